What follows belongs to an exercise in optimizing a design on an open flow for small area, a short achievable clock period and few clock cycles; a production flow would make more cautious choices.
At most, simulation tests tie the RTL to the original design; equivalence was not proved.
Runs are listed by start time; runs that overlapped did not see each other's results, and the first one shown may already differ from the original design.
Not every run is shown, and edits may drop behaviour that the tests do not exercise.
The RTL of run 2 was laid out without a check of its function.
Power figures rest on the tool's default switching activity, not on a simulated workload.

## flow/config.mk

```make
export PLATFORM = sky130hd
export DESIGN_NAME = MIPS
export DESIGN_NICKNAME = MIPS
export VERILOG_FILES = /design/flow/design.v
export SDC_FILE = /design/flow/constraint.sdc
export NUM_CORES = 4
export LEC_CHECK = 0
export CAP_MARGIN = 20
export CORE_MARGIN = 2
export CORE_UTILIZATION = 30
export PLACE_DENSITY = 0.45
export SLEW_MARGIN = 20
```

## flow/constraint.sdc

```tcl
create_clock -name core_clock -period 32.0 [get_ports {clk}]
set_input_delay 6.4000 -clock core_clock [delete_from_list [all_inputs] [get_ports {clk}]]
set_output_delay 6.4000 -clock core_clock [all_outputs]
set_load 0.01 [all_outputs]
```

## flow/design.v

```verilog
module MIPS(
    clk,
    rst_n,
    in_valid,
    instruction,
	output_reg,
    out_valid,
    out_1,
	out_2,
	out_3,
	out_4,
	instruction_fail
);
input clk;
input rst_n;
input in_valid;
input [31:0] instruction;
input [19:0] output_reg;
output logic out_valid, instruction_fail;
output logic [15:0] out_1, out_2, out_3, out_4;
logic in_valid_reg;
logic fail_opcode, fail_rs, fail_rt, fail_rd, fail_func, op_0,fail_gcd;
logic instruction_fail_nxt,instruction_fail_delay;
logic op_0_delay;
logic [2:0] rs_address,rs_address_nxt,rt_address,rt_address_nxt,rd_address,rd_address_nxt,func,func_nxt,write_address,write_address_nxt;
logic [15:0] rs_reg,rt_reg,ans_reg,rs_nxt,rt_nxt,ans_nxt;
logic [15:0] imm,imm_nxt;
logic [3:0] shamt,shamt_nxt;
logic [19:0] output_address_reg,output_address_nxt;
logic [15:0]out_1_nxt,out_2_nxt,out_3_nxt,out_4_nxt,out_valid_nxt;
logic [15:0] Mem[0:5],Mem_nxt[0:5];
logic [15:0] GCD_A,GCD_B,GCD_A_nxt,GCD_B_nxt;
logic [2:0] GCD_ans_address,GCD_ans_address_nxt;
logic GCD_done;
logic [1:0] state,state_nxt;
parameter INPUT = 0;
parameter CALCULATE = 1;
parameter GCD = 2;
parameter OUTPUT = 3;
assign op_0 = (in_valid && instruction[31:26] == 6'b000000) ? 1 : 0;
assign fail_opcode = in_valid && !op_0 && instruction[31:26] != 6'b001000;
assign fail_rs = in_valid &&
                 instruction[25:21] != 5'b10001 &&
                 instruction[25:21] != 5'b10010 &&
                 instruction[25:21] != 5'b01000 &&
                 instruction[25:21] != 5'b10111 &&
                 instruction[25:21] != 5'b11111 &&
                 instruction[25:21] != 5'b10000;
assign fail_rt = in_valid &&
                 instruction[20:16] != 5'b10001 && 
                 instruction[20:16] != 5'b10010 &&
                 instruction[20:16] != 5'b01000 &&
                 instruction[20:16] != 5'b10111 &&
                 instruction[20:16] != 5'b11111 &&
                 instruction[20:16] != 5'b10000;
assign fail_rd = in_valid && op_0 && (instruction[15:11] != 5'b10001 &&
                                                        instruction[15:11] != 5'b10010 &&
                                                        instruction[15:11] != 5'b01000 &&
                                                        instruction[15:11] != 5'b10111 &&
                                                        instruction[15:11] != 5'b11111 &&
                                                        instruction[15:11] != 5'b10000);
assign fail_func = in_valid && op_0 && (instruction[6:0] != 7'b0100000 &&
                                                           instruction[6:0] != 7'b0100100 &&
                                                           instruction[6:0] != 7'b0100101 &&
                                                           instruction[6:0] != 7'b0100111 &&
                                                           instruction[6:0] != 7'b0000000 &&
                                                           instruction[6:0] != 7'b0000010 &&
                                                           instruction[6:0] != 7'b1111000);
assign fail_gcd = in_valid && op_0 && instruction[6:0] == 7'b1111000 && (!rs_nxt || !rt_nxt);
assign instruction_fail_nxt = fail_opcode || fail_rs || fail_rt || fail_rd || fail_func || fail_gcd;
always_ff @(posedge clk or negedge rst_n) begin
    if(!rst_n) state <= INPUT;
    else state <= state_nxt;
end
always_comb begin
    case(state)
        INPUT: begin
            if(func_nxt == 7 && in_valid && !instruction_fail_nxt && op_0 ) state_nxt = GCD;
            else if(in_valid) state_nxt = CALCULATE;
            else state_nxt = INPUT;
        end
        CALCULATE: state_nxt = OUTPUT;
        GCD: begin
            if(GCD_done) state_nxt = OUTPUT;
            else state_nxt = GCD;
        end
        OUTPUT: state_nxt = INPUT;
        default: state_nxt = INPUT;
    endcase
end
always_ff @(posedge clk or negedge rst_n) begin
    if(!rst_n) begin
        for(int i = 0;i < 6;i++) begin
            Mem[i] <= 0;
        end
    end
    else begin
        for(int i = 0;i < 6;i++) begin
            Mem[i] <= Mem_nxt[i];
        end
    end
end
always_ff @(posedge clk or negedge rst_n) begin
    if(!rst_n) begin
        in_valid_reg <= 0;
        imm <= 0;
        shamt <= 0;
        output_address_reg <= 0;
        rs_reg <= 0;
        rt_reg <= 0;
        ans_reg <= 0;
        rs_address <= 6;
        rt_address <= 6;
        rd_address <= 6;
        write_address <= 6;
        op_0_delay <= 0;
        func <= 0;
    end
    else begin
        in_valid_reg <= in_valid;
        imm <= imm_nxt;
        shamt <= shamt_nxt;
        output_address_reg <= output_address_nxt;
        rs_reg <= rs_nxt;
        rt_reg <= rt_nxt;
        ans_reg <= ans_nxt;
        rs_address <= rs_address_nxt;
        rt_address <= rt_address_nxt;
        rd_address <= rd_address_nxt;
        write_address <= write_address_nxt;
        op_0_delay <= op_0;
        func <= func_nxt;
    end
end
always_comb begin
    if(in_valid) begin
        imm_nxt = instruction[15:0];
        shamt_nxt = instruction[11:7];
        output_address_nxt = output_reg;
    end
    else  begin
        imm_nxt = imm;
        shamt_nxt = shamt;
        output_address_nxt = output_address_reg;
    end
end
always_comb begin
    if(in_valid) begin
        case(instruction[25:21])
        5'b10001: begin rs_address_nxt = 0;rs_nxt = Mem[0]; end
        5'b10010: begin rs_address_nxt = 1;rs_nxt = Mem[1]; end
        5'b01000: begin rs_address_nxt = 2;rs_nxt = Mem[2]; end
        5'b10111: begin rs_address_nxt = 3;rs_nxt = Mem[3]; end
        5'b11111: begin rs_address_nxt = 4;rs_nxt = Mem[4]; end
        5'b10000: begin rs_address_nxt = 5;rs_nxt = Mem[5]; end
        default:  begin rs_address_nxt = 6;rs_nxt = 0; end
        endcase
        case(instruction[20:16])
        5'b10001: begin rt_address_nxt = 0; rt_nxt = Mem[0];end
        5'b10010: begin rt_address_nxt = 1; rt_nxt = Mem[1];end
        5'b01000: begin rt_address_nxt = 2; rt_nxt = Mem[2];end
        5'b10111: begin rt_address_nxt = 3; rt_nxt = Mem[3];end
        5'b11111: begin rt_address_nxt = 4; rt_nxt = Mem[4];end
        5'b10000: begin rt_address_nxt = 5; rt_nxt = Mem[5];end
        default:  begin rt_address_nxt = 6; rt_nxt = 0;end
        endcase
        case(instruction[15:11])
        5'b10001: begin rd_address_nxt = 0;end
        5'b10010: begin rd_address_nxt = 1;end
        5'b01000: begin rd_address_nxt = 2;end
        5'b10111: begin rd_address_nxt = 3;end
        5'b11111: begin rd_address_nxt = 4;end
        5'b10000: begin rd_address_nxt = 5;end
        default:  begin rd_address_nxt = 6;end
        endcase
        case(instruction[6:0])
        7'b0100000:begin func_nxt = 1;end
        7'b0100100:begin func_nxt = 2;end
        7'b0100101:begin func_nxt = 3;end
        7'b0100111:begin func_nxt = 4;end
        7'b0000000:begin func_nxt = 5;end
        7'b0000010:begin func_nxt = 6;end
        7'b1111000:begin func_nxt = 7;end
        default:   begin func_nxt = 0;end
        endcase
    end
    else begin
        rs_nxt = 0;rt_nxt = 0;
        rs_address_nxt = 6;rt_address_nxt = 6;rd_address_nxt = 6;func_nxt = 0;
    end
end
always_comb begin
    if(op_0) write_address_nxt = rd_address_nxt;
    else write_address_nxt = rt_address_nxt;
end
always_comb begin
    if(state == CALCULATE && op_0_delay && !instruction_fail_delay) begin
        case(func)
            1: ans_nxt = rs_reg + rt_reg;
            2: ans_nxt = rs_reg & rt_reg; 
            3: ans_nxt = rs_reg | rt_reg; 
            4: ans_nxt = ~(rs_reg | rt_reg); 
            5: ans_nxt = rt_reg << shamt;
            default: ans_nxt = rt_reg >> shamt;
        endcase
    end
    else if(state == CALCULATE && !instruction_fail_delay) begin
        ans_nxt = rs_reg + imm_nxt;
    end
    else begin
        ans_nxt = 0;
    end
end
always_ff @(posedge clk or negedge rst_n) begin
    if(!rst_n) begin
        GCD_A <= 0;
        GCD_B <= 0;
        GCD_ans_address <= 0;
    end
    else begin
        GCD_A <= GCD_A_nxt;
        GCD_B <= GCD_B_nxt;
        GCD_ans_address <= GCD_ans_address_nxt;
    end
end
always_comb begin
    if(state == GCD && !instruction_fail_delay && in_valid_reg) begin
        GCD_done = 0;
        if(rs_reg >= rt_reg) begin GCD_A_nxt = rs_reg; GCD_B_nxt = rt_reg; end
        else begin GCD_A_nxt = rt_reg; GCD_B_nxt = rs_reg; end
        GCD_ans_address_nxt = rd_address;
    end        
    else if(!GCD_B) begin  
        GCD_done = 0;
        GCD_A_nxt = 0;
        GCD_B_nxt = 0;
        GCD_ans_address_nxt = 0;
    end
    else begin
        GCD_A_nxt = GCD_B;
        GCD_B_nxt = GCD_A % GCD_B;
        GCD_ans_address_nxt = GCD_ans_address;
        if(!GCD_B_nxt) GCD_done = 1;
        else GCD_done = 0;
    end
end
always_comb begin
    if(state == CALCULATE && !instruction_fail_delay && write_address == 0) Mem_nxt[0] = ans_nxt;
    else if(GCD_done && state == GCD && GCD_ans_address == 0) Mem_nxt[0] = GCD_B;
    else Mem_nxt[0] = Mem[0];
    if(state == CALCULATE && !instruction_fail_delay && write_address == 1) Mem_nxt[1] = ans_nxt;
    else if(GCD_done && state == GCD && GCD_ans_address == 1) Mem_nxt[1] = GCD_B;
    else Mem_nxt[1] = Mem[1];
    if(state == CALCULATE && !instruction_fail_delay && write_address == 2) Mem_nxt[2] = ans_nxt;
    else if(GCD_done && state == GCD && GCD_ans_address == 2) Mem_nxt[2] = GCD_B;
    else Mem_nxt[2] = Mem[2];
    if(state == CALCULATE && !instruction_fail_delay && write_address == 3) Mem_nxt[3] = ans_nxt;
    else if(GCD_done && state == GCD && GCD_ans_address == 3) Mem_nxt[3] = GCD_B;
    else Mem_nxt[3] = Mem[3];
    if(state == CALCULATE && !instruction_fail_delay && write_address == 4) Mem_nxt[4] = ans_nxt;
    else if(GCD_done && state == GCD && GCD_ans_address == 4) Mem_nxt[4] = GCD_B;
    else Mem_nxt[4] = Mem[4];
    if(state == CALCULATE && !instruction_fail_delay && write_address == 5) Mem_nxt[5] = ans_nxt;
    else if(GCD_done && state == GCD && GCD_ans_address == 5) Mem_nxt[5] = GCD_B;
    else Mem_nxt[5] = Mem[5];
end
always_ff @(posedge clk or negedge rst_n) begin
    if(!rst_n) begin
        out_valid <= 0;
        out_1 <= 0;
        out_2 <= 0;
        out_3 <= 0;
        out_4 <= 0;
        instruction_fail <= 0;
        instruction_fail_delay <= 0;
    end
    else begin
        out_valid <= out_valid_nxt;
        out_1 <= out_1_nxt;
        out_2 <= out_2_nxt;
        out_3 <= out_3_nxt;
        out_4 <= out_4_nxt;
        instruction_fail <= instruction_fail_delay;
        instruction_fail_delay <= instruction_fail_nxt;
    end
end
always_comb begin
    if(state_nxt == OUTPUT && !instruction_fail_delay) begin
        case(output_address_reg[4:0])
        5'b10001: out_1_nxt = Mem_nxt[0];
        5'b10010: out_1_nxt = Mem_nxt[1];
        5'b01000: out_1_nxt = Mem_nxt[2];
        5'b10111: out_1_nxt = Mem_nxt[3];
        5'b11111: out_1_nxt = Mem_nxt[4];
        5'b10000: out_1_nxt = Mem_nxt[5];
        default:  out_1_nxt = 0;
        endcase
        case(output_address_reg[9:5])
        5'b10001: out_2_nxt = Mem_nxt[0];
        5'b10010: out_2_nxt = Mem_nxt[1];
        5'b01000: out_2_nxt = Mem_nxt[2];
        5'b10111: out_2_nxt = Mem_nxt[3];
        5'b11111: out_2_nxt = Mem_nxt[4];
        5'b10000: out_2_nxt = Mem_nxt[5];
        default:  out_2_nxt = 0;
        endcase
        case(output_address_reg[14:10])
        5'b10001: out_3_nxt = Mem_nxt[0];
        5'b10010: out_3_nxt = Mem_nxt[1];
        5'b01000: out_3_nxt = Mem_nxt[2];
        5'b10111: out_3_nxt = Mem_nxt[3];
        5'b11111: out_3_nxt = Mem_nxt[4];
        5'b10000: out_3_nxt = Mem_nxt[5];
        default:  out_3_nxt = 0;
        endcase
        case(output_address_reg[19:15])
        5'b10001: out_4_nxt = Mem_nxt[0];
        5'b10010: out_4_nxt = Mem_nxt[1];
        5'b01000: out_4_nxt = Mem_nxt[2];
        5'b10111: out_4_nxt = Mem_nxt[3];
        5'b11111: out_4_nxt = Mem_nxt[4];
        5'b10000: out_4_nxt = Mem_nxt[5];
        default:  out_4_nxt = 0;
        endcase
    end
    else begin
        out_1_nxt = 0;
        out_2_nxt = 0;
        out_3_nxt = 0;
        out_4_nxt = 0;
    end
    if(state_nxt == OUTPUT) out_valid_nxt = 1;
    else out_valid_nxt = 0;
end
endmodule
```

## flow/run.sh

```bash
#!/bin/bash
# synth_recipe.tcl (not shown) runs the flow's synth.tcl, then flattens the netlist and writes it again
# the make line also repeats each setting of config.mk as NAME=value (left out here)
make -C /OpenROAD-flow-scripts/flow DESIGN_CONFIG=/design/flow/config.mk WORK_HOME=/design/flow/orfs CLKGATE_MAP_FILE= SYNTH_SCRIPT=/design/flow/synth_recipe.tcl finish
```

==> metrics.yaml, run 1 <==
finish:
  utilization_pct: 35.5
  drive_gt1_share_pct: 12.6
  syn2layout_area_growth_pct: 17.0
  largest_reg_flops: 96
  layout_common_cells: "nor2_1, nand2_1, dfrtp_1"
  nFillCells: 10000
  final_common_cell: "nor2_1"
  final_nets: 4019
die:
  start_util_pct: 30.4
  die_w_um: 314
  fp.dieH_um: 314
  rows: 113
  core-area_sq_um: 95200
  dieArea_sq_um: 98800
  pin_count: 121
clock_tree:
  path_clk_slew_ps: 70
  clockBufferDepth: 3
  clkSinkCount: 283
  cts_tree: "done"
  root_buffer: "clkbuf_16"
  cts_buffers: 34
  insertion_delay_ps: 600
  cts_max_level: 2
logic_synthesis:
  yosysSeqAreaShare_pct: 24.5
  synth_edf_count: 0
  synth_seq_cells: 283
  syn_nets: 3888
  yosys_warnings: 3
  async_flop_share_pct: 100
  syn_inst: 3627
  synthFlopType: "dfrtp_1"
  ys_types: 105
  synth_area_sq_um: 28900
  synth.avg_cell_area_sq_um: 7.96
setup_path:
  required_ps: 32440
  cp_max_fo: 23
  cpPeakStageDelay_ps: 610
  cp.arrival_ps: 30840
  cp_slowest_cell: "or4_4"
  critPathCaptureType: "flop"
  path_class: "flop to flop"
  cp_common_cell: "ha_1"
  critPathLaunchType: "flop"
drt:
  viasPerCell: 6.13
  num_vias: 31000
  ant_nets: 0
  wl_per_cell_um: 28.5
  remaining_drc_errors: 0
  drt_wl_total_um: 144000
  drtIter0Drc: 3313
  dr.pass1.iters: 8
timing:
  fin_worst_hold_slack_ps: 504
  slew_violations: 0
  slew_headroom_pct: 20.9
  worst_slew_pin_slew_ps: 1190
  fmax_ghz: 0.0329
  setup_viol: 0
  hold_viol: 0
  post-route-min-period_ps: 30410
  fin_skew_ps: 48.1
  period_share_pct: 95.0
global_route:
  grt_pass1_vias: 29600
  grt_pass1_wl_um: 206000
  grtUsageTotal_pct: 28.1
  grt_max_degree: 92
  gr-total-overflow: 0
  antenna_found_initial: 3
placement:
  gp_congestion: 0.984
  port_buffers: 120
  post-dp-hpwl_um: 107000
job:
  drv_cap: 0
hold_path:
  hp-class: "flop to flop"
outcome:
  status: "finished clean"
==> path summary, 6_finish.rpt <==
| path | slack, ps | cells after the start | startpoint | to |
|---|---|---|---|---|
| worst max-delay path | 1590 | 124 | GCD_B[12] | out_4[9] |
| worst min-delay path | 500 | 1 | imm[3] | imm[3] |
| min in group asynchronous | 5790 | 1 | rst_n | instruction_fail |
| worst max register to register | 1590 | 124 | GCD_B[12] | out_4[9] |
| max in group asynchronous | 23800 | 3 | rst_n | GCD_B[12] |
| worst min register to register | 500 | 1 | imm[3] | imm[3] |
==> area by class of cell <==
class / instances / area [sq um] / area share (%)
Clock inverter: 13 / 171 / 0.507
Sequential cell: 283 / 7090 / 21.0
Timing Repair Buffer: 300 / 2570 / 7.61
Multi-Input combinational cell: 2979 / 20800 / 61.6
Clock buffer: 48 / 975 / 2.88
Inverter: 160 / 601 / 1.78
Antenna cell: 1 / 2.50 / 0.00740
Tap cell: 1265 / 1580 / 4.68
==> worst max-delay path: cells and delay by family (launching register included) <==
family | cells | cell delay [ps]
compound gates | 60 | 12990
simple gates | 26 | 7340
fa+ha+maj | 15 | 4630
buf+inv | 17 | 2810
mux | 6 | 1920
flops | 1 | 490
==> what timing repair did <==
item,4_1_cts,5_1_grt
setup buffers,0,8
endpoints found under the setup margin,78,178
hold buffers,0,0
pin swaps,0,8
resized for setup,7,83
==> per-stage QoR <==
step           setup slack, ps  setup TNS, ps  std cells  area, sq um
3_5_place_dp              -505         -14310       4979        32200
4_1_cts                   27.8              0       5040        33400
2_1_floorplan             2180              0       3627        28900
5_1_grt                  -35.2          -51.2       5048        33800
3_3_place_gp              -455          -8060       4978        32200
6_report                  1590              0       5049        33800
==> cell families after synthesis <==
kind of cell / share of synthesized area, %
DFF: 24.5
and+or+nand+nor: 19.1
xor gates and xnor gates: 2.91
AOI/OAI and AO/OA: 30.8
buffers and inverters: 4.98
muxes: 8.72
adders and majority gates: 9.00
==> synth_stat cells (all sizes together) (11+ instances only) <==
cell type | number | share of area, %
a41oi | 12 | 0.36
o22a | 26 | 0.79
clkbuf | 166 | 2.2
nor4 | 36 | 1.1
mux2i | 157 | 5.5
mux2 | 65 | 2.5
a211o | 13 | 0.39
o31ai | 33 | 0.86
xor2 | 34 | 1.0
nor2b | 25 | 0.54
xnor2 | 62 | 1.9
a21o | 63 | 1.6
a31oi | 96 | 2.2
nand2b | 26 | 0.56
nand4 | 29 | 0.63
a222oi | 14 | 0.49
inv | 160 | 2.1
a2111oi | 16 | 0.55
nand3 | 97 | 1.7
nor2 | 381 | 5.0
and2 | 33 | 0.72
o211ai | 41 | 1.1
or2 | 16 | 0.35
o21a | 45 | 1.2
nor3 | 85 | 1.7
o221ai | 25 | 0.76
dfrtp | 279 | 24
a21bo | 20 | 0.69
a2bb2oi | 13 | 0.39
o21bai | 16 | 0.42
or4 | 12 | 0.32
buf | 39 | 0.74
o22ai | 75 | 1.6
a211oi | 54 | 1.5
ha | 203 | 8.8
a221oi | 37 | 1.1
nand2 | 305 | 4.0
a22oi | 100 | 2.6
a21oi | 296 | 5.2
and3 | 34 | 0.74
nor3b | 11 | 0.29
a21boi | 14 | 0.36
o21ai | 188 | 3.3
or3 | 32 | 0.69
==> metal layers <==
metal	up-vias	routed length (um)	GRT usage, %
met4	2	8600	14.8
met3	392	9930	3.30
met1	15000	60500	37.5
met5	-	11	0
li1	14000	-	-
met2	1575	64600	44.5
Testbench counts, summed over its fixed seeds: cycles 10,087.
Power of run 1 is not shown: the default activity estimate is doubtful for this run.
==> inputs of run 2 (changes only) <==
==> flow/design.v (replaced) <==
module MIPS(
    clk,
    rst_n,
    in_valid,
    instruction,
    output_reg,
    out_valid,
    out_1,
    out_2,
    out_3,
    out_4,
    instruction_fail
);
input clk;
input rst_n;
input in_valid;
input [31:0] instruction;
input [19:0] output_reg;
output logic out_valid, instruction_fail;
output logic [15:0] out_1, out_2, out_3, out_4;
function automatic [5:0] dec(input [4:0] c);
    dec[0] = (c == 5'b10001);
    dec[1] = (c == 5'b10010);
    dec[2] = (c == 5'b01000);
    dec[3] = (c == 5'b10111);
    dec[4] = (c == 5'b11111);
    dec[5] = (c == 5'b10000);
endfunction
function automatic [15:0] strip(input [15:0] x);
    logic [15:0] y;
    y = x;
    if (y[7:0] == 8'd0) y = y >> 8;
    if (y[3:0] == 4'd0) y = y >> 4;
    if (y[1:0] == 2'd0) y = y >> 2;
    if (y[0] == 1'b0)   y = y >> 1;
    strip = y;
endfunction
function automatic [3:0] ctz(input [15:0] x);
    logic [15:0] y;
    y = x;
    ctz[3] = (y[7:0] == 8'd0); if (ctz[3]) y = y >> 8;
    ctz[2] = (y[3:0] == 4'd0); if (ctz[2]) y = y >> 4;
    ctz[1] = (y[1:0] == 2'd0); if (ctz[1]) y = y >> 2;
    ctz[0] = (y[0] == 1'b0);
endfunction
function automatic pow2(input [15:0] x);
    pow2 = (x != 16'd0) && ((x & (x - 16'd1)) == 16'd0);
endfunction
logic [15:0] R [0:5];
logic [15:0] A, B;
logic [3:0]  sh;
logic op_add, op_and, op_or, op_nor, op_shl, op_shr;
logic busy;
logic [5:0] dest;
logic [3:0] hit;
logic [5:0] osel [0:3];
logic [5:0]  rs1h, rt1h, rd1h, wdest;
logic        rtype, addi, f_add, f_and, f_or, f_nor, f_shl, f_shr, f_gcd, is_gcd;
logic        fail, za, zb;
logic [15:0] ra, rb;
logic [5:0]  zf;
assign rs1h  = dec(instruction[25:21]);
assign rt1h  = dec(instruction[20:16]);
assign rd1h  = dec(instruction[15:11]);
assign rtype = (instruction[31:26] == 6'b000000);
assign addi  = (instruction[31:26] == 6'b001000);
assign f_add = (instruction[6:0] == 7'b0100000);
assign f_and = (instruction[6:0] == 7'b0100100);
assign f_or  = (instruction[6:0] == 7'b0100101);
assign f_nor = (instruction[6:0] == 7'b0100111);
assign f_shl = (instruction[6:0] == 7'b0000000);
assign f_shr = (instruction[6:0] == 7'b0000010);
assign f_gcd = (instruction[6:0] == 7'b1111000);
assign is_gcd = rtype && f_gcd;
assign wdest = rtype ? rd1h : rt1h;
always_comb begin
    ra = 16'd0;
    rb = 16'd0;
    for (int j = 0; j < 6; j++) begin
        zf[j] = (R[j] == 16'd0);
        ra = ra | ({16{rs1h[j]}} & R[j]);
        rb = rb | ({16{rt1h[j]}} & R[j]);
    end
end
assign za = |(rs1h & zf);
assign zb = |(rt1h & zf);
assign fail = !(rtype || addi) || !(|rs1h) || !(|rt1h) ||
              (rtype && (!(|rd1h) ||
                         !(f_add || f_and || f_or || f_nor || f_shl || f_shr || f_gcd))) ||
              (is_gcd && (za || zb));
logic [15:0] sa, sb;
logic        pa, pb, gterm;
assign sa = strip(ra);
assign sb = strip(rb);
assign pa = pow2(ra);
assign pb = pow2(rb);
assign gterm = (sa == sb) || pa || pb;
logic [16:0] d0a, d1a;
logic [15:0] d0b, d1b, d0, d1;
logic [15:0] u1, v1, u2, v2;
logic        t1, t2;
assign d0a = {1'b0, A} - {1'b0, B};
assign d0b = B - A;
assign d0  = d0a[16] ? d0b : d0a[15:0];
assign u1  = d0a[16] ? A : B;
assign v1  = strip({1'b0, d0[15:1]});
assign t1  = (v1 == 16'd1) || (v1 == u1);
assign d1a = {1'b0, u1} - {1'b0, v1};
assign d1b = v1 - u1;
assign d1  = d1a[16] ? d1b : d1a[15:0];
assign u2  = d1a[16] ? u1 : v1;
assign v2  = strip({1'b0, d1[15:1]});
assign t2  = (v2 == 16'd1) || (v2 == u2);
logic [15:0] res;
always_comb begin
    res = ({16{op_add}} & (A + B))
        | ({16{op_and}} & (A & B))
        | ({16{op_or}}  & (A | B))
        | ({16{op_nor}} & ~(A | B))
        | ({16{op_shl}} & (B << sh))
        | ({16{op_shr}} & (B >> sh));
end
always_ff @(posedge clk or negedge rst_n) begin
    if (!rst_n) begin
        out_valid <= 1'b0;
        busy <= 1'b0;
    end else if (in_valid) begin
        out_valid <= !(is_gcd && !fail && !gterm);
        busy <= is_gcd && !fail && !gterm;
    end else if (busy) begin
        out_valid <= t1 || t2;
        busy <= !(t1 || t2);
    end else begin
        out_valid <= 1'b0;
    end
end
always_ff @(posedge clk) begin
    if (in_valid) begin
        A <= is_gcd ? sa : ra;
        if (is_gcd) B <= {sb[15:1] & {15{!pa}}, sb[0]};
        else if (addi) B <= instruction[15:0];
        else B <= rb;
        sh <= is_gcd ? ctz(ra | rb) : instruction[10:7];
        op_add <= addi || f_add;
        op_and <= !addi && f_and;
        op_or  <= !addi && f_or;
        op_nor <= !addi && f_nor;
        op_shl <= !addi && (f_shl || f_gcd);
        op_shr <= !addi && f_shr;
        instruction_fail <= fail;
        dest <= fail ? 6'd0 : wdest;
        hit[0] <= !fail && |(dec(output_reg[4:0])   & wdest);
        hit[1] <= !fail && |(dec(output_reg[9:5])   & wdest);
        hit[2] <= !fail && |(dec(output_reg[14:10]) & wdest);
        hit[3] <= !fail && |(dec(output_reg[19:15]) & wdest);
        osel[0] <= fail ? 6'd0 : dec(output_reg[4:0])   & ~wdest;
        osel[1] <= fail ? 6'd0 : dec(output_reg[9:5])   & ~wdest;
        osel[2] <= fail ? 6'd0 : dec(output_reg[14:10]) & ~wdest;
        osel[3] <= fail ? 6'd0 : dec(output_reg[19:15]) & ~wdest;
    end else if (busy) begin
        A <= u2;
        B <= t1 ? v1 : v2;
    end
end
always_ff @(posedge clk or negedge rst_n) begin
    if (!rst_n) begin
        for (int j = 0; j < 6; j++) R[j] <= 16'd0;
    end else begin
        for (int j = 0; j < 6; j++)
            if (out_valid && dest[j]) R[j] <= res;
    end
end
logic [15:0] o [0:3];
always_comb begin
    for (int k = 0; k < 4; k++) begin
        o[k] = {16{hit[k]}} & res;
        for (int j = 0; j < 6; j++)
            o[k] = o[k] | ({16{osel[k][j]}} & R[j]);
    end
end
assign out_1 = o[0];
assign out_2 = o[1];
assign out_3 = o[2];
assign out_4 = o[3];
endmodule
==> run 2 against run 1 <==
  * Still clean on timing, DRC and antenna
  * Register-to-register slack better by 18000 ps
  * Final cell count is 21% lower
  * First-iteration DRC count is 24% higher
  * Fmax is 140% higher
  * Critical path depth is 108 lower
  * Largest cell class unchanged
==> metrics.yaml, run 2 <==
outcome:
  status: "finished clean"  # unchanged
global_route:
  grt_max_degree: 62  # was 92
  antenna_found_initial: 8  # was 3
  gr-total-overflow: 0  # unchanged
  grtUsageTotal_pct: 29.4  # was 28.1%
  grt_pass1_wl_um: 174000  # was 206000 um
  grt_pass1_vias: 24600  # was 29600
die:
  start_util_pct: 30.3  # was 30.4%
  pin_count: 121  # unchanged
  die_w_um: 281  # was 314 um
  dieArea_sq_um: 78800  # was 98800 sq um
  fp.dieH_um: 281  # was 314 um
  core-area_sq_um: 75800  # was 95200 sq um
  rows: 101  # was 113
setup_path:
  r2r-end: "busy"  # was out_4[9]
  required_ps: 32400  # was 32440 ps
  cp_common_cell: "nand4_1"  # was ha_1
  cp.arrival_ps: 12820  # was 30840 ps
  critPathCaptureType: "flop"  # unchanged
  cpPeakStageDelay_ps: 960  # was 610 ps
  r2r_start: "B[2]"  # was GCD_B[12]
  path_cells: "clkdlybuf4s50_1 > and4_1 > and2_1 > a22oi_1 > and3_1 > nand4_1 > nor2_1 > a21oi_1 > o21a_1 > inv_1 > mux2i_1 > xor2_1 > nand4_1 > nor3_1 > a31oi_1 > a31o_1"
  critPathLaunchType: "primary input"  # was flop
  path_class: "primary input to flop"  # was flop to flop
  cp_slowest_cell: "nor2_1"  # was or4_4
  cp_max_fo: 17  # was 23
  rrSetupSlack_ps: 19820  # was 1590 ps
  r2r_cells: 32  # was 124
timing:
  worst_slew_pin_slew_ps: 1210  # was 1190 ps
  tns_ps: 0  # unchanged
  period_share_pct: 38.8  # was 95.0%
  slew_headroom_pct: 18.2  # was 20.9%
  setup_viol: 0  # unchanged
  fin_skew_ps: 23.7  # was 48.1 ps
  rsz0062_at_grt: "false"
  slew_violations: 0  # unchanged
  fmax_ghz: 0.0805  # was 0.0329 GHz
  hold_viol: 0  # unchanged
  post-route-min-period_ps: 12420  # was 30410 ps
logic_synthesis:
  yosys_warnings: 4  # was 3
  ys_types: 117  # was 105
  synth_area_leaders: "dfrtp_1, edfxtp_1, a21oi_1"  # was dfrtp_1, ha_1, mux2i_1
  synth_most_common_cell: "nor2_1"  # unchanged
  synth_area_sq_um: 23000  # was 28900 sq um
  synth_seq_cells: 175  # was 283
  synth_fa_ha_area_share_pct: 5.68  # was 9.00%
  yosysSeqAreaShare_pct: 20.7  # was 24.5%
  syn_inst: 3152  # was 3627
  synth_top_area_share_pct: 10.7  # was 24.2%
  synth_top_family_by_area: "compound AO/OA/AOI/OAI gates"  # unchanged
  synth_common_cells: "nor2_1, a21oi_1, nand2_1, clkbuf_1, o21ai_0"  # was nor2_1, nand2_1, a21oi_1, dfrtp_1, ha_1
  synth_top_area_cell: "dfrtp_1"  # unchanged
  synthSimpleGateAreaFrac_pct: 22.7  # was 19.1%
  synth_compound_area_share_pct: 35.5  # was 30.8%
  synth.avg_cell_area_sq_um: 7.29  # was 7.96 sq um
  async_flop_share_pct: 56.0  # was 100%
  synth_xor_xnor_area_share_pct: 2.29  # was 2.91%
  syn_nets: 3305  # was 3888
  synth_edf_count: 77  # was 0
  synthFlopType: "dfrtp_1"  # unchanged
  synth_mux_area_share_pct: 5.30  # was 8.72%
clock_tree:
  cts_buffers: 17  # was 34
  path_clk_slew_ps: 80  # was 70 ps
  cts_setup_buffers: 0  # unchanged
  clockBufferDepth: 2  # was 3
  clkSinkCount: 175  # was 283
  insertion_delay_ps: 510  # was 600 ps
  post_cts_resized: 0  # was 7
  cts_max_level: 4  # was 2
  root_buffer: "clkbuf_16"  # unchanged
  hold_buffers: 0  # unchanged
  cts_tree: "done"  # unchanged
job:
  drv_cap: 0  # unchanged
placement:
  gp_congestion: 1.02  # was 0.984
  port_buffers: 120  # unchanged
  post-dp-hpwl_um: 92700  # was 107000 um
  dp_cells: 3976  # was 4979
finish:
  largest_reg_flops: 96  # unchanged
  fin_cells: 4010  # was 5049
  final_nets: 3170  # was 4019
  nFillCells: 8176  # was 10000
  final_common_cell: "nor2_1"  # unchanged
  largest-register: "R"
  drive_gt1_share_pct: 6.73  # was 12.6%
  utilization_pct: 33.2  # was 35.5%
  layout_common_cells: "nor2_1, a21oi_1, nand2_1"  # was nor2_1, nand2_1, dfrtp_1
  syn2layout_area_growth_pct: 9.65  # was 17.0%
drt:
  remaining_drc_errors: 0  # unchanged
  dr.pass1.iters: 7  # was 8
  drt_wl_total_um: 119000  # was 144000 um
  ant_nets: 0  # unchanged
  viasPerCell: 6.63  # was 6.13
  drtIter0Drc: 4093  # was 3313
  wl_per_cell_um: 29.6  # was 28.5 um
  num_vias: 26600  # was 31000
hold_path:
  worstHoldPathCells: 1  # unchanged
  worstHoldEndpoint: "busy"  # was imm[3]
  hp-class: "flop to flop"  # unchanged
  hp-start: "busy"  # was imm[3]
run 2: cell types whose count changed after synthesis, sizes merged, moves of 51 or more:
| cell | delta |
|---|---|
| clkbuf | +98 |
| a31oi | -72 |
| edfxtp | +77 |
| mux2i | -80 |
| a221oi | +51 |
| ha | -110 |
| dfrtp | -181 |
| a22oi | +61 |
run 2: critical path, delay by kind of cell:
kind / cells / cell delay [ps]
compound gates: 5 / 1400
xor+xnor: 1 / 190
buf+inv: 2 / 1010
mux: 1 / 450
simple gates: 7 / 3320
run 2: kinds of logic (layout without fill, tap and decap cells):
logic type               Yosys count  count (layout)
AO/OA/AOI/OAI                   1179            1179
XOR/XNOR                          60              60
adder cells (fa/ha/maj)          102             102
buffers and inverters            452             330
flip-flops                       175             175
multiplexers                     111             111
other                              0               2
AND/OR/NAND/NOR                 1073            1073
run 2: how the worst max path moves through the flow:
stage	start	to	slack, ps
after floorplan	instruction[24]	busy	21280
after global placement	instruction[17]	busy	19090
after detailed placement	instruction[17]	busy	19130
after CTS	instruction[17]	busy	19650
after global routing	instruction[17]	busy	19130
final	instruction[17]	busy	19580
run 2: cell type report:
| cell class | instances | area (sq um) | share of cell area [%] |
|---|---|---|---|
| antenna | 2 | 5.00 | 0.0199 |
| multi-input combinational | 2525 | 16500 | 65.4 |
| inverter | 118 | 448 | 1.78 |
| sequential | 175 | 4760 | 18.9 |
| clock inverter | 14 | 175 | 0.696 |
| timing repair buffer | 180 | 1650 | 6.54 |
| clock buffer | 18 | 450 | 1.79 |
| tap | 978 | 1220 | 4.86 |
run 2: stage by stage:
step | hold slack (ps) | area (sq um) | setup slack (ps)
global placement | 491 | 24500 | 19090
floorplan | 474 | 23000 | 21280
finish | 529 | 25200 | 19580
global route | 557 | 25200 | 19130
CTS | 528 | 25200 | 19650
detailed placement | 509 | 24500 | 19130
run 2: routing by layer:
layer	global-route usage, %	wire, um	part of all wire [%]	vias up
met2	44.9	52200	44	1593
met5	0	13	0.011	-
li1	-	-	-	11600
met1	42.0	52800	44	13200
met3	5.64	10700	9.0	217
met4	8.17	3100	2.6	2
Power of run 2 is not shown: default switching activity piles up to over one toggle a cycle in this logic, so the estimate is an artifact.
==> inputs of run 3 (changes only) <==
--- a/flow/design.v
+++ b/flow/design.v
@@ -43,13 +43,33 @@
     ctz[1] = (y[1:0] == 2'd0); if (ctz[1]) y = y >> 2;
     ctz[0] = (y[0] == 1'b0);
 endfunction
-function automatic pow2(input [15:0] x);
-    pow2 = (x != 16'd0) && ((x & (x - 16'd1)) == 16'd0);
+function automatic onehot16(input [15:0] x);
+    logic any, multi;
+    any = 1'b0;
+    multi = 1'b0;
+    for (int i = 0; i < 16; i++) begin
+        multi = multi | (any & x[i]);
+        any = any | x[i];
+    end
+    onehot16 = any && !multi;
+endfunction
+function automatic [15:0] sstrip(input [15:0] x, input neg);
+    logic [16:0] y;
+    y = {neg, x};
+    if (y[7:0] == 8'd0) y = {{8{neg}}, y[16:8]};
+    if (y[3:0] == 4'd0) y = {{4{neg}}, y[16:4]};
+    if (y[1:0] == 2'd0) y = {{2{neg}}, y[16:2]};
+    if (y[0] == 1'b0)   y = {neg, y[16:1]};
+    sstrip = {y[15:1] ^ {15{neg}}, y[0]};
+endfunction
+function automatic [15:0] rev(input [15:0] x);
+    for (int i = 0; i < 16; i++) rev[i] = x[15 - i];
 endfunction
 logic [15:0] R [0:5];
 logic [15:0] A, B;
+logic        Bneg;
 logic [3:0]  sh;
-logic op_add, op_and, op_or, op_nor, op_shl, op_shr;
+logic op_add, op_and, op_or, op_nor, op_shl, op_shr, op_one;
 logic busy;
 logic [5:0] dest;
 logic [3:0] hit;
@@ -88,37 +108,34 @@
               (rtype && (!(|rd1h) ||
                          !(f_add || f_and || f_or || f_nor || f_shl || f_shr || f_gcd))) ||
               (is_gcd && (za || zb));
-logic [15:0] sa, sb;
-logic        pa, pb, gterm;
-assign sa = strip(ra);
-assign sb = strip(rb);
-assign pa = pow2(ra);
-assign pb = pow2(rb);
-assign gterm = (sa == sb) || pa || pb;
-logic [16:0] d0a, d1a;
-logic [15:0] d0b, d1b, d0, d1;
-logic [15:0] u1, v1, u2, v2;
+logic        pa, pb, eqab, p2, gterm;
+assign pa = onehot16(ra);
+assign pb = onehot16(rb);
+assign p2 = pa || pb;
+assign eqab = (ra == rb);
+assign gterm = eqab || p2;
+logic [15:0] us1, vs1, vs2, u1, u2;
+logic [16:0] d1, d2;
 logic        t1, t2;
-assign d0a = {1'b0, A} - {1'b0, B};
-assign d0b = B - A;
-assign d0  = d0a[16] ? d0b : d0a[15:0];
-assign u1  = d0a[16] ? A : B;
-assign v1  = strip({1'b0, d0[15:1]});
-assign t1  = (v1 == 16'd1) || (v1 == u1);
-assign d1a = {1'b0, u1} - {1'b0, v1};
-assign d1b = v1 - u1;
-assign d1  = d1a[16] ? d1b : d1a[15:0];
-assign u2  = d1a[16] ? u1 : v1;
-assign v2  = strip({1'b0, d1[15:1]});
-assign t2  = (v2 == 16'd1) || (v2 == u2);
-logic [15:0] res;
+assign us1 = strip(A);
+assign vs1 = sstrip(B, Bneg);
+assign d1  = {1'b0, us1} - {1'b0, vs1};
+assign u1  = d1[16] ? us1 : vs1;
+assign t1  = (d1 == 17'd0) || (vs1 == 16'd1);
+assign vs2 = sstrip(d1[15:0], d1[16]);
+assign d2  = {1'b0, u1} - {1'b0, vs2};
+assign u2  = d2[16] ? u1 : vs2;
+assign t2  = (d2 == 17'd0) || (vs2 == 16'd1);
+logic [15:0] res, shl;
+assign shl = B << sh;
 always_comb begin
     res = ({16{op_add}} & (A + B))
         | ({16{op_and}} & (A & B))
         | ({16{op_or}}  & (A | B))
         | ({16{op_nor}} & ~(A | B))
-        | ({16{op_shl}} & (B << sh))
-        | ({16{op_shr}} & (B >> sh));
+        | ({16{op_shl}} & shl)
+        | ({16{op_shr}} & rev(shl))
+        | ({16{op_one}} & (16'd1 << sh));
 end
 always_ff @(posedge clk or negedge rst_n) begin
     if (!rst_n) begin
@@ -136,16 +153,20 @@
 end
 always_ff @(posedge clk) begin
     if (in_valid) begin
-        A <= is_gcd ? sa : ra;
-        if (is_gcd) B <= {sb[15:1] & {15{!pa}}, sb[0]};
-        else if (addi) B <= instruction[15:0];
+        A <= ra;
+        if (addi) B <= instruction[15:0];
+        else if (rtype && f_shr) B <= rev(rb);
         else B <= rb;
-        sh <= is_gcd ? ctz(ra | rb) : instruction[10:7];
+        Bneg <= 1'b0;
+        if (!is_gcd) sh <= instruction[10:7];
+        else if (eqab && !p2) sh <= 4'd0;
+        else sh <= ctz(ra | rb);
         op_add <= addi || f_add;
         op_and <= !addi && f_and;
         op_or  <= !addi && f_or;
         op_nor <= !addi && f_nor;
-        op_shl <= !addi && (f_shl || f_gcd);
+        op_shl <= !addi && (f_shl || (f_gcd && !p2));
+        op_one <= !addi && f_gcd && p2;
         op_shr <= !addi && f_shr;
         instruction_fail <= fail;
         dest <= fail ? 6'd0 : wdest;
@@ -159,7 +180,10 @@
         osel[3] <= fail ? 6'd0 : dec(output_reg[19:15]) & ~wdest;
     end else if (busy) begin
         A <= u2;
-        B <= t1 ? v1 : v2;
+        if (t1) B <= u1;
+        else if (t2) B <= u2;
+        else B <= d2[15:0];
+        Bneg <= d2[16];
     end
 end
 always_ff @(posedge clk or negedge rst_n) begin
--- a/flow/config.mk
+++ b/flow/config.mk
@@ -5,6 +5,7 @@
 export SDC_FILE = /design/flow/constraint.sdc
 export NUM_CORES = 4
 export LEC_CHECK = 0
+export ABC_AREA = 1
 export CAP_MARGIN = 20
 export CORE_MARGIN = 2
 export CORE_UTILIZATION = 30
==> run 3 against run 2 <==
  * Critical path type is now flop to output pin
  * Count of clock-buffer cells in the layout down 1
  * Register-to-register slack improved by 2500 ps
  * Synthesized area shrank 9.4%
  * Critical path depth is 19 higher
  * Hold slack improved by 22 ps
==> metrics.yaml, run 3 <==
outcome:
  status: "finished clean"  # unchanged
die:
  core-area_sq_um: 68600  # was 75800 sq um
  start_util_pct: 30.3  # about the same
  dieArea_sq_um: 71500  # was 78800 sq um
  rows: 96  # was 101
  fp.dieH_um: 267  # was 281 um
  die_w_um: 267  # was 281 um
  pin_count: 121  # unchanged
logic_synthesis:
  synthFlopType: "dfrtp_1"  # unchanged
  synth_top_area_cell: "nand2_1"  # was dfrtp_1
  synth_top_area_share_pct: 17.0  # was 10.7%
  synth_area_sq_um: 20800  # was 23000 sq um
  syn_inst: 3314  # was 3152
  syn_nets: 3441  # was 3305
  synth_seq_cells: 177  # was 175
  synth.avg_cell_area_sq_um: 6.28  # was 7.29 sq um
  yosysSeqAreaShare_pct: 23.1  # was 20.7%
  synth_area_leaders: "nand2_1, dfrtp_1, edfxtp_1"  # was dfrtp_1, edfxtp_1, a21oi_1
  synth_edf_count: 78  # was 77
  synth_most_common_cell: "nand2_1"  # was nor2_1
  synth_common_cells: "nand2_1, inv_1, o21ai_0, nor2_1, nand3_1"  # was nor2_1, a21oi_1, nand2_1, clkbuf_1, o21ai_0
  yosys_warnings: 4  # unchanged
  ys_types: 63  # was 117
  async_flop_share_pct: 55.4  # was 56.0%
timing:
  fin_skew_ps: 21.6  # was 23.7 ps
  slew_headroom_pct: 21.7  # was 18.2%
  worst_slew_pin_slew_ps: 1170  # was 1210 ps
  fmax_ghz: 0.0834  # was 0.0805 GHz
  rsz0062_at_grt: "false"  # unchanged
  slew_violations: 0  # unchanged
  tns_ps: 0  # unchanged
  period_share_pct: 37.5  # was 38.8%
  hold_viol: 0  # unchanged
  post-route-min-period_ps: 11990  # was 12420 ps
  setup_viol: 0  # unchanged
setup_path:
  critPathLaunchType: "flop"  # was primary input
  critPathCaptureType: "output pin"  # was flop
  cpPeakStageDelay_ps: 530  # was 960 ps
  cp_slowest_cell: "clkdlybuf4s50_1"  # was nor2_1
  cp.arrival_ps: 5590  # was 12820 ps
  required_ps: 25600  # was 32400 ps
  cp_common_cell: "nor2_1"  # was nand4_1
  rrSetupSlack_ps: 22330  # was 19820 ps
  cp_max_fo: 10  # was 17
  path_class: "flop to output pin"  # was primary input to flop
drt:
  wl_per_cell_um: 24.4  # was 29.6 um
  remaining_drc_errors: 0  # unchanged
  num_vias: 24500  # was 26600
  dr.pass1.iters: 6  # was 7
  drtIter0Drc: 2469  # was 4093
  drt_wl_total_um: 105000  # was 119000 um
  ant_nets: 0  # unchanged
  viasPerCell: 5.68  # was 6.63
finish:
  drive_gt1_share_pct: 7.68  # was 6.73%
  ff_latch_area_sq_um: 4810  # was 4760 sq um
  final_common_cell: "nand2_1"  # was nor2_1
  syn2layout_area_growth_pct: 13.1  # was 9.65%
  largest-register: "R"  # unchanged
  layout_common_cells: "nand2_1, inv_1, o21ai_0"  # was nor2_1, a21oi_1, nand2_1
  final_nets: 3488  # was 3170
  utilization_pct: 34.3  # was 33.2%
  largest_reg_flops: 96  # unchanged
  nFillCells: 7491  # was 8176
  multiInputGateArea_sq_um: 13800  # was 16500 sq um
  antenna_cells: 0  # was 2
job:
  drv_cap: 0  # unchanged
clock_tree:
  cts_buffers: 17  # unchanged
  hold_buffers: 0  # unchanged
  clockBufferDepth: 2  # unchanged
  cts_tree: "done"  # unchanged
  cts_setup_buffers: 0  # unchanged
  insertion_delay_ps: 510  # about the same
  cts_max_level: 4  # unchanged
  root_buffer: "clkbuf_16"  # unchanged
  clkSinkCount: 177  # was 175
  post_cts_resized: 0  # unchanged
  path_clk_slew_ps: 80  # about the same
global_route:
  antenna_found_initial: 0  # was 8
  grt_max_degree: 58  # was 62
  grt_pass1_wl_um: 154000  # was 174000 um
  grtUsageTotal_pct: 28.9  # was 29.4%
  grt_pass1_vias: 23300  # was 24600
  gr-total-overflow: 0  # unchanged
placement:
  gp_congestion: 0.977  # was 1.02
  port_buffers: 120  # unchanged
  post-dp-hpwl_um: 80500  # was 92700 um
hold_path:
  hp-class: "flop to flop"  # unchanged
[run 3: metal layers]
metal / wire [um] / vias up / share of wire (%) / GRT usage (%)
met4: 3260 / 0 / 3.1 / 9.17
met3: 7790 / 203 / 7.4 / 5.34
met5: 0 / - / 0 / 0.347
met1: 45700 / 11700 / 43 / 38.3
met2: 48400 / 1157 / 46 / 47.5
li1: - / 11400 / - / -
[run 3: cell type report]
| class | count | share of cell area [%] |
|---|---|---|
| Multi-Input combinational cell | 2570 | 58.4 |
| Timing Repair Buffer | 174 | 6.80 |
| Tap cell | 931 | 4.95 |
| Clock inverter | 15 | 0.861 |
| Clock buffer | 17 | 1.81 |
| Inverter | 421 | 6.71 |
| Sequential cell | 177 | 20.4 |
[run 3: path summary, 6_finish.rpt]
check	endpoint	depth (start not counted)	from
worst max-delay path	out_3[15]	35	B[1]
max in group asynchronous	R[2][0]	2	rst_n
worst min-delay path	Bneg	1	busy
min in group asynchronous	R[3][13]	1	rst_n
worst min register to register	Bneg	1	busy
worst max register to register	B[3]	44	A[7]
[run 3: worst max-delay path: cells and delay by family, from the launching register on]
| family | cells | cell delay, ps |
|---|---|---|
| AOI/OAI and AO/OA | 11 | 1750 |
| and+or+nand+nor | 19 | 1640 |
| buffers and inverters | 4 | 980 |
| DFF | 1 | 480 |
| adders and majority gates | 1 | 240 |
[run 3: cell families after synthesis]
family	count (synthesis)	share of synthesized area [%]
flip-flops	177	23.1
multiplexers	10	0.481
adder cells (fa/ha/maj)	73	4.45
XOR/XNOR	25	1.14
AND/OR/NAND/NOR	1726	37.7
AO/OA/AOI/OAI	736	22.1
buffers and inverters	567	11.0
[run 3: through the flow]
step | hold slack, ps | cell area [sq um] | cells | worst slack, ps
finish | 550 | 23500 | 4305 | 20010
detailed placement | 523 | 22900 | 4273 | 20540
floorplan | 458 | 20800 | 3314 | 21670
CTS | 541 | 23500 | 4305 | 19970
global placement | 530 | 22900 | 4273 | 20480
global route | 572 | 23500 | 4305 | 19400
Testbench counts for the RTL of run 3, summed over its fixed seeds: cycles 6,181.
Power of run 3 is left out for the same reason.
==> inputs of run 4 (changes only) <==
==> flow/flow/run.sh (new file) <==
#!/bin/bash
# Standard layout (standard.sh, unchanged synthesis and steps), with
# timing repair asked to over-fix setup by a margin, so that the achieved
# period improves although the 32 ns target is met without repair.
set -euo pipefail
export SETUP_SLACK_MARGIN=22
bash standard.sh > standard.log 2>&1
==> flow/standard.sh (new file) <==
#!/bin/bash
# synth_recipe.tcl (not shown) runs the flow's synth.tcl, then flattens the netlist and writes it again
# the make line also repeats each setting of config.mk as NAME=value (left out here)
make -C /OpenROAD-flow-scripts/flow DESIGN_CONFIG=/design/flow/config.mk WORK_HOME=/design/flow/orfs CLKGATE_MAP_FILE= SYNTH_SCRIPT=/design/flow/synth_recipe.tcl "${@:-finish}"
removed: flow/run.sh
==> run 4 against run 3 <==
  * Wire length increased by 3.2%
  * Final area increased by 7.3%
  * Synthesized area unchanged
  * Count of clock-buffer cells in the layout unchanged
  * Non-clock buffer count increased by 124
  * Fmax increased by 4.7%
  * Largest cell class unchanged
  * Still clean
==> metrics.yaml, run 4 <==
timing:
  setup_viol: 0  # unchanged
  period_share_pct: 35.8  # was 37.5%
  worst_slew_pin_slew_ps: 1240  # was 1170 ps
  slew_headroom_pct: 17.3  # was 21.7%
  hold_viol: 0  # unchanged
  post-route-min-period_ps: 11450  # was 11990 ps
  rsz0062_at_grt: "true"  # was false
  setup_slack_ps: 20550  # was 20010 ps
  fmax_ghz: 0.0874  # was 0.0834 GHz
  tns_ps: 0  # unchanged
  slew_violations: 0  # unchanged
  fin_skew_ps: 19.9  # was 21.6 ps
clock_tree:
  cts_max_level: 4  # unchanged
  root_buffer: "clkbuf_16"  # unchanged
  cts_buffers: 17  # unchanged
  hold_buffers: 0  # unchanged
  path_clk_slew_ps: 80  # about the same
  cts_tree: "done"  # unchanged
  clkSinkCount: 177  # unchanged
  clockBufferDepth: 2  # unchanged
  insertion_delay_ps: 510  # about the same
placement:
  post_dp_cell_area_sq_um: 22900  # about the same
  gp_congestion: 0.981  # was 0.977
  post-dp-hpwl_um: 80900  # was 80500 um
  port_buffers: 120  # unchanged
  dp_slack_ps: 20710  # was 20540 ps
logic_synthesis:
  syn_nets: 3441  # unchanged
  synth.avg_cell_area_sq_um: 6.28  # unchanged
  synth_seq_cells: 177  # unchanged
  async_flop_share_pct: 55.4  # unchanged
  yosysSeqAreaShare_pct: 23.1  # unchanged
  yosys_warnings: 4  # unchanged
  synth_edf_count: 78  # unchanged
  synthFlopType: "dfrtp_1"  # unchanged
  synth_top_area_share_pct: 17.0  # unchanged
  synth_area_leaders: "nand2_1, dfrtp_1, edfxtp_1"  # unchanged
  synth_most_common_cell: "nand2_1"  # unchanged
  synth_top_area_cell: "nand2_1"  # unchanged
  synth_common_cells: "nand2_1, inv_1, o21ai_0, nor2_1, nand3_1"  # unchanged
  syn_inst: 3314  # unchanged
  ys_types: 63  # unchanged
  synth_area_sq_um: 20800  # unchanged
outcome:
  status: "finished clean"  # unchanged
setup_path:
  r2r_start: "B[1]"  # was A[7]
  cp_max_fo: 5  # was 10
  critPathCaptureType: "output pin"  # unchanged
  rrSetupSlack_ps: 22780  # was 22330 ps
  r2r-end: "B[2]"  # was B[3]
  critPathLaunchType: "flop"  # unchanged
  cp_common_cell: "nor2_1"  # unchanged
  cp.arrival_ps: 5050  # was 5590 ps
  r2r_cells: 59  # was 44
  cpPeakStageDelay_ps: 470  # was 530 ps
  cp_slowest_cell: "edfxtp_1"  # was clkdlybuf4s50_1
  path_class: "flop to output pin"  # unchanged
  required_ps: 25600  # about the same
finish:
  largest_reg_flops: 96  # unchanged
  largest-register: "R"  # unchanged
  nFillCells: 7465  # was 7491
  syn2layout_area_growth_pct: 21.4  # was 13.1%
  final_common_cell: "nand2_1"  # unchanged
  layout_common_cells: "nand2_1, inv_1, o21ai_0"  # unchanged
  drive_gt1_share_pct: 16.4  # was 7.68%
  final_nets: 3612  # was 3488
  postLayoutCellArea_sq_um: 25300  # was 23500 sq um
global_route:
  grt_max_degree: 67  # was 58
  grt_pass1_wl_um: 158000  # was 154000 um
  gr-total-overflow: 0  # unchanged
  antenna_found_initial: 6  # was 0
  grt_pass1_vias: 24000  # was 23300
  grtUsageTotal_pct: 29.6  # was 28.9%
hold_path:
  worstHoldEndpoint: "Bneg"  # unchanged
  worstHoldPathCells: 1  # unchanged
  hp-start: "busy"  # unchanged
  hp-class: "flop to flop"  # unchanged
die:
  fp.dieH_um: 267  # unchanged
  pin_count: 121  # unchanged
  core-area_sq_um: 68600  # unchanged
  start_util_pct: 30.3  # unchanged
  die_w_um: 267  # unchanged
  dieArea_sq_um: 71500  # unchanged
  rows: 96  # unchanged
drt:
  drt_wl_total_um: 108000  # was 105000 um
  remaining_drc_errors: 0  # unchanged
  viasPerCell: 5.72  # was 5.68
  wl_per_cell_um: 24.5  # was 24.4 um
  drtIter0Drc: 2481  # was 2469
  dr.pass1.iters: 6  # unchanged
  num_vias: 25400  # was 24500
  ant_nets: 0  # unchanged
job:
  drv_cap: 0  # unchanged
## run 4: cell count changes in the layout (fill, tap and decap cells not counted), sizes merged
cell and change:
buf +168, bufinv +3, clkbuf +4, clkdlybuf4s15 +7
clkdlybuf4s50 -71, clkinv -4, clkinvlp +2, diode +3
dlygate4sd2 +9, dlymetal6s2s +7, inv -1
## run 4: area by class of cell
type	count	area, sq um	area share [%]
well taps	931	1160	4.61
clock buffers	17	425	1.68
flip-flops and latches	177	4810	19.1
inverters	421	1640	6.48
repair buffers	298	2440	9.66
multi-input cells	2570	14600	57.7
diodes	3	7.51	0.0297
clock inverters	15	196	0.777
## run 4: logic make-up (layout without fill, tap and decap cells)
| kind of cell | after synthesis | count (layout) | synth area share [%] |
|---|---|---|---|
| flip-flops | 177 | 177 | 23.1 |
| other | 0 | 3 | 0 |
| buffers and inverters | 567 | 751 | 11.0 |
| AO/OA/AOI/OAI | 736 | 736 | 22.1 |
| multiplexers | 10 | 10 | 0.481 |
| XOR/XNOR | 25 | 25 | 1.14 |
| AND/OR/NAND/NOR | 1726 | 1726 | 37.7 |
| adder cells (fa/ha/maj) | 73 | 73 | 4.45 |
## run 4: how the worst max path moves through the flow
stage,startpoint,to,slack (ps)
4_1_cts,B[1],out_2[15],20620
6_report,B[1],out_2[15],20550
3_5_place_dp,A[1],out_2[15],20710
2_1_floorplan,A[1],out_3[15],21850
3_3_place_gp,A[1],out_2[15],20800
5_1_grt,B[1],out_2[15],20290
## run 4: repair_timing
item | in CTS | in global routing
endpoints found under the hold margin | 0 | 0
setup buffers | 89 | 46
gates resized for setup | 324 | 120
endpoints found under the setup margin | 72 | 106
pin swaps | 24 | 28
## run 4: worst max-delay path: cells and delay by family, from the launching register on
family | cells | cell delay (ps)
simple gates | 19 | 1630
flops | 1 | 470
compound gates | 11 | 1630
fa+ha+maj | 1 | 200
buf+inv | 4 | 600
## run 4: through the flow
stage | cells | hold WS (ps) | utilization, %
after floorplan | 3314 | 458 | -
after CTS | 4383 | 543 | 35.6
after detailed placement | 4262 | 541 | 33.3
after global routing | 4431 | 585 | 36.8
after global placement | 4262 | 542 | 33.3
final | 4432 | 548 | 36.8
## run 4: per-layer routing
| layer | GRT usage [%] | share of wire [%] |
|---|---|---|
| met1 | 38.9 | 42 |
| met2 | 48.5 | 45 |
| met3 | 5.39 | 8.5 |
| met4 | 10.3 | 3.9 |
| met5 | 0 | 0.021 |
Power of run 4 is left out for the same reason.
==> inputs of run 5 (changes only) <==
==> flow/run.sh (new file) <==
#!/bin/bash
# synth_recipe.tcl (not shown) runs the flow's synth.tcl, then flattens the netlist and writes it again
# the make line also repeats each setting of config.mk as NAME=value (left out here)
make -C /OpenROAD-flow-scripts/flow DESIGN_CONFIG=/design/flow/config.mk WORK_HOME=/design/flow/orfs CLKGATE_MAP_FILE= SYNTH_SCRIPT=/design/flow/synth_recipe.tcl finish
--- a/flow/config.mk
+++ b/flow/config.mk
@@ -5,7 +5,6 @@
 export SDC_FILE = /design/flow/constraint.sdc
 export NUM_CORES = 4
 export LEC_CHECK = 0
-export ABC_AREA = 1
 export CAP_MARGIN = 20
 export CORE_MARGIN = 2
 export CORE_UTILIZATION = 30
removed: flow/flow/run.sh
removed: flow/standard.sh
==> run 5 against run 4 <==
  * Die area grew 1.4%
  * Sequential share of layout area grew 1.6 points
  * Critical path depth fell by 16
  * Count of clock-buffer cells in the layout unchanged
  * Synthesized area increased by 1.4%
  * Highest routed layer unchanged
  * Still clean on timing, DRC and antenna
  * Global-route usage decreased by 2.4 points
  * Register-to-register slack worse by 2400 ps
  * Final area down 7.9%
  * Setup slack got worse by 630 ps
  * Final cell count decreased by 17%
==> metrics.yaml, run 5 <==
outcome:
  status: "finished clean"  # unchanged
timing:
  setup_viol: 0  # unchanged
  slew_violations: 0  # unchanged
  period_share_pct: 37.7  # was 35.8%
  worst_slew_pin_slew_ps: 1160  # was 1240 ps
  fin_skew_ps: 14.1  # was 19.9 ps
  hold_viol: 0  # unchanged
  fmax_ghz: 0.0828  # was 0.0874 GHz
  post-route-min-period_ps: 12070  # was 11450 ps
  tns_ps: 0  # unchanged
  rsz0062_at_grt: "false"  # was true
  slew_headroom_pct: 22.4  # was 17.3%
drt:
  ant_nets: 0  # unchanged
  dr.pass1.iters: 8  # was 6
  drtIter0Drc: 3243  # was 2481
  drt_wl_total_um: 103000  # was 108000 um
  remaining_drc_errors: 0  # unchanged
  wl_per_cell_um: 28.2  # was 24.5 um
  num_vias: 23400  # was 25400
  viasPerCell: 6.39  # was 5.72
die:
  pin_count: 121  # unchanged
  rows: 97  # was 96
  core-area_sq_um: 69800  # was 68600 sq um
  fp.dieH_um: 269  # was 267 um
  die_w_um: 269  # was 267 um
  dieArea_sq_um: 72500  # was 71500 sq um
  start_util_pct: 30.2  # was 30.3%
setup_path:
  required_ps: 25600  # about the same
  rrSetupSlack_ps: 20350  # was 22780 ps
  r2r-end: "B[0]"  # was B[2]
  r2r_start: "B[0]"  # was B[1]
  crit_path_end: "out_3[12]"  # was out_2[15]
  r2r_cells: 28  # was 59
  cp_common_cell: "a21oi_1"  # was nor2_1
  critPathLaunchType: "flop"  # unchanged
  cp_max_fo: 15  # was 5
  path_class: "flop to output pin"  # unchanged
  startpoint: "B[0]"  # was B[1]
  path_cells: "ha_1 > fa_1 > a21o_1 > a21o_1 > a21oi_1 > nor2_1 > nor2_1 > o21bai_1 > a21oi_1 > o21bai_1 > a21oi_1 > o21bai_1 > a21oi_1 > xnor2_1 > a221oi_1 > buf_4 > nand2b_1 > nand4_1 > clkdlybuf4s50_1"
  cpPeakStageDelay_ps: 700  # was 470 ps
  cp_slowest_cell: "edfxtp_1"  # unchanged
  critPathCaptureType: "output pin"  # unchanged
  cp.arrival_ps: 5670  # was 5050 ps
logic_synthesis:
  synth_common_cells: "nor2_1, a21oi_1, a22oi_1, clkbuf_1, nand2_1"  # was nand2_1, inv_1, o21ai_0, nor2_1, nand3_1
  synth_top_area_cell: "dfrtp_1"  # was nand2_1
  synth_area_leaders: "dfrtp_1, edfxtp_1, a22oi_1"  # was nand2_1, dfrtp_1, edfxtp_1
  synth_edf_count: 78  # unchanged
  syn_nets: 2946  # was 3441
  synth_fa_ha_area_share_pct: 4.49  # was 4.45%
  synth_mux_area_share_pct: 6.28  # was 0.481%
  synth_top_area_share_pct: 11.6  # was 17.0%
  synth_compound_area_share_pct: 32.3  # was 22.1%
  synth_area_sq_um: 21100  # was 20800 sq um
  synthFlopType: "dfrtp_1"  # unchanged
  synthSimpleGateAreaFrac_pct: 23.1  # was 37.7%
  syn_inst: 2819  # was 3314
  synth_top_family_by_area: "compound AO/OA/AOI/OAI gates"  # was simple AND/OR/NAND/NOR gates
  synth.avg_cell_area_sq_um: 7.49  # was 6.28 sq um
  yosysSeqAreaShare_pct: 22.8  # was 23.1%
  synth_seq_cells: 177  # unchanged
  synth_xor_xnor_area_share_pct: 3.39  # was 1.14%
  ys_types: 117  # was 63
  async_flop_share_pct: 55.4  # unchanged
  yosys_warnings: 4  # unchanged
  synth_most_common_cell: "nor2_1"  # was nand2_1
global_route:
  grtUsageTotal_pct: 27.2  # was 29.6%
  gr-total-overflow: 0  # unchanged
  grt_pass1_vias: 22200  # was 24000
  antenna_found_initial: 2  # was 6
  grt_max_degree: 63  # was 67
  grt_pass1_wl_um: 151000  # was 158000 um
finish:
  final_nets: 2831  # was 3612
  utilization_pct: 33.4  # was 36.8%
  layout_common_cells: "nor2_1, a21oi_1, a22oi_1"  # was nand2_1, inv_1, o21ai_0
  largest_reg_flops: 96  # unchanged
  largest-register: "R"  # unchanged
  final_common_cell: "nor2_1"  # was nand2_1
  antenna_cells: 0  # was 3
  drive_gt1_share_pct: 6.00  # was 16.4%
  syn2layout_area_growth_pct: 10.3  # was 21.4%
clock_tree:
  post_cts_resized: 0  # was 324
  cts_tree: "done"  # unchanged
  cts_max_level: 4  # unchanged
  cts_buffers: 17  # unchanged
  path_clk_slew_ps: 80  # about the same
  insertion_delay_ps: 480  # was 510 ps
  cts_setup_buffers: 0  # was 89
  hold_buffers: 0  # unchanged
  root_buffer: "clkbuf_16"  # unchanged
  clkSinkCount: 177  # unchanged
  clockBufferDepth: 2  # unchanged
placement:
  port_buffers: 120  # unchanged
  post-dp-hpwl_um: 77600  # was 80900 um
  gp_congestion: 0.950  # was 0.981
hold_path:
  hp-class: "flop to flop"  # unchanged
job:
  drv_cap: 0  # unchanged
[run 5: cell types whose count changed in the layout (fill, tap and decap cells not counted), sizes merged, moves of 71 or more]
cell / previous run / this run
o21ai: 313 / 138
clkdlybuf4s50: 47 / 118
nand2b: 0 / 81
nand2: 1008 / 199
a22oi: 3 / 225
buf: 224 / 41
a21oi: 144 / 264
mux2i: 10 / 105
nand3: 247 / 54
inv: 422 / 121
[run 5: final cells by class]
| cell class | instances | area, sq um |
|---|---|---|
| multi-input combinational | 2234 | 14800 |
| fill | 7460 | 46500 |
| tap | 940 | 1180 |
| clock buffer | 17 | 425 |
| inverter | 114 | 428 |
| sequential | 177 | 4810 |
| clock inverter | 15 | 169 |
| timing repair buffer | 160 | 1490 |
[run 5: per-stage QoR]
stage	instance area [sq um]	hold slack, ps	setup slack [ps]	std cells
floorplan	21100	468	21700	2819
global placement	22700	575	19790	3624
detailed placement	22700	581	19900	3624
CTS	23300	602	19720	3656
global route	23300	624	19590	3657
finish	23300	608	19930	3657
[run 5: critical path: cells and delay by family (launching register included)]
kind            cells  cell delay [ps]
simple gates        4              500
flops               1              700
fa+ha+maj           2              830
xor+xnor            1              130
compound gates     10             2200
buf+inv             2              830
[run 5: worst min path at each step]
stage	start	end	slack [ps]	depth (start not counted)
CTS	busy	Bneg	600	1
global placement	busy	Bneg	570	1
detailed placement	busy	Bneg	580	1
global route	busy	Bneg	620	1
floorplan	busy	Bneg	470	1
finish	busy	Bneg	610	1
[run 5: per-layer routing]
layer  global-route usage [%]  wire length (um)  up-vias
met2                     46.1             49200     1304
li1                         -                 -    10400
met3                     3.58              7060      288
met1                     34.2             41600    11400
met5                        0                14        -
met4                     12.6              5140        4
[run 5: kinds of logic (layout without fill, tap and decap cells)]
group           count (synthesis)  after routing
flops                         177            177
buf+inv                       408            306
simple gates                  979            979
fa+ha+maj                      75             75
xor+xnor                       77             77
compound gates                981            981
mux                           122            122
Power of run 5 is left out for the same reason.
==> inputs of run 6 (changes only) <==
==> flow/design.v (replaced) <==
module MIPS(
    clk,
    rst_n,
    in_valid,
    instruction,
    output_reg,
    out_valid,
    out_1,
    out_2,
    out_3,
    out_4,
    instruction_fail
);
input clk;
input rst_n;
input in_valid;
input [31:0] instruction;
input [19:0] output_reg;
output logic out_valid, instruction_fail;
output logic [15:0] out_1, out_2, out_3, out_4;
function automatic [5:0] dec(input [4:0] c);
    dec[0] = (c == 5'b10001);
    dec[1] = (c == 5'b10010);
    dec[2] = (c == 5'b01000);
    dec[3] = (c == 5'b10111);
    dec[4] = (c == 5'b11111);
    dec[5] = (c == 5'b10000);
endfunction
function automatic [15:0] strip(input [15:0] x);
    logic [15:0] y;
    y = x;
    if (y[7:0] == 8'd0) y = y >> 8;
    if (y[3:0] == 4'd0) y = y >> 4;
    if (y[1:0] == 2'd0) y = y >> 2;
    if (y[0] == 1'b0)   y = y >> 1;
    strip = y;
endfunction
function automatic [15:0] sstrip(input [15:0] x, input neg);
    logic [16:0] y;
    y = {neg, x};
    if (y[7:0] == 8'd0) y = {{8{neg}}, y[16:8]};
    if (y[3:0] == 4'd0) y = {{4{neg}}, y[16:4]};
    if (y[1:0] == 2'd0) y = {{2{neg}}, y[16:2]};
    if (y[0] == 1'b0)   y = {neg, y[16:1]};
    sstrip = {y[15:1] ^ {15{neg}}, y[0]};
endfunction
function automatic [3:0] ctz(input [15:0] x);
    logic [15:0] y;
    y = x;
    ctz[3] = (y[7:0] == 8'd0); if (ctz[3]) y = y >> 8;
    ctz[2] = (y[3:0] == 4'd0); if (ctz[2]) y = y >> 4;
    ctz[1] = (y[1:0] == 2'd0); if (ctz[1]) y = y >> 2;
    ctz[0] = (y[0] == 1'b0);
endfunction
function automatic [15:0] lowbit(input [15:0] x);
    logic seen;
    seen = 1'b0;
    for (int i = 0; i < 16; i++) begin
        lowbit[i] = x[i] && !seen;
        seen = seen || x[i];
    end
endfunction
function automatic onehot16(input [15:0] x);
    logic any, multi;
    any = 1'b0;
    multi = 1'b0;
    for (int i = 0; i < 16; i++) begin
        multi = multi | (any & x[i]);
        any = any | x[i];
    end
    onehot16 = any && !multi;
endfunction
function automatic [15:0] rev(input [15:0] x);
    for (int i = 0; i < 16; i++) rev[i] = x[15 - i];
endfunction
logic [15:0] R [0:5];
logic [15:0] A, B;
logic        Bneg;
logic [3:0]  sh;
logic op_add, op_and, op_or, op_nor, op_shl, op_shr, op_one;
logic busy, first;
logic [5:0] dest;
logic [3:0] hit;
logic [5:0] osel [0:3];
logic [5:0]  rs1h, rt1h, rd1h, wdest;
logic        rtype, addi, f_add, f_and, f_or, f_nor, f_shl, f_shr, f_gcd, is_gcd;
logic        fail, za, zb, pa, pb, same, gdone;
logic [15:0] ra, rb;
logic [5:0]  zf, pf;
assign rs1h  = dec(instruction[25:21]);
assign rt1h  = dec(instruction[20:16]);
assign rd1h  = dec(instruction[15:11]);
assign rtype = (instruction[31:26] == 6'b000000);
assign addi  = (instruction[31:26] == 6'b001000);
assign f_add = (instruction[6:0] == 7'b0100000);
assign f_and = (instruction[6:0] == 7'b0100100);
assign f_or  = (instruction[6:0] == 7'b0100101);
assign f_nor = (instruction[6:0] == 7'b0100111);
assign f_shl = (instruction[6:0] == 7'b0000000);
assign f_shr = (instruction[6:0] == 7'b0000010);
assign f_gcd = (instruction[6:0] == 7'b1111000);
assign is_gcd = rtype && f_gcd;
assign wdest = rtype ? rd1h : rt1h;
always_comb begin
    ra = 16'd0;
    rb = 16'd0;
    for (int j = 0; j < 6; j++) begin
        zf[j] = (R[j] == 16'd0);
        pf[j] = onehot16(R[j]);
        ra = ra | ({16{rs1h[j]}} & R[j]);
        rb = rb | ({16{rt1h[j]}} & R[j]);
    end
end
assign za = |(rs1h & zf);
assign zb = |(rt1h & zf);
assign pa = |(rs1h & pf);
assign pb = |(rt1h & pf);
assign same = (instruction[25:21] == instruction[20:16]);
assign fail = !(rtype || addi) || !(|rs1h) || !(|rt1h) ||
              (rtype && (!(|rd1h) ||
                         !(f_add || f_and || f_or || f_nor || f_shl || f_shr || f_gcd))) ||
              (is_gcd && (za || zb));
assign gdone = same || pa || pb;
logic [15:0] u1, u2;
logic [16:0] d2;
logic        t1, t2;
MIPS_gcd_step gcd_step (.A(A), .B(B), .Bneg(Bneg), .u1(u1), .u2(u2), .d2(d2), .t1(t1), .t2(t2));
logic [15:0] res;
MIPS_alu_out alu_out (
    .A(A), .B(B), .sh(sh),
    .op_add(op_add), .op_and(op_and), .op_or(op_or), .op_nor(op_nor),
    .op_shl(op_shl), .op_shr(op_shr), .op_one(op_one),
    .hit(hit), .osel0(osel[0]), .osel1(osel[1]), .osel2(osel[2]), .osel3(osel[3]),
    .R0(R[0]), .R1(R[1]), .R2(R[2]), .R3(R[3]), .R4(R[4]), .R5(R[5]),
    .res(res), .out_1(out_1), .out_2(out_2), .out_3(out_3), .out_4(out_4));
always_ff @(posedge clk or negedge rst_n) begin
    if (!rst_n) begin
        out_valid <= 1'b0;
        busy <= 1'b0;
    end else if (in_valid) begin
        out_valid <= !(is_gcd && !fail && !gdone);
        busy <= is_gcd && !fail && !gdone;
    end else if (busy) begin
        out_valid <= t1 || t2;
        busy <= !(t1 || t2);
    end else begin
        out_valid <= 1'b0;
    end
end
always_ff @(posedge clk) begin
    if (busy) begin
        A <= t1 ? u1 : u2;
        B <= d2[15:0];
        Bneg <= d2[16];
    end else begin
        if (rtype && f_shl) A <= rb;
        else if (rtype && f_shr) A <= rev(rb);
        else A <= ra;
        B <= addi ? instruction[15:0] : rb;
        Bneg <= 1'b0;
    end
end
always_ff @(posedge clk) begin
    first <= in_valid;
    if (busy) begin
        if (first) sh <= ctz(A | B);
    end else begin
        sh <= instruction[10:7];
    end
end
always_ff @(posedge clk) begin
    if (!busy) begin
        op_add <= addi || f_add;
        op_and <= !addi && f_and;
        op_or  <= !addi && (f_or || (f_gcd && same));
        op_nor <= !addi && f_nor;
        op_shl <= !addi && (f_shl || (f_gcd && !gdone));
        op_shr <= !addi && f_shr;
        op_one <= !addi && f_gcd && !same && (pa || pb);
        instruction_fail <= fail;
        dest <= fail ? 6'd0 : wdest;
        hit[0] <= !fail && |(dec(output_reg[4:0])   & wdest);
        hit[1] <= !fail && |(dec(output_reg[9:5])   & wdest);
        hit[2] <= !fail && |(dec(output_reg[14:10]) & wdest);
        hit[3] <= !fail && |(dec(output_reg[19:15]) & wdest);
        osel[0] <= fail ? 6'd0 : dec(output_reg[4:0])   & ~wdest;
        osel[1] <= fail ? 6'd0 : dec(output_reg[9:5])   & ~wdest;
        osel[2] <= fail ? 6'd0 : dec(output_reg[14:10]) & ~wdest;
        osel[3] <= fail ? 6'd0 : dec(output_reg[19:15]) & ~wdest;
    end
end
always_ff @(posedge clk or negedge rst_n) begin
    if (!rst_n) begin
        for (int j = 0; j < 6; j++) R[j] <= 16'd0;
    end else begin
        for (int j = 0; j < 6; j++)
            if (out_valid && dest[j]) R[j] <= res;
    end
end
endmodule
module MIPS_gcd_step (
    input  logic [15:0] A,
    input  logic [15:0] B,
    input  logic        Bneg,
    output logic [15:0] u1,
    output logic [15:0] u2,
    output logic [16:0] d2,
    output logic        t1,
    output logic        t2
);
function automatic [5:0] dec(input [4:0] c);
    dec[0] = (c == 5'b10001);
    dec[1] = (c == 5'b10010);
    dec[2] = (c == 5'b01000);
    dec[3] = (c == 5'b10111);
    dec[4] = (c == 5'b11111);
    dec[5] = (c == 5'b10000);
endfunction
function automatic [15:0] strip(input [15:0] x);
    logic [15:0] y;
    y = x;
    if (y[7:0] == 8'd0) y = y >> 8;
    if (y[3:0] == 4'd0) y = y >> 4;
    if (y[1:0] == 2'd0) y = y >> 2;
    if (y[0] == 1'b0)   y = y >> 1;
    strip = y;
endfunction
function automatic [15:0] sstrip(input [15:0] x, input neg);
    logic [16:0] y;
    y = {neg, x};
    if (y[7:0] == 8'd0) y = {{8{neg}}, y[16:8]};
    if (y[3:0] == 4'd0) y = {{4{neg}}, y[16:4]};
    if (y[1:0] == 2'd0) y = {{2{neg}}, y[16:2]};
    if (y[0] == 1'b0)   y = {neg, y[16:1]};
    sstrip = {y[15:1] ^ {15{neg}}, y[0]};
endfunction
function automatic [3:0] ctz(input [15:0] x);
    logic [15:0] y;
    y = x;
    ctz[3] = (y[7:0] == 8'd0); if (ctz[3]) y = y >> 8;
    ctz[2] = (y[3:0] == 4'd0); if (ctz[2]) y = y >> 4;
    ctz[1] = (y[1:0] == 2'd0); if (ctz[1]) y = y >> 2;
    ctz[0] = (y[0] == 1'b0);
endfunction
function automatic [15:0] lowbit(input [15:0] x);
    logic seen;
    seen = 1'b0;
    for (int i = 0; i < 16; i++) begin
        lowbit[i] = x[i] && !seen;
        seen = seen || x[i];
    end
endfunction
function automatic onehot16(input [15:0] x);
    logic any, multi;
    any = 1'b0;
    multi = 1'b0;
    for (int i = 0; i < 16; i++) begin
        multi = multi | (any & x[i]);
        any = any | x[i];
    end
    onehot16 = any && !multi;
endfunction
function automatic [15:0] rev(input [15:0] x);
    for (int i = 0; i < 16; i++) rev[i] = x[15 - i];
endfunction
logic [15:0] us1, vs1, vs2;
logic [16:0] d1;
assign us1 = strip(A);
assign vs1 = sstrip(B, Bneg);
assign d1  = {1'b0, us1} - {1'b0, vs1};
assign u1  = d1[16] ? us1 : vs1;
assign t1  = (d1 == 17'd0) || (vs1 == 16'd1);
assign vs2 = sstrip(d1[15:0], d1[16]);
assign d2  = {1'b0, u1} - {1'b0, vs2};
assign u2  = d2[16] ? u1 : vs2;
assign t2  = (d2 == 17'd0) || (vs2 == 16'd1);
endmodule
module MIPS_alu_out (
    input  logic [15:0] A,
    input  logic [15:0] B,
    input  logic [3:0]  sh,
    input  logic        op_add, op_and, op_or, op_nor, op_shl, op_shr, op_one,
    input  logic [3:0]  hit,
    input  logic [5:0]  osel0, osel1, osel2, osel3,
    input  logic [15:0] R0, R1, R2, R3, R4, R5,
    output logic [15:0] res,
    output logic [15:0] out_1, out_2, out_3, out_4
);
function automatic [5:0] dec(input [4:0] c);
    dec[0] = (c == 5'b10001);
    dec[1] = (c == 5'b10010);
    dec[2] = (c == 5'b01000);
    dec[3] = (c == 5'b10111);
    dec[4] = (c == 5'b11111);
    dec[5] = (c == 5'b10000);
endfunction
function automatic [15:0] strip(input [15:0] x);
    logic [15:0] y;
    y = x;
    if (y[7:0] == 8'd0) y = y >> 8;
    if (y[3:0] == 4'd0) y = y >> 4;
    if (y[1:0] == 2'd0) y = y >> 2;
    if (y[0] == 1'b0)   y = y >> 1;
    strip = y;
endfunction
function automatic [15:0] sstrip(input [15:0] x, input neg);
    logic [16:0] y;
    y = {neg, x};
    if (y[7:0] == 8'd0) y = {{8{neg}}, y[16:8]};
    if (y[3:0] == 4'd0) y = {{4{neg}}, y[16:4]};
    if (y[1:0] == 2'd0) y = {{2{neg}}, y[16:2]};
    if (y[0] == 1'b0)   y = {neg, y[16:1]};
    sstrip = {y[15:1] ^ {15{neg}}, y[0]};
endfunction
function automatic [3:0] ctz(input [15:0] x);
    logic [15:0] y;
    y = x;
    ctz[3] = (y[7:0] == 8'd0); if (ctz[3]) y = y >> 8;
    ctz[2] = (y[3:0] == 4'd0); if (ctz[2]) y = y >> 4;
    ctz[1] = (y[1:0] == 2'd0); if (ctz[1]) y = y >> 2;
    ctz[0] = (y[0] == 1'b0);
endfunction
function automatic [15:0] lowbit(input [15:0] x);
    logic seen;
    seen = 1'b0;
    for (int i = 0; i < 16; i++) begin
        lowbit[i] = x[i] && !seen;
        seen = seen || x[i];
    end
endfunction
function automatic onehot16(input [15:0] x);
    logic any, multi;
    any = 1'b0;
    multi = 1'b0;
    for (int i = 0; i < 16; i++) begin
        multi = multi | (any & x[i]);
        any = any | x[i];
    end
    onehot16 = any && !multi;
endfunction
function automatic [15:0] rev(input [15:0] x);
    for (int i = 0; i < 16; i++) rev[i] = x[15 - i];
endfunction
logic [15:0] shl;
assign shl = A << sh;
always_comb begin
    res = ({16{op_add}} & (A + B))
        | ({16{op_and}} & (A & B))
        | ({16{op_or}}  & (A | B))
        | ({16{op_nor}} & ~(A | B))
        | ({16{op_shl}} & shl)
        | ({16{op_shr}} & rev(shl))
        | ({16{op_one}} & lowbit(A | B));
end
logic [15:0] R [0:5];
logic [5:0]  osel [0:3];
assign R[0] = R0; assign R[1] = R1; assign R[2] = R2;
assign R[3] = R3; assign R[4] = R4; assign R[5] = R5;
assign osel[0] = osel0; assign osel[1] = osel1; assign osel[2] = osel2; assign osel[3] = osel3;
logic [15:0] o [0:3];
always_comb begin
    for (int k = 0; k < 4; k++) begin
        o[k] = {16{hit[k]}} & res;
        for (int j = 0; j < 6; j++)
            o[k] = o[k] | ({16{osel[k][j]}} & R[j]);
    end
end
assign out_1 = o[0];
assign out_2 = o[1];
assign out_3 = o[2];
assign out_4 = o[3];
endmodule
--- a/flow/config.mk
+++ b/flow/config.mk
@@ -10,3 +10,4 @@
 export CORE_UTILIZATION = 30
 export PLACE_DENSITY = 0.45
 export SLEW_MARGIN = 20
+export SYNTH_HIERARCHICAL = 1
==> run 6 against run 5 <==
  * Die area is 0.22% higher
  * Register-to-register slack improved by 1300 ps
  * Utilization increased by 0.63 points
  * Largest cell class unchanged
==> metrics.yaml, run 6 <==
outcome:
  status: "finished clean"  # unchanged
die:
  start_util_pct: 30.3  # was 30.2%
  dieArea_sq_um: 72600  # was 72500 sq um
  fp.dieH_um: 270  # was 269 um
  rows: 97  # unchanged
  pin_count: 121  # unchanged
  core-area_sq_um: 69900  # was 69800 sq um
  die_w_um: 270  # was 269 um
logic_synthesis:
  synth_common_cells: "a22oi_1, nand2_1, nor2_1, o21ai_0, clkbuf_1"  # was nor2_1, a21oi_1, a22oi_1, clkbuf_1, nand2_1
  synth_top_area_cell: "dfrtp_1"  # unchanged
  synth_edf_count: 46  # was 78
  synth_most_common_cell: "a22oi_1"  # was nor2_1
  yosysSeqAreaShare_pct: 21.3  # was 22.8%
  synth_area_leaders: "dfrtp_1, a22oi_1, edfxtp_1"  # was dfrtp_1, edfxtp_1, a22oi_1
  syn_inst: 2589  # was 2819
  synthFlopType: "dfrtp_1"  # unchanged
  syn_nets: 2699  # was 2946
  synth_top_area_share_pct: 11.6  # about the same
  yosys_warnings: 16  # was 4
  synth_seq_cells: 178  # was 177
  ys_types: 127  # was 117
  synth_area_sq_um: 21100  # about the same
  synth.avg_cell_area_sq_um: 8.17  # was 7.49 sq um
  async_flop_share_pct: 55.1  # was 55.4%
clock_tree:
  cts_setup_buffers: 0  # unchanged
  cts_buffers: 17  # unchanged
  hold_buffers: 0  # unchanged
  root_buffer: "clkbuf_16"  # unchanged
  cts_tree: "done"  # unchanged
  clockBufferDepth: 2  # unchanged
  insertion_delay_ps: 500  # was 480 ps
  cts_max_level: 4  # unchanged
  clkSinkCount: 178  # was 177
  path_clk_slew_ps: 70  # was 80 ps
  post_cts_resized: 0  # unchanged
setup_path:
  critPathLaunchType: "flop"  # unchanged
  critPathCaptureType: "output pin"  # unchanged
  path_class: "flop to output pin"  # unchanged
  cp_max_fo: 18  # was 15
  required_ps: 25600  # about the same
  rrSetupSlack_ps: 21650  # was 20350 ps
  r2r_start: "B[1]"  # was B[0]
  startpoint: "A[1]"  # was B[0]
  r2r_cells: 33  # was 28
  cp.arrival_ps: 4780  # was 5670 ps
placement:
  post-dp-hpwl_um: 74300  # was 77600 um
  port_buffers: 120  # unchanged
  gp_congestion: 0.966  # was 0.950
finish:
  final_nets: 2702  # was 2831
  largest_reg_flops: 96  # unchanged
  antenna_cells: 0  # unchanged
  largest-register: "R"  # unchanged
  syn2layout_area_growth_pct: 12.4  # was 10.3%
  layout_common_cells: "a22oi_1, nand2_1, nor2_1"  # was nor2_1, a21oi_1, a22oi_1
  drive_gt1_share_pct: 11.8  # was 6.00%
  nFillCells: 7352  # was 7460
  final_common_cell: "a22oi_1"  # was nor2_1
global_route:
  grt_max_degree: 69  # was 63
  gr-total-overflow: 0  # unchanged
  grt_pass1_vias: 21600  # was 22200
  grtUsageTotal_pct: 26.5  # was 27.2%
  antenna_found_initial: 2  # unchanged
  grt_pass1_wl_um: 146000  # was 151000 um
drt:
  ant_nets: 0  # unchanged
  remaining_drc_errors: 0  # unchanged
  num_vias: 22800  # was 23400
  dr.pass1.iters: 7  # was 8
  drtIter0Drc: 2569  # was 3243
  wl_per_cell_um: 28.2  # about the same
  drt_wl_total_um: 100000  # was 103000 um
  viasPerCell: 6.44  # was 6.39
timing:
  post-route-min-period_ps: 11180  # was 12070 ps
  fin_skew_ps: 15.3  # was 14.1 ps
  fin_worst_hold_slack_ps: 796  # was 608 ps
  tns_ps: 0  # unchanged
  slew_headroom_pct: 23.2  # was 22.4%
  rsz0062_at_grt: "false"  # unchanged
  slew_violations: 0  # unchanged
  worst_slew_pin_slew_ps: 1150  # was 1160 ps
  hold_viol: 0  # unchanged
  period_share_pct: 34.9  # was 37.7%
  fmax_ghz: 0.0894  # was 0.0828 GHz
  setup_viol: 0  # unchanged
hold_path:
  hp-class: "flop to flop"  # unchanged
  hp-start: "R[3][5]"  # was busy
  worstHoldPathCells: 1  # unchanged
job:
  drv_cap: 0  # unchanged
[run 6: cell types whose count changed after synthesis, sizes merged, moves of 33 or more]
cell / change
clkbuf: -84
mux2: +108
nand4: -59
nand3: +41
a21oi: -146
dfxtp: +33
a22oi: +38
nand2b: -57
buf: -36
a21o: +33
nor2: -142
[run 6: final cells by class]
cell class	instances	area, sq um	share of cell area (%)
Clock inverter	12	166	0.700
Clock buffer	20	457	1.92
Multi-Input combinational cell	2147	15600	65.7
Tap cell	940	1180	4.95
Timing Repair Buffer	158	1510	6.34
Inverter	90	339	1.43
Sequential cell	178	4520	19.0
[run 6: worst paths after layout]
| path | to |
|---|---|
| worst min-delay path | R[3][5] |
| max in group asynchronous | busy |
| worst min register to register | R[3][5] |
| min in group asynchronous | R[1][7] |
| worst max register to register | out_valid |
| worst max-delay path | out_1[15] |
[run 6: cell families after synthesis]
| kind of cell | share of synthesized area [%] |
|---|---|
| DFF | 21.3 |
| buffers and inverters | 5.16 |
| xor gates and xnor gates | 3.76 |
| and+or+nand+nor | 21.4 |
| adders and majority gates | 3.91 |
| muxes | 12.3 |
| AOI/OAI and AO/OA | 32.2 |
[run 6: modules after synthesis (local to each module, per instance)]
module / copies in the design / flip-flops and latches / cells
MIPS_gcd_step: 1 / 0 / 817
MIPS: 1 / 178 / 1041
MIPS_alu_out: 1 / 0 / 731
[run 6: worst max-delay path, stage by stage (launching register included)]
cell and delay, ps:
dfxtp_1 810, inv_1 100, ha_1 310, a21oi_1 220, nor3b_1 100, o31ai_1 770
o41a_1 230, xor2_1 70, o21a_1 300, o21ai_0 680, clkdlybuf4s50_1 680
[run 6: stage by stage]
stage                     worst slack (ps)  std cells  instance area (sq um)  utilization, %
final                                20820       3545                  23800            34.0
after global routing                 20660       3545                  23800            34.0
after CTS                            20920       3543                  23700            33.9
after detailed placement             21480       3511                  23100            33.0
after global placement               21580       3510                  23100            33.0
after floorplan                      23170       2589                  21100               -
[run 6: routing by layer]
layer  part of all wire (%)  track usage [%]  up-vias
met5                  0.013                0        -
met4                    4.2             11.5        2
met3                    7.0             4.13      217
met2                     47             44.0     1198
met1                     41             34.0    11200
li1                       -                -    10200
Testbench counts for the RTL of run 6, summed over its fixed seeds: cycles 6,193.
Power of run 6 is not shown: the default activity estimate is doubtful for this run.
==> inputs of run 7 (changes only) <==
--- a/flow/config.mk
+++ b/flow/config.mk
@@ -5,6 +5,7 @@
 export SDC_FILE = /design/flow/constraint.sdc
 export NUM_CORES = 4
 export LEC_CHECK = 0
+export ABC_AREA = 1
 export CAP_MARGIN = 20
 export CORE_MARGIN = 2
 export CORE_UTILIZATION = 30
==> run 7 against run 6 <==
  * Fmax up 12%
  * First-iteration DRC count is 1.8% higher
  * Register-to-register slack better by 1200 ps
  * Critical endpoint is now out_4[5]
==> metrics.yaml, run 7 <==
clock_tree:
  path_clk_slew_ps: 70  # about the same
  post_cts_resized: 0  # unchanged
  clkSinkCount: 178  # unchanged
  root_buffer: "clkbuf_16"  # unchanged
  clockBufferDepth: 2  # unchanged
  cts_tree: "done"  # unchanged
  cts_max_level: 4  # unchanged
  insertion_delay_ps: 510  # was 500 ps
  hold_buffers: 0  # unchanged
  cts_setup_buffers: 0  # unchanged
  cts_buffers: 17  # unchanged
logic_synthesis:
  ys_types: 74  # was 127
  synth_top_area_share_pct: 21.7  # was 11.6%
  syn_nets: 3840  # was 2699
  synth_most_common_cell: "nand2_1"  # was a22oi_1
  synth_common_cells: "nand2_1, inv_1, nand3_1, o21ai_0, nor2_1"  # was a22oi_1, nand2_1, nor2_1, o21ai_0, clkbuf_1
  async_flop_share_pct: 55.1  # unchanged
  synth_area_sq_um: 22000  # was 21100 sq um
  synth_area_leaders: "nand2_1, dfrtp_1, inv_1"  # was dfrtp_1, a22oi_1, edfxtp_1
  synth_seq_cells: 178  # unchanged
  synth_edf_count: 46  # unchanged
  synthFlopType: "dfrtp_1"  # unchanged
  yosysSeqAreaShare_pct: 20.5  # was 21.3%
  synth_top_area_cell: "nand2_1"  # was dfrtp_1
  synth.avg_cell_area_sq_um: 5.90  # was 8.17 sq um
  yosys_warnings: 16  # unchanged
  syn_inst: 3730  # was 2589
setup_path:
  path_cells: "inv_1 > ha_1 > a21oi_1 > o21ai_2 > nand2_1 > nand2_1 > o21ai_0 > nand3b_1 > nand2_1 > nand2_1 > clkdlybuf4s50_1"  # was inv_1 > ha_1 > a21oi_1 > nor3b_1 > o31ai_1 > o41a_1 > xor2_1 > o21a_1 > o21ai_0 > clkdlybuf4s50_1
  path_class: "flop to output pin"  # unchanged
  rrSetupSlack_ps: 22870  # was 21650 ps
  required_ps: 25600  # about the same
  worst-path-buf-inv: 2  # unchanged
  r2r-end: "A[5]"  # was out_valid
  critPathLaunchType: "flop"  # unchanged
  critPathCaptureType: "output pin"  # unchanged
  cp_common_cell: "nand2_1"
  critPathTopFamily: "simple AND/OR/NAND/NOR gates"  # was compound AO/OA/AOI/OAI gates
  r2r_start: "B[6]"  # was B[1]
  cpPeakStageDelay_ps: 550  # was 810 ps
  r2r_cells: 42  # was 33
  cp_slowest_cell: "dfxtp_1"  # unchanged
  cp.arrival_ps: 3550  # was 4780 ps
  cp_max_fo: 7  # was 18
timing:
  fin_skew_ps: 21.5  # was 15.3 ps
  setup_slack_ps: 22050  # was 20820 ps
  worst_slew_pin_slew_ps: 1110  # was 1150 ps
  tns_ps: 0  # unchanged
  slew_headroom_pct: 26.2  # was 23.2%
  post-route-min-period_ps: 9950  # was 11180 ps
  rsz0062_at_grt: "false"  # unchanged
  setup_viol: 0  # unchanged
  slew_violations: 0  # unchanged
  fmax_ghz: 0.100  # was 0.0894 GHz
  period_share_pct: 31.1  # was 34.9%
  hold_viol: 0  # unchanged
outcome:
  status: "finished clean"  # unchanged
finish:
  final_nets: 3850  # was 2702
  drive_gt1_share_pct: 7.38  # was 11.8%
  largest-register: "R"  # unchanged
  final_common_cell: "nand2_1"  # was a22oi_1
  largest_reg_flops: 96  # unchanged
  layout_common_cells: "nand2_1, inv_1, nand3_1"  # was a22oi_1, nand2_1, nor2_1
  antenna_cells: 0  # unchanged
  syn2layout_area_growth_pct: 10.6  # was 12.4%
global_route:
  grt_max_degree: 60  # was 69
  gr-total-overflow: 0  # unchanged
  grt_pass1_vias: 24600  # was 21600
  grtUsageTotal_pct: 28.1  # was 26.5%
  grt_pass1_wl_um: 159000  # was 146000 um
  antenna_found_initial: 2  # unchanged
die:
  start_util_pct: 30.2  # was 30.3%
  pin_count: 121  # unchanged
  die_w_um: 275  # was 270 um
  fp.dieH_um: 275  # was 270 um
  core-area_sq_um: 72800  # was 69900 sq um
  rows: 99  # was 97
  dieArea_sq_um: 75500  # was 72600 sq um
placement:
  post-dp-hpwl_um: 83800  # was 74300 um
  gp_congestion: 1.00  # was 0.966
  dp_slack_ps: 22240  # was 21480 ps
  port_buffers: 120  # unchanged
job:
  drv_cap: 0  # unchanged
drt:
  remaining_drc_errors: 0  # unchanged
  dr.pass1.iters: 6  # was 7
  viasPerCell: 5.49  # was 6.44
  drtIter0Drc: 2616  # was 2569
  wl_per_cell_um: 22.8  # was 28.2 um
  ant_nets: 0  # unchanged
  num_vias: 25900  # was 22800
  drt_wl_total_um: 107000  # was 100000 um
hold_path:
  hp-start: "R[2][10]"  # was R[3][5]
  worstHoldPathCells: 2  # was 1
  hp-class: "flop to flop"  # unchanged
  worstHoldEndpoint: "R[2][10]"  # was R[3][5]
## run 7: changes by cell type after synthesis, sizes merged, moves of 71 or more
cell	delta
a22oi	-259
inv	+384
mux2	-118
mux2i	-93
nand2	+1125
nand3	+263
nand4	+71
nor2	+147
o21ai	+163
## run 7: kinds of logic after synthesis
family / Yosys count / synth area share (%)
AOI/OAI and AO/OA: 679 / 19.2
xor gates and xnor gates: 18 / 0.751
adders and majority gates: 55 / 3.20
buffers and inverters: 621 / 11.7
and+or+nand+nor: 2177 / 44.6
muxes: 2 / 0.0910
DFF: 178 / 20.5
## run 7: metal layers
metal  track usage [%]  routed length [um]  vias to the layer above
met1              37.2               47400                    12100
met5                 0                   9                        -
met3              4.43                6790                      230
li1                  -                   -                    12400
met4              11.7                4750                        2
met2              45.6               48300                     1040
## run 7: worst max-delay path by stage
stage	cells after the start	end	start	slack, ps
floorplan	11	out_1[12]	A[0]	23800
global placement	11	A[0]	instruction[28]	22200
detailed placement	11	A[0]	instruction[28]	22240
CTS	11	out_3[5]	A[2]	22130
global route	12	out_1[5]	A[2]	21860
finish	11	out_4[5]	A[2]	22050
## run 7: final cells by class
type                    instances  area, sq um
fillers                      8320        48500
multi-input cells            2931        14900
flip-flops and latches        178         4510
inverters                     476         1800
repair buffers                136         1320
well taps                     959         1200
clock buffers                  20          448
clock inverters                12          115
## run 7: per-module statistics from Yosys, one instance, submodules excluded
module,flip-flops and latches,cell area (sq um),copies in the design
MIPS_gcd_step,0,5840,1
MIPS_alu_out,0,5560,1
MIPS,178,10600,1
## run 7: worst min-delay path: stages (launching register included)
cell	delay [ps]
dfrtp_1	410
nand2_1	60
o21ai_0	60
## run 7: through the flow
stage | cells | area [sq um] | hold WS [ps] | util, %
finish | 4712 | 24300 | 571 | 33.4
global route | 4712 | 24300 | 620 | 33.4
CTS | 4712 | 24300 | 575 | 33.4
detailed placement | 4680 | 23800 | 564 | 32.6
global placement | 4680 | 23800 | 540 | 32.6
floorplan | 3730 | 22000 | 495 | -
Power of run 7 is not shown: the default activity estimate is doubtful for this run.
==> inputs of run 8 (changes only) <==
--- a/flow/config.mk
+++ b/flow/config.mk
@@ -8,7 +8,7 @@
 export ABC_AREA = 1
 export CAP_MARGIN = 20
 export CORE_MARGIN = 2
-export CORE_UTILIZATION = 30
-export PLACE_DENSITY = 0.45
+export CORE_UTILIZATION = 55
+export PLACE_DENSITY = 0.65
 export SLEW_MARGIN = 20
 export SYNTH_HIERARCHICAL = 1
==> run 8 against run 7 <==
  * Non-clock buffer count down 3
  * Critical path depth unchanged
  * First-iteration DRC count up 56%
  * Clock skew down 3.5 ps
  * Critical endpoint is now out_1[5]
==> metrics.yaml, run 8 <==
setup_path:
  critPathLaunchType: "flop"  # unchanged
  critPathCaptureType: "output pin"  # unchanged
  cp_max_fo: 7  # unchanged
  path_class: "flop to output pin"  # unchanged
  cp.arrival_ps: 3650  # was 3550 ps
  required_ps: 25600  # about the same
finish:
  layout_common_cells: "nand2_1, inv_1, nand3_1"  # unchanged
  syn2layout_area_growth_pct: 8.32  # was 10.6%
  final_common_cell: "nand2_1"  # unchanged
  largest-register: "R"  # unchanged
  drive_gt1_share_pct: 7.28  # was 7.38%
  largest_reg_flops: 96  # unchanged
  fin_cells: 4277  # was 4712
  utilization_pct: 60.1  # was 33.4%
  final_nets: 3847  # was 3850
placement:
  gp_congestion: 1.11  # was 1.00
  post-dp-hpwl_um: 72700  # was 83800 um
  dp_cells: 4243  # was 4680
  port_buffers: 120  # unchanged
logic_synthesis:
  synth_area_sq_um: 22000  # unchanged
  async_flop_share_pct: 55.1  # unchanged
  syn_inst: 3730  # unchanged
  synth_area_leaders: "nand2_1, dfrtp_1, inv_1"  # unchanged
  synth_seq_cells: 178  # unchanged
  ys_types: 74  # unchanged
  yosys_warnings: 16  # unchanged
  synth_most_common_cell: "nand2_1"  # unchanged
  yosysSeqAreaShare_pct: 20.5  # unchanged
  synth_top_area_share_pct: 21.7  # unchanged
  synth_top_area_cell: "nand2_1"  # unchanged
  syn_nets: 3840  # unchanged
  synthFlopType: "dfrtp_1"  # unchanged
  synth_edf_count: 46  # unchanged
  synth_common_cells: "nand2_1, inv_1, nand3_1, o21ai_0, nor2_1"  # unchanged
  synth.avg_cell_area_sq_um: 5.90  # unchanged
die:
  pin_count: 121  # unchanged
  rows: 73  # was 99
  dieArea_sq_um: 41600  # was 75500 sq um
  core-area_sq_um: 39600  # was 72800 sq um
  die_w_um: 204  # was 275 um
  start_util_pct: 55.5  # was 30.2%
  fp.dieH_um: 204  # was 275 um
clock_tree:
  cts_buffers: 17  # unchanged
  cts_max_level: 4  # unchanged
  insertion_delay_ps: 460  # was 510 ps
  post_cts_resized: 0  # unchanged
  hold_buffers: 0  # unchanged
  clockBufferDepth: 2  # unchanged
  root_buffer: "clkbuf_16"  # unchanged
  path_clk_slew_ps: 90  # was 70 ps
  clkSinkCount: 178  # unchanged
  cts_tree: "done"  # unchanged
  cts_setup_buffers: 0  # unchanged
timing:
  fin_skew_ps: 18.0  # was 21.5 ps
  fmax_ghz: 0.0995  # was 0.100 GHz
  hold_viol: 0  # unchanged
  rsz0062_at_grt: "false"  # unchanged
  post-route-min-period_ps: 10050  # was 9950 ps
  slew_headroom_pct: 28.3  # was 26.2%
  slew_violations: 0  # unchanged
  tns_ps: 0  # unchanged
  period_share_pct: 31.4  # was 31.1%
  fin_worst_hold_slack_ps: 580  # was 571 ps
  worst_slew_pin_slew_ps: 1060  # was 1110 ps
  setup_viol: 0  # unchanged
global_route:
  antenna_found_initial: 1  # was 2
  grt_pass1_vias: 25900  # was 24600
  grt_pass1_wl_um: 145000  # was 159000 um
  grt_max_degree: 68  # was 60
  gr-total-overflow: 0  # unchanged
  grtUsageTotal_pct: 44.9  # was 28.1%
job:
  drv_cap: 0  # unchanged
drt:
  viasPerCell: 6.48  # was 5.49
  remaining_drc_errors: 0  # unchanged
  drtIter0Drc: 4077  # was 2616
  ant_nets: 0  # unchanged
  num_vias: 27700  # was 25900
  drt_wl_total_um: 95300  # was 107000 um
  wl_per_cell_um: 22.3  # was 22.8 um
  dr.pass1.iters: 11  # was 6
hold_path:
  hp-class: "flop to flop"  # unchanged
outcome:
  status: "finished clean"  # unchanged
run 8: cell count changes in the layout (fill, tap and decap cells not counted), moves of 2 or more:
cell	before	now
inv_8	3	1
inv_6	6	4
clkinv_8	1	6
buf_4	17	14
diode_2	0	2
inv_12	0	3
run 8: per-module statistics from Yosys (local to each module, per instance):
| module | times used | area, sq um | flops+latches | cells inside |
|---|---|---|---|---|
| MIPS | 1 | 10600 | 178 | 1469 |
| MIPS_gcd_step | 1 | 5840 | 0 | 1185 |
| MIPS_alu_out | 1 | 5560 | 0 | 1076 |
run 8: through the flow:
step                instance area (sq um)  setup WS [ps]
finish                              23800          21950
detailed placement                  23200          22460
CTS                                 23800          22170
global route                        23800          21880
global placement                    23200          22390
floorplan                           22000          23800
run 8: area by class of cell:
class	instances	area, sq um
clock inverter	15	201
timing repair buffer	133	1300
antenna	2	5.00
inverter	476	1800
sequential	178	4510
tap	525	657
fill	3957	15800
clock buffer	17	425
multi-input combinational	2931	14900
run 8: kinds of logic after synthesis:
group	count (synthesis)	synth area share, %
AOI/OAI and AO/OA	679	19.2
xor gates and xnor gates	18	0.751
adders and majority gates	55	3.20
buffers and inverters	621	11.7
DFF	178	20.5
muxes	2	0.0910
and+or+nand+nor	2177	44.6
run 8: worst paths after layout:
| path | from | end | slack (ps) | depth (start not counted) |
|---|---|---|---|---|
| max | A[2] | out_1[5] | 21950 | 11 |
| min | first | sh[1] | 580 | 1 |
| max reg2reg | B[1] | A[0] | 23050 | 43 |
| min reg2reg | first | sh[1] | 580 | 1 |
| max in group asynchronous | rst_n | out_valid | 24800 | 2 |
| min in group asynchronous | rst_n | R[3][6] | 5870 | 1 |
run 8: worst max-delay path: stages, from the launching register on:
cell,delay [ps]
dfxtp_1,510
inv_1,110
ha_1,400
a21oi_1,230
o21ai_2,120
nand2_1,70
nand2_1,130
o21ai_0,290
nand3b_1,540
nand2_1,210
nand2_1,80
clkdlybuf4s50_1,490
run 8: metal layers:
metal,wire length [um],part of all wire (%),track usage (%),up-vias
met5,77,0.081,1.43,-
met4,7720,8.1,29.2,2
met3,12300,13,10.4,617
met2,41300,43,71.8,2078
met1,34000,36,54.3,12600
li1,-,-,-,12500
Power of run 8 is not shown: the default activity estimate is doubtful for this run.
==> inputs of run 9 (changes only) <==
==> flow/flow/run.sh (new file) <==
#!/bin/bash
# The standard layout (standard.sh: standard synthesis and ORFS steps),
# with one change: the buffers that global placement puts on every input and
# output port are sky130_fd_sc_hd__buf_2 instead of the cell buffer_ports
# picks by default (a slow delay buffer, clkdlybuf4s50_1).
set -euo pipefail
export BUFFER_PORTS_ARGS="-buffer_cell sky130_fd_sc_hd__buf_2"
bash standard.sh > standard.log 2>&1
==> flow/standard.sh (new file) <==
#!/bin/bash
# synth_recipe.tcl (not shown) runs the flow's synth.tcl, then flattens the netlist and writes it again
# the make line also repeats each setting of config.mk as NAME=value (left out here)
make -C /OpenROAD-flow-scripts/flow DESIGN_CONFIG=/design/flow/config.mk WORK_HOME=/design/flow/orfs CLKGATE_MAP_FILE= SYNTH_SCRIPT=/design/flow/synth_recipe.tcl "${@:-finish}"
--- a/flow/config.mk
+++ b/flow/config.mk
@@ -8,7 +8,7 @@
 export ABC_AREA = 1
 export CAP_MARGIN = 20
 export CORE_MARGIN = 2
-export CORE_UTILIZATION = 55
-export PLACE_DENSITY = 0.65
+export CORE_UTILIZATION = 30
+export PLACE_DENSITY = 0.45
 export SLEW_MARGIN = 20
 export SYNTH_HIERARCHICAL = 1
removed: flow/run.sh
==> run 9 against run 8 <==
  * Critical path depth up 4
  * Setup slack better by 490 ps
  * Sequential cell count unchanged
  * Utilization down 28 points
  * Synthesized cell count unchanged
  * Non-clock buffer count up 3
  * Hold slack worse by 3.4 ps
==> metrics.yaml, run 9 <==
outcome:
  status: "finished clean"  # unchanged
logic_synthesis:
  synth_seq_cells: 178  # unchanged
  synth_top_area_cell: "nand2_1"  # unchanged
  synth_top_area_share_pct: 21.7  # unchanged
  synth.avg_cell_area_sq_um: 5.90  # unchanged
  synth_edf_count: 46  # unchanged
  synthFlopType: "dfrtp_1"  # unchanged
  syn_nets: 3840  # unchanged
  synth_most_common_cell: "nand2_1"  # unchanged
  yosysSeqAreaShare_pct: 20.5  # unchanged
  syn_inst: 3730  # unchanged
  ys_types: 74  # unchanged
  synth_common_cells: "nand2_1, inv_1, nand3_1, o21ai_0, nor2_1"  # unchanged
  async_flop_share_pct: 55.1  # unchanged
  synth_area_sq_um: 22000  # unchanged
  yosys_warnings: 16  # unchanged
  synth_area_leaders: "nand2_1, dfrtp_1, inv_1"  # unchanged
setup_path:
  path_cells: "inv_1 > ha_1 > nand2_1 > inv_1 > nand2_1 > and2_1 > nor2_1 > nor2_1 > nand2_1 > nand2_1 > nand3_1 > nand2_2 > nand2_1 > nand2_1 > buf_2"  # was inv_1 > ha_1 > a21oi_1 > o21ai_2 > nand2_1 > nand2_1 > o21ai_0 > nand3b_1 > nand2_1 > nand2_1 > clkdlybuf4s50_1
  critPathTopFamily: "simple AND/OR/NAND/NOR gates"  # unchanged
  path_class: "flop to output pin"  # unchanged
  cp_max_fo: 7  # unchanged
  critPathCaptureType: "output pin"  # unchanged
  cp_common_cell: "nand2_1"  # unchanged
  required_ps: 25600  # about the same
  worst-path-buf-inv: 3  # was 2
  cp_slowest_cell: "dfxtp_1"  # was nand3b_1
  cpPeakStageDelay_ps: 680  # was 540 ps
  critPathLaunchType: "flop"  # unchanged
  cp.arrival_ps: 3150  # was 3650 ps
global_route:
  gr-total-overflow: 0  # unchanged
  grt_max_degree: 70  # was 68
  grtUsageTotal_pct: 27.7  # was 44.9%
  grt_pass1_vias: 24400  # was 25900
  grt_pass1_wl_um: 157000  # was 145000 um
  antenna_found_initial: 0  # was 1
die:
  fp.dieH_um: 275  # was 204 um
  start_util_pct: 30.2  # was 55.5%
  core-area_sq_um: 72800  # was 39600 sq um
  die_w_um: 275  # was 204 um
  pin_count: 121  # unchanged
  dieArea_sq_um: 75500  # was 41600 sq um
  rows: 99  # was 73
timing:
  slew_headroom_pct: 24.0  # was 28.3%
  fin_skew_ps: 28.0  # was 18.0 ps
  post-route-min-period_ps: 9550  # was 10050 ps
  setup_slack_ps: 22450  # was 21950 ps
  fin_worst_hold_slack_ps: 576  # was 580 ps
  worst_slew_pin_slew_ps: 1140  # was 1060 ps
  setup_viol: 0  # unchanged
  fmax_ghz: 0.105  # was 0.0995 GHz
  slew_violations: 0  # unchanged
  tns_ps: 0  # unchanged
  hold_viol: 0  # unchanged
  period_share_pct: 29.9  # was 31.4%
  rsz0062_at_grt: "false"  # unchanged
placement:
  dp_slack_ps: 22790  # was 22460 ps
  gp_congestion: 1.02  # was 1.11
  port_buffers: 120  # unchanged
  post-dp-hpwl_um: 82600  # was 72700 um
finish:
  largest_reg_flops: 96  # unchanged
  antenna_cells: 0  # was 2
  largest-register: "R"  # unchanged
  nFillCells: 8327  # was 3957
  drive_gt1_share_pct: 10.5  # was 7.28%
  syn2layout_area_growth_pct: 7.98  # was 8.32%
  final_nets: 3850  # was 3847
  utilization_pct: 32.6  # was 60.1%
  layout_common_cells: "nand2_1, inv_1, nand3_1"  # unchanged
  final_common_cell: "nand2_1"  # unchanged
clock_tree:
  cts_max_level: 4  # unchanged
  root_buffer: "clkbuf_16"  # unchanged
  post_cts_resized: 0  # unchanged
  clockBufferDepth: 2  # unchanged
  cts_buffers: 17  # unchanged
  clkSinkCount: 178  # unchanged
  path_clk_slew_ps: 80  # was 90 ps
  cts_tree: "done"  # unchanged
  insertion_delay_ps: 510  # was 460 ps
  cts_setup_buffers: 0  # unchanged
  hold_buffers: 0  # unchanged
drt:
  viasPerCell: 5.50  # was 6.48
  drt_wl_total_um: 106000  # was 95300 um
  num_vias: 25900  # was 27700
  remaining_drc_errors: 0  # unchanged
  dr.pass1.iters: 6  # was 11
  ant_nets: 0  # unchanged
  wl_per_cell_um: 22.5  # was 22.3 um
  drtIter0Drc: 2622  # was 4077
hold_path:
  hp-class: "flop to flop"  # unchanged
job:
  drv_cap: 0  # unchanged
==> run 9: cell counts after synthesis <==
No cell type changed its count.
==> run 9: worst reg2reg max path: cells and delay by family (launching register included) <==
kind,cells,cell delay (ps)
and+or+nand+nor,25,4330
adders and majority gates,2,720
DFF,1,520
xor gates and xnor gates,2,710
AOI/OAI and AO/OA,10,2340
buffers and inverters,3,310
==> run 9: stage by stage <==
stage               std cells  cell area [sq um]
finish                   4712              23800
global route             4712              23800
CTS                      4712              23800
detailed placement       4680              23200
global placement         4680              23200
floorplan                3730              22000
==> run 9: cell type report <==
| type | count | area (sq um) | area share (%) |
|---|---|---|---|
| inverters | 476 | 1800 | 7.56 |
| multi-input cells | 2931 | 14900 | 62.9 |
| repair buffers | 136 | 723 | 3.04 |
| clock inverters | 15 | 159 | 0.669 |
| flip-flops and latches | 178 | 4510 | 19.0 |
| clock buffers | 17 | 425 | 1.79 |
| well taps | 959 | 1200 | 5.05 |
==> run 9: metal layers <==
| metal | vias to the layer above | share of wire [%] | track usage, % |
|---|---|---|---|
| met4 | 0 | 3.8 | 11.4 |
| met1 | 12200 | 44 | 36.6 |
| met3 | 203 | 6.9 | 4.18 |
| li1 | 12500 | - | - |
| met5 | - | 0 | 0 |
| met2 | 1085 | 46 | 45.0 |
==> run 9: final timing paths <==
path | start | slack [ps] | cells past startpoint | endpoint
worst max-delay path | A[10] | 22450 | 15 | out_2[15]
worst min-delay path | R[2][10] | 580 | 2 | R[2][10]
worst max register to register | B[7] | 22940 | 42 | A[1]
worst min register to register | R[2][10] | 580 | 2 | R[2][10]
max in group asynchronous | rst_n | 24930 | 2 | R[3][14]
min in group asynchronous | rst_n | 5880 | 1 | R[2][11]
==> run 9: kinds of logic after synthesis <==
family	count (synthesis)	share of synthesized area [%]
adders and majority gates	55	3.20
xor gates and xnor gates	18	0.751
AOI/OAI and AO/OA	679	19.2
and+or+nand+nor	2177	44.6
buffers and inverters	621	11.7
muxes	2	0.0910
DFF	178	20.5
==> run 9: modules after synthesis (local to each module, per instance) <==
| module | flops+latches | area [sq um] | cells inside | copies in the design |
|---|---|---|---|---|
| MIPS | 178 | 10600 | 1469 | 1 |
| MIPS_alu_out | 0 | 5560 | 1076 | 1 |
| MIPS_gcd_step | 0 | 5840 | 1185 | 1 |
Power of run 9 is not shown: the default activity estimate is doubtful for this run.
==> inputs of run 10 (changes only) <==
--- a/flow/config.mk
+++ b/flow/config.mk
@@ -6,9 +6,9 @@
 export NUM_CORES = 4
 export LEC_CHECK = 0
 export ABC_AREA = 1
-export CAP_MARGIN = 20
+export CAP_MARGIN = 50
 export CORE_MARGIN = 2
 export CORE_UTILIZATION = 30
 export PLACE_DENSITY = 0.45
-export SLEW_MARGIN = 20
+export SLEW_MARGIN = 50
 export SYNTH_HIERARCHICAL = 1
==> run 10 against run 9 <==
  * Wire length increased by 0.29%
  * Die area stayed put
  * Utilization rose by 0.48 points
  * Critical path depth fell by 4
  * Final cell count rose by 0.66%
  * Setup slack improved by 60 ps
  * First-iteration DRC count down 1.2%
  * Count of clock-buffer cells in the layout grew 2
  * Global-route usage hardly changed
  * Critical endpoint is now out_1[5]
  * Largest cell class unchanged
  * Highest routed layer unchanged
==> metrics.yaml, run 10 <==
logic_synthesis:
  async_flop_share_pct: 55.1  # unchanged
  syn_inst: 3730  # unchanged
  syn_nets: 3840  # unchanged
  yosys_warnings: 16  # unchanged
  synthFlopType: "dfrtp_1"  # unchanged
  synth.avg_cell_area_sq_um: 5.90  # unchanged
  synth_top_area_share_pct: 21.7  # unchanged
  synth_area_sq_um: 22000  # unchanged
  synth_edf_count: 46  # unchanged
  synth_top_area_cell: "nand2_1"  # unchanged
  yosysSeqAreaShare_pct: 20.5  # unchanged
  synth_seq_cells: 178  # unchanged
  synth_common_cells: "nand2_1, inv_1, nand3_1, o21ai_0, nor2_1"  # unchanged
  ys_types: 74  # unchanged
  synth_most_common_cell: "nand2_1"  # unchanged
  synth_area_leaders: "nand2_1, dfrtp_1, inv_1"  # unchanged
setup_path:
  critPathTopFamily: "simple AND/OR/NAND/NOR gates"  # unchanged
  cpPeakStageDelay_ps: 480  # was 680 ps
  cp_max_fo: 7  # unchanged
  required_ps: 25600  # about the same
  critPathCaptureType: "output pin"  # unchanged
  worst-path-buf-inv: 2  # was 3
  cp_common_cell: "nand2_1"  # unchanged
  critPathLaunchType: "flop"  # unchanged
  path_class: "flop to output pin"  # unchanged
  path_cells: "inv_1 > ha_1 > a21oi_1 > o21ai_2 > nand2_1 > nand2_1 > o21ai_0 > nand3b_1 > nand2_1 > nand2_1 > buf_2"  # was inv_1 > ha_1 > nand2_1 > inv_1 > nand2_1 > and2_1 > nor2_1 > nor2_1 > nand2_1 > nand2_1 > nand3_1 > nand2_2 > nand2_1 > nand2_1 > buf_2
  cp_slowest_cell: "dfxtp_1"  # unchanged
  cp.arrival_ps: 3090  # was 3150 ps
die:
  pin_count: 121  # unchanged
  start_util_pct: 30.2  # unchanged
  dieArea_sq_um: 75500  # unchanged
  die_w_um: 275  # unchanged
  core-area_sq_um: 72800  # unchanged
  rows: 99  # unchanged
  fp.dieH_um: 275  # unchanged
finish:
  syn2layout_area_growth_pct: 9.55  # was 7.98%
  ff_latch_area_sq_um: 4510  # unchanged
  largest-register: "R"  # unchanged
  final_common_cell: "nand2_1"  # unchanged
  antenna_cells: 0  # unchanged
  final_nets: 3881  # was 3850
  nFillCells: 8289  # was 8327
  layout_common_cells: "nand2_1, inv_1, nand3_1"  # unchanged
  drive_gt1_share_pct: 11.4  # was 10.5%
  multiInputGateArea_sq_um: 15000  # was 14900 sq um
  utilization_pct: 33.1  # was 32.6%
  largest_reg_flops: 96  # unchanged
clock_tree:
  clkSinkCount: 178  # unchanged
  cts_max_level: 4  # unchanged
  post_cts_resized: 0  # unchanged
  clockBufferDepth: 2  # unchanged
  insertion_delay_ps: 510  # about the same
  cts_buffers: 17  # unchanged
  root_buffer: "clkbuf_16"  # unchanged
  cts_setup_buffers: 0  # unchanged
  hold_buffers: 0  # unchanged
  path_clk_slew_ps: 70  # was 80 ps
  cts_tree: "done"  # unchanged
hold_path:
  hp-class: "flop to flop"  # unchanged
job:
  drv_cap: 0  # unchanged
drt:
  wl_per_cell_um: 22.4  # was 22.5 um
  dr.pass1.iters: 6  # unchanged
  drtIter0Drc: 2590  # was 2622
  remaining_drc_errors: 0  # unchanged
  num_vias: 26200  # was 25900
  ant_nets: 0  # unchanged
  drt_wl_total_um: 106000  # about the same
  viasPerCell: 5.52  # was 5.50
timing:
  rsz0062_at_grt: "false"  # unchanged
  period_share_pct: 29.7  # was 29.9%
  fin_skew_ps: 23.1  # was 28.0 ps
  tns_ps: 0  # unchanged
  worst_slew_pin_slew_ps: 807  # was 1140 ps
  slew_violations: 0  # unchanged
  slew_headroom_pct: 46.2  # was 24.0%
  hold_viol: 0  # unchanged
  post-route-min-period_ps: 9490  # was 9550 ps
  fmax_ghz: 0.105  # about the same
  setup_viol: 0  # unchanged
  fin_worst_hold_slack_ps: 585  # was 576 ps
global_route:
  grt_max_degree: 70  # unchanged
  grt_pass1_wl_um: 157000  # about the same
  gr-total-overflow: 0  # unchanged
  grtUsageTotal_pct: 27.7  # about the same
  antenna_found_initial: 0  # unchanged
  grt_pass1_vias: 24700  # was 24400
placement:
  port_buffers: 120  # unchanged
  post-dp-hpwl_um: 83700  # was 82600 um
  gp_congestion: 1.02  # unchanged
outcome:
  status: "finished clean"  # unchanged
[run 10: final cells by class]
type / count / area share (%)
Clock buffer: 19 / 1.80
Clock inverter: 13 / 0.659
Inverter: 476 / 7.45
Multi-Input combinational cell: 2931 / 62.2
Sequential cell: 178 / 18.7
Tap cell: 959 / 4.98
Timing Repair Buffer: 167 / 4.17
[run 10: through the flow]
stage | worst slack (ps) | cells | instance area [sq um]
floorplan | 23800 | 3730 | 22000
global placement | 22830 | 4680 | 23200
detailed placement | 23050 | 4710 | 23500
CTS | 22500 | 4742 | 24100
global route | 22220 | 4743 | 24100
finish | 22510 | 4743 | 24100
[run 10: kinds of logic after synthesis]
logic type,count (synthesis),share of synthesized area [%]
AND/OR/NAND/NOR,2177,44.6
AO/OA/AOI/OAI,679,19.2
buffers and inverters,621,11.7
flip-flops,178,20.5
adder cells (fa/ha/maj),55,3.20
XOR/XNOR,18,0.751
multiplexers,2,0.0910
[run 10: worst paths after layout]
| kind | slack, ps | cells past startpoint | startpoint | endpoint |
|---|---|---|---|---|
| max | 22510 | 11 | A[2] | out_1[5] |
| max reg2reg | 23180 | 45 | B[6] | A[2] |
| min reg2reg | 590 | 1 | first | sh[1] |
| min in group asynchronous | 5890 | 1 | rst_n | R[2][11] |
| max in group asynchronous | 25140 | 2 | rst_n | busy |
| min | 590 | 1 | first | sh[1] |
[run 10: per-layer routing]
layer,track usage [%],share of wire (%),vias to the layer above
met4,12.3,4.5,0
li1,-,-,12500
met2,44.6,45,1140
met1,36.7,44,12300
met3,4.00,6.7,239
met5,0,0,-
[run 10: Yosys stat by module (local to each module, per instance)]
module | flops+latches | copies in the design | area [sq um] | cells inside
MIPS_alu_out | 0 | 1 | 5560 | 1076
MIPS | 178 | 1 | 10600 | 1469
MIPS_gcd_step | 0 | 1 | 5840 | 1185
Power of run 10 is not shown: the default activity estimate is doubtful for this run.
==> inputs of run 11 (changes only) <==
--- a/flow/config.mk
+++ b/flow/config.mk
@@ -6,9 +6,9 @@
 export NUM_CORES = 4
 export LEC_CHECK = 0
 export ABC_AREA = 1
-export CAP_MARGIN = 50
+export CAP_MARGIN = 75
 export CORE_MARGIN = 2
 export CORE_UTILIZATION = 30
 export PLACE_DENSITY = 0.45
-export SLEW_MARGIN = 50
+export SLEW_MARGIN = 75
 export SYNTH_HIERARCHICAL = 1
==> run 11 against run 10 <==
  * Utilization rose by 2.2 points
  * Clock skew rose by 3.8 ps
  * Count of clock-buffer cells in the layout fell by 2
  * Final cell count rose by 2.3%
  * Sequential share of layout area fell by 0.79 points
  * Via count rose by 1.7%
==> metrics.yaml, run 11 <==
setup_path:
  cpPeakStageDelay_ps: 410  # was 480 ps
  cp_slowest_cell: "edfxtp_1"  # was dfxtp_1
  path_cells: "buf_2 > buf_2 > buf_2 > inv_6 > nand2_1 > nand3_1 > nand2_2 > nand2_1 > nand3_1 > nand3_1 > nand2_1 > inv_1 > nand2_2 > nand2_1 > nand2_1 > buf_2"  # was inv_1 > ha_1 > a21oi_1 > o21ai_2 > nand2_1 > nand2_1 > o21ai_0 > nand3b_1 > nand2_1 > nand2_1 > buf_2
  critPathCaptureType: "output pin"  # unchanged
  rrSetupSlack_ps: 23590  # was 23180 ps
  cp_max_fo: 19  # was 7
  cp.arrival_ps: 3000  # was 3090 ps
  path_class: "flop to output pin"  # unchanged
  critPathLaunchType: "flop"  # unchanged
  cp_common_cell: "nand2_1"  # unchanged
  required_ps: 25600  # about the same
die:
  start_util_pct: 30.2  # unchanged
  dieArea_sq_um: 75500  # unchanged
  die_w_um: 275  # unchanged
  rows: 99  # unchanged
  core-area_sq_um: 72800  # unchanged
  fp.dieH_um: 275  # unchanged
  pin_count: 121  # unchanged
clock_tree:
  cts_max_level: 4  # unchanged
  cts_tree: "done"  # unchanged
  insertion_delay_ps: 510  # about the same
  clockBufferDepth: 2  # unchanged
  post_cts_resized: 0  # unchanged
  cts_setup_buffers: 0  # unchanged
  root_buffer: "clkbuf_16"  # unchanged
  path_clk_slew_ps: 80  # was 70 ps
  cts_buffers: 17  # unchanged
  clkSinkCount: 178  # unchanged
  hold_buffers: 0  # unchanged
drt:
  ant_nets: 0  # unchanged
  drtIter0Drc: 2718  # was 2590
  dr.pass1.iters: 6  # unchanged
  num_vias: 26600  # was 26200
  remaining_drc_errors: 0  # unchanged
  drt_wl_total_um: 107000  # was 106000 um
  viasPerCell: 5.48  # was 5.52
  wl_per_cell_um: 22.0  # was 22.4 um
timing:
  tns_ps: 0  # unchanged
  rsz0062_at_grt: "false"  # unchanged
  setup_viol: 0  # unchanged
  fmax_ghz: 0.106  # was 0.105 GHz
  fin_skew_ps: 26.9  # was 23.1 ps
  hold_viol: 0  # unchanged
  post-route-min-period_ps: 9400  # was 9490 ps
  slew_violations: 0  # unchanged
  period_share_pct: 29.4  # was 29.7%
  slew_headroom_pct: 73.6  # was 46.2%
  worst_slew_pin_slew_ps: 394  # was 807 ps
global_route:
  busiest_layer: "met2"  # unchanged
  gr-usage-met2_pct: 45.0  # was 44.6%
  grt_pass1_vias: 25100  # was 24700
  gr-total-overflow: 0  # unchanged
  antenna_found_initial: 0  # unchanged
  met3_usage_pct: 3.73  # was 4.00%
  use_met1_pct: 37.0  # was 36.7%
  grt_pass1_wl_um: 159000  # was 157000 um
  grt_max_degree: 49  # was 70
  grtUsageTotal_pct: 27.9  # was 27.7%
job:
  drv_cap: 0  # unchanged
finish:
  multiInputGateArea_sq_um: 15800  # was 15000 sq um
  nFillCells: 8257  # was 8289
  largest-register: "R"  # unchanged
  layout_common_cells: "nand2_1, inv_1, nand3_1"  # unchanged
  final_common_cell: "nand2_1"  # unchanged
  final_nets: 3991  # was 3881
  ff_latch_area_sq_um: 4610  # was 4510 sq um
  largest_reg_flops: 96  # unchanged
  antenna_cells: 0  # unchanged
  syn2layout_area_growth_pct: 16.9  # was 9.55%
  drive_gt1_share_pct: 18.0  # was 11.4%
placement:
  port_buffers: 120  # unchanged
  post-dp-hpwl_um: 85400  # was 83700 um
  gp_congestion: 1.02  # unchanged
logic_synthesis:
  synth_seq_cells: 178  # unchanged
  synth_edf_count: 46  # unchanged
  synth_top_area_cell: "nand2_1"  # unchanged
  synth_top_area_share_pct: 21.7  # unchanged
  synthFlopType: "dfrtp_1"  # unchanged
  ys_types: 74  # unchanged
  yosys_warnings: 16  # unchanged
  synth_common_cells: "nand2_1, inv_1, nand3_1, o21ai_0, nor2_1"  # unchanged
  async_flop_share_pct: 55.1  # unchanged
  yosysSeqAreaShare_pct: 20.5  # unchanged
  synth_area_sq_um: 22000  # unchanged
  syn_inst: 3730  # unchanged
  syn_nets: 3840  # unchanged
  synth.avg_cell_area_sq_um: 5.90  # unchanged
  synth_most_common_cell: "nand2_1"  # unchanged
  synth_area_leaders: "nand2_1, dfrtp_1, inv_1"  # unchanged
outcome:
  status: "finished clean"  # unchanged
hold_path:
  hp-class: "flop to flop"  # unchanged
## run 11: per-layer routing
| metal | up-vias | wire length, um |
|---|---|---|
| met4 | 0 | 4990 |
| met3 | 267 | 7070 |
| met2 | 1144 | 48000 |
| li1 | 12700 | - |
| met5 | - | 0 |
| met1 | 12500 | 46700 |
## run 11: through the flow
step | util (%) | setup WS, ps | hold slack [ps] | std cells | area [sq um]
floorplan | - | 23800 | 495 | 3730 | 22000
global route | 35.3 | 22400 | 609 | 4853 | 25700
detailed placement | 34.3 | 23200 | 569 | 4815 | 25000
finish | 35.3 | 22600 | 582 | 4853 | 25700
CTS | 35.1 | 22630 | 591 | 4847 | 25600
global placement | 31.8 | 22830 | 563 | 4680 | 23200
## run 11: modules after synthesis, one instance, submodules excluded
module	times used	flops+latches	cells inside	cell area [sq um]
MIPS_gcd_step	1	0	1185	5840
MIPS	1	178	1469	10600
MIPS_alu_out	1	0	1076	5560
## run 11: cell families after synthesis
family	count (synthesis)	share of synthesized area, %
AOI/OAI and AO/OA	679	19.2
xor gates and xnor gates	18	0.751
adders and majority gates	55	3.20
buffers and inverters	621	11.7
DFF	178	20.5
muxes	2	0.0910
and+or+nand+nor	2177	44.6
## run 11: final timing paths
kind	startpoint	to	cells after the start
setup / recovery	sh[0]	out_4[15]	16
setup reg to reg	B[6]	A[1]	46
min in group asynchronous	rst_n	R[2][11]	1
hold / removal	first	sh[2]	1
max in group asynchronous	rst_n	out_valid	3
hold reg to reg	first	sh[2]	1
## run 11: layout make-up
| cell class | instances | area share (%) |
|---|---|---|
| multi-input cells | 2931 | 61.5 |
| inverters | 476 | 7.05 |
| clock buffers | 17 | 1.65 |
| clock inverters | 15 | 0.632 |
| flip-flops and latches | 178 | 17.9 |
| repair buffers | 277 | 6.59 |
| well taps | 959 | 4.67 |
## run 11: worst max-delay path: cells and delay by family, from the launching register on
kind | cells | cell delay (ps)
and+or+nand+nor | 10 | 1110
buffers and inverters | 6 | 970
DFF | 1 | 410
Power of run 11 is not shown: the default activity estimate is doubtful for this run.
==> inputs of run 12 (changes only) <==
==> flow/flow/run.sh (replaced) <==
#!/bin/bash
# The standard layout (standard.sh: standard synthesis and ORFS steps),
# with two changes: port buffers are sky130_fd_sc_hd__buf_2 (instead of the
# slow delay buffer buffer_ports picks by default), and timing repair aims
# 22.6 ns above the 32 ns target's zero slack, so that it also shortens the
# few slowest paths.
set -euo pipefail
export BUFFER_PORTS_ARGS="-buffer_cell sky130_fd_sc_hd__buf_2"
export SETUP_SLACK_MARGIN=22.6
bash standard.sh > standard.log 2>&1
--- a/flow/config.mk
+++ b/flow/config.mk
@@ -6,9 +6,9 @@
 export NUM_CORES = 4
 export LEC_CHECK = 0
 export ABC_AREA = 1
-export CAP_MARGIN = 75
+export CAP_MARGIN = 20
 export CORE_MARGIN = 2
 export CORE_UTILIZATION = 30
 export PLACE_DENSITY = 0.45
-export SLEW_MARGIN = 75
+export SLEW_MARGIN = 20
 export SYNTH_HIERARCHICAL = 1
==> run 12 against run 11 <==
  * Via count fell by 2.4%
  * Utilization shrank 2.4 points
  * Non-clock buffer count down 133
  * Final area down 6.9%
  * Global-route usage fell by 0.18 points
  * Wire length down 0.43%
  * Setup slack improved by 110 ps
  * Die area stayed put
==> metrics.yaml, run 12 <==
outcome:
  status: "finished clean"  # unchanged
timing:
  hold_viol: 0  # unchanged
  tns_ps: 0  # unchanged
  slew_headroom_pct: 26.2  # was 73.6%
  worst_slew_pin_slew_ps: 1110  # was 394 ps
  slew_violations: 0  # unchanged
  fmax_ghz: 0.108  # was 0.106 GHz
  period_share_pct: 29.0  # was 29.4%
  setup_viol: 0  # unchanged
  fin_skew_ps: 31.8  # was 26.9 ps
  rsz0062_at_grt: "false"  # unchanged
  post-route-min-period_ps: 9290  # was 9400 ps
setup_path:
  cp_max_fo: 11  # was 19
  cp.arrival_ps: 2890  # was 3000 ps
  critPathLaunchType: "flop"  # unchanged
  critPathCaptureType: "output pin"  # unchanged
  path_class: "flop to output pin"  # unchanged
  required_ps: 25600  # about the same
die:
  start_util_pct: 30.2  # unchanged
  pin_count: 121  # unchanged
  core-area_sq_um: 72800  # unchanged
  dieArea_sq_um: 75500  # unchanged
  fp.dieH_um: 275  # unchanged
  rows: 99  # unchanged
  die_w_um: 275  # unchanged
logic_synthesis:
  synth_common_cells: "nand2_1, inv_1, nand3_1, o21ai_0, nor2_1"  # unchanged
  synth_top_area_cell: "nand2_1"  # unchanged
  synth_most_common_cell: "nand2_1"  # unchanged
  synth_area_leaders: "nand2_1, dfrtp_1, inv_1"  # unchanged
  yosysSeqAreaShare_pct: 20.5  # unchanged
  synth.avg_cell_area_sq_um: 5.90  # unchanged
  synth_edf_count: 46  # unchanged
  syn_nets: 3840  # unchanged
  synth_top_area_share_pct: 21.7  # unchanged
  synth_seq_cells: 178  # unchanged
  synthFlopType: "dfrtp_1"  # unchanged
  syn_inst: 3730  # unchanged
  async_flop_share_pct: 55.1  # unchanged
  synth_area_sq_um: 22000  # unchanged
  ys_types: 74  # unchanged
  yosys_warnings: 16  # unchanged
global_route:
  grt_max_degree: 70  # was 49
  antenna_found_initial: 0  # unchanged
  gr-total-overflow: 0  # unchanged
  grtUsageTotal_pct: 27.7  # was 27.9%
  grt_pass1_vias: 24500  # was 25100
  grt_pass1_wl_um: 157000  # was 159000 um
placement:
  post-dp-hpwl_um: 82600  # was 85400 um
  gp_congestion: 1.02  # unchanged
  port_buffers: 120  # unchanged
finish:
  final_common_cell: "nand2_1"  # unchanged
  antenna_cells: 0  # unchanged
  largest-register: "R"  # unchanged
  utilization_pct: 32.9  # was 35.3%
  nFillCells: 8321  # was 8257
  layout_common_cells: "nand2_1, inv_1, nand3_1"  # unchanged
  final_nets: 3859  # was 3991
  syn2layout_area_growth_pct: 8.81  # was 16.9%
  largest_reg_flops: 96  # unchanged
  drive_gt1_share_pct: 11.6  # was 18.0%
clock_tree:
  insertion_delay_ps: 510  # about the same
  cts_buffers: 17  # unchanged
  cts_tree: "done"  # unchanged
  clockBufferDepth: 2  # unchanged
  clkSinkCount: 178  # unchanged
  root_buffer: "clkbuf_16"  # unchanged
  hold_buffers: 0  # unchanged
  cts_max_level: 4  # unchanged
  path_clk_slew_ps: 80  # about the same
job:
  drv_cap: 0  # unchanged
hold_path:
  hp-class: "flop to flop"  # unchanged
drt:
  viasPerCell: 5.50  # was 5.48
  num_vias: 26000  # was 26600
  drtIter0Drc: 2626  # was 2718
  ant_nets: 0  # unchanged
  remaining_drc_errors: 0  # unchanged
  drt_wl_total_um: 106000  # was 107000 um
  wl_per_cell_um: 22.5  # was 22.0 um
  dr.pass1.iters: 8  # was 6
## run 12: logic make-up (layout without fill, tap and decap cells)
family / after synthesis / in the layout / share of synthesized area [%]
simple gates: 2177 / 2177 / 44.6
xor+xnor: 18 / 18 / 0.751
fa+ha+maj: 55 / 55 / 3.20
mux: 2 / 2 / 0.0910
compound gates: 679 / 679 / 19.2
flops: 178 / 178 / 20.5
buf+inv: 621 / 653 / 11.7
## run 12: worst paths after layout
| check | start | to | slack (ps) | cells past startpoint |
|---|---|---|---|---|
| max in group asynchronous | rst_n | R[3][14] | 24910 | 2 |
| min | R[2][10] | R[2][10] | 580 | 2 |
| min in group asynchronous | rst_n | R[2][11] | 5890 | 1 |
| max | op_and | out_4[0] | 22710 | 9 |
| min reg2reg | R[2][10] | R[2][10] | 580 | 2 |
| max reg2reg | B[1] | A[2] | 23340 | 42 |
## run 12: worst max-delay path: stages (launching register included)
cell and delay (ps):
edfxtp_1 690, inv_1 270, o21ai_0 280, a21oi_1 60, o21ai_0 160, a31oi_1 80, nand2_1 380, nand2_1 90
nand2_1 190, buf_2 170
## run 12: final cells by class
| cell class | instances | area [sq um] | area share, % |
|---|---|---|---|
| Multi-Input combinational cell | 2931 | 15000 | 62.6 |
| Sequential cell | 178 | 4560 | 19.0 |
| Inverter | 476 | 1800 | 7.52 |
| Tap cell | 959 | 1200 | 5.01 |
| Timing Repair Buffer | 144 | 800 | 3.34 |
| Clock buffer | 17 | 425 | 1.78 |
| Clock inverter | 15 | 159 | 0.664 |
| Timing Repair inverter | 1 | 5.00 | 0.0209 |
## run 12: routing by layer
layer / vias up / wire length (um) / track usage, %
met5: - / 0 / 0
met4: 0 / 4020 / 11.1
met3: 207 / 7480 / 4.27
met2: 1108 / 48400 / 45.1
met1: 12200 / 46400 / 36.6
li1: 12500 / - / -
## run 12: timing repair
| item | CTS | global route |
|---|---|---|
| buffers inserted | 5 | 3 |
| pin swaps | 1 | 3 |
| resized for setup | 8 | 38 |
| endpoints found under the setup margin | 38 | 74 |
| gates cloned | 0 | 1 |
## run 12: modules after synthesis, one instance, submodules excluded
module,cell area (sq um),flip-flops and latches
MIPS_gcd_step,5840,0
MIPS_alu_out,5560,0
MIPS,10600,178
## run 12: per-stage QoR
stage / cells / hold WS (ps) / setup slack, ps / area (sq um)
floorplan: 3730 / 495 / 23800 / 22000
global placement: 4680 / 563 / 22830 / 23200
detailed placement: 4680 / 562 / 22790 / 23200
CTS: 4717 / 581 / 22600 / 23800
global route: 4721 / 628 / 22600 / 23900
finish: 4721 / 577 / 22710 / 23900
Power of run 12 is not shown: the default activity estimate is doubtful for this run.
==> inputs of run 13 (changes only) <==
--- a/flow/design.v
+++ b/flow/design.v
@@ -70,6 +70,11 @@
     end
     onehot16 = any && !multi;
 endfunction
+function automatic [2:0] idx(input [5:0] h);
+    idx = 3'd7;
+    for (int j = 0; j < 6; j++)
+        if (h[j]) idx = j[2:0];
+endfunction
 function automatic [15:0] rev(input [15:0] x);
     for (int i = 0; i < 16; i++) rev[i] = x[15 - i];
 endfunction
@@ -81,7 +86,7 @@
 logic busy, first;
 logic [5:0] dest;
 logic [3:0] hit;
-logic [5:0] osel [0:3];
+logic [2:0] osel [0:3];
 logic [5:0]  rs1h, rt1h, rd1h, wdest;
 logic        rtype, addi, f_add, f_and, f_or, f_nor, f_shl, f_shr, f_gcd, is_gcd;
 logic        fail, za, zb, pa, pb, same, gdone;
@@ -183,10 +188,10 @@
         hit[1] <= !fail && |(dec(output_reg[9:5])   & wdest);
         hit[2] <= !fail && |(dec(output_reg[14:10]) & wdest);
         hit[3] <= !fail && |(dec(output_reg[19:15]) & wdest);
-        osel[0] <= fail ? 6'd0 : dec(output_reg[4:0])   & ~wdest;
-        osel[1] <= fail ? 6'd0 : dec(output_reg[9:5])   & ~wdest;
-        osel[2] <= fail ? 6'd0 : dec(output_reg[14:10]) & ~wdest;
-        osel[3] <= fail ? 6'd0 : dec(output_reg[19:15]) & ~wdest;
+        osel[0] <= fail ? 3'd7 : idx(dec(output_reg[4:0]) & ~wdest);
+        osel[1] <= fail ? 3'd7 : idx(dec(output_reg[9:5]) & ~wdest);
+        osel[2] <= fail ? 3'd7 : idx(dec(output_reg[14:10]) & ~wdest);
+        osel[3] <= fail ? 3'd7 : idx(dec(output_reg[19:15]) & ~wdest);
     end
 end
 always_ff @(posedge clk or negedge rst_n) begin
@@ -260,6 +265,11 @@
     end
     onehot16 = any && !multi;
 endfunction
+function automatic [2:0] idx(input [5:0] h);
+    idx = 3'd7;
+    for (int j = 0; j < 6; j++)
+        if (h[j]) idx = j[2:0];
+endfunction
 function automatic [15:0] rev(input [15:0] x);
     for (int i = 0; i < 16; i++) rev[i] = x[15 - i];
 endfunction
@@ -281,7 +291,7 @@
     input  logic [3:0]  sh,
     input  logic        op_add, op_and, op_or, op_nor, op_shl, op_shr, op_one,
     input  logic [3:0]  hit,
-    input  logic [5:0]  osel0, osel1, osel2, osel3,
+    input  logic [2:0]  osel0, osel1, osel2, osel3,
     input  logic [15:0] R0, R1, R2, R3, R4, R5,
     output logic [15:0] res,
     output logic [15:0] out_1, out_2, out_3, out_4
@@ -338,6 +348,11 @@
     end
     onehot16 = any && !multi;
 endfunction
+function automatic [2:0] idx(input [5:0] h);
+    idx = 3'd7;
+    for (int j = 0; j < 6; j++)
+        if (h[j]) idx = j[2:0];
+endfunction
 function automatic [15:0] rev(input [15:0] x);
     for (int i = 0; i < 16; i++) rev[i] = x[15 - i];
 endfunction
@@ -353,7 +368,7 @@
         | ({16{op_one}} & lowbit(A | B));
 end
 logic [15:0] R [0:5];
-logic [5:0]  osel [0:3];
+logic [2:0]  osel [0:3];
 assign R[0] = R0; assign R[1] = R1; assign R[2] = R2;
 assign R[3] = R3; assign R[4] = R4; assign R[5] = R5;
 assign osel[0] = osel0; assign osel[1] = osel1; assign osel[2] = osel2; assign osel[3] = osel3;
@@ -362,7 +377,7 @@
     for (int k = 0; k < 4; k++) begin
         o[k] = {16{hit[k]}} & res;
         for (int j = 0; j < 6; j++)
-            o[k] = o[k] | ({16{osel[k][j]}} & R[j]);
+            o[k] = o[k] | ({16{osel[k] == j}} & R[j]);
     end
 end
 assign out_1 = o[0];
==> flow/flow/run.sh (replaced) <==
#!/bin/bash
# The standard layout (standard.sh: standard synthesis and ORFS steps),
# with one change: the buffers that global placement puts on every input and
# output port are sky130_fd_sc_hd__buf_2 instead of the cell buffer_ports
# picks by default (a slow delay buffer, clkdlybuf4s50_1).
set -euo pipefail
export BUFFER_PORTS_ARGS="-buffer_cell sky130_fd_sc_hd__buf_2"
bash standard.sh > standard.log 2>&1
==> run 13 against run 12 <==
  * Via count up 1.1%
  * Hold slack got worse by 9.4 ps
  * Synthesized area shrank 0.66%
  * Sequential share of layout area down 1.4 points
  * Setup slack worse by 280 ps
  * Synthesized cell count is 0.40% higher
  * Fmax down 3.0%
  * Clock skew fell by 19 ps
  * Critical path depth unchanged
  * Largest cell class unchanged
==> metrics.yaml, run 13 <==
die:
  core-area_sq_um: 71900  # was 72800 sq um
  fp.dieH_um: 274  # was 275 um
  rows: 98  # was 99
  start_util_pct: 30.4  # was 30.2%
  die_w_um: 274  # was 275 um
  pin_count: 121  # unchanged
  dieArea_sq_um: 75000  # was 75500 sq um
finish:
  drive_gt1_share_pct: 10.1  # was 11.6%
  nFillCells: 8335  # was 8321
  layout_common_cells: "nand2_1, inv_1, nand3_1"  # unchanged
  final_common_cell: "nand2_1"  # unchanged
  final_nets: 3867  # was 3859
  largest-register: "R"  # unchanged
  multiInputGateArea_sq_um: 14900  # was 15000 sq um
  largest_reg_flops: 96  # unchanged
  utilization_pct: 32.8  # was 32.9%
  syn2layout_area_growth_pct: 7.89  # was 8.81%
  ff_latch_area_sq_um: 4150  # was 4560 sq um
logic_synthesis:
  syn_inst: 3745  # was 3730
  synth_area_leaders: "nand2_1, dfrtp_1, inv_1"  # unchanged
  synthFlopType: "dfrtp_1"  # unchanged
  synth_seq_cells: 166  # was 178
  synth.avg_cell_area_sq_um: 5.84  # was 5.90 sq um
  synth_area_sq_um: 21900  # was 22000 sq um
  synth_edf_count: 34  # was 46
  syn_nets: 3855  # was 3840
  ys_types: 69  # was 74
  yosys_warnings: 16  # unchanged
  synth_most_common_cell: "nand2_1"  # unchanged
  async_flop_share_pct: 59.0  # was 55.1%
  synth_top_area_share_pct: 18.9  # was 21.7%
  synth_common_cells: "nand2_1, inv_1, nand3_1, o21ai_0, nor2_1"  # unchanged
  yosysSeqAreaShare_pct: 19.0  # was 20.5%
  synth_top_area_cell: "nand2_1"  # unchanged
global_route:
  antenna_found_initial: 2  # was 0
  grt_max_degree: 74  # was 70
  grtUsageTotal_pct: 26.8  # was 27.7%
  grt_pass1_vias: 24100  # was 24500
  grt_pass1_wl_um: 153000  # was 157000 um
  gr-total-overflow: 0  # unchanged
clock_tree:
  cts_tree: "done"  # unchanged
  root_buffer: "clkbuf_16"  # unchanged
  cts_max_level: 4  # unchanged
  cts_buffers: 17  # unchanged
  insertion_delay_ps: 470  # was 510 ps
  post_cts_resized: 0  # was 8
  clockBufferDepth: 2  # unchanged
  clkSinkCount: 166  # was 178
  hold_buffers: 0  # unchanged
  cts_setup_buffers: 0  # was 5
  path_clk_slew_ps: 80  # about the same
drt:
  met1_length_um: 47300  # was 46400 um
  highest_layer: "met4"  # unchanged
  num_vias: 26200  # was 26000
  dr.pass1.iters: 11  # was 8
  met2_wirelength_um: 44200  # was 48400 um
  wl_met3_um: 8140  # was 7480 um
  ant_nets: 0  # unchanged
  drtIter0Drc: 3188  # was 2626
  viasPerCell: 5.56  # was 5.50
  wl_per_cell_um: 21.7  # was 22.5 um
  drt_wl_total_um: 103000  # was 106000 um
  remaining_drc_errors: 0  # unchanged
placement:
  port_buffers: 120  # unchanged
  gp_congestion: 0.946  # was 1.02
  post-dp-hpwl_um: 82200  # was 82600 um
setup_path:
  cp_max_fo: 8  # was 11
  path_class: "flop to output pin"  # unchanged
  critPathCaptureType: "output pin"  # unchanged
  critPathLaunchType: "flop"  # unchanged
  required_ps: 25600  # about the same
  cp.arrival_ps: 3180  # was 2890 ps
  rrSetupSlack_ps: 23330  # was 23340 ps
timing:
  slew_headroom_pct: 27.8  # was 26.2%
  period_share_pct: 29.9  # was 29.0%
  setup_viol: 0  # unchanged
  fin_skew_ps: 13.2  # was 31.8 ps
  slew_violations: 0  # unchanged
  tns_ps: 0  # unchanged
  hold_viol: 0  # unchanged
  rsz0062_at_grt: "false"  # unchanged
  fmax_ghz: 0.104  # was 0.108 GHz
  post-route-min-period_ps: 9580  # was 9290 ps
  worst_slew_pin_slew_ps: 1080  # was 1110 ps
job:
  drv_cap: 0  # unchanged
hold_path:
  hp-class: "flop to flop"  # unchanged
outcome:
  status: "finished clean"  # unchanged
run 13: cell count changes in the layout (fill, tap and decap cells not counted), moves of 18 or more:
cell	change
o2111ai_1	-41
nand2_1	-174
nand4_1	-19
dfxtp_2	-19
o22ai_1	+150
a221oi_1	-42
nor3_1	+67
o21ai_1	+31
nor2_1	-18
inv_1	+50
nand3_1	+51
dfxtp_1	+24
run 13: modules after synthesis, one instance, submodules excluded:
| module | copies in the design | cells |
|---|---|---|
| MIPS | 1 | 1435 |
| MIPS_alu_out | 1 | 1109 |
| MIPS_gcd_step | 1 | 1201 |
run 13: critical path: stages (launching register included):
cell and delay (ps):
dfxtp_1 650, inv_1 90, ha_1 320, nand3_1 90, nand3_1 140, o21ai_0 400, nand4_1 490, nand2_1 170
nand3_1 160, buf_2 190
run 13: final timing paths:
path,start,to,cells past startpoint
max in group asynchronous,rst_n,R[2][0],2
setup reg to reg,B[6],A[1],46
min in group asynchronous,rst_n,R[0][9],1
hold reg to reg,R[2][8],R[2][8],2
hold / removal,R[2][8],R[2][8],2
setup / recovery,A[1],out_1[3],9
run 13: per-layer routing:
metal	track usage, %	up-vias
met5	0	-
met4	7.49	0
met3	4.59	195
met2	40.8	1146
met1	38.6	12300
li1	-	12600
run 13: area by class of cell:
cell class,count,area share (%)
Multi-Input combinational cell,2900,63.4
Sequential cell,166,17.6
Inverter,541,8.64
Tap cell,950,5.04
Timing Repair Buffer,131,2.91
Clock buffer,17,1.80
Clock inverter,15,0.621
Antenna cell,1,0.0106
run 13: cell families (layout without fill, tap and decap cells):
logic type | after synthesis | after routing | synth area share [%]
and+or+nand+nor | 2047 | 2047 | 42.5
AOI/OAI and AO/OA | 757 | 757 | 20.8
buffers and inverters | 679 | 704 | 12.7
DFF | 166 | 166 | 19.0
adders and majority gates | 55 | 55 | 3.22
xor gates and xnor gates | 23 | 23 | 0.956
muxes | 18 | 18 | 0.824
other | 0 | 1 | 0
run 13: through the flow:
step / hold WS (ps) / setup WS (ps) / cells / cell area [sq um]
6_report: 568 / 22420 / 4721 / 23600
3_5_place_dp: 543 / 22670 / 4688 / 23000
4_1_cts: 562 / 22510 / 4720 / 23600
3_3_place_gp: 547 / 22740 / 4688 / 23000
5_1_grt: 608 / 22260 / 4720 / 23600
2_1_floorplan: 474 / 23710 / 3745 / 21900
Testbench counts for the RTL of run 13, summed over its fixed seeds: cycles 6,193.
Power of run 13 is not shown: the default activity estimate is doubtful for this run.
==> inputs of run 14 (changes only) <==
==> flow/flow/run.sh (replaced) <==
#!/bin/bash
# The standard layout (standard.sh: standard synthesis and ORFS steps),
# with two changes: port buffers are sky130_fd_sc_hd__buf_2 (instead of the
# slow delay buffer buffer_ports picks by default), and timing repair aims
# 23.2 ns above the 32 ns target's zero slack, so that it also shortens the
# few slowest paths.
set -euo pipefail
export BUFFER_PORTS_ARGS="-buffer_cell sky130_fd_sc_hd__buf_2"
export SETUP_SLACK_MARGIN=23.2
bash standard.sh > standard.log 2>&1
==> run 14 against run 13 <==
  * Largest cell class unchanged
  * Critical path depth increased by 1
  * Register-to-register slack improved by 740 ps
  * First-iteration DRC count increased by 4.2%
  * Hold slack got worse by 2.7 ps
  * Critical path type unchanged
==> metrics.yaml, run 14 <==
logic_synthesis:
  synth_seq_cells: 166  # unchanged
  synth_common_cells: "nand2_1, inv_1, nand3_1, o21ai_0, nor2_1"  # unchanged
  ys_types: 69  # unchanged
  yosys_warnings: 16  # unchanged
  synth_top_area_cell: "nand2_1"  # unchanged
  synth_most_common_cell: "nand2_1"  # unchanged
  synth_edf_count: 34  # unchanged
  syn_nets: 3855  # unchanged
  synth_area_sq_um: 21900  # unchanged
  synth_area_leaders: "nand2_1, dfrtp_1, inv_1"  # unchanged
  yosysSeqAreaShare_pct: 19.0  # unchanged
  synth_top_area_share_pct: 18.9  # unchanged
  async_flop_share_pct: 59.0  # unchanged
  synthFlopType: "dfrtp_1"  # unchanged
  synth.avg_cell_area_sq_um: 5.84  # unchanged
  syn_inst: 3745  # unchanged
timing:
  hold_viol: 0  # unchanged
  slew_violations: 0  # unchanged
  setup_slack_ps: 23020  # was 22420 ps
  fin_skew_ps: 12.6  # was 13.2 ps
  slew_headroom_pct: 33.8  # was 27.8%
  tns_ps: 0  # unchanged
  period_share_pct: 28.1  # was 29.9%
  setup_viol: 0  # unchanged
  fmax_ghz: 0.111  # was 0.104 GHz
  rsz0062_at_grt: "true"  # was false
  post-route-min-period_ps: 8980  # was 9580 ps
  worst_slew_pin_slew_ps: 993  # was 1080 ps
finish:
  syn2layout_area_growth_pct: 18.8  # was 7.89%
  drive_gt1_share_pct: 19.6  # was 10.1%
  largest-register: "R"  # unchanged
  layout_common_cells: "nand2_1, inv_1, nand3_1"  # unchanged
  antenna_cells: 0  # was 1
  largest_reg_flops: 96  # unchanged
  final_common_cell: "nand2_1"  # unchanged
  final_nets: 3971  # was 3867
setup_path:
  required_ps: 25600  # about the same
  critPathCaptureType: "output pin"  # unchanged
  cp.arrival_ps: 2580  # was 3180 ps
  cpPeakStageDelay_ps: 420  # was 650 ps
  cp_slowest_cell: "fa_2"  # was dfxtp_1
  path_cells: "ha_4 > fa_2 > buf_4 > o21ai_2 > a21oi_2 > a31oi_2 > o211ai_4 > nand2_1 > nand2_2 > buf_6"  # was inv_1 > ha_1 > nand3_1 > nand3_1 > o21ai_0 > nand4_1 > nand2_1 > nand3_1 > buf_2
  cp_max_fo: 5  # was 8
  critPathLaunchType: "flop"  # unchanged
  path_class: "flop to output pin"  # unchanged
global_route:
  grt_pass1_wl_um: 158000  # was 153000 um
  gr-total-overflow: 0  # unchanged
  grt_max_degree: 74  # unchanged
  grt_pass1_vias: 24600  # was 24100
  antenna_found_initial: 3  # was 2
  grtUsageTotal_pct: 27.5  # was 26.8%
clock_tree:
  cts_max_level: 4  # unchanged
  clkSinkCount: 166  # unchanged
  root_buffer: "clkbuf_16"  # unchanged
  path_clk_slew_ps: 80  # about the same
  insertion_delay_ps: 470  # about the same
  cts_tree: "done"  # unchanged
  cts_buffers: 17  # unchanged
  clockBufferDepth: 2  # unchanged
drt:
  drtIter0Drc: 3321  # was 3188
  num_vias: 27000  # was 26200
  viasPerCell: 5.60  # was 5.56
  remaining_drc_errors: 0  # unchanged
  wl_per_cell_um: 22.1  # was 21.7 um
  dr.pass1.iters: 8  # was 11
  drt_wl_total_um: 106000  # was 103000 um
  ant_nets: 0  # unchanged
die:
  dieArea_sq_um: 75000  # unchanged
  die_w_um: 274  # unchanged
  rows: 98  # unchanged
  fp.dieH_um: 274  # unchanged
  pin_count: 121  # unchanged
  start_util_pct: 30.4  # unchanged
  core-area_sq_um: 71900  # unchanged
outcome:
  status: "finished clean"  # unchanged
placement:
  gp_congestion: 0.946  # unchanged
  dp_slack_ps: 22670  # unchanged
  port_buffers: 120  # unchanged
  post-dp-hpwl_um: 82200  # unchanged
job:
  drv_cap: 0  # unchanged
hold_path:
  hp-class: "flop to flop"  # unchanged
## run 14: cell types whose count changed in the layout (fill, tap and decap cells not counted), moves of 18 or more
cell and delta:
buf_4 +83, buf_6 +23, dfxtp_1 -30, dfxtp_4 +23, ha_1 -19, ha_4 +18, inv_1 -20, nand2_1 -84
nand2_2 +59, nand2_4 +24, nand3_1 -68, nand3_2 +54, nor2_1 -22
## run 14: what timing repair did
action                     4_1_cts  5_1_grt
setup endpoints to repair       65       91
resized for setup              218      199
setup buffers                   58       44
pin swaps                       39       61
hold buffers                     0        0
cloned                           1        1
## run 14: area by class of cell
cell class	count	area [sq um]
clock buffer	17	425
timing repair inverter	1	7.51
inverter	541	2050
timing repair buffer	233	1600
clock inverter	15	146
fill	8124	45900
sequential	166	4250
multi-input combinational	2901	16300
tap	950	1190
## run 14: cell families (layout without fill, tap and decap cells)
group	after synthesis	after routing	share of synthesized area (%)
AO/OA/AOI/OAI	757	758	20.8
XOR/XNOR	23	23	0.956
adder cells (fa/ha/maj)	55	55	3.22
buffers and inverters	679	807	12.7
flip-flops	166	166	19.0
multiplexers	18	18	0.824
AND/OR/NAND/NOR	2047	2047	42.5
## run 14: worst max-delay path, delay by kind of cell, from the launching register on
kind / cells / cell delay [ps]
fa+ha+maj: 2 / 590
flops: 1 / 380
buf+inv: 2 / 310
simple gates: 2 / 250
compound gates: 4 / 570
## run 14: worst paths after layout
path	slack, ps	end	depth (start not counted)	from
max in group asynchronous	24830	R[1][0]	2	rst_n
hold reg to reg	570	R[2][8]	2	R[2][8]
hold / removal	570	R[2][8]	2	R[2][8]
setup reg to reg	24070	A[2]	47	B[3]
setup / recovery	23020	out_1[2]	10	A[0]
min in group asynchronous	5840	R[0][9]	1	rst_n
## run 14: through the flow
stage          area [sq um]  std cells  util, %  hold WS [ps]
2_1_floorplan         21900       3745        -           474
3_3_place_gp          23000       4688     32.0           547
3_5_place_dp          23000       4688     32.0           543
4_1_cts               24800       4779     34.5           562
5_1_grt               26000       4824     36.1           608
6_report              26000       4824     36.1           565
## run 14: Yosys stat by module (local to each module, per instance)
module         cells inside  flops+latches  cell area, sq um
MIPS                   1435            166             10300
MIPS_alu_out           1109              0              5540
MIPS_gcd_step          1201              0              5970
## run 14: layer usage
metal | wire, um | GRT usage (%) | share of wire, % | vias up
met4 | 3300 | 7.79 | 3.1 | 0
met5 | 0 | 0 | 0 | -
met1 | 48700 | 39.7 | 46 | 12700
met2 | 46100 | 42.2 | 43 | 1245
li1 | - | - | - | 12800
met3 | 8340 | 4.18 | 7.8 | 199
Power of run 14 is not shown: the default activity estimate is doubtful for this run.
==> inputs of run 15 (changes only) <==
==> flow/flow/run.sh (replaced) <==
#!/bin/bash
# The standard layout (standard.sh: standard synthesis and ORFS steps),
# with two changes: port buffers are sky130_fd_sc_hd__buf_2 (instead of the
# slow delay buffer buffer_ports picks by default), and timing repair aims
# 22.8 ns above the 32 ns target's zero slack, so that it also shortens the
# few slowest paths.
set -euo pipefail
export BUFFER_PORTS_ARGS="-buffer_cell sky130_fd_sc_hd__buf_2"
export SETUP_SLACK_MARGIN=22.8
bash standard.sh > standard.log 2>&1
==> run 15 against run 14 <==
  * Clock skew hardly changed
  * Synthesized area did not move
  * Global-route usage fell by 0.68 points
  * Hold slack better by 4.2 ps
  * Synthesized cell count unchanged
  * Utilization down 2.3 points
  * Wire length shrank 3.0%
  * Fmax fell by 2.1%
  * Critical endpoint is now out_3[13]
  * Via count fell by 2.6%
==> metrics.yaml, run 15 <==
setup_path:
  path_cells: "nor2_1 > nand2_1 > o22ai_1 > nor3_1 > nand2_1 > buf_2"  # was ha_4 > fa_2 > buf_4 > o21ai_2 > a21oi_2 > a31oi_2 > o211ai_4 > nand2_1 > nand2_2 > buf_6
  path_class: "flop to output pin"  # unchanged
  cpPeakStageDelay_ps: 660  # was 420 ps
  cp_common_cell: "nand2_1"
  cp.arrival_ps: 2780  # was 2580 ps
  rrSetupSlack_ps: 23720  # was 24070 ps
  cp_max_fo: 16  # was 5
  startpoint: "osel[2][1]"  # was A[0]
  required_ps: 25600  # about the same
  critPathLaunchType: "flop"  # unchanged
  critPathCaptureType: "output pin"  # unchanged
  cp_slowest_cell: "nor3_1"  # was fa_2
  r2r_start: "Bneg"  # was B[3]
clock_tree:
  insertion_delay_ps: 470  # about the same
  clkSinkCount: 166  # unchanged
  path_clk_slew_ps: 80  # about the same
  clockBufferDepth: 2  # unchanged
  cts_tree: "done"  # unchanged
  root_buffer: "clkbuf_16"  # unchanged
  cts_buffers: 17  # unchanged
  cts_max_level: 4  # unchanged
die:
  die_w_um: 274  # unchanged
  dieArea_sq_um: 75000  # unchanged
  fp.dieH_um: 274  # unchanged
  start_util_pct: 30.4  # unchanged
  core-area_sq_um: 71900  # unchanged
  pin_count: 121  # unchanged
  rows: 98  # unchanged
logic_synthesis:
  synth_most_common_cell: "nand2_1"  # unchanged
  synth.avg_cell_area_sq_um: 5.84  # unchanged
  synth_top_area_cell: "nand2_1"  # unchanged
  synthFlopType: "dfrtp_1"  # unchanged
  synth_area_leaders: "nand2_1, dfrtp_1, inv_1"  # unchanged
  yosysSeqAreaShare_pct: 19.0  # unchanged
  yosys_warnings: 16  # unchanged
  syn_nets: 3855  # unchanged
  synth_area_sq_um: 21900  # unchanged
  async_flop_share_pct: 59.0  # unchanged
  syn_inst: 3745  # unchanged
  synth_edf_count: 34  # unchanged
  synth_common_cells: "nand2_1, inv_1, nand3_1, o21ai_0, nor2_1"  # unchanged
  synth_seq_cells: 166  # unchanged
  ys_types: 69  # unchanged
  synth_top_area_share_pct: 18.9  # unchanged
timing:
  slew_violations: 0  # unchanged
  fin_worst_hold_slack_ps: 569  # was 565 ps
  setup_viol: 0  # unchanged
  fmax_ghz: 0.109  # was 0.111 GHz
  post-route-min-period_ps: 9180  # was 8980 ps
  worst_slew_pin_slew_ps: 988  # was 993 ps
  period_share_pct: 28.7  # was 28.1%
  tns_ps: 0  # unchanged
  slew_headroom_pct: 34.1  # was 33.8%
  fin_skew_ps: 13.1  # was 12.6 ps
  hold_viol: 0  # unchanged
  rsz0062_at_grt: "true"  # unchanged
hold_path:
  hp-class: "flop to flop"  # unchanged
  hp-start: "R[2][8]"  # unchanged
finish:
  layout_common_cells: "nand2_1, inv_1, nand3_1"  # unchanged
  largest-register: "R"  # unchanged
  fin_cells: 4755  # was 4824
  final_common_cell: "nand2_1"  # unchanged
  largest_reg_flops: 96  # unchanged
  final_nets: 3902  # was 3971
  syn2layout_area_growth_pct: 11.1  # was 18.8%
  antenna_cells: 0  # unchanged
  drive_gt1_share_pct: 13.0  # was 19.6%
placement:
  dp_cells: 4688  # unchanged
  post-dp-hpwl_um: 82200  # unchanged
  port_buffers: 120  # unchanged
  gp_congestion: 0.946  # unchanged
global_route:
  gr-total-overflow: 0  # unchanged
  grtUsageTotal_pct: 26.8  # was 27.5%
  grt_pass1_vias: 24300  # was 24600
  grt_max_degree: 74  # unchanged
  antenna_found_initial: 3  # unchanged
  grt_pass1_wl_um: 154000  # was 158000 um
outcome:
  status: "finished clean"  # unchanged
drt:
  remaining_drc_errors: 0  # unchanged
  dr.pass1.iters: 6  # was 8
  ant_nets: 0  # unchanged
  wl_per_cell_um: 21.7  # was 22.1 um
  viasPerCell: 5.53  # was 5.60
  drtIter0Drc: 3098  # was 3321
  num_vias: 26300  # was 27000
  drt_wl_total_um: 103000  # was 106000 um
job:
  drv_cap: 0  # unchanged
run 15: cell families (layout without fill, tap and decap cells):
family / Yosys count / in the layout / synth area share [%]
and+or+nand+nor: 2047 / 2047 / 42.5
AOI/OAI and AO/OA: 757 / 758 / 20.8
buffers and inverters: 679 / 738 / 12.7
DFF: 166 / 166 / 19.0
adders and majority gates: 55 / 55 / 3.22
xor gates and xnor gates: 23 / 23 / 0.956
muxes: 18 / 18 / 0.824
run 15: path summary, 6_finish.rpt:
| path | endpoint | depth (start not counted) |
|---|---|---|
| min reg2reg | R[2][8] | 2 |
| min in group asynchronous | R[0][9] | 1 |
| max in group asynchronous | R[4][4] | 2 |
| max | out_3[13] | 6 |
| max reg2reg | A[2] | 42 |
| min | R[2][8] | 2 |
run 15: stage by stage:
step / setup WS [ps] / util [%] / cell area (sq um)
after floorplan: 23710 / - / 21900
after global placement: 22740 / 32.0 / 23000
after detailed placement: 22670 / 32.0 / 23000
after CTS: 22800 / 33.1 / 23800
after global routing: 22740 / 33.8 / 24300
final: 22820 / 33.8 / 24300
run 15: area by class of cell:
class / count / area [sq um]
timing repair inverter: 1 / 7.51
fill: 8330 / 47600
inverter: 541 / 2050
sequential: 166 / 4220
tap: 950 / 1190
clock buffer: 17 / 425
clock inverter: 15 / 146
multi-input combinational: 2901 / 15300
timing repair buffer: 164 / 957
run 15: Yosys stat by module, one instance, submodules excluded:
module	area, sq um	times used
MIPS	10300	1
MIPS_alu_out	5540	1
MIPS_gcd_step	5970	1
run 15: worst max-delay path, delay by kind of cell (launching register included):
family                 cells  cell delay [ps]
DFF                        1              470
buffers and inverters      1              160
and+or+nand+nor            4             1510
AOI/OAI and AO/OA          1              160
run 15: routing by layer:
layer | up-vias | part of all wire [%] | GRT usage [%] | wire, um
met5 | - | 0 | 0 | 0
met4 | 0 | 2.7 | 7.55 | 2790
met3 | 176 | 7.7 | 4.61 | 7930
met2 | 1094 | 43 | 41.0 | 44800
met1 | 12400 | 46 | 38.6 | 47700
li1 | 12700 | - | - | -
run 15: repair_timing:
| item | 4_1_cts | 5_1_grt |
|---|---|---|
| gates cloned | 0 | 2 |
| setup endpoints to repair | 55 | 71 |
| hold buffers | 0 | 0 |
| buffers inserted | 12 | 21 |
| resized for setup | 31 | 91 |
| hold endpoints to repair | 0 | 0 |
| pin swaps | 6 | 10 |
Power of run 15 is not shown: the default activity estimate is doubtful for this run.
==> inputs of run 16 (changes only) <==
--- a/flow/config.mk
+++ b/flow/config.mk
@@ -8,7 +8,7 @@
 export ABC_AREA = 1
 export CAP_MARGIN = 20
 export CORE_MARGIN = 2
-export CORE_UTILIZATION = 30
-export PLACE_DENSITY = 0.45
+export CORE_UTILIZATION = 40
+export PLACE_DENSITY = 0.55
 export SLEW_MARGIN = 20
 export SYNTH_HIERARCHICAL = 1
==> run 16 against run 15 <==
  * Wire length shrank 4.6%
  * Critical path depth grew 1
  * Synthesized area is the same
  * Global-route usage grew 6.9 points
  * Die area shrank 25%
  * Largest cell class unchanged
  * Via count grew 1.5%
  * Synthesized cell count is the same
  * Hold slack lost 20 ps
  * First-iteration DRC count grew 24%
  * Fmax shrank 0.51%
==> metrics.yaml, run 16 <==
job:
  drv_cap: 0  # unchanged
logic_synthesis:
  async_flop_share_pct: 59.0  # unchanged
  synth_area_sq_um: 21900  # unchanged
  yosys_warnings: 16  # unchanged
  synth_edf_count: 34  # unchanged
  synth_top_area_share_pct: 18.9  # unchanged
  yosysSeqAreaShare_pct: 19.0  # unchanged
  synth_common_cells: "nand2_1, inv_1, nand3_1, o21ai_0, nor2_1"  # unchanged
  ys_types: 69  # unchanged
  synth_seq_cells: 166  # unchanged
  syn_inst: 3745  # unchanged
  synth.avg_cell_area_sq_um: 5.84  # unchanged
  syn_nets: 3855  # unchanged
  synth_most_common_cell: "nand2_1"  # unchanged
  synthFlopType: "dfrtp_1"  # unchanged
  synth_top_area_cell: "nand2_1"  # unchanged
  synth_area_leaders: "nand2_1, dfrtp_1, inv_1"  # unchanged
setup_path:
  cpPeakStageDelay_ps: 720  # was 660 ps
  worst-path-buf-inv: 2  # was 1
  rrSetupSlack_ps: 23670  # was 23720 ps
  required_ps: 25600  # about the same
  cp_max_fo: 16  # unchanged
  critPathTopFamily: "simple AND/OR/NAND/NOR gates"  # unchanged
  critPathLaunchType: "flop"  # unchanged
  cp_common_cell: "nand2_1"  # unchanged
  cp.arrival_ps: 2820  # was 2780 ps
  path_class: "flop to output pin"  # unchanged
  cp_slowest_cell: "nand2_1"  # was nor3_1
  r2r_cells: 44  # was 42
  r2r_start: "B[1]"  # was Bneg
  path_cells: "inv_1 > nor2_1 > nand2_1 > o22ai_1 > nor3_1 > nand2_1 > buf_2"  # was nor2_1 > nand2_1 > o22ai_1 > nor3_1 > nand2_1 > buf_2
  r2r-end: "A[2]"  # unchanged
  critPathCaptureType: "output pin"  # unchanged
placement:
  port_buffers: 120  # unchanged
  gp_congestion: 1.05  # was 0.946
  post-dp-hpwl_um: 76100  # was 82200 um
timing:
  hold_viol: 0  # unchanged
  slew_headroom_pct: 26.4  # was 34.1%
  post-route-min-period_ps: 9220  # was 9180 ps
  fin_skew_ps: 18.9  # was 13.1 ps
  fmax_ghz: 0.108  # was 0.109 GHz
  slew_violations: 0  # unchanged
  tns_ps: 0  # unchanged
  rsz0062_at_grt: "true"  # unchanged
  setup_viol: 0  # unchanged
  period_share_pct: 28.8  # was 28.7%
  worst_slew_pin_slew_ps: 1100  # was 988 ps
clock_tree:
  insertion_delay_ps: 470  # about the same
  path_clk_slew_ps: 80  # about the same
  root_buffer: "clkbuf_16"  # unchanged
  cts_buffers: 17  # unchanged
  cts_tree: "done"  # unchanged
  hold_buffers: 0  # unchanged
  cts_max_level: 4  # unchanged
  clockBufferDepth: 2  # unchanged
  clkSinkCount: 166  # unchanged
global_route:
  grt_pass1_wl_um: 147000  # was 154000 um
  gr-total-overflow: 0  # unchanged
  grt_max_degree: 70  # was 74
  grtUsageTotal_pct: 33.8  # was 26.8%
  grt_pass1_vias: 23700  # was 24300
  antenna_found_initial: 1  # was 3
hold_path:
  worstHoldEndpoint: "R[4][13]"  # was R[2][8]
  worstHoldPathCells: 2  # unchanged
  hp-class: "flop to flop"  # unchanged
  hp-start: "R[4][13]"  # was R[2][8]
drt:
  dr.pass1.iters: 7  # was 6
  remaining_drc_errors: 0  # unchanged
  drt_wl_total_um: 98400  # was 103000 um
  drtIter0Drc: 3830  # was 3098
  viasPerCell: 5.96  # was 5.53
  wl_per_cell_um: 22.0  # was 21.7 um
  ant_nets: 0  # unchanged
  num_vias: 26700  # was 26300
finish:
  utilization_pct: 44.0  # was 33.8%
  largest_reg_flops: 96  # unchanged
  antenna_cells: 0  # unchanged
  syn2layout_area_growth_pct: 8.56  # was 11.1%
  drive_gt1_share_pct: 12.0  # was 13.0%
  layout_common_cells: "nand2_1, inv_1, nand3_1"  # unchanged
  final_nets: 3886  # was 3902
  largest-register: "R"  # unchanged
  nFillCells: 5873  # was 8330
  final_common_cell: "nand2_1"  # unchanged
die:
  dieArea_sq_um: 56500  # was 75000 sq um
  fp.dieH_um: 238  # was 274 um
  rows: 85  # was 98
  pin_count: 121  # unchanged
  start_util_pct: 40.5  # was 30.4%
  core-area_sq_um: 53900  # was 71900 sq um
  die_w_um: 238  # was 274 um
outcome:
  status: "finished clean"  # unchanged
-- run 16: cell counts after synthesis --
No cell type changed its count.
-- run 16: layer usage --
layer  part of all wire, %  global-route usage, %  vias to the layer above  routed length [um]
met5                0.0071                      0                        -                   7
met4                   4.6                   14.2                        2                4510
met3                    12                   6.39                      258               11400
met2                    40                   47.7                     1618               39300
met1                    44                   49.6                    12200               43300
li1                      -                      -                    12600                   -
-- run 16: worst max path at each step --
stage,startpoint,endpoint,slack [ps],cells after the start
finish,osel[2][0],out_3[15],22780,7
global route,A[5],out_2[14],22750,13
CTS,A[5],out_1[6],22800,13
detailed placement,instruction[27],A[3],22740,11
global placement,instruction[27],A[12],22890,11
floorplan,A[0],out_1[6],23710,9
-- run 16: logic make-up (layout without fill, tap and decap cells) --
logic type               Yosys count  in the layout  synth area share, %
AND/OR/NAND/NOR                 2047           2047                 42.5
AO/OA/AOI/OAI                    757            757                 20.8
buffers and inverters            679            723                 12.7
flip-flops                       166            166                 19.0
adder cells (fa/ha/maj)           55             55                 3.22
XOR/XNOR                          23             23                0.956
multiplexers                      18             18                0.824
-- run 16: worst register-to-register path: cells and delay by family, from the launching register on --
kind	cells	cell delay, ps
adder cells (fa/ha/maj)	2	730
AO/OA/AOI/OAI	7	1170
buffers and inverters	5	610
flip-flops	1	460
XOR/XNOR	2	610
AND/OR/NAND/NOR	27	4360
multiplexers	1	260
-- run 16: Yosys stat by module (local to each module, per instance) --
module,area (sq um),flops+latches
MIPS,10300,166
MIPS_gcd_step,5970,0
MIPS_alu_out,5540,0
-- run 16: layout make-up --
type | instances | area (sq um) | area share (%)
clock inverters | 14 | 181 | 0.765
repair buffers | 150 | 848 | 3.58
well taps | 696 | 871 | 3.67
flip-flops and latches | 166 | 4230 | 17.8
multi-input cells | 2900 | 15100 | 63.7
clock buffers | 18 | 450 | 1.90
inverters | 541 | 2040 | 8.61
-- run 16: through the flow --
stage	setup WS (ps)	std cells	hold WS (ps)	area, sq um
floorplan	23710	3745	474	21900
global placement	22890	4435	507	22700
detailed placement	22740	4436	515	22700
CTS	22800	4475	557	23500
global route	22750	4485	573	23700
finish	22780	4485	549	23700
-- run 16: what timing repair did --
item | CTS | global route
buffers inserted | 7 | 10
pin swaps | 4 | 6
setup endpoints to repair | 63 | 71
resized for setup | 34 | 53
Power of run 16 is not shown: the default activity estimate is doubtful for this run.
==> inputs of run 17 (changes only) <==
--- a/flow/config.mk
+++ b/flow/config.mk
@@ -8,7 +8,8 @@
 export ABC_AREA = 1
 export CAP_MARGIN = 20
 export CORE_MARGIN = 2
-export CORE_UTILIZATION = 40
-export PLACE_DENSITY = 0.55
+export CORE_UTILIZATION = 30
+export PLACE_DENSITY = 0.45
 export SLEW_MARGIN = 20
 export SYNTH_HIERARCHICAL = 1
+export TNS_END_PERCENT = 10
==> run 17 against run 16 <==
  * Still clean
  * Final area up 1.8%
  * Synthesized cell count unchanged
  * Die area up 33%
  * Synthesized area unchanged
  * Global-route usage down 6.9 points
  * Hold slack better by 27 ps
  * Final cell count up 5.9%
  * Critical endpoint is now out_1[2]
  * Highest routed layer is now met4
==> metrics.yaml, run 17 <==
outcome:
  status: "finished clean"  # unchanged
finish:
  nFillCells: 8323  # was 5873
  syn2layout_area_growth_pct: 10.5  # was 8.56%
  multiInputGateArea_sq_um: 15200  # was 15100 sq um
  final_nets: 3895  # was 3886
  largest-register: "R"  # unchanged
  antenna_cells: 0  # unchanged
  utilization_pct: 33.6  # was 44.0%
  drive_gt1_share_pct: 12.6  # was 12.0%
  ff_latch_area_sq_um: 4220  # was 4230 sq um
  largest_reg_flops: 96  # unchanged
  layout_common_cells: "nand2_1, inv_1, nand3_1"  # unchanged
  final_common_cell: "nand2_1"  # unchanged
timing:
  fmax_ghz: 0.109  # was 0.108 GHz
  slew_violations: 0  # unchanged
  rsz0062_at_grt: "true"  # unchanged
  period_share_pct: 28.7  # was 28.8%
  fin_skew_ps: 12.3  # was 18.9 ps
  slew_headroom_pct: 34.1  # was 26.4%
  hold_viol: 0  # unchanged
  setup_slack_ps: 22810  # was 22780 ps
  fin_worst_hold_slack_ps: 576  # was 549 ps
  post-route-min-period_ps: 9190  # was 9220 ps
  setup_viol: 0  # unchanged
  tns_ps: 0  # unchanged
  worst_slew_pin_slew_ps: 986  # was 1100 ps
setup_path:
  critPathCaptureType: "output pin"  # unchanged
  startpoint: "osel[0][1]"  # was osel[2][0]
  required_ps: 25600  # about the same
  path_class: "flop to output pin"  # unchanged
  cp_slowest_cell: "nor3_2"  # was nand2_1
  r2r_start: "Bneg"  # was B[1]
  critPathLaunchType: "flop"  # unchanged
  path_cells: "nor3_2 > clkinv_1 > o22ai_1 > nor3_1 > nand2_1 > buf_2"  # was inv_1 > nor2_1 > nand2_1 > o22ai_1 > nor3_1 > nand2_1 > buf_2
  cpPeakStageDelay_ps: 600  # was 720 ps
  cp_max_fo: 10  # was 16
  cp.arrival_ps: 2790  # was 2820 ps
drt:
  wl_per_cell_um: 21.7  # was 22.0 um
  dr.pass1.iters: 8  # was 7
  viasPerCell: 5.54  # was 5.96
  drtIter0Drc: 3051  # was 3830
  drt_wl_total_um: 103000  # was 98400 um
  ant_nets: 0  # unchanged
  remaining_drc_errors: 0  # unchanged
  num_vias: 26300  # was 26700
logic_synthesis:
  syn_inst: 3745  # unchanged
  synth.avg_cell_area_sq_um: 5.84  # unchanged
  ys_types: 69  # unchanged
  synth_area_sq_um: 21900  # unchanged
  synth_seq_cells: 166  # unchanged
  synthFlopType: "dfrtp_1"  # unchanged
  yosys_warnings: 16  # unchanged
  synth_most_common_cell: "nand2_1"  # unchanged
  synth_top_area_share_pct: 18.9  # unchanged
  async_flop_share_pct: 59.0  # unchanged
  syn_nets: 3855  # unchanged
  synth_edf_count: 34  # unchanged
  yosysSeqAreaShare_pct: 19.0  # unchanged
  synth_top_area_cell: "nand2_1"  # unchanged
  synth_common_cells: "nand2_1, inv_1, nand3_1, o21ai_0, nor2_1"  # unchanged
  synth_area_leaders: "nand2_1, dfrtp_1, inv_1"  # unchanged
die:
  dieArea_sq_um: 75000  # was 56500 sq um
  core-area_sq_um: 71900  # was 53900 sq um
  pin_count: 121  # unchanged
  start_util_pct: 30.4  # was 40.5%
  fp.dieH_um: 274  # was 238 um
  rows: 98  # was 85
  die_w_um: 274  # was 238 um
hold_path:
  hp-class: "flop to flop"  # unchanged
  hp-start: "R[2][8]"  # was R[4][13]
placement:
  port_buffers: 120  # unchanged
  dp_slack_ps: 22670  # was 22740 ps
  post-dp-hpwl_um: 82200  # was 76100 um
  gp_congestion: 0.946  # was 1.05
clock_tree:
  insertion_delay_ps: 470  # about the same
  cts_max_level: 4  # unchanged
  path_clk_slew_ps: 80  # about the same
  clockBufferDepth: 2  # unchanged
  cts_buffers: 17  # unchanged
  cts_tree: "done"  # unchanged
  clkSinkCount: 166  # unchanged
  root_buffer: "clkbuf_16"  # unchanged
global_route:
  grt_pass1_wl_um: 154000  # was 147000 um
  grt_pass1_vias: 24200  # was 23700
  grtUsageTotal_pct: 26.8  # was 33.8%
  grt_max_degree: 74  # was 70
  antenna_found_initial: 2  # was 1
  gr-total-overflow: 0  # unchanged
job:
  drv_cap: 0  # unchanged
[run 17: changes by cell type in the layout (fill, tap and decap cells not counted), sizes merged]
cell	change
clkbuf	-1
a21oi	+1
inv	+5
bufinv	-2
buf	+7
clkinv	-5
clkinvlp	+4
[run 17: path summary, 6_finish.rpt]
| kind | to | slack, ps | cells after the start |
|---|---|---|---|
| worst max-delay path | out_1[2] | 22810 | 6 |
| worst min-delay path | R[2][8] | 580 | 2 |
| worst max register to register | A[2] | 23710 | 43 |
| worst min register to register | R[2][8] | 580 | 2 |
| max in group asynchronous | R[1][6] | 24820 | 2 |
| min in group asynchronous | R[0][9] | 5850 | 1 |
[run 17: per-layer routing]
layer / up-vias / wire length [um] / GRT usage [%]
met4: 0 / 2850 / 7.55
met3: 178 / 8170 / 4.70
met5: - / 0 / 0
met1: 12400 / 47300 / 38.5
met2: 1115 / 44700 / 40.9
li1: 12700 / - / -
[run 17: metrics by stage]
| step | cell area, sq um | std cells |
|---|---|---|
| final | 24200 | 4748 |
| after global routing | 24200 | 4748 |
| after CTS | 23700 | 4726 |
| after detailed placement | 23000 | 4688 |
| after global placement | 23000 | 4688 |
| after floorplan | 21900 | 3745 |
[run 17: cells by family after synthesis]
logic type	synth area share, %
AND/OR/NAND/NOR	42.5
adder cells (fa/ha/maj)	3.22
AO/OA/AOI/OAI	20.8
multiplexers	0.824
flip-flops	19.0
XOR/XNOR	0.956
buffers and inverters	12.7
[run 17: worst max-delay path, delay by kind of cell, from the launching register on]
kind / cells / cell delay [ps]
and+or+nand+nor: 3 / 860
buffers and inverters: 2 / 720
DFF: 1 / 500
AOI/OAI and AO/OA: 1 / 240
[run 17: what timing repair did]
action	in CTS	in global routing
gates cloned	0	2
hold buffers	0	0
endpoints found under the setup margin	55	83
resized for setup	19	86
pin swaps	5	11
buffers inserted	6	20
[run 17: final cells by class]
| class | count | area share [%] |
|---|---|---|
| Multi-Input combinational cell | 2901 | 63.0 |
| Sequential cell | 166 | 17.5 |
| Inverter | 541 | 8.47 |
| Tap cell | 950 | 4.92 |
| Timing Repair Buffer | 157 | 3.74 |
| Clock buffer | 17 | 1.76 |
| Clock inverter | 15 | 0.606 |
| Timing Repair inverter | 1 | 0.0311 |
[run 17: per-module statistics from Yosys, one instance, submodules excluded]
module	times used	cell area, sq um	flops+latches	cells
MIPS	1	10300	166	1435
MIPS_alu_out	1	5540	0	1109
MIPS_gcd_step	1	5970	0	1201
Power of run 17 is not shown: the default activity estimate is doubtful for this run.
==> inputs of run 18 (changes only) <==
--- a/flow/config.mk
+++ b/flow/config.mk
@@ -5,11 +5,9 @@
 export SDC_FILE = /design/flow/constraint.sdc
 export NUM_CORES = 4
 export LEC_CHECK = 0
-export ABC_AREA = 1
 export CAP_MARGIN = 20
 export CORE_MARGIN = 2
 export CORE_UTILIZATION = 30
 export PLACE_DENSITY = 0.45
 export SLEW_MARGIN = 20
 export SYNTH_HIERARCHICAL = 1
-export TNS_END_PERCENT = 10
==> run 18 against run 17 <==
  * Synthesized cell count shrank 25%
  * Synthesized area grew 3.0%
  * Sequential share of layout area shrank 2.3 points
  * Largest cell class unchanged
  * Clock skew grew 6.6 ps
  * Register-to-register slack lost 750 ps
  * Critical path type unchanged
  * Hold slack gained 170 ps
  * Sequential cell count is the same
  * Die area grew 2.9%
  * Final area grew 16%
  * Setup slack lost 550 ps
  * First-iteration DRC count grew 2.0%
  * Final cell count shrank 15%
==> metrics.yaml, run 18 <==
outcome:
  status: "finished clean"  # unchanged
pwr:
  seqPwrFrac_pct: 10.3
  clockPowerShare_pct: 8.2
  p_leak_nw: 11.3
  design_power_total_mw: 2.50
  swShare_pct: 56.4
  vdd_drop_max_uv: 105
  power_switching_mw: 1.41
  p_int_mw: 1.09
  p_per_area_nw_per_um2: 89.3
  p_comb_share_pct: 81.5
setup_path:
  rrSetupSlack_ps: 22960  # was 23710 ps
  r2r-end: "out_valid"  # was A[2]
  critPathTopFamily: "compound AO/OA/AOI/OAI gates"  # was simple AND/OR/NAND/NOR gates
  cp_max_fo: 4  # was 10
  required_ps: 25600  # about the same
  path_cells: "buf_6 > buf_12 > buf_8 > mux4_2 > a221oi_2 > o21ai_1 > a221oi_2 > o211ai_1 > buf_4 > a221o_1 > buf_2"  # was nor3_2 > clkinv_1 > o22ai_1 > nor3_1 > nand2_1 > buf_2
  path_class: "flop to output pin"  # unchanged
  cp_common_cell: "a221oi_2"
  cp_num_cells: 11  # was 6
  startpoint: "A[0]"  # was osel[0][1]
  critPathCaptureType: "output pin"  # unchanged
  cp.arrival_ps: 3340  # was 2790 ps
  r2r_cells: 39  # was 43
  cp_slowest_cell: "mux4_2"  # was nor3_2
  cpPeakStageDelay_ps: 570  # was 600 ps
  worst-path-buf-inv: 5  # was 2
  critPathLaunchType: "flop"  # unchanged
  r2r_start: "A[0]"  # was Bneg
global_route:
  grt_pass1_vias: 24100  # was 24200
  grt_pass1_wl_um: 168000  # was 154000 um
  grtUsageTotal_pct: 28.8  # was 26.8%
  gr-total-overflow: 0  # unchanged
  grt_max_degree: 71  # was 74
  antenna_found_initial: 4  # was 2
logic_synthesis:
  syn_nets: 2935  # was 3855
  synth_area_leaders: "dfrtp_1, mux2_2, mux2i_1"  # was nand2_1, dfrtp_1, inv_1
  synth_most_common_cell: "nor2_1"  # was nand2_1
  ys_types: 126  # was 69
  synthFlopType: "dfrtp_1"  # unchanged
  synth_top_area_share_pct: 10.9  # was 18.9%
  yosysSeqAreaShare_pct: 18.5  # was 19.0%
  synth_top_area_cell: "dfrtp_1"  # was nand2_1
  synth_common_cells: "nor2_1, nand2_1, o21ai_0, mux2i_1, mux2_2"  # was nand2_1, inv_1, nand3_1, o21ai_0, nor2_1
  synth.avg_cell_area_sq_um: 7.97  # was 5.84 sq um
  syn_inst: 2825  # was 3745
  yosys_warnings: 16  # unchanged
  async_flop_share_pct: 59.0  # unchanged
  synth_seq_cells: 166  # unchanged
  synth_edf_count: 34  # unchanged
  synth_area_sq_um: 22500  # was 21900 sq um
die:
  pin_count: 121  # unchanged
  die_w_um: 278  # was 274 um
  start_util_pct: 30.3  # was 30.4%
  core-area_sq_um: 74300  # was 71900 sq um
  fp.dieH_um: 278  # was 274 um
  dieArea_sq_um: 77200  # was 75000 sq um
  rows: 100  # was 98
clock_tree:
  root_buffer: "clkbuf_16"  # unchanged
  path_clk_slew_ps: 70  # was 80 ps
  cts_tree: "done"  # unchanged
  cts_max_level: 4  # unchanged
  insertion_delay_ps: 490  # was 470 ps
  hold_buffers: 0  # unchanged
  clkSinkCount: 166  # unchanged
  clockBufferDepth: 2  # unchanged
  cts_buffers: 17  # unchanged
hold_path:
  worstHoldPathCells: 2  # unchanged
  hp-class: "flop to flop"  # unchanged
  worstHoldEndpoint: "R[5][7]"  # was R[2][8]
  hp-start: "R[5][7]"  # was R[2][8]
finish:
  largest_reg_flops: 96  # unchanged
  layout_common_cells: "nor2_1, buf_4, nand2_1"  # was nand2_1, inv_1, nand3_1
  final_nets: 3161  # was 3895
  final_common_cell: "nor2_1"  # was nand2_1
  antenna_cells: 0  # unchanged
  syn2layout_area_growth_pct: 24.5  # was 10.5%
  postLayoutCellArea_sq_um: 28000  # was 24200 sq um
  drive_gt1_share_pct: 29.8  # was 12.6%
  largest-register: "R"  # unchanged
timing:
  tns_ps: 0  # unchanged
  worst_slew_pin_slew_ps: 1190  # was 986 ps
  setup_viol: 0  # unchanged
  period_share_pct: 30.4  # was 28.7%
  fin_skew_ps: 18.9  # was 12.3 ps
  slew_violations: 0  # unchanged
  fmax_ghz: 0.103  # was 0.109 GHz
  slew_headroom_pct: 20.7  # was 34.1%
  post-route-min-period_ps: 9740  # was 9190 ps
  hold_viol: 0  # unchanged
  fin_worst_hold_slack_ps: 749  # was 576 ps
  rsz0062_at_grt: "true"  # unchanged
drt:
  num_vias: 26000  # was 26300
  viasPerCell: 6.44  # was 5.54
  drt_wl_total_um: 116000  # was 103000 um
  met2_wirelength_um: 50800  # was 44700 um
  remaining_drc_errors: 0  # unchanged
  wl_per_cell_um: 28.8  # was 21.7 um
  wl_met3_um: 9470  # was 8170 um
  ant_nets: 0  # unchanged
  drtIter0Drc: 3112  # was 3051
  highest_layer: "met5"  # was met4
  dr.pass1.iters: 9  # was 8
  met1_length_um: 50500  # was 47300 um
placement:
  port_buffers: 120  # unchanged
  post-dp-hpwl_um: 82100  # was 82200 um
  post_dp_cell_area_sq_um: 24100  # was 23000 sq um
  gp_congestion: 0.980  # was 0.946
job:
  drv_cap: 0  # unchanged
run 18: worst max-delay path by stage:
stage	endpoint	slack, ps
after global routing	out_2[8]	22210
after floorplan	out_2[8]	22800
after global placement	out_valid	21690
after detailed placement	out_valid	21530
after CTS	out_2[8]	22280
final	out_3[12]	22260
run 18: cell type report:
cell class / count / area [sq um]
tap: 969 / 1210
inverter: 97 / 378
fill: 7677 / 46300
clock inverter: 14 / 135
multi-input combinational: 2369 / 18500
clock buffer: 18 / 429
sequential: 166 / 4250
timing repair buffer: 400 / 3100
run 18: Yosys stat by module, one instance, submodules excluded:
module	copies in the design	cells inside	area [sq um]	flip-flops and latches
MIPS_alu_out	1	870	6370	0
MIPS_gcd_step	1	912	6110	0
MIPS	1	1043	10000	166
run 18: power groups by stage:
stage	Clock, mW	Combinational (mW)	Sequential, mW
6_report	0.206	2.04	0.257
5_1_grt	0.218	2.18	0.257
4_1_cts	0.210	1.82	0.255
3_5_place_dp	0	1.74	0.264
3_3_place_gp	0	1.74	0.263
2_1_floorplan	0	1.28	0.243
run 18: logic make-up (layout without fill, tap and decap cells):
kind of cell / after synthesis / after routing / share of synthesized area [%]
flops: 166 / 166 / 18.5
compound gates: 918 / 919 / 29.6
fa+ha+maj: 69 / 69 / 3.76
simple gates: 970 / 970 / 22.2
mux: 343 / 343 / 17.8
xor+xnor: 68 / 68 / 2.95
buf+inv: 291 / 529 / 5.35
run 18: layer usage:
metal | up-vias | global-route usage (%)
met4 | 8 | 12.3
met5 | - | 0
met3 | 277 | 4.69
met1 | 12800 | 39.7
met2 | 1457 | 44.3
li1 | 11400 | -
run 18: repair_timing:
item	in CTS	in global routing
pin swaps	82	67
endpoints found under the setup margin	89	89
gates resized for setup	257	125
buffers inserted	149	60
cloned	2	2
run 18: metrics by stage:
stage	setup slack, ps	instances	utilization (%)
2_1_floorplan	22800	2825	-
3_3_place_gp	21690	3788	32.4
3_5_place_dp	21530	3788	32.4
4_1_cts	22280	3971	36.1
5_1_grt	22210	4033	37.7
6_report	22260	4033	37.7
run 18: worst min-delay path, cell delays in order, from the launching register on:
cell and delay [ps]:
dfrtp_1 320, buf_4 220, mux2_2 180
==> inputs of run 19 (changes only) <==
==> flow/flow/run.sh (replaced) <==
#!/bin/bash
# The standard layout (standard.sh: ORFS steps from synthesis to the
# final layout) with three changes:
#  - synthesis is synth_recipe.tcl unchanged, except that ABC maps the GCD
#    step module (MIPS_gcd_step) with flow/abc_gcd.script (area-oriented
#    mapping under a delay target) and the other modules with ORFS's own
#    abc_area.script (a copy in flow/); registers are untouched by ABC;
#  - port buffers are sky130_fd_sc_hd__buf_2 (instead of the slow delay
#    buffer buffer_ports picks by default);
#  - timing repair aims 22.8 ns above the 32 ns target's zero slack, so that
#    it also shortens the slowest paths.
set -euo pipefail
here=$(pwd)
cat > "$here/flow_synth.tcl" <<TCL
proc abc {args} {
  set i [lsearch -exact \$args -script]
  if {\$i >= 0} { set args [lreplace \$args \$i [expr {\$i + 1}]] }
  yosys abc -script $here/flow/abc_gcd.script {*}\$args MIPS_gcd_step
  yosys abc -script $here/flow/abc_area.script {*}\$args MIPS_alu_out
  yosys abc -script $here/flow/abc_area.script {*}\$args MIPS
}
source $here/synth_recipe.tcl
TCL
sed "s#SYNTH_SCRIPT=[^ ]*#SYNTH_SCRIPT=$here/flow_synth.tcl#" standard.sh > flow_standard.sh
grep -q "SYNTH_SCRIPT=$here/flow_synth.tcl" flow_standard.sh
export BUFFER_PORTS_ARGS="-buffer_cell sky130_fd_sc_hd__buf_2"
export SETUP_SLACK_MARGIN=22.8
bash flow_standard.sh > standard.log 2>&1
==> flow/flow/abc_area.script (new file) <==
strash
dch
map -B 0.9
topo
stime -c
buffer -c
upsize -c
dnsize -c
==> flow/flow/abc_gcd.script (new file) <==
strash
dch
map -D 6000
topo
stime -c
buffer -c
upsize -c
dnsize -c
--- a/flow/config.mk
+++ b/flow/config.mk
@@ -5,6 +5,7 @@
 export SDC_FILE = /design/flow/constraint.sdc
 export NUM_CORES = 4
 export LEC_CHECK = 0
+export ABC_AREA = 1
 export CAP_MARGIN = 20
 export CORE_MARGIN = 2
 export CORE_UTILIZATION = 30
==> run 19 against run 18 <==
  * Largest power group unchanged
  * First-iteration DRC count is 0.77% lower
  * Synthesized cell count is 19% higher
  * Sequential power is 11% lower
  * Still clean
  * Hold slack worse by 210 ps
  * Wire length is 14% lower
  * Critical path type unchanged
  * Die area is 9.7% lower
  * Register-to-register slack better by 640 ps
==> metrics.yaml, run 19 <==
finish:
  final_common_cell: "nand2_1"  # was nor2_1
  largest-register: "R"  # unchanged
  multiInputGateArea_sq_um: 14100  # was 18500 sq um
  final_nets: 3540  # was 3161
  layout_common_cells: "nand2_1, inv_1, o21ai_0"  # was nor2_1, buf_4, nand2_1
  ff_latch_area_sq_um: 4230  # was 4250 sq um
  postLayoutCellArea_sq_um: 23000  # was 28000 sq um
  drive_gt1_share_pct: 14.7  # was 29.8%
  nFillCells: 7609  # was 7677
  syn2layout_area_growth_pct: 13.1  # was 24.5%
  utilization_pct: 34.3  # was 37.7%
  largest_reg_flops: 96  # unchanged
setup_path:
  r2r_start: "B[0]"  # was A[0]
  r2r_cells: 45  # was 39
  critPathCaptureType: "output pin"  # unchanged
  rrSetupSlack_ps: 23600  # was 22960 ps
  cp_max_fo: 16  # was 4
  required_ps: 25600  # about the same
  r2r-end: "out_valid"  # unchanged
  path_class: "flop to output pin"  # unchanged
  critPathLaunchType: "flop"  # unchanged
  cp.arrival_ps: 2780  # was 3340 ps
logic_synthesis:
  synth_seq_cells: 166  # unchanged
  synth_top_area_share_pct: 15.2  # was 10.9%
  synth_top_area_cell: "nand2_1"  # was dfrtp_1
  synth_area_sq_um: 20300  # was 22500 sq um
  ys_types: 77  # was 126
  synth_most_common_cell: "nand2_1"  # was nor2_1
  syn_nets: 3475  # was 2935
  async_flop_share_pct: 59.0  # unchanged
  synth_edf_count: 34  # unchanged
  synth_common_cells: "nand2_1, inv_1, nor2_1, o21ai_0, o22ai_1"  # was nor2_1, nand2_1, o21ai_0, mux2i_1, mux2_2
  yosys_warnings: 16  # unchanged
  synth.avg_cell_area_sq_um: 6.03  # was 7.97 sq um
  yosysSeqAreaShare_pct: 20.5  # was 18.5%
  synth_area_leaders: "nand2_1, dfrtp_1, inv_1"  # was dfrtp_1, mux2_2, mux2i_1
  synthFlopType: "dfrtp_1"  # unchanged
  syn_inst: 3365  # was 2825
drt:
  wl_per_cell_um: 23.2  # was 28.8 um
  drt_wl_total_um: 100000  # was 116000 um
  drtIter0Drc: 3088  # was 3112
  remaining_drc_errors: 0  # unchanged
  dr.pass1.iters: 7  # was 9
  ant_nets: 0  # unchanged
  viasPerCell: 5.65  # was 6.44
  num_vias: 24400  # was 26000
pwr:
  swShare_pct: 60.6  # was 56.4%
  p_per_area_nw_per_um2: 97.7  # was 89.3 nW/um^2
  p_comb_share_pct: 79.9  # was 81.5%
  p_leak_nw: 12.0  # was 11.3 nW
  p_int_mw: 0.884  # was 1.09 mW
  clockPowerShare_pct: 9.9  # was 8.2%
  design_power_total_mw: 2.24  # was 2.50 mW
  seqPwrFrac_pct: 10.3  # about the same
  vdd_drop_max_uv: 126  # was 105 uV
  power_switching_mw: 1.36  # was 1.41 mW
timing:
  slew_headroom_pct: 27.6  # was 20.7%
  period_share_pct: 28.7  # was 30.4%
  rsz0062_at_grt: "true"  # unchanged
  fmax_ghz: 0.109  # was 0.103 GHz
  fin_skew_ps: 15.4  # was 18.9 ps
  worst_slew_pin_slew_ps: 1080  # was 1190 ps
  post-route-min-period_ps: 9180  # was 9740 ps
  tns_ps: 0  # unchanged
  hold_viol: 0  # unchanged
  setup_viol: 0  # unchanged
  slew_violations: 0  # unchanged
hold_path:
  worstHoldEndpoint: "R[2][8]"  # was R[5][7]
  hp-start: "R[2][8]"  # was R[5][7]
  worstHoldPathCells: 2  # unchanged
  hp-class: "flop to flop"  # unchanged
clock_tree:
  cts_tree: "done"  # unchanged
  path_clk_slew_ps: 70  # about the same
  insertion_delay_ps: 500  # was 490 ps
  clkSinkCount: 166  # unchanged
  root_buffer: "clkbuf_16"  # unchanged
  hold_buffers: 0  # unchanged
  cts_buffers: 17  # unchanged
  clockBufferDepth: 2  # unchanged
  cts_max_level: 4  # unchanged
global_route:
  grt_max_degree: 70  # was 71
  grtUsageTotal_pct: 27.8  # was 28.8%
  antenna_found_initial: 4  # unchanged
  grt_pass1_wl_um: 146000  # was 168000 um
  grt_pass1_vias: 22300  # was 24100
  gr-total-overflow: 0  # unchanged
die:
  rows: 95  # was 100
  core-area_sq_um: 67000  # was 74300 sq um
  fp.dieH_um: 264  # was 278 um
  dieArea_sq_um: 69800  # was 77200 sq um
  start_util_pct: 30.3  # about the same
  pin_count: 121  # unchanged
  die_w_um: 264  # was 278 um
placement:
  post_dp_cell_area_sq_um: 21500  # was 24100 sq um
  post-dp-hpwl_um: 76100  # was 82100 um
  gp_congestion: 0.982  # was 0.980
  port_buffers: 120  # unchanged
outcome:
  status: "finished clean"  # unchanged
job:
  drv_cap: 0  # unchanged
==> run 19: layout make-up <==
cell class                 instances  share of cell area [%]
clock inverter                    14                   0.730
multi-input combinational       2558                    61.3
tap                              873                    4.76
clock buffer                      18                    1.87
antenna                            1                  0.0109
inverter                         516                    8.52
timing repair buffer             170                    4.36
sequential                       166                    18.4
timing repair inverter             1                  0.0327
==> run 19: repair_timing <==
item / 4_1_cts / 5_1_grt
buffers inserted: 16 / 20
pin swaps: 13 / 16
endpoints found under the setup margin: 66 / 79
resized for setup: 83 / 76
gates cloned: 1 / 3
==> run 19: through the flow <==
stage,setup slack [ps],hold slack (ps),std cells
floorplan,23700,474,3365
global placement,22380,532,4244
detailed placement,22400,513,4244
CTS,22790,529,4293
global route,22780,574,4316
finish,22820,539,4317
==> run 19: power groups by stage <==
stage	clock network (mW)	registers, mW	logic (mW)
floorplan	0	0.228	1.33
global placement	0	0.235	1.74
detailed placement	0	0.236	1.71
CTS	0.226	0.231	1.73
global route	0.233	0.231	1.98
finish	0.222	0.230	1.79
==> run 19: kinds of logic after synthesis <==
logic type	synth area share, %
buf+inv	12.7
xor+xnor	2.70
fa+ha+maj	3.46
compound gates	25.0
simple gates	34.5
flops	20.5
mux	1.23
==> run 19: how the worst max path moves through the flow <==
stage,start,endpoint,cells after the start,slack [ps]
floorplan,A[0],out_1[6],9,23700
global placement,instruction[27],A[0],11,22380
detailed placement,instruction[27],A[0],11,22400
CTS,A[7],out_1[9],11,22790
global route,A[0],out_3[14],12,22780
finish,osel[2][0],out_3[12],7,22820
==> run 19: modules after synthesis, one instance, submodules excluded <==
module	flip-flops and latches	area (sq um)
MIPS	166	10300
MIPS_alu_out	0	5540
MIPS_gcd_step	0	4420
==> run 19: per-layer routing <==
metal  routed length [um]  GRT usage (%)
met1                46500           40.2
met2                41300           40.0
met3                 8220           5.45
met4                 4030           11.0
met5                   25              0
==> run 19: worst max-delay path, stage by stage (launching register included) <==
cell	delay, ps
edfxtp_1	480
inv_1	160
nor2_1	60
nand2_1	700
o22ai_1	160
nor3_1	460
nand2_1	110
buf_2	150
==> inputs of run 20 (changes only) <==
--- a/flow/flow/run.sh
+++ b/flow/flow/run.sh
@@ -16,7 +16,7 @@
   set i [lsearch -exact \$args -script]
   if {\$i >= 0} { set args [lreplace \$args \$i [expr {\$i + 1}]] }
   yosys abc -script $here/flow/abc_gcd.script {*}\$args MIPS_gcd_step
-  yosys abc -script $here/flow/abc_area.script {*}\$args MIPS_alu_out
+  yosys abc -script $here/flow/abc_alu.script {*}\$args MIPS_alu_out
   yosys abc -script $here/flow/abc_area.script {*}\$args MIPS
 }
 source $here/synth_recipe.tcl
==> flow/flow/abc_alu.script (new file) <==
&get -n
&st
&dch
&nf
&st
&syn2
&if -g -K 6
&synch2
&nf
&st
&syn2
&if -g -K 6
&synch2
&nf
&st
&syn2
&if -g -K 6
&synch2
&nf
&st
&syn2
&if -g -K 6
&synch2
&nf
&st
&syn2
&if -g -K 6
&synch2
&nf
&put
buffer -c
topo
stime -c
upsize -c
dnsize -c
==> run 20 against run 19 <==
  * Combinational power grew 5%
  * Utilization grew 2.7 points
  * Sequential power is essentially flat
  * Sequential cell count is the same
  * Critical endpoint is now out_1[6]
  * Largest power group unchanged
==> metrics.yaml, run 20 <==
outcome:
  status: "finished clean"  # unchanged
logic_synthesis:
  synth_top_area_share_pct: 11.6  # was 15.2%
  synth_most_common_cell: "nand2_1"  # unchanged
  synth_seq_cells: 166  # unchanged
  yosysSeqAreaShare_pct: 19.7  # was 20.5%
  synth_area_leaders: "dfrtp_1, nand2_1, o21ai_0"  # was nand2_1, dfrtp_1, inv_1
  ys_types: 103  # was 77
  synth.avg_cell_area_sq_um: 6.76  # was 6.03 sq um
  async_flop_share_pct: 59.0  # unchanged
  synth_edf_count: 34  # unchanged
  synth_area_sq_um: 21100  # was 20300 sq um
  synthFlopType: "dfrtp_1"  # unchanged
  syn_inst: 3126  # was 3365
  yosys_warnings: 16  # unchanged
  synth_top_area_cell: "dfrtp_1"  # was nand2_1
  syn_nets: 3236  # was 3475
  synth_common_cells: "nand2_1, inv_1, nor2_1, o21ai_0, a21oi_1"  # was nand2_1, inv_1, nor2_1, o21ai_0, o22ai_1
clock_tree:
  cts_tree: "done"  # unchanged
  clkSinkCount: 166  # unchanged
  root_buffer: "clkbuf_16"  # unchanged
  path_clk_slew_ps: 80  # was 70 ps
  cts_max_level: 4  # unchanged
  cts_buffers: 17  # unchanged
  clockBufferDepth: 2  # unchanged
  insertion_delay_ps: 480  # was 500 ps
  hold_buffers: 0  # unchanged
setup_path:
  critPathTopFamily: "compound AO/OA/AOI/OAI gates"  # was simple AND/OR/NAND/NOR gates
  critPathLaunchType: "flop"  # unchanged
  cp_slowest_cell: "or4b_4"  # was nand2_1
  required_ps: 25600  # about the same
  path_class: "flop to output pin"  # unchanged
  cp.arrival_ps: 3210  # was 2780 ps
  worst-path-buf-inv: 4  # was 2
  cpPeakStageDelay_ps: 640  # was 700 ps
  path_cells: "buf_4 > buf_4 > buf_4 > mux2i_2 > nor2_1 > a222oi_1 > o211ai_1 > or4b_4 > a221o_1 > buf_2"  # was inv_1 > nor2_1 > nand2_1 > o22ai_1 > nor3_1 > nand2_1 > buf_2
  cp_max_fo: 4  # was 16
  critPathCaptureType: "output pin"  # unchanged
  cp_common_cell: "buf_4"  # was nand2_1
finish:
  layout_common_cells: "nand2_1, inv_1, nor2_1"  # was nand2_1, inv_1, o21ai_0
  drive_gt1_share_pct: 22.5  # was 14.7%
  final_common_cell: "nand2_1"  # unchanged
  largest_reg_flops: 96  # unchanged
  syn2layout_area_growth_pct: 22.3  # was 13.1%
  largest-register: "R"  # unchanged
  final_nets: 3420  # was 3540
timing:
  slew_headroom_pct: 26.7  # was 27.6%
  slew_violations: 0  # unchanged
  tns_ps: 0  # unchanged
  period_share_pct: 30.0  # was 28.7%
  fmax_ghz: 0.104  # was 0.109 GHz
  worst_slew_pin_slew_ps: 1100  # was 1080 ps
  fin_worst_hold_slack_ps: 675  # was 539 ps
  setup_slack_ps: 22390  # was 22820 ps
  hold_viol: 0  # unchanged
  setup_viol: 0  # unchanged
  rsz0062_at_grt: "true"  # unchanged
  fin_skew_ps: 25.5  # was 15.4 ps
  post-route-min-period_ps: 9610  # was 9180 ps
hold_path:
  hp-class: "flop to flop"  # unchanged
placement:
  gp_congestion: 0.996  # was 0.982
  post-dp-hpwl_um: 79700  # was 76100 um
  dp_slack_ps: 22190  # was 22400 ps
  port_buffers: 120  # unchanged
drt:
  highest_layer: "met5"  # unchanged
  drtIter0Drc: 2858  # was 3088
  num_vias: 25000  # was 24400
  viasPerCell: 5.86  # was 5.65
  wl_met3_um: 9860  # was 8220 um
  remaining_drc_errors: 0  # unchanged
  wl_per_cell_um: 25.6  # was 23.2 um
  dr.pass1.iters: 8  # was 7
  ant_nets: 0  # unchanged
  met1_length_um: 48000  # was 46500 um
  met2_wirelength_um: 46000  # was 41300 um
  drt_wl_total_um: 109000  # was 100000 um
pwr:
  p_per_area_nw_per_um2: 90.1  # was 97.7 nW/um^2
  seqPwrFrac_pct: 9.8  # was 10.3%
  p_int_mw: 0.935  # was 0.884 mW
  vdd_drop_max_uv: 102  # was 126 uV
  p_comb_share_pct: 80.7  # was 79.9%
  p_leak_nw: 12.2  # was 12.0 nW
  clockPowerShare_pct: 9.5  # was 9.9%
  power_switching_mw: 1.39  # was 1.36 mW
  swShare_pct: 59.9  # was 60.6%
global_route:
  grtUsageTotal_pct: 28.8  # was 27.8%
  grt_max_degree: 56  # was 70
  antenna_found_initial: 5  # was 4
  gr-total-overflow: 0  # unchanged
  grt_pass1_vias: 23400  # was 22300
  grt_pass1_wl_um: 157000  # was 146000 um
die:
  core-area_sq_um: 69900  # was 67000 sq um
  pin_count: 121  # unchanged
  die_w_um: 269  # was 264 um
  start_util_pct: 30.2  # was 30.3%
  fp.dieH_um: 269  # was 264 um
  rows: 97  # was 95
  dieArea_sq_um: 72600  # was 69800 sq um
job:
  drv_cap: 0  # unchanged
-- run 20: cell types whose count changed in the layout (fill, tap and decap cells not counted), moves of 48 or more --
cell,delta
inv_1,-153
nand3_1,-85
buf_6,+48
o22ai_1,-167
nand2_1,-223
mux2i_1,+73
buf_4,+109
-- run 20: kinds of logic (layout without fill, tap and decap cells) --
logic type | Yosys count | after routing | synth area share [%]
simple gates | 1227 | 1232 | 26.2
compound gates | 915 | 915 | 28.0
buf+inv | 525 | 717 | 9.93
mux | 173 | 173 | 10.1
flops | 166 | 166 | 19.7
xor+xnor | 65 | 65 | 2.80
fa+ha+maj | 55 | 55 | 3.33
other cells | 0 | 2 | 0
-- run 20: per-layer routing --
layer / up-vias / track usage [%]
met5: - / 0
met4: 6 / 13.7
met3: 250 / 5.63
met2: 1400 / 42.3
met1: 11900 / 40.2
li1: 11400 / -
-- run 20: final timing paths --
path                            slack [ps]       end  cells after the start    start
worst max register to register       23460     A[14]                     39     B[6]
worst min register to register         670   R[2][3]                      2  R[2][3]
min in group asynchronous             5920   R[5][2]                      1    rst_n
worst min-delay path                   670   R[2][3]                      2  R[2][3]
worst max-delay path                 22390  out_1[6]                     10     A[0]
max in group asynchronous            24820  R[0][10]                      2    rst_n
-- run 20: repair_timing --
action                                  4_1_cts  5_1_grt
hold endpoints to repair                      0        0
gates resized for setup                     231       72
gates cloned                                  1        5
pin swaps                                    79       55
endpoints found under the setup margin       82       85
setup buffers                               108       48
-- run 20: per-stage QoR --
| step | utilization [%] | std cells | area, sq um | power (mW) |
|---|---|---|---|---|
| floorplan | - | 3126 | 21100 | 1.56 |
| finish | 37.0 | 4265 | 25800 | 2.33 |
| detailed placement | 32.2 | 4069 | 22500 | 1.96 |
| global placement | 32.2 | 4069 | 22500 | 1.96 |
| CTS | 35.8 | 4210 | 25000 | 2.23 |
| global route | 37.0 | 4263 | 25800 | 2.55 |
-- run 20: worst reg2reg max path, delay by kind of cell (launching register included) --
| family | cells | cell delay (ps) |
|---|---|---|
| AO/OA/AOI/OAI | 13 | 2900 |
| XOR/XNOR | 3 | 890 |
| adder cells (fa/ha/maj) | 2 | 780 |
| buffers and inverters | 6 | 820 |
| flip-flops | 1 | 390 |
| multiplexers | 1 | 130 |
| AND/OR/NAND/NOR | 14 | 2500 |
-- run 20: final cells by class --
class                   count  area, sq um
flip-flops and latches    166         4260
clock inverters            15          189
inverters                 362         1370
diodes                      2         5.00
repair buffers            323         2410
clock buffers              17          425
well taps                 940         1180
fillers                  7498        44100
multi-input cells        2440        16000
-- run 20: modules after synthesis (local to each module, per instance) --
| module | times used | cell area [sq um] |
|---|---|---|
| MIPS | 1 | 10300 |
| MIPS_alu_out | 1 | 6370 |
| MIPS_gcd_step | 1 | 4420 |
-- run 20: power groups by stage --
stage / logic, mW / registers (mW) / clock network [mW]
6_report: 1.88 / 0.229 / 0.221
5_1_grt: 2.09 / 0.229 / 0.234
4_1_cts: 1.78 / 0.228 / 0.227
3_5_place_dp: 1.72 / 0.237 / 0
3_3_place_gp: 1.72 / 0.237 / 0
2_1_floorplan: 1.33 / 0.228 / 0
==> inputs of run 21 (changes only) <==
--- a/flow/flow/run.sh
+++ b/flow/flow/run.sh
@@ -16,8 +16,8 @@
   set i [lsearch -exact \$args -script]
   if {\$i >= 0} { set args [lreplace \$args \$i [expr {\$i + 1}]] }
   yosys abc -script $here/flow/abc_gcd.script {*}\$args MIPS_gcd_step
-  yosys abc -script $here/flow/abc_alu.script {*}\$args MIPS_alu_out
-  yosys abc -script $here/flow/abc_area.script {*}\$args MIPS
+  yosys abc -script $here/flow/abc_area.script {*}\$args MIPS_alu_out
+  yosys abc -script $here/flow/abc_top.script {*}\$args MIPS
 }
 source $here/synth_recipe.tcl
 TCL
==> flow/flow/abc_top.script (new file) <==
strash
dch
map -a
topo
stime -c
buffer -c
upsize -c
dnsize -c
removed: flow/flow/abc_alu.script
==> run 21 against run 20 <==
  * Final area shrank 13%
  * Clock skew shrank 13 ps
  * Via count decreased by 2.7%
  * Setup slack better by 440 ps
  * Sequential power rose by 25%
  * Clock power down 4%
  * Wire length is 6.4% lower
  * Critical path depth shrank 4
  * Final cell count down 0.56%
  * Highest routed layer is now met4
==> metrics.yaml, run 21 <==
die:
  core-area_sq_um: 65500  # was 69900 sq um
  die_w_um: 261  # was 269 um
  fp.dieH_um: 261  # was 269 um
  dieArea_sq_um: 67900  # was 72600 sq um
  start_util_pct: 30.2  # about the same
  rows: 94  # was 97
  pin_count: 121  # unchanged
setup_path:
  critPathCaptureType: "output pin"  # unchanged
  cp.arrival_ps: 2760  # was 3210 ps
  critPathLaunchType: "flop"  # unchanged
  path_class: "flop to output pin"  # unchanged
  required_ps: 25600  # about the same
  r2r_start: "A[4]"  # was B[6]
  cp_max_fo: 16  # was 4
  r2r_cells: 50  # was 39
  rrSetupSlack_ps: 23610  # was 23460 ps
  r2r-end: "out_valid"  # was A[14]
drt:
  drtIter0Drc: 3047  # was 2858
  num_vias: 24300  # was 25000
  viasPerCell: 5.73  # was 5.86
  remaining_drc_errors: 0  # unchanged
  ant_nets: 0  # unchanged
  drt_wl_total_um: 102000  # was 109000 um
  wl_per_cell_um: 24.1  # was 25.6 um
  dr.pass1.iters: 8  # unchanged
pwr:
  p_comb_share_pct: 79.3  # was 80.7%
  vdd_drop_max_uv: 119  # was 102 uV
  p_leak_nw: 10.5  # was 12.2 nW
  p_per_area_nw_per_um2: 107  # was 90.1 nW/um^2
  p_int_mw: 0.909  # was 0.935 mW
  swShare_pct: 62.3  # was 59.9%
  seqPwrFrac_pct: 11.9  # was 9.8%
  clockPowerShare_pct: 8.9  # was 9.5%
  power_switching_mw: 1.50  # was 1.39 mW
finish:
  drive_gt1_share_pct: 14.5  # was 22.5%
  nFillCells: 7307  # was 7498
  layout_common_cells: "nand2_1, inv_1, nor2_1"  # unchanged
  final_nets: 3474  # was 3420
  largest-register: "R"  # unchanged
  syn2layout_area_growth_pct: 14.5  # was 22.3%
  ff_latch_area_sq_um: 4240  # was 4260 sq um
  largest_reg_flops: 96  # unchanged
  antenna_cells: 0  # was 2
  final_common_cell: "nand2_1"  # unchanged
  multiInputGateArea_sq_um: 13500  # was 16000 sq um
logic_synthesis:
  async_flop_share_pct: 59.0  # unchanged
  ys_types: 76  # was 103
  synth_area_leaders: "nand2_1, dfrtp_1, inv_1"  # was dfrtp_1, nand2_1, o21ai_0
  yosys_warnings: 16  # unchanged
  synth_seq_cells: 166  # unchanged
  synth_xor_xnor_area_share_pct: 2.73  # was 2.80%
  synth_area_sq_um: 19800  # was 21100 sq um
  synth_compound_area_share_pct: 27.2  # was 28.0%
  synth_top_area_share_pct: 13.3  # was 11.6%
  synth_mux_area_share_pct: 0.456  # was 10.1%
  synth_fa_ha_area_share_pct: 3.56  # was 3.33%
  syn_nets: 3368  # was 3236
  synth_edf_count: 34  # unchanged
  synth_common_cells: "nand2_1, inv_1, nor2_1, o21ai_0, o22ai_1"  # was nand2_1, inv_1, nor2_1, o21ai_0, a21oi_1
  synthSimpleGateAreaFrac_pct: 32.4  # was 26.2%
  synth_most_common_cell: "nand2_1"  # unchanged
  synthFlopType: "dfrtp_1"  # unchanged
  synth_top_area_cell: "nand2_1"  # was dfrtp_1
  syn_inst: 3258  # was 3126
  synth.avg_cell_area_sq_um: 6.06  # was 6.76 sq um
  synth_top_family_by_area: "simple AND/OR/NAND/NOR gates"  # was compound AO/OA/AOI/OAI gates
  yosysSeqAreaShare_pct: 21.0  # was 19.7%
clock_tree:
  cts_buffers: 17  # unchanged
  path_clk_slew_ps: 70  # was 80 ps
  cts_tree: "done"  # unchanged
  clkSinkCount: 166  # unchanged
  clockBufferDepth: 2  # unchanged
  root_buffer: "clkbuf_16"  # unchanged
  cts_max_level: 4  # unchanged
  insertion_delay_ps: 470  # was 480 ps
global_route:
  antenna_found_initial: 3  # was 5
  gr-total-overflow: 0  # unchanged
  grt_max_degree: 56  # unchanged
  grt_pass1_vias: 22000  # was 23400
  grt_pass1_wl_um: 146000  # was 157000 um
  grtUsageTotal_pct: 29.0  # was 28.8%
placement:
  gp_congestion: 0.990  # was 0.996
  post-dp-hpwl_um: 77900  # was 79700 um
  port_buffers: 120  # unchanged
timing:
  worst_slew_pin_slew_ps: 1120  # was 1100 ps
  fin_worst_hold_slack_ps: 517  # was 675 ps
  fin_skew_ps: 12.9  # was 25.5 ps
  setup_viol: 0  # unchanged
  slew_violations: 0  # unchanged
  hold_viol: 0  # unchanged
  rsz0062_at_grt: "true"  # unchanged
  fmax_ghz: 0.109  # was 0.104 GHz
  tns_ps: 0  # unchanged
  slew_headroom_pct: 25.2  # was 26.7%
  period_share_pct: 28.6  # was 30.0%
  post-route-min-period_ps: 9160  # was 9610 ps
hold_path:
  hp-class: "flop to flop"  # unchanged
  worstHoldEndpoint: "R[3][9]"  # was R[2][3]
  worstHoldPathCells: 2  # unchanged
  hp-start: "R[3][9]"  # was R[2][3]
outcome:
  status: "finished clean"  # unchanged
job:
  drv_cap: 0  # unchanged
## run 21: changes by cell type after synthesis, sizes merged, moves of 28 or more
cell    previous run  this run
o22ai             40       208
inv              356       502
nand2            589       716
mux2i            104         9
nand3            114       185
nor3              51       105
a221o             42         0
mux2              41         0
o21ai            373       333
o211ai            40         7
clkbuf           106        74
mux4              28         0
## run 21: worst max-delay path by stage
stage | from | end | cells past startpoint
2_1_floorplan | instruction[23] | op_one | 11
3_3_place_gp | instruction[17] | op_one | 10
3_5_place_dp | instruction[22] | osel[2][1] | 16
4_1_cts | B[0] | out_1[4] | 11
5_1_grt | A[2] | out_valid | 50
6_report | osel[2][2] | out_3[2] | 6
## run 21: kinds of logic after synthesis
kind of cell             count (synthesis)
AO/OA/AOI/OAI                          879
AND/OR/NAND/NOR                       1458
multiplexers                             9
adder cells (fa/ha/maj)                 55
flip-flops                             166
XOR/XNOR                                59
buffers and inverters                  632
## run 21: power by group through the flow
stage / Combinational [mW] / Sequential, mW / Clock [mW]
CTS: 1.86 / 0.285 / 0.217
finish: 1.91 / 0.286 / 0.213
global placement: 1.88 / 0.292 / 0
detailed placement: 1.85 / 0.291 / 0
global route: 2.12 / 0.286 / 0.224
floorplan: 1.39 / 0.258 / 0
## run 21: what timing repair did
| action | 4_1_cts | 5_1_grt |
|---|---|---|
| pin swaps | 3 | 20 |
| setup buffers | 14 | 34 |
| hold buffers | 0 | 0 |
| resized for setup | 62 | 79 |
| endpoints found under the setup margin | 81 | 88 |
| cloned | 2 | 2 |
## run 21: stage by stage
stage | cells | worst slack (ps) | cell area (sq um) | utilization [%] | total power, mW
final | 4241 | 22840 | 22600 | 34.5 | 2.41
after global routing | 4241 | 22750 | 22600 | 34.5 | 2.63
after CTS | 4205 | 22800 | 22100 | 33.7 | 2.37
after detailed placement | 4157 | 22300 | 21200 | 32.3 | 2.14
after global placement | 4157 | 22270 | 21200 | 32.3 | 2.17
after floorplan | 3258 | 23510 | 19800 | - | 1.65
## run 21: per-module statistics from Yosys, one instance, submodules excluded
| module | area (sq um) | cells | copies in the design |
|---|---|---|---|
| MIPS | 9800 | 1328 | 1 |
| MIPS_alu_out | 5540 | 1109 | 1 |
| MIPS_gcd_step | 4420 | 821 | 1 |
## run 21: critical path, stage by stage, from the launching register on
cell and delay, ps:
edfxtp_1 430, inv_1 150, nand3_1 800, o22ai_1 470
nor3_1 100, nand2_1 160, buf_2 170
## run 21: final cells by class
type	count	share of cell area, %
Clock buffer	18	1.90
Multi-Input combinational cell	2463	59.8
Sequential cell	166	18.7
Tap cell	864	4.78
Inverter	507	8.49
Timing Repair Buffer	208	5.64
Timing Repair inverter	1	0.0332
Clock inverter	14	0.658
## run 21: routing by layer
| layer | vias to the layer above | wire (um) | track usage (%) | share of wire (%) |
|---|---|---|---|---|
| met5 | - | 0 | 0 | 0 |
| met4 | 0 | 4430 | 10.8 | 4.3 |
| met3 | 252 | 9250 | 5.26 | 9.1 |
| met2 | 1282 | 45700 | 46.5 | 45 |
| met1 | 11400 | 42700 | 38.8 | 42 |
| li1 | 11400 | - | - | - |
==> inputs of run 22 (changes only) <==
--- a/flow/flow/run.sh
+++ b/flow/flow/run.sh
@@ -1,10 +1,12 @@
 #!/bin/bash
 # The standard layout (standard.sh: ORFS steps from synthesis to the
 # final layout) with three changes:
-#  - synthesis is synth_recipe.tcl unchanged, except that ABC maps the GCD
-#    step module (MIPS_gcd_step) with flow/abc_gcd.script (area-oriented
-#    mapping under a delay target) and the other modules with ORFS's own
-#    abc_area.script (a copy in flow/); registers are untouched by ABC;
+#  - synthesis is synth_recipe.tcl unchanged, except that ABC maps each
+#    module with its own script: the GCD step module (MIPS_gcd_step) with
+#    flow/abc_gcd.script (area-oriented mapping under a delay target), the
+#    top module (MIPS) with flow/abc_top.script (area-only mapping), and the
+#    ALU/output module with ORFS's own abc_area.script (a copy in flow/);
+#    registers are untouched by ABC;
 #  - port buffers are sky130_fd_sc_hd__buf_2 (instead of the slow delay
 #    buffer buffer_ports picks by default);
 #  - timing repair aims 22.8 ns above the 32 ns target's zero slack, so that
==> run 22 against run 21 <==
  * Still clean
  * Sequential power about the same
  * Synthesized area did not move
  * Count of clock-buffer cells in the layout unchanged
  * Setup slack is the same
  * Register-to-register slack about the same
  * Clock power barely moved
  * Sequential share of layout area stayed put
  * Final cell count did not move
  * Die area did not move
  * Final area stayed put
  * Hold slack did not move
  * First-iteration DRC count unchanged
==> metrics.yaml, run 22 <==
timing:
  slew_headroom_pct: 25.2  # unchanged
  worst_slew_pin_slew_ps: 1120  # unchanged
  fin_worst_hold_slack_ps: 517  # unchanged
  period_share_pct: 28.6  # unchanged
  rsz0062_at_grt: "true"  # unchanged
  fin_skew_ps: 12.9  # unchanged
  tns_ps: 0  # unchanged
  slew_violations: 0  # unchanged
  fmax_ghz: 0.109  # unchanged
  setup_viol: 0  # unchanged
  hold_viol: 0  # unchanged
  post-route-min-period_ps: 9160  # unchanged
clock_tree:
  cts_tree: "done"  # unchanged
  clockBufferDepth: 2  # unchanged
  hold_buffers: 0  # unchanged
  insertion_delay_ps: 470  # about the same
  path_clk_slew_ps: 70  # about the same
  clkSinkCount: 166  # unchanged
  cts_buffers: 17  # unchanged
  cts_max_level: 4  # unchanged
  root_buffer: "clkbuf_16"  # unchanged
die:
  core-area_sq_um: 65500  # unchanged
  pin_count: 121  # unchanged
  fp.dieH_um: 261  # unchanged
  die_w_um: 261  # unchanged
  start_util_pct: 30.2  # unchanged
  rows: 94  # unchanged
  dieArea_sq_um: 67900  # unchanged
setup_path:
  critPathLaunchType: "flop"  # unchanged
  cp.arrival_ps: 2760  # about the same
  cp_max_fo: 16  # unchanged
  crit_path_end: "out_3[2]"  # unchanged
  critPathCaptureType: "output pin"  # unchanged
  r2r_start: "A[4]"  # unchanged
  r2r-end: "out_valid"  # unchanged
  required_ps: 25600  # about the same
  startpoint: "osel[2][2]"  # unchanged
  path_class: "flop to output pin"  # unchanged
  r2r_cells: 50  # unchanged
  rrSetupSlack_ps: 23610  # about the same
global_route:
  grt_max_degree: 56  # unchanged
  antenna_found_initial: 3  # unchanged
  grt_pass1_vias: 22000  # unchanged
  grt_pass1_wl_um: 146000  # unchanged
  grtUsageTotal_pct: 29.0  # unchanged
  gr-total-overflow: 0  # unchanged
pwr:
  vdd_drop_max_uv: 119  # unchanged
  p_per_area_nw_per_um2: 107  # unchanged
  swShare_pct: 62.3  # unchanged
  p_comb_share_pct: 79.3  # about the same
  clockPowerShare_pct: 8.9  # about the same
  p_int_mw: 0.909  # unchanged
  power_switching_mw: 1.50  # unchanged
  p_leak_nw: 10.5  # unchanged
  seqPwrFrac_pct: 11.9  # about the same
logic_synthesis:
  synth_area_sq_um: 19800  # unchanged
  synth_seq_cells: 166  # unchanged
  synthFlopType: "dfrtp_1"  # unchanged
  synth_top_area_cell: "nand2_1"  # unchanged
  async_flop_share_pct: 59.0  # unchanged
  synth_area_leaders: "nand2_1, dfrtp_1, inv_1"  # unchanged
  synth_edf_count: 34  # unchanged
  synth_common_cells: "nand2_1, inv_1, nor2_1, o21ai_0, o22ai_1"  # unchanged
  ys_types: 76  # unchanged
  yosys_warnings: 16  # unchanged
  synth_most_common_cell: "nand2_1"  # unchanged
  yosysSeqAreaShare_pct: 21.0  # unchanged
  synth.avg_cell_area_sq_um: 6.06  # unchanged
  synth_top_area_share_pct: 13.3  # unchanged
  syn_nets: 3368  # unchanged
  syn_inst: 3258  # unchanged
placement:
  post-dp-hpwl_um: 77900  # unchanged
  dp_cells: 4157  # unchanged
  post_dp_cell_area_sq_um: 21200  # unchanged
  gp_congestion: 0.990  # unchanged
  port_buffers: 120  # unchanged
drt:
  highest_layer: "met4"  # unchanged
  remaining_drc_errors: 0  # unchanged
  drt_wl_total_um: 102000  # unchanged
  wl_per_cell_um: 24.1  # unchanged
  met2_wirelength_um: 45700  # unchanged
  drtIter0Drc: 3047  # unchanged
  dr.pass1.iters: 8  # unchanged
  ant_nets: 0  # unchanged
  met1_length_um: 42700  # unchanged
  viasPerCell: 5.73  # unchanged
  wl_met3_um: 9250  # unchanged
  num_vias: 24300  # unchanged
finish:
  postLayoutCellArea_sq_um: 22600  # unchanged
  fin_cells: 4241  # unchanged
  largest_reg_flops: 96  # unchanged
  layout_common_cells: "nand2_1, inv_1, nor2_1"  # unchanged
  nFillCells: 7307  # unchanged
  final_nets: 3474  # unchanged
  multiInputGateArea_sq_um: 13500  # unchanged
  syn2layout_area_growth_pct: 14.5  # unchanged
  drive_gt1_share_pct: 14.5  # unchanged
  ff_latch_area_sq_um: 4240  # unchanged
  antenna_cells: 0  # unchanged
  largest-register: "R"  # unchanged
  final_common_cell: "nand2_1"  # unchanged
hold_path:
  hp-class: "flop to flop"  # unchanged
job:
  drv_cap: 0  # unchanged
outcome:
  status: "finished clean"  # unchanged
[run 22: cell counts after synthesis]
No cell type changed its count.
[run 22: cell families (layout without fill, tap and decap cells)]
| family | Yosys count | after routing | synth area share (%) |
|---|---|---|---|
| AO/OA/AOI/OAI | 879 | 879 | 27.2 |
| adder cells (fa/ha/maj) | 55 | 55 | 3.56 |
| AND/OR/NAND/NOR | 1458 | 1461 | 32.4 |
| buffers and inverters | 632 | 748 | 12.6 |
| XOR/XNOR | 59 | 59 | 2.73 |
| multiplexers | 9 | 9 | 0.456 |
| flip-flops | 166 | 166 | 21.0 |
[run 22: per-stage QoR]
stage               power [mW]  utilization (%)  setup WS (ps)
floorplan                 1.65                -          23510
global placement          2.17             32.3          22270
detailed placement        2.14             32.3          22300
CTS                       2.37             33.7          22800
global route              2.63             34.5          22750
finish                    2.41             34.5          22840
[run 22: final cells by class]
cell class | count | share of cell area [%]
clock buffers | 18 | 1.90
clock inverters | 14 | 0.658
inverters | 507 | 8.49
multi-input cells | 2463 | 59.8
flip-flops and latches | 166 | 18.7
well taps | 864 | 4.78
repair buffers | 208 | 5.64
repair inverters | 1 | 0.0332
[run 22: how the worst min path moves through the flow]
stage | cells past startpoint | slack (ps) | from | to
2_1_floorplan | 2 | 470 | R[2][4] | R[2][4]
3_3_place_gp | 2 | 490 | R[3][9] | R[3][9]
3_5_place_dp | 2 | 510 | R[3][9] | R[3][9]
4_1_cts | 2 | 520 | R[3][9] | R[3][9]
5_1_grt | 2 | 550 | R[3][5] | R[3][5]
6_report | 2 | 520 | R[3][9] | R[3][9]
[run 22: Yosys stat by module (local to each module, per instance)]
| module | times used | area, sq um | cells | flops+latches |
|---|---|---|---|---|
| MIPS | 1 | 9800 | 1328 | 166 |
| MIPS_gcd_step | 1 | 4420 | 821 | 0 |
| MIPS_alu_out | 1 | 5540 | 1109 | 0 |
[run 22: timing repair]
action	4_1_cts	5_1_grt
buffers inserted	14	34
endpoints found under the hold margin	0	0
resized for setup	62	79
cloned	2	2
pin swaps	3	20
endpoints found under the setup margin	81	88
[run 22: metal layers]
metal / vias to the layer above / GRT usage [%]
li1: 11400 / -
met4: 0 / 10.8
met5: - / 0
met1: 11400 / 38.8
met3: 252 / 5.26
met2: 1282 / 46.5
[run 22: critical path, stage by stage, from the launching register on]
cell and delay (ps):
edfxtp_1 430, inv_1 150, nand3_1 800, o22ai_1 470, nor3_1 100, nand2_1 160
buf_2 170
[run 22: power groups by stage]
stage	combinational, mW	clock, mW	sequential [mW]
6_report	1.91	0.213	0.286
5_1_grt	2.12	0.224	0.286
4_1_cts	1.86	0.217	0.285
3_5_place_dp	1.85	0	0.291
3_3_place_gp	1.88	0	0.292
2_1_floorplan	1.39	0	0.258
==> inputs of run 23 (changes only) <==
--- a/flow/flow/run.sh
+++ b/flow/flow/run.sh
@@ -9,7 +9,7 @@
 #    registers are untouched by ABC;
 #  - port buffers are sky130_fd_sc_hd__buf_2 (instead of the slow delay
 #    buffer buffer_ports picks by default);
-#  - timing repair aims 22.8 ns above the 32 ns target's zero slack, so that
+#  - timing repair aims 23.0 ns above the 32 ns target's zero slack, so that
 #    it also shortens the slowest paths.
 set -euo pipefail
 here=$(pwd)
@@ -26,5 +26,5 @@
 sed "s#SYNTH_SCRIPT=[^ ]*#SYNTH_SCRIPT=$here/flow_synth.tcl#" standard.sh > flow_standard.sh
 grep -q "SYNTH_SCRIPT=$here/flow_synth.tcl" flow_standard.sh
 export BUFFER_PORTS_ARGS="-buffer_cell sky130_fd_sc_hd__buf_2"
-export SETUP_SLACK_MARGIN=22.8
+export SETUP_SLACK_MARGIN=23.0
 bash flow_standard.sh > standard.log 2>&1
==> run 23 against run 22 <==
  * Register-to-register slack about the same
  * Largest power group unchanged
  * Sequential power about the same
  * Hold slack got worse by 1.5 ps
  * Critical endpoint is now out_1[7]
  * First-iteration DRC count increased by 1.5%
  * Critical path type unchanged
  * Highest routed layer unchanged
  * Still clean on timing, DRC and antenna
==> metrics.yaml, run 23 <==
drt:
  wl_met3_um: 9720  # was 9250 um
  dr.pass1.iters: 8  # unchanged
  remaining_drc_errors: 0  # unchanged
  wl_per_cell_um: 24.1  # about the same
  met2_wirelength_um: 46400  # was 45700 um
  viasPerCell: 5.74  # was 5.73
  met1_length_um: 42800  # was 42700 um
  ant_nets: 0  # unchanged
  drtIter0Drc: 3092  # was 3047
  drt_wl_total_um: 103000  # was 102000 um
  highest_layer: "met4"  # unchanged
  num_vias: 24600  # was 24300
setup_path:
  path_class: "flop to output pin"  # unchanged
  rrSetupSlack_ps: 23610  # about the same
  required_ps: 25600  # about the same
  r2r_cells: 53  # was 50
  critPathCaptureType: "output pin"  # unchanged
  critPathLaunchType: "flop"  # unchanged
  cp_max_fo: 10  # was 16
  r2r-end: "out_valid"  # unchanged
  r2r_start: "A[0]"  # was A[4]
  cp.arrival_ps: 2670  # was 2760 ps
finish:
  drive_gt1_share_pct: 18.1  # was 14.5%
  utilization_pct: 36.0  # was 34.5%
  layout_common_cells: "nand2_1, inv_1, nor2_1"  # unchanged
  final_nets: 3516  # was 3474
  postLayoutCellArea_sq_um: 23600  # was 22600 sq um
  final_common_cell: "nand2_1"  # unchanged
  largest-register: "R"  # unchanged
  syn2layout_area_growth_pct: 19.2  # was 14.5%
  fin_cells: 4283  # was 4241
  largest_reg_flops: 96  # unchanged
  antenna_cells: 0  # unchanged
  nFillCells: 7228  # was 7307
die:
  fp.dieH_um: 261  # unchanged
  core-area_sq_um: 65500  # unchanged
  pin_count: 121  # unchanged
  start_util_pct: 30.2  # unchanged
  die_w_um: 261  # unchanged
  dieArea_sq_um: 67900  # unchanged
  rows: 94  # unchanged
logic_synthesis:
  syn_inst: 3258  # unchanged
  async_flop_share_pct: 59.0  # unchanged
  synth_top_area_cell: "nand2_1"  # unchanged
  syn_nets: 3368  # unchanged
  synthSimpleGateAreaFrac_pct: 32.4  # unchanged
  ys_types: 76  # unchanged
  synth_area_sq_um: 19800  # unchanged
  synth_most_common_cell: "nand2_1"  # unchanged
  synth_area_leaders: "nand2_1, dfrtp_1, inv_1"  # unchanged
  synth.avg_cell_area_sq_um: 6.06  # unchanged
  synth_compound_area_share_pct: 27.2  # unchanged
  synth_mux_area_share_pct: 0.456  # unchanged
  synth_edf_count: 34  # unchanged
  yosys_warnings: 16  # unchanged
  yosysSeqAreaShare_pct: 21.0  # unchanged
  synthFlopType: "dfrtp_1"  # unchanged
  synth_common_cells: "nand2_1, inv_1, nor2_1, o21ai_0, o22ai_1"  # unchanged
  synth_top_family_by_area: "simple AND/OR/NAND/NOR gates"  # unchanged
  synth_fa_ha_area_share_pct: 3.56  # unchanged
  synth_xor_xnor_area_share_pct: 2.73  # unchanged
  synth_seq_cells: 166  # unchanged
  synth_top_area_share_pct: 13.3  # unchanged
pwr:
  swShare_pct: 61.4  # was 62.3%
  design_power_total_mw: 2.48  # was 2.41 mW
  power_switching_mw: 1.52  # was 1.50 mW
  seqPwrFrac_pct: 11.5  # was 11.9%
  p_per_area_nw_per_um2: 105  # was 107 nW/um^2
  vdd_drop_max_uv: 118  # was 119 uV
  p_int_mw: 0.957  # was 0.909 mW
  p_leak_nw: 10.8  # was 10.5 nW
  clockPowerShare_pct: 8.6  # was 8.9%
  p_comb_share_pct: 79.9  # was 79.3%
timing:
  fmax_ghz: 0.110  # was 0.109 GHz
  rsz0062_at_grt: "true"  # unchanged
  fin_worst_hold_slack_ps: 515  # was 517 ps
  period_share_pct: 28.3  # was 28.6%
  tns_ps: 0  # unchanged
  hold_viol: 0  # unchanged
  slew_violations: 0  # unchanged
  setup_slack_ps: 22930  # was 22840 ps
  setup_viol: 0  # unchanged
  worst_slew_pin_slew_ps: 1070  # was 1120 ps
  fin_skew_ps: 12.3  # was 12.9 ps
  post-route-min-period_ps: 9070  # was 9160 ps
  slew_headroom_pct: 28.9  # was 25.2%
placement:
  post-dp-hpwl_um: 77900  # unchanged
  post_dp_cell_area_sq_um: 21200  # unchanged
  gp_congestion: 0.990  # unchanged
  dp_cells: 4157  # unchanged
  port_buffers: 120  # unchanged
  dp_slack_ps: 22300  # unchanged
hold_path:
  worstHoldPathCells: 2  # unchanged
  hp-start: "R[3][9]"  # unchanged
  worstHoldEndpoint: "R[3][9]"  # unchanged
  hp-class: "flop to flop"  # unchanged
global_route:
  antenna_found_initial: 2  # was 3
  grt_pass1_wl_um: 148000  # was 146000 um
  grt_max_degree: 56  # unchanged
  grtUsageTotal_pct: 29.3  # was 29.0%
  gr-total-overflow: 0  # unchanged
  grt_pass1_vias: 22200  # was 22000
clock_tree:
  cts_tree: "done"  # unchanged
  insertion_delay_ps: 470  # about the same
  cts_buffers: 17  # unchanged
  clockBufferDepth: 2  # unchanged
  clkSinkCount: 166  # unchanged
  hold_buffers: 0  # unchanged
  cts_max_level: 4  # unchanged
  path_clk_slew_ps: 70  # about the same
  root_buffer: "clkbuf_16"  # unchanged
job:
  drv_cap: 0  # unchanged
outcome:
  status: "finished clean"  # unchanged
==> run 23: power by group through the flow <==
stage | clock, mW | sequential [mW] | combinational, mW
2_1_floorplan | 0 | 0.258 | 1.39
3_3_place_gp | 0 | 0.292 | 1.88
3_5_place_dp | 0 | 0.291 | 1.85
4_1_cts | 0.217 | 0.283 | 1.88
5_1_grt | 0.224 | 0.285 | 2.20
6_report | 0.214 | 0.285 | 1.98
==> run 23: layout make-up <==
type | instances | area (sq um) | share of cell area, %
clock buffer | 18 | 429 | 1.82
clock inverter | 14 | 149 | 0.632
inverter | 507 | 1940 | 8.22
multi-input combinational | 2463 | 14000 | 59.3
sequential | 166 | 4260 | 18.1
tap | 864 | 1080 | 4.59
timing repair buffer | 250 | 1720 | 7.30
timing repair inverter | 1 | 7.51 | 0.0319
==> run 23: worst max path at each step <==
stage | depth (start not counted) | startpoint | slack, ps | end
after floorplan | 11 | instruction[23] | 23510 | op_one
after global placement | 10 | instruction[17] | 22270 | op_one
after detailed placement | 16 | instruction[22] | 22300 | osel[2][1]
after CTS | 11 | A[0] | 22930 | out_4[6]
after global routing | 53 | A[0] | 22880 | busy
final | 6 | osel[0][1] | 22930 | out_1[7]
==> run 23: metal layers <==
metal  vias up  global-route usage [%]
met4         0                    10.8
met1     11500                    39.1
li1      11400                       -
met3       257                    5.14
met2      1390                    47.4
met5         -                       0
==> run 23: critical path, stage by stage, from the launching register on <==
cell and delay, ps:
edfxtp_1 490, nor3_4 590, clkinv_2 440, o22ai_1 270
nor3_2 110, nand2_2 160, buf_6 120
==> run 23: repair_timing <==
action | in CTS | in global routing
gates cloned | 2 | 2
resized for setup | 138 | 154
pin swaps | 17 | 48
setup buffers | 48 | 42
setup endpoints to repair | 91 | 90
==> run 23: cells by family after synthesis <==
| logic type | Yosys count |
|---|---|
| simple gates | 1458 |
| compound gates | 879 |
| xor+xnor | 59 |
| buf+inv | 632 |
| fa+ha+maj | 55 |
| flops | 166 |
| mux | 9 |
==> run 23: per-module statistics from Yosys, one instance, submodules excluded <==
module         times used  flops+latches  cells
MIPS_gcd_step           1              0    821
MIPS                    1            166   1328
MIPS_alu_out            1              0   1109

[afterwards: timing with drivers on the ports]
No port has a modelled driver above. Below, the same layouts with a new extraction and two added sets of constraints.
Step 1: set_driving_cell puts a clkbuf_16 on clk and a buf_2 on each other input, an assumption about the parent block.
Step 2, shift: input delay + t, output delay - t, t = (earliest + latest rising clock arrival at the registers) / 2. This alone moves slack from input paths to output paths.
a / b / c = no drivers / after step 1 / after step 2; a / b = the first two.
| run | t, ns | setup slack, ns | slew at the worst register clock pin (ns) |
|---|---|---|---|
| run 1 | 0.641 | 1.594 / 1.594 / 1.594 | 0.08 / 0.08 |
| run 2 | 0.565 | 19.580 / 19.623 / 19.058 | 0.09 / 0.09 |
| run 3 | 0.559 | 20.011 / 19.950 / 20.446 | 0.09 / 0.09 |
| run 4 | 0.557 | 20.554 / 20.500 / 21.057 | 0.09 / 0.09 |
| run 5 | 0.533 | 19.925 / 19.869 / 19.742 | 0.08 / 0.08 |
| run 6 | 0.546 | 20.817 / 20.759 / 21.305 | 0.08 / 0.08 |
| run 7 | 0.561 | 22.049 / 21.984 / 22.240 | 0.08 / 0.08 |
| run 8 | 0.504 | 21.952 / 21.897 / 22.096 | 0.09 / 0.09 |
| run 9 | 0.559 | 22.447 / 22.385 / 22.759 | 0.09 / 0.09 |
| run 10 | 0.562 | 22.507 / 22.441 / 22.970 | 0.08 / 0.08 |
| run 11 | 0.566 | 22.603 / 22.535 / 23.100 | 0.09 / 0.09 |
| run 12 | 0.563 | 22.709 / 22.644 / 22.722 | 0.09 / 0.09 |
| run 13 | 0.524 | 22.425 / 22.362 / 22.558 | 0.08 / 0.08 |
| run 14 | 0.528 | 23.017 / 22.954 / 22.849 | 0.08 / 0.08 |
| run 15 | 0.530 | 22.824 / 22.760 / 22.766 | 0.08 / 0.08 |
| run 16 | 0.512 | 22.777 / 22.725 / 22.806 | 0.08 / 0.08 |
| run 17 | 0.522 | 22.805 / 22.742 / 22.616 | 0.08 / 0.08 |
| run 18 | 0.552 | 22.260 / 22.192 / 22.452 | 0.08 / 0.08 |
| run 19 | 0.554 | 22.819 / 22.761 / 22.634 | 0.08 / 0.08 |
| run 20 | 0.530 | 22.394 / 22.333 / 22.722 | 0.08 / 0.08 |
| run 21 | 0.530 | 22.837 / 22.774 / 22.513 | 0.07 / 0.07 |
| run 22 | 0.530 | 22.837 / 22.774 / 22.513 | 0.07 / 0.07 |
| run 23 | 0.530 | 22.934 / 22.872 / 22.662 | 0.07 / 0.07 |
After both steps setup and hold are still met in every run listed. For run 2, which loses most, drivers alone change the setup slack by +0.043 ns; drivers and shift together by -0.522 ns.
